Source: an optimization exercise on an open RTL-to-GDS flow (aim: small area and a short achievable clock period). Production flows keep margins and buffers that such runs may drop. Where RTL was checked, it was by simulation tests only, not by an equivalence proof against the original. Runs are listed by start time; runs that overlapped did not see each other's results, and the first one shown may already differ from the original design. The series may have gaps, and a smaller design here may also do less where the tests do not look. For run 3, only the layout was checked, not whether the RTL still works.

[flow/design.v]
module mux2x1 (
    input [31:0]in1,
    input [31:0]in2,
    input select,
    output reg [31:0] out
);
always @(*) begin
    if (!select) begin
        out<=in1;
    end else begin
        out<=in2;
    end
end
endmodule
module mux4x1 (
    input [31:0]in1,
    input [31:0]in2,
    input [31:0]in3,
    input [31:0]in4,
    input [1:0]select,
    output reg [31:0] out
);
always @(*) begin
    case (select)
        2'b00:begin
            out<=in1;
        end
        2'b01:begin
            out<=in2;
        end
        2'b10:begin
            out<=in3;
        end
        2'b11:begin
            out<=in4;
        end
    endcase
end
endmodule
module mux5x1 (
    input [31:0]in1,
    input [31:0]in2,
    input [31:0]in3,
    input [31:0]in4,
    input [31:0]in5,
    input [2:0]select,
    output reg [31:0] out
);
always @(*) begin
    case (select)
        3'b000:begin
            out<=in1;
        end
        3'b001:begin
            out<=in2;
        end
        3'b010:begin
            out<=in3;
        end
        3'b011:begin
            out<=in4;
        end
        3'b100:begin
            out<=in5;
        end
        default:begin
            out<=in5;
        end
    endcase
end
endmodule
module complementer (
    input [31:0]in,
    output [31:0]out
);
wire [31:0]notout;
assign notout=in^32'b11111111111111111111111111111111;
assign out=notout+1;
endmodule
module alu(RESULT, DATA1, DATA2, SELECT, ROTATE,zero_signal,sign_bit_signal,sltu_bit_signal);		 
	input [31:0] DATA1,DATA2;
	output reg [31:0] RESULT;
	input [2:0] SELECT;
    input ROTATE;
    output zero_signal,sign_bit_signal,sltu_bit_signal;
	wire[31:0] ADD,AND,OR,XOR,SLL,SRL,SRA,SLT,SLTU;
	assign  ADD=DATA1 + DATA2;
	assign  AND=DATA1 & DATA2;
	assign  OR=DATA1 | DATA2;
	assign  XOR=DATA1 ^ DATA2;
	assign  SLL = DATA1 << DATA2; 
	assign  SRL = DATA1 >> DATA2;						  
    assign  SRA = DATA1 >>> DATA2;	
	assign  SLT = ($signed(DATA1) < $signed(DATA2)) ? 32'd1 : 32'd0; 
	assign  SLTU = ($unsigned(DATA1) < $unsigned(DATA2)) ? 32'd1 : 32'd0;
	always @ (*)
	begin
		case(SELECT)
			3'd0 : 
        	begin						
				RESULT <= ADD;
			end
			3'd1 : 
        	begin			
          		RESULT <= SLL;
        	end
			3'd2 : 
       		begin
				RESULT <= SLT;
			end
			3'd3 : 
        	begin
				RESULT <= SLTU;
			end
      		3'd4 : 
        	begin
				RESULT <= XOR;
			end
      		3'd5 : 
        	begin
				case(ROTATE)
            		1'b0:                       
              			RESULT <= SRL;
            		1'b1:                        
              			RESULT <= SRA;
				endcase
				end
			3'd6 :
        	begin
				RESULT <= OR;
			end
			3'd7 :
        	begin
				RESULT <= AND;
			end
		endcase
  end
  assign zero_signal= ~(|RESULT);                                       
  assign sign_bit_signal=RESULT[31];                                    
  assign sltu_bit_signal=SLTU[0];	
endmodule
module mul(RESULT, DATA1, DATA2, SELECT);
  input [31:0] DATA1, DATA2;
  input [2:0] SELECT;
  output reg [31:0] RESULT;
  wire [63:0] MUL,MULH,MULHU,MULHSU;
  wire [31:0] DIV,DIVU,REM,REMU;
	assign MUL = $signed(DATA1) * $signed(DATA2);                       
  assign MULHU = $unsigned(DATA1) * $unsigned(DATA2);     
  assign MULHSU = $signed(DATA1) * $unsigned(DATA2);      
  wire DIV_ZERO = (DATA2 == 32'd0);
  wire DIV_OVF = (DATA1 == 32'h80000000) && (DATA2 == 32'hffffffff);
  wire [31:0] DIV_S = $signed(DATA1) / $signed(DATA2);
  wire [31:0] REM_S = $signed(DATA1) % $signed(DATA2);
	assign DIV = DIV_ZERO ? 32'hffffffff : DIV_OVF ? 32'h80000000 : DIV_S;    
  assign DIVU = DIV_ZERO ? 32'hffffffff : $unsigned(DATA1) / $unsigned(DATA2);     
  assign REM = DIV_ZERO ? DATA1 : DIV_OVF ? 32'd0 : REM_S;    
  assign REMU = DIV_ZERO ? DATA1 : DATA1 % DATA2;                           
  always @(*) 
  begin
    case (SELECT)
      3'd0: RESULT <= MUL[31:0];  
      3'd1: RESULT <= MUL[63:32];   
      3'd2: RESULT <= MULHSU[63:32];   
      3'd3: RESULT <= MULHU[63:32];  
      3'd4: RESULT <= DIV;
      3'd5: RESULT <= DIVU;
      3'd6: RESULT <= REM;
      3'd7: RESULT <= REMU;
    endcase
  end
endmodule
module Branch_jump_controller (
    Branch_address,
    Alu_Jump_imm,
    func_3,
    branch_signal,
    jump_signal,
    zero_signal,
    sign_bit_signal,
    sltu_bit_signal,
    Branch_jump_PC_OUT,
    branch_jump_mux_signal
);
input [31:0] Branch_address,Alu_Jump_imm;
input [2:0] func_3;
input branch_signal,jump_signal,zero_signal,sign_bit_signal,sltu_bit_signal;
output reg branch_jump_mux_signal;
output reg [31:0] Branch_jump_PC_OUT;
wire beq,bge,bne,blt,bltu,bgeu;
assign  beq= (~func_3[2]) & (~func_3[1]) &  (~func_3[0]) & zero_signal;
assign  bne= (~func_3[2]) & (~func_3[1]) &  (func_3[0]) & (~zero_signal);
assign  bge= (func_3[2]) & (~func_3[1]) &  (func_3[0]) & (~sign_bit_signal);
assign  blt= (func_3[2]) & (~func_3[1]) &  (~func_3[0]) & (~zero_signal) & sign_bit_signal;
assign  bltu= (func_3[2]) & (func_3[1]) &  (~func_3[0]) & (~zero_signal) & sltu_bit_signal;
assign  bgeu= (func_3[2]) & (func_3[1]) &  (func_3[0]) & (~sltu_bit_signal);
always @(*)begin
    branch_jump_mux_signal<=(branch_signal &(beq|bge|bne|blt|bltu|bgeu)) | (jump_signal) | 1'b0;
end
always @(*) begin
    if (jump_signal==1'b1) begin
        Branch_jump_PC_OUT<=Alu_Jump_imm;
    end
    else begin
        Branch_jump_PC_OUT<=Branch_address;
    end
end
endmodule
module Wire_module (
    Instruction,
    B_imm,
    J_imm,
    S_imm,
    U_imm,
    I_imm
);
input  [31:0] Instruction;
output [31:0] B_imm,J_imm,S_imm,U_imm,I_imm;
assign B_imm={{20{Instruction[31]}},Instruction[7],Instruction[30:25],Instruction[11:8],1'b0};
assign J_imm={{12{Instruction[31]}},Instruction[19:12],Instruction[20],Instruction[30:21],1'b0};
assign S_imm={{21{Instruction[31]}},Instruction[30:25],Instruction[11:7]};
assign U_imm={Instruction[31:12],{12{1'b0}}};
assign I_imm={{21{Instruction[31]}},Instruction[30:20]};
endmodule
module control(
	d_mem_r, 
	d_mem_w,
	jump, 
	branch, 
	wrten_reg,
	mux_d_mem,
	mux_result,
	mux_inp_2,
	mux_complmnt, 
	mux_inp_1,
	mux_wire_module, 
	alu_op, 
	opcode, 
	fun_3, 
	fun_7
	);
	input [6:0] opcode;
	input [2:0] fun_3;
	input [6:0] fun_7;
	output reg [2:0] alu_op;
	output reg mux_complmnt, mux_inp_1, mux_inp_2, mux_d_mem, wrten_reg, branch, jump, d_mem_r, d_mem_w;
	output reg [2:0] mux_wire_module;
	output reg [1:0] mux_result;
	always @ (*)
	begin
		case(opcode)
			7'b0110111: begin
				d_mem_r <= 1'd0;
				d_mem_w <= 1'd0;
				jump <= 1'd0;
				branch <= 1'd0;
				wrten_reg <= 1'd1;
				mux_complmnt <= 1'd0;
				mux_d_mem <= 1'd1;
				mux_result <= 1'd1;
				mux_inp_2 <= 1'd0;
				mux_inp_1 <= 1'd0;
				mux_wire_module <= 3'd3;
				alu_op <= 3'd0;
			end
			7'b0010111: begin
				d_mem_r <= 1'd0;
				d_mem_w <= 1'd0;
				jump <= 1'd0;
				branch <= 1'd0;
				wrten_reg <= 1'd1;
				mux_complmnt <= 1'd0;
				mux_d_mem <= 1'd1;
				mux_result <= 2'd2;
				mux_inp_2 <= 1'd1;
				mux_inp_1 <= 1'd1;
				mux_wire_module <= 3'd3;
				alu_op <= 3'd0;
			end
			7'b1101111: begin
				d_mem_r <= 1'd0;
				d_mem_w <= 1'd0;
				jump <= 1'd1;
				branch <= 1'd0;
				wrten_reg <= 1'd1;
				mux_complmnt <= 1'd0;
				mux_d_mem <= 1'd1;
				mux_result <= 2'd3;
				mux_inp_2 <= 1'd1;
				mux_inp_1 <= 1'd1;
				mux_wire_module <= 3'd1;
				alu_op <= 3'd0;
			end
			7'b1100111: begin
				d_mem_r <= 1'd0;
				d_mem_w <= 1'd0;
				jump <= 1'd1;
				branch <= 1'd0;
				wrten_reg <= 1'd1;
				mux_complmnt <= 1'd0;
				mux_d_mem <= 1'd1;
				mux_result <= 2'd3;
				mux_inp_2 <= 1'd1;
				mux_inp_1 <= 1'd0;
				mux_wire_module <= 3'd4;
				alu_op <= 3'd0;
			end
			7'b1100011: begin
				d_mem_r <= 1'd0;
				d_mem_w <= 1'd0;
				jump <= 1'd0;
				branch <= 1'd1;
				wrten_reg <= 1'd0;
				mux_complmnt <= 1'd1;
				mux_d_mem <= 1'd0;
				mux_result <= 1'd0;
				mux_inp_2 <= 1'd0;
				mux_inp_1 <= 1'd0;
				mux_wire_module <= 3'd0;
				alu_op <= 3'd0;
			end
			7'b0000011: begin
				d_mem_r <= 1'd1;
				d_mem_w <= 1'd0;
				jump <= 1'd0;
				branch <= 1'd0;
				wrten_reg <= 1'd1;
				mux_complmnt <= 1'd0;
				mux_d_mem <= 1'd0;
				mux_result <= 2'd2;
				mux_inp_2 <= 1'd1;
				mux_inp_1 <= 1'd0;
				mux_wire_module <= 3'd4;
				alu_op <= 3'd0;
			end
			7'b0100011: begin
				d_mem_r <= 1'd0;
				d_mem_w <= 1'd1;
				jump <= 1'd0;
				branch <= 1'd0;
				wrten_reg <= 1'd0;
				mux_complmnt <= 1'd0;
				mux_d_mem <= 1'd0;
				mux_result <= 2'd2;
				mux_inp_2 <= 1'd1;
				mux_inp_1 <= 1'd0;
				mux_wire_module <= 3'd2;
				alu_op <= 3'd0;
			end
			7'b0010011: begin
				d_mem_r <= 1'd0;
				d_mem_w <= 1'd0;
				jump <= 1'd0;
				branch <= 1'd0;
				wrten_reg <= 1'd1;
				mux_complmnt <= 1'd0;
				mux_d_mem <= 1'd1;
				mux_result <= 2'd2;
				mux_inp_2 <= 1'd1;
				mux_inp_1 <= 1'd0;
				mux_wire_module <= 3'd4;
				alu_op <= fun_3;
			end
			7'b0110011: begin
				d_mem_r <= 1'd0;
				d_mem_w <= 1'd0;
				jump <= 1'd0;
				branch <= 1'd0;
				wrten_reg <= 1'd1;
				mux_complmnt <= fun_7[5] ? 1'd1 : 1'd0;
				mux_d_mem <= 1'd1;
				mux_result <= (fun_7 == 7'b0000001) ? 2'd0 : 2'd2;
				mux_inp_2 <= 1'd0;
				mux_inp_1 <= 1'd0;
				mux_wire_module <= 3'd0;
				alu_op <= fun_3;
			end
			default: begin
				d_mem_r <= 1'd0;
				d_mem_w <= 1'd0;
				jump <= 1'd0;
				branch <= 1'd0;
				wrten_reg <= 1'd0;
				mux_complmnt <= 1'd0;
				mux_d_mem <= 1'd0;
				mux_result <= 1'd0;
				mux_inp_2 <= 1'd0;
				mux_inp_1 <= 1'd0;
				mux_wire_module <= 3'd0;
				alu_op <= fun_3;
			end
		endcase
	end
endmodule
module reg_file (OUT1, OUT2, IN, INADDRESS, OUT1ADDRESS, OUT2ADDRESS, WRITE, CLK, RESET,reg0_output,reg1_output,reg2_output,reg3_output,reg4_output,reg5_output,reg6_output);
	input [31:0] IN;								 
	input [4:0] OUT1ADDRESS, OUT2ADDRESS;		 
	input [4:0] INADDRESS;						 
	input  WRITE, CLK, RESET;					 
	output reg [31:0] OUT1, OUT2;				 
	reg [31:0] Register [31:0];					 
	integer j;									 
	output [31:0] reg0_output,reg1_output,reg2_output,reg3_output,reg4_output,reg5_output,reg6_output;
	always @ (posedge CLK,posedge RESET)			
	begin
		if(RESET)
		begin
				for(j = 0; j <= 31; j = j +1 )
				begin
					Register[j] <= 32'b00000000000000000000000000000000;			 
				end
		end
		else if(WRITE)
		begin
			Register[INADDRESS] <= IN;		 
		end
	end
	always @ (*)
	begin
		OUT1 <= Register[OUT1ADDRESS];		 
		OUT2 <= Register[OUT2ADDRESS];		 
	end
	assign reg0_output=Register[0];
	assign reg1_output=Register[1];
	assign reg2_output=Register[2];
	assign reg3_output=Register[3];
	assign reg4_output=Register[4];
	assign reg5_output=Register[5];
	assign reg6_output=Register[6];
endmodule
module Data_load_controller (
    func3,
    data_mem_in,
    data_out
);
input [2:0] func3;
input [31:0] data_mem_in;
output reg [31:0] data_out;
wire [31:0] lb,lbu,lh,lhu;
assign lb ={{24{data_mem_in[7]}},data_mem_in[7:0]};
assign lbu ={{24{1'b0}},data_mem_in[7:0]};
assign lh ={{16{data_mem_in[15]}},data_mem_in[15:0]};
assign lhu ={{16{1'b0}},data_mem_in[15:0]};
always @(*) begin
    case(func3)
        3'b000:begin
            data_out<=lb;
        end
        3'b001:begin
            data_out<=lh;
        end
        3'b010:begin
            data_out<=data_mem_in;
        end
        3'b100:begin
            data_out<=lbu;
        end
        3'b101:begin
            data_out<=lhu;
        end
		  default: begin
				data_out <= 32'd0;
			end
    endcase
end
endmodule
module Data_store_controller (
    func3,
    to_data_memory,
    data2
);
input [2:0] func3;
input [31:0] data2;
output reg [31:0] to_data_memory;
wire [31:0] sh,sb;
assign sb ={{24{1'b0}},data2[7:0]};
assign sh ={{16{1'b0}},data2[15:0]};
always @(*)begin
    case(func3)
        3'b000: begin     
            to_data_memory <= sb;
        end
        3'b001: begin    
            to_data_memory <= sh;
        end
        3'b010:begin        
            to_data_memory <= data2;
        end
		  default: begin
				to_data_memory <= data2;
			end
    endcase
end
endmodule
module instruction_fetch_unit (
    input [31:0] branch_jump_addres,
    input branch_or_jump_signal,
    input data_memory_busywait,
    input reset,
    input clock,
    input instruction_mem_busywait,
    output reg [31:0] PC,INCREMENTED_PC_by_four,
    output busywait
);
wire [31:0]mux6out;
or(busywait,instruction_mem_busywait,data_memory_busywait);
mux2x1 mux6(INCREMENTED_PC_by_four,branch_jump_addres,branch_or_jump_signal,mux6out);
always @(*) begin
    INCREMENTED_PC_by_four <=PC+4;
end
always @(posedge clock,posedge reset) begin  
	 if(reset)begin
		PC <= -4;
	 end
    else if(busywait == 1'b0)begin  
        PC <= mux6out;
    end
end  
endmodule
module IF(pc_in, pc_4_in, instration_in, reset, clk,busywait,branch_jump_signal,pc_out, pc_4_out, instration_out);
  input [31:0] pc_in, pc_4_in, instration_in;
  output reg [31:0] pc_out, pc_4_out, instration_out;
  input busywait,branch_jump_signal;
  input  reset, clk;
  always @(posedge clk,posedge reset)
  begin
    if(reset)begin
      pc_out <=32'd0;
      pc_4_out <=32'd0;
      instration_out <=32'd0;
    end else if (branch_jump_signal)begin
      pc_out <=32'd0;
      pc_4_out <=32'd0;
      instration_out <=32'd0;
    end else if (!busywait) begin
      pc_out <=pc_in;
      pc_4_out <=pc_4_in;
      instration_out <=instration_in;
    end
  end
endmodule
module instruction_decode_unit (
  reg0_output,reg1_output,reg2_output,reg3_output,reg4_output,reg5_output,reg6_output,
  write_address_for_current_instruction,
  rotate_signal,
  d_mem_r, 
	d_mem_w,
  branch,
  jump,
  write_reg_en,
  mux_d_mem,
	mux_result,
	mux_inp_2, 
  mux_complmnt,
	mux_inp_1,
  alu_op,
  fun_3,
  data_1,
  data_2,
  mux_1_out,
  instration,
  data_in,
  write_reg_enable_signal_from_pre,
  write_address_from_pre,
  clk, 
  reset
  );
  output [4:0] write_address_for_current_instruction;
  output [31:0] data_1, data_2, mux_1_out;
  output mux_complmnt, mux_inp_2, mux_inp_1, mux_d_mem, write_reg_en,d_mem_r, d_mem_w, branch, jump,rotate_signal;
  output [2:0] alu_op, fun_3;
  output [1:0] mux_result;
  input [31:0] instration, data_in;
  input write_reg_enable_signal_from_pre, clk, reset;
  input [4:0] write_address_from_pre;
  wire [2:0] mux_wire_module;
  wire [31:0] B_imm, J_imm, S_imm, U_imm, I_imm;
  output [31:0] reg0_output,reg1_output,reg2_output,reg3_output,reg4_output,reg5_output,reg6_output;
  assign write_address_for_current_instruction=instration[11:7];
  assign fun_3=instration[14:12];
  assign rotate_signal=instration[30];
  control control_unit(d_mem_r, d_mem_w, jump, branch, write_reg_en, mux_d_mem, mux_result, mux_inp_2, mux_complmnt, mux_inp_1, mux_wire_module, alu_op, instration[6:0], instration[14:12], instration[31:25]); 
  reg_file register_file(data_1, data_2, data_in, write_address_from_pre, instration[19:15], instration[24:20], write_reg_enable_signal_from_pre, clk, reset,reg0_output,reg1_output,reg2_output,reg3_output,reg4_output,reg5_output,reg6_output);
  Wire_module wire_module(instration,B_imm, J_imm, S_imm, U_imm, I_imm);
  mux5x1 mux_1(B_imm, J_imm, S_imm, U_imm, I_imm, mux_wire_module, mux_1_out);
endmodule
module ID(
  rotate_signal_in,
  d_mem_r_in, 
	d_mem_w_in,
  branch_in,
  jump_in,
  write_reg_en_in,
  mux_d_mem_in,
	mux_result_in,
	mux_inp_2_in, 
  mux_complmnt_in,
	mux_inp_1_in,
  alu_op_in,
  fun_3_in,
  write_address_in,
  data_1_in,
  data_2_in,
  mux_1_out_in,
  pc_in,
  pc_4_in,
  reset,
  clk,
  busywait,
  branch_jump_signal,
  rotate_signal_out, mux_complmnt_out, mux_inp_2_out, mux_inp_1_out, mux_d_mem_out, write_reg_en_out,d_mem_r_out, d_mem_w_out, branch_out, jump_out,
  pc_4_out, pc_out, data_1_out, data_2_out, mux_1_out_out,mux_result_out,write_address_out,
  alu_op_out, fun_3_out
  );
  input [31:0] pc_4_in, pc_in, data_1_in, data_2_in, mux_1_out_in;
  output reg [31:0] pc_4_out, pc_out, data_1_out, data_2_out, mux_1_out_out;
  input rotate_signal_in, mux_complmnt_in, mux_inp_2_in, mux_inp_1_in, mux_d_mem_in, write_reg_en_in, reset, clk, d_mem_r_in, d_mem_w_in, branch_in, jump_in;
  output reg rotate_signal_out, mux_complmnt_out, mux_inp_2_out, mux_inp_1_out, mux_d_mem_out, write_reg_en_out,d_mem_r_out, d_mem_w_out, branch_out, jump_out;
  input [2:0] alu_op_in, fun_3_in;
  output reg [2:0] alu_op_out, fun_3_out;
  input busywait,branch_jump_signal;
  input [1:0] mux_result_in;
  output reg [1:0] mux_result_out;
  input [4:0] write_address_in;
  output reg [4:0] write_address_out;
  always @(posedge clk)
  begin
    if (!reset && !branch_jump_signal && !busywait)
      mux_result_out <= mux_result_in;
  end
  always @(posedge clk,posedge reset)
  begin
    if(reset)begin
      rotate_signal_out <=  1'b0;
      mux_complmnt_out <=  1'b0;
      mux_inp_2_out <= 1'b0;
      mux_inp_1_out <= 1'b0;
      mux_d_mem_out <=  1'b0;
      write_reg_en_out <= 1'b0;
      d_mem_r_out <= 1'b0;
      d_mem_w_out <=1'b0;
      branch_out <=1'b0;
      jump_out <=1'b0;
      alu_op_out <= 3'b000;
      fun_3_out <= 3'b000;
      pc_4_out <= 31'd0;
      pc_out <= 31'd0;
      data_1_out <= 31'd0;
      data_2_out <= 31'd0;
      mux_1_out_out <= 31'd0;
      write_address_out <= 5'd0;
    end else if(branch_jump_signal)begin
      rotate_signal_out <=  1'b0;
      mux_complmnt_out <=  1'b0;
      mux_inp_2_out <= 1'b0;
      mux_inp_1_out <= 1'b0;
      mux_d_mem_out <=  1'b0;
      write_reg_en_out <= 1'b0;
      d_mem_r_out <= 1'b0;
      d_mem_w_out <=1'b0;
      branch_out <=1'b0;
      jump_out <=1'b0;
      alu_op_out <= 3'b000;
      fun_3_out <= 3'b000;
      pc_4_out <= 31'd0;
      pc_out <= 31'd0;
      data_1_out <= 31'd0;
      data_2_out <= 31'd0;
      mux_1_out_out <= 31'd0;
      write_address_out <= 5'd0;
    end else if (!busywait) begin
      rotate_signal_out <=rotate_signal_in;
      mux_complmnt_out <=mux_complmnt_in;
      mux_inp_2_out <= mux_inp_2_in;
      mux_inp_1_out <=mux_inp_1_in;
      mux_d_mem_out <=  mux_d_mem_in;
      write_reg_en_out <= write_reg_en_in;
      d_mem_r_out <= d_mem_r_in;
      d_mem_w_out <=d_mem_w_in;
      branch_out <=branch_in;
      jump_out <=jump_in;
      pc_4_out <=pc_4_in;
      pc_out <= pc_in;
      data_1_out <=data_1_in;
      data_2_out <=data_2_in;
      mux_1_out_out <=mux_1_out_in;
      write_address_out <=write_address_in;
      alu_op_out <=alu_op_in;
      fun_3_out <=fun_3_in;
    end
  end
endmodule
module instruction_execute_unit (
    input [31:0] data1,data2,PC,INCREMENTED_PC_by_four,mux1out,
    input [1:0]mux4signal,
    input mux2signal,mux3signal,muxComplentsignal,rotate_signal,branch_signal,jump_signal,
    input [2:0]func3,aluop,
    output [31:0] branch_jump_addres,
    output [31:0] result,
    output branch_or_jump_signal
);
wire [31:0]input1,input2,alu_result,mul_div_result,input2Complement,complemtMuxOut;
wire zero_signal,sign_bit_signal,sltu_bit_signal;
reg [31:0] branch_adress;
mux2x1 mux2(data1,PC,mux2signal,input1);
mux2x1 mux3(data2,mux1out,mux3signal,input2);
complementer cmpl(input2,input2Complement);
mux2x1 muxComplent(input2,input2Complement,muxComplentsignal,complemtMuxOut);
mul mul_unit(mul_div_result,input1,input2,func3);
alu alu_unit(alu_result,input1,complemtMuxOut,aluop,rotate_signal,zero_signal,sign_bit_signal,sltu_bit_signal);
mux4x1 mux4(mul_div_result,mux1out,alu_result,INCREMENTED_PC_by_four,mux4signal,result);
Branch_jump_controller bjunit(branch_adress,alu_result,func3,branch_signal,jump_signal,zero_signal,sign_bit_signal,sltu_bit_signal,branch_jump_addres,branch_or_jump_signal);
always @(*) begin
    branch_adress<=PC+mux1out;
end
endmodule
module EX(
  d_mem_r_in, 
	d_mem_w_in,
  mux_d_mem_in,
  write_reg_en_in,
  write_address_in,
  fun_3_in,
  data_2_in,
  result_mux_4_in,
  reset,
  clk,
  busywait,
  data_2_out, 
  result_mux_4_out,
  mux_d_mem_out, 
  write_reg_en_out, 
  d_mem_r_out, 
  d_mem_w_out,
  fun_3_out,
  write_address_out
  );
  input [31:0] data_2_in, result_mux_4_in;
  output reg [31:0] data_2_out, result_mux_4_out;
  input mux_d_mem_in, write_reg_en_in, reset, clk, d_mem_r_in, d_mem_w_in,busywait;
  output reg mux_d_mem_out, write_reg_en_out, d_mem_r_out, d_mem_w_out;
  input [2:0] fun_3_in;
  output reg [2:0] fun_3_out;
  input [4:0] write_address_in;
  output reg [4:0] write_address_out;
  always @(posedge clk,posedge reset)
  begin
    if(reset)begin
      data_2_out <= 31'd0;
      result_mux_4_out <= 31'd0;
      mux_d_mem_out <= 1'b0;
      write_reg_en_out <= 1'b0;
      d_mem_r_out <= 1'b0;
      d_mem_w_out <= 1'b0;
      fun_3_out<= 3'b000;
      write_address_out <= 5'd0;
    end else if (!busywait) begin
      data_2_out <=data_2_in;
      result_mux_4_out <=result_mux_4_in;
      mux_d_mem_out <=mux_d_mem_in;
      write_reg_en_out <=write_reg_en_in;
      d_mem_r_out <= d_mem_r_in;
      d_mem_w_out <= d_mem_w_in;
      fun_3_out<=fun_3_in;
      write_address_out <=write_address_in;
    end
  end
endmodule
module memory_access_unit (
    input clock,reset,
    input mem_read_signal,mem_write_signal,mux5signal,
    input [31:0] mux4_out_result,data2,
    input [2:0] func3,
    input [31:0] data_from_dcache,
    input busywait_from_dcache,
    output data_memory_busywait,
    output [31:0] mux5_out_write_data,
    output dcache_read,dcache_write,
    output [31:0] dcache_address,dcache_writedata
);
    wire [31:0] load_data,store_data;
    wire [31:0] from_data_cache_out;
    assign from_data_cache_out = data_from_dcache;
    assign data_memory_busywait = busywait_from_dcache;
    assign dcache_read = mem_read_signal;
    assign dcache_write = mem_write_signal;
    assign dcache_address = mux4_out_result;
    assign dcache_writedata = store_data;
    Data_store_controller dsc(func3,store_data,data2);
    Data_load_controller dlc(func3,from_data_cache_out,load_data);
    mux2x1 mux5(load_data,mux4_out_result,mux5signal,mux5_out_write_data);
endmodule
module cpu(
    input clk,
    input reset,
    input [31:0] instruction_from_icache,
    input busywait_from_icache,
    input [31:0] data_from_dcache,
    input busywait_from_dcache,
    output [31:0] address_to_icache,
    output [31:0] reg0_output,reg1_output,reg2_output,reg3_output,reg4_output,reg5_output,reg6_output,
    output dcache_read,
    output dcache_write,
    output [31:0] dcache_address,
    output [31:0] dcache_writedata
  );
  wire d_mem_r_id_unit_out, d_mem_w_id_unit_out,branch_id_unit_out,jump_id_unit_out,write_reg_en_id_unit_out,mux_d_mem_id_unit_out,mux_inp_2_id_unit_out,mux_complmnt_id_unit_out,mux_inp_1_id_unit_out, rotate_signal_id_unit_out;
  wire branch_or_jump_signal,data_memory_busywait,busywait;
  wire [31:0] pc_instruction_fetch_unit_out,pc_4_instruction_fetch_unit_out,branch_jump_addres;
  wire [31:0]instruction_instruction_fetch_unit_out,pc_if_reg_out, pc_4_if_reg_out, instration_if_reg_out;
  wire [31:0] write_data,data_1_id_unit_out,data_2_id_unit_out,mux_1_out_id_unit_out;
  wire [4:0] write_address_for_current_instruction_id_unit_out;
  wire [1:0]mux_result_id_unit_out;
  wire [2:0] alu_op_id_unit_out,fun_3_id_unit_out,alu_op_id_reg_out,fun_3_id_reg_out,fun_3_ex_reg_out;
  wire rotate_signal_id_reg_out,mux_complmnt_id_reg_out,mux_inp_2_id_reg_out,mux_inp_1_id_reg_out,mux_d_mem_id_reg_out,write_reg_en_id_reg_out,d_mem_r_id_reg_out,d_mem_w_id_reg_out,branch_id_reg_out,jump_id_reg_out;
  wire [31:0] pc_4_id_reg_out,pc_id_reg_out,data_1_id_reg_out,data_2_id_reg_out,mux_1_out_id_reg_out;
  wire [1:0] mux_result_id_reg_out;
  wire [4:0] write_address_id_reg_out,write_address_ex_reg_out;
  wire [31:0]result_iex_unit_out,data_2_ex_reg_out,result_mux_4_ex_reg_out;
  wire mux_d_mem_ex_reg_out,write_reg_en_ex_reg_out,d_mem_r_ex_reg_out,d_mem_w_ex_reg_out;
  wire [31:0] Register_value_output_wires [31:0];
  assign address_to_icache = pc_instruction_fetch_unit_out;
  instruction_fetch_unit if_unit(
    branch_jump_addres, 
    branch_or_jump_signal, 
    data_memory_busywait, 
    reset, 
    clk, 
    busywait_from_icache,
    pc_instruction_fetch_unit_out, 
    pc_4_instruction_fetch_unit_out,
    busywait
    );
  IF if_reg(
    pc_instruction_fetch_unit_out, 
    pc_4_instruction_fetch_unit_out, 
    instruction_from_icache, 
    reset, 
    clk,
    busywait,
    branch_or_jump_signal,
    pc_if_reg_out, 
    pc_4_if_reg_out, 
    instration_if_reg_out
    );
  instruction_decode_unit id_unit(
    reg0_output,reg1_output,reg2_output,reg3_output,reg4_output,reg5_output,reg6_output,
    write_address_for_current_instruction_id_unit_out,
    rotate_signal_id_unit_out,
    d_mem_r_id_unit_out, 
    d_mem_w_id_unit_out,
    branch_id_unit_out,
    jump_id_unit_out,
    write_reg_en_id_unit_out,
    mux_d_mem_id_unit_out,
    mux_result_id_unit_out,
    mux_inp_2_id_unit_out, 
    mux_complmnt_id_unit_out,
    mux_inp_1_id_unit_out,
    alu_op_id_unit_out,
    fun_3_id_unit_out,
    data_1_id_unit_out,
    data_2_id_unit_out,
    mux_1_out_id_unit_out,
    instration_if_reg_out,
    write_data,
    write_reg_en_ex_reg_out,
    write_address_ex_reg_out,
    clk, 
    reset
    );
  ID id_reg(
  rotate_signal_id_unit_out,
  d_mem_r_id_unit_out, 
	d_mem_w_id_unit_out,
  branch_id_unit_out,
  jump_id_unit_out,
  write_reg_en_id_unit_out,
  mux_d_mem_id_unit_out,
	mux_result_id_unit_out,
	mux_inp_2_id_unit_out, 
  mux_complmnt_id_unit_out,
	mux_inp_1_id_unit_out,
  alu_op_id_unit_out,
  fun_3_id_unit_out,
  write_address_for_current_instruction_id_unit_out,
  data_1_id_unit_out,
  data_2_id_unit_out,
  mux_1_out_id_unit_out,
  pc_if_reg_out,
  pc_4_if_reg_out,
  reset,
  clk,
  busywait,
  branch_or_jump_signal,
  rotate_signal_id_reg_out, 
  mux_complmnt_id_reg_out, 
  mux_inp_2_id_reg_out, 
  mux_inp_1_id_reg_out, 
  mux_d_mem_id_reg_out, 
  write_reg_en_id_reg_out,
  d_mem_r_id_reg_out, 
  d_mem_w_id_reg_out, 
  branch_id_reg_out, 
  jump_id_reg_out,
  pc_4_id_reg_out, 
  pc_id_reg_out, 
  data_1_id_reg_out, 
  data_2_id_reg_out, 
  mux_1_out_id_reg_out,
  mux_result_id_reg_out,
  write_address_id_reg_out,
  alu_op_id_reg_out, 
  fun_3_id_reg_out
  );
  instruction_execute_unit iex_unit(
    data_1_id_reg_out,
    data_2_id_reg_out,
    pc_id_reg_out,
    pc_4_id_reg_out,
    mux_1_out_id_reg_out,
    mux_result_id_reg_out,
    mux_inp_1_id_reg_out,
    mux_inp_2_id_reg_out,
    mux_complmnt_id_reg_out,
    rotate_signal_id_reg_out,
    branch_id_reg_out,
    jump_id_reg_out,
    fun_3_id_reg_out,
    alu_op_id_reg_out,
    branch_jump_addres,
    result_iex_unit_out,
    branch_or_jump_signal
  );
  EX ex_reg(
    d_mem_r_id_reg_out, 
	  d_mem_w_id_reg_out,
    mux_d_mem_id_reg_out,
    write_reg_en_id_reg_out,
    write_address_id_reg_out,
    fun_3_id_reg_out,
    data_2_id_reg_out,
    result_iex_unit_out,
    reset,
    clk,
    busywait,
    data_2_ex_reg_out, 
    result_mux_4_ex_reg_out,
    mux_d_mem_ex_reg_out, 
    write_reg_en_ex_reg_out, 
    d_mem_r_ex_reg_out, 
    d_mem_w_ex_reg_out,
    fun_3_ex_reg_out,
    write_address_ex_reg_out
  );
  memory_access_unit mem_access_unit(
    clk,
    reset,
    d_mem_r_ex_reg_out,
    d_mem_w_ex_reg_out,
    mux_d_mem_ex_reg_out,
    result_mux_4_ex_reg_out,
    data_2_ex_reg_out,
    fun_3_ex_reg_out,
    data_from_dcache,
    busywait_from_dcache,
    data_memory_busywait,
    write_data,
    dcache_read,
    dcache_write,
    dcache_address,
    dcache_writedata
    );
endmodule
[flow/run.sh]
#!/bin/bash
# synth_recipe.tcl (not shown) runs the flow's synth.tcl, then flattens the netlist and writes it again
# the make line also repeats each setting of config.mk as NAME=value (left out here)
make -C /OpenROAD-flow-scripts/flow DESIGN_CONFIG=/design/flow/config.mk WORK_HOME=/design/flow/orfs CLKGATE_MAP_FILE= SYNTH_SCRIPT=/design/flow/synth_recipe.tcl finish
[flow/config.mk]
export PLATFORM = sky130hd
export DESIGN_NAME = cpu
export DESIGN_NICKNAME = cpu
export VERILOG_FILES = /design/flow/design.v
export SDC_FILE = /design/flow/constraint.sdc
export NUM_CORES = 8
export LEC_CHECK = 0
export CAP_MARGIN = 35
export CORE_MARGIN = 2
export CORE_UTILIZATION = 40
export SLEW_MARGIN = 35
[flow/constraint.sdc]
create_clock -name core_clock -period 120.0 [get_ports {clk}]
set_input_delay 24.0000 -clock core_clock [delete_from_list [all_inputs] [get_ports {clk}]]
set_output_delay 24.0000 -clock core_clock [all_outputs]
set_load 0.01 [all_outputs]
==> results of run 1 <==
sequential cells by signal, summed over array words and instances (netlist names), 2 cells and up:
register,cells
id_unit.register_file.Register,1024
ex_reg.data_2_out,32
ex_reg.result_mux_4_out,32
id_reg.data_1_out,32
id_reg.data_2_out,32
id_reg.mux_1_out_out,32
id_reg.pc_out,32
if_reg.instration_out,32
if_reg.pc_4_out,32
if_unit.PC,32
id_reg.pc_4_out,30
if_reg.pc_out,30
ex_reg.write_address_out,5
id_reg.write_address_out,5
ex_reg.fun_3_out,3
id_reg.alu_op_out,3
id_reg.fun_3_out,3
id_reg.mux_result_out,2
synthesized netlist by cell type, types with 41 or more instances:
| master | instances | area, sq um |
|---|---|---|
| nand4_1 | 291 | 1821 |
| inv_1 | 1856 | 6967 |
| o211ai_1 | 175 | 1314 |
| a31o_2 | 44 | 385.4 |
| mux2i_1 | 208 | 2082 |
| o31a_1 | 41 | 359.1 |
| nor3b_1 | 41 | 307.8 |
| mux2_2 | 149 | 1678 |
| o31ai_1 | 111 | 833.3 |
| xnor2_1 | 649 | 5684 |
| xor2_1 | 334 | 2925 |
| a31oi_1 | 232 | 1451 |
| o21ai_0 | 1342 | 6716 |
| nor2b_1 | 158 | 988.5 |
| a21oi_1 | 1905 | 9534 |
| nor2_1 | 2379 | 8930 |
| fa_1 | 1475 | 29530 |
| a211o_1 | 53 | 464.2 |
| and4_1 | 48 | 420.4 |
| buf_2 | 91 | 455.4 |
| or3_1 | 182 | 1139 |
| a21o_1 | 357 | 2680 |
| a221oi_1 | 565 | 4949 |
| a211oi_1 | 200 | 1501 |
| o21a_1 | 284 | 2132 |
| and2_1 | 108 | 675.7 |
| nand2b_1 | 166 | 1039 |
| or2_2 | 124 | 775.7 |
| o21bai_1 | 91 | 683.2 |
| o22ai_1 | 66 | 412.9 |
| a41oi_1 | 42 | 367.9 |
| buf_1 | 135 | 506.7 |
| clkbuf_1 | 1102 | 4136 |
| nor3_1 | 499 | 2497 |
| ha_1 | 1583 | 19810 |
| nor4_1 | 91 | 569.3 |
| nand3_1 | 379 | 1897 |
| dfrtp_1 | 1374 | 34380 |
| and3_1 | 135 | 844.6 |
| a22oi_1 | 64 | 480.5 |
| nand2_1 | 3115 | 11690 |
| o221ai_1 | 101 | 884.6 |
| a22o_1 | 470 | 4116 |
stage by stage:
stage	instances	util
detailed placement	29640	0.4325
finish	30010	0.4444
global placement	29610	0.4303
CTS	29910	0.4433
global route	29930	0.4440
floorplan	23670	-
worst max-delay path: cells and delay by family (launching register included):
family | cells | cell delay (ns)
adders and majority gates | 31 | 10.27
xor gates and xnor gates | 2 | 0.65
AOI/OAI and AO/OA | 174 | 52.96
and+or+nand+nor | 103 | 29.73
muxes | 6 | 2.80
buffers and inverters | 28 | 8.14
DFF | 1 | 0.68
path summary, 6_finish.rpt:
path                            slack, ns                                      to  depth (start not counted)                   startpoint
worst max-delay path                14.21             ex_reg.result_mux_4_out[23]                        344         id_reg.mux_inp_2_out
worst min-delay path                 0.47             ex_reg.write_address_out[3]                          2  id_reg.write_address_out[3]
max in group asynchronous           93.02                    id_reg.alu_op_out[0]                          6                        reset
worst max register to register      14.21             ex_reg.result_mux_4_out[23]                        344         id_reg.mux_inp_2_out
min in group asynchronous           24.19  id_unit.register_file.Register[28][14]                          2                        reset
worst min register to register       0.47             ex_reg.write_address_out[3]                          2  id_reg.write_address_out[3]
cell type report:
| class | count | area, sq um |
|---|---|---|
| Clock inverter | 45 | 619.3 |
| Inverter | 1886 | 7092 |
| Tap cell | 6223 | 7786 |
| Fill cell | 47290 | 262100 |
| Multi-Input combinational cell | 19010 | 144200 |
| Timing Repair Buffer | 1127 | 9894 |
| Clock buffer | 225 | 4508 |
| Sequential cell | 1406 | 35250 |
| Antenna cell | 88 | 220.2 |
cell usage in the layout (no fill, tap or decap), types with 486 or more instances in the layout:
| master | count |
|---|---|
| a221oi_1 | 564 |
| inv_1 | 1835 |
| nand2_1 | 3105 |
| dfrtp_1 | 1366 |
| a21oi_1 | 1873 |
| nor3_1 | 486 |
| ha_1 | 1582 |
| nor2_1 | 2283 |
| fa_1 | 1472 |
| xnor2_1 | 601 |
| o21ai_0 | 1322 |
| buf_4 | 669 |
per-layer routing:
metal | part of all wire | track usage
met2 | 0.40 | 0.6399
met4 | 0.098 | 0.3498
met1 | 0.37 | 0.5611
met5 | 0.00085 | 0.005001
met3 | 0.13 | 0.1601
kinds of logic after synthesis:
logic type | Yosys count | synth area share
AO/OA/AOI/OAI | 6689 | 0.2342
XOR/XNOR | 983 | 0.04540
adder cells (fa/ha/maj) | 3058 | 0.2602
buffers and inverters | 3253 | 0.06600
flip-flops | 1406 | 0.1858
multiplexers | 382 | 0.02265
AND/OR/NAND/NOR | 7894 | 0.1859
==> results.txt, run 1 <==
CP max FO 79; slew of the pin with the lowest slew margin 1.129 ns; CP max stage cell nor2_1; number of synthesized flops with an enable pin 2; Critical Path RT 120.67 ns; pin count of the biggest net entering global routing around 190; postcts setup bufs 0; ys async rst share 0.9986; number of synthesized register bits 1406; vias roughly 200k; Post-Syn Instances 23670; setup TNS 0 ns; initial antenna violation count 141; run status timing/DRC/antenna clean; Crit. End Element register; Layout Nets 26710; # DRC 0; Post-Syn Area per Cell 8.013 sq um; Main synth FF type dfrtp_1; die area 479600 sq um; mapped cell area 189600 sq um; vias in the first global route 189000; area of the core 471700 sq um; WS Path Type register to register; clock skew between 0.1 and 0.15 ns; share of cells above drive strength 1 0.07837; post_cts resized 0; fin area 209600 sq um; pre-CTS setup slack around 17 ns; htree depth 4; Max Cap Viol 0; final period utilization 0.8816; Starting DRT DRC Count roughly 29000; GRT Overall Usage 0.4531; RSZ-0062 raised after global routing no; die width 692.6 microns; CP Data Arrival Time around 110 ns; Clock Sinks 1406; Setup crit start kind register; CTS root buf clkbuf_16; Min Hold Slack between 0.4 and 0.5 ns; Post-DRT Antenna Nets 0; WL final 1121000 microns; YS warnings 16; grt total ovfl 0; Clk pin slew, worst setup/hold paths 0.08 ns; CP peak stage delay 0.81 ns; count of different cell masters after synthesis 137; IO buf count 389; first-pass GRT wire length 1535000 microns; Vias/cell 6.672; DR pass1 iterations 9; CTS tree done; worst rel slew slack 0.2379; Avg WL per Cell 37.35 microns; synthesis-to-finish area growth 10.53%; setup ws final 14.21 ns; Fin. Hold Viols 0; Initial Util 0.4020; clk buf depth 4; cts bufs inserted 156; row cnt 252; post-detail-place hpwl 848300 microns; maximum clock rate about 9.5 MHz; Routability Congestion around 1.1; Post-Place Cell Area 204000 sq um; Ports 390; Clock Latency Late Sink ~0.86 ns; Final Setup Violations 0; Most common cell on crit path ha_1; Slew Viols, Final 0; Hold Crit Class register to register; die height 692.6 microns; register area share after synthesis 0.1858; Min Clock Period, post-route around 110 ns; hold_buf cts 0; Post-Synthesis Net Count 26790
Power of run 1 is left out: the tool's default activity adds up to more than one toggle a clock period on the data nets, which glitch-free logic cannot reach.
==> run 2: too many edits to list; what changed since run 1 <==
flow/design.v: 974 -> 2579 lines; modules unchanged: 0
  srt_qsel: new, 1031 lines, not shown
  div_pre: new, 37 lines
  srt_step: new, 15 lines
  srt_iters: new, 28 lines
  div_post: new, 28 lines
  mul33: new, 1193 lines, shown in part
  reg_file: edited, 36 -> 23 lines
  cpu: edited, 182 -> 224 lines
  removed: mux2x1, mux4x1, mux5x1, complementer, alu, mul, Branch_jump_controller, Wire_module, control, Data_load_controller, Data_store_controller, instruction_fetch_unit, IF, instruction_decode_unit, ID, instruction_execute_unit, EX, memory_access_unit
==> module div_pre as of run 2 <==
module div_pre(
  input  [31:0] a, b,
  input         sgn,
  output [61:0] w,
  output [31:0] dp,
  output [4:0]  s,
  output        qneg, rneg, dz, one
);
  wire xs = sgn & a[31];
  wire ds = sgn & b[31];
  wire [31:0] xu = xs ? -a : a;
  wire [31:0] du = ds ? -b : b;
  wire le1 = ~|du[31:1];
  assign dz = le1 & ~du[0];
  assign one = le1 & du[0];
  assign qneg = xs ^ ds;
  assign rneg = xs;
  wire [31:0] d0 = du;
  wire s4 = ~|d0[31:16];
  wire [31:0] d1 = s4 ? {d0[15:0], 16'd0} : d0;
  wire s3 = ~|d1[31:24];
  wire [31:0] d2 = s3 ? {d1[23:0], 8'd0} : d1;
  wire s2 = ~|d2[31:28];
  wire [31:0] d3 = s2 ? {d2[27:0], 4'd0} : d2;
  wire s1 = ~|d3[31:30];
  wire [31:0] d4 = s1 ? {d3[29:0], 2'd0} : d3;
  wire s0 = ~d4[31];
  wire [31:0] d5 = s0 ? {d4[30:0], 1'd0} : d4;
  assign s = le1 ? 5'd0 : {s4, s3, s2, s1, s0};
  assign dp = le1 ? 32'd0 : d5;
  wire [61:0] x0 = {30'd0, xu};
  wire [61:0] x1 = (s4 & ~le1) ? {x0[45:0], 16'd0} : x0;
  wire [61:0] x2 = (s3 & ~le1) ? {x1[53:0], 8'd0} : x1;
  wire [61:0] x3 = (s2 & ~le1) ? {x2[57:0], 4'd0} : x2;
  wire [61:0] x4 = (s1 & ~le1) ? {x3[59:0], 2'd0} : x3;
  assign w = (s0 & ~le1) ? {x4[60:0], 1'd0} : x4;
endmodule
==> module srt_step as of run 2 <==
module srt_step(
  input  [34:0] si, ci,
  input  [31:0] dp,
  output [34:0] so, co,
  output [2:0]  q
);
  wire [6:0] y = si[34:28] + ci[34:28];
  srt_qsel sel(.idx(dp[30:28]), .y(y), .q(q));
  wire pos = ~q[2] & (q[1] | q[0]);
  wire [34:0] m = ({35{q[0]}} & {3'b000, dp}) | ({35{q[1]}} & {2'b00, dp, 1'b0});
  wire [34:0] x = m ^ {35{pos}};
  assign so = si ^ ci ^ x;
  wire [34:0] mj = (si & ci) | (si & x) | (ci & x);
  assign co = {mj[33:0], pos};
endmodule
==> module srt_iters as of run 2 <==
module srt_iters #(parameter J0 = 0, parameter J1 = 16) (
  input  [34:0] si, ci,
  input  [31:0] dp,
  input  [29:0] wl,
  output [34:0] so, co,
  output [3*(J1-J0)-1:0] qd
);
  wire [34:0] ss [J0:J1];
  wire [34:0] cc [J0:J1];
  assign ss[J0] = si;
  assign cc[J0] = ci;
  genvar j;
  generate
    for (j = J0; j < J1; j = j + 1) begin : it
      wire [34:0] sm, cy;
      srt_step st(.si(ss[j]), .ci(cc[j]), .dp(dp), .so(sm), .co(cy), .q(qd[3*(J1-1-j) +: 3]));
      if (j == 15) begin : last
        assign ss[j+1] = sm;
        assign cc[j+1] = cy;
      end else begin : mid
        assign ss[j+1] = {sm[32:0], wl[29-2*j -: 2]};
        assign cc[j+1] = {cy[32:0], 2'b00};
      end
    end
  endgenerate
  assign so = ss[J1];
  assign co = cc[J1];
endmodule
==> module div_post as of run 2 <==
module div_post(
  input  [34:0] rs, rc,
  input  [47:0] qd,
  input  [31:0] dp,
  input  [4:0]  s,
  input         qneg, rneg, dz, one, selr,
  output [31:0] res
);
  wire [34:0] r = rs + rc;
  wire [34:0] r2 = rs + rc + {3'b000, dp};
  wire neg = r[34];
  wire [31:0] rf = neg ? r2[31:0] : r[31:0];
  reg [31:0] p, n;
  integer k;
  always @(*) begin
    for (k = 0; k < 16; k = k + 1) begin
      p[2*k +: 2] = qd[3*k+2] ? 2'b00 : qd[3*k +: 2] & 2'b11;
      n[2*k +: 2] = qd[3*k+2] ? qd[3*k +: 2] : 2'b00;
    end
  end
  wire [31:0] qv = p + ~n + {31'd0, ~neg};
  wire [31:0] ru = rf >> s;
  wire [31:0] qu = one ? ru : qv;
  wire [31:0] rr = one ? 32'd0 : ru;
  wire [31:0] qs = qneg ? -qu : qu;
  wire [31:0] rsg = rneg ? -rr : rr;
  assign res = selr ? rsg : (dz ? 32'hffffffff : qs);
endmodule
==> module mul33 as of run 2, first 41 of 1193 lines <==
module mul33(input [32:0] a, input [32:0] b, output [63:0] p);
  wire [33:0] bx = {b[32], b};
  wire [34:0] ax = {{2{a[32]}}, a};
  wire neg0 = bx[1];
  wire one0 = bx[0] ^ 1'b0;
  wire two0 = (bx[1] & ~bx[0] & ~1'b0) | (~bx[1] & bx[0] & 1'b0);
  wire [34:0] pp0;
  assign pp0[0] = (one0 & ax[0]) ^ neg0;
  assign pp0[34:1] = (({34{one0}} & ax[34:1]) | ({34{two0}} & ax[33:0])) ^ {34{neg0}};
  wire neg1 = bx[3];
  wire one1 = bx[2] ^ bx[1];
  wire two1 = (bx[3] & ~bx[2] & ~bx[1]) | (~bx[3] & bx[2] & bx[1]);
  wire [34:0] pp1;
  assign pp1[0] = (one1 & ax[0]) ^ neg1;
  assign pp1[34:1] = (({34{one1}} & ax[34:1]) | ({34{two1}} & ax[33:0])) ^ {34{neg1}};
  wire neg2 = bx[5];
  wire one2 = bx[4] ^ bx[3];
  wire two2 = (bx[5] & ~bx[4] & ~bx[3]) | (~bx[5] & bx[4] & bx[3]);
  wire [34:0] pp2;
  assign pp2[0] = (one2 & ax[0]) ^ neg2;
  assign pp2[34:1] = (({34{one2}} & ax[34:1]) | ({34{two2}} & ax[33:0])) ^ {34{neg2}};
  wire neg3 = bx[7];
  wire one3 = bx[6] ^ bx[5];
  wire two3 = (bx[7] & ~bx[6] & ~bx[5]) | (~bx[7] & bx[6] & bx[5]);
  wire [34:0] pp3;
  assign pp3[0] = (one3 & ax[0]) ^ neg3;
  assign pp3[34:1] = (({34{one3}} & ax[34:1]) | ({34{two3}} & ax[33:0])) ^ {34{neg3}};
  wire neg4 = bx[9];
  wire one4 = bx[8] ^ bx[7];
  wire two4 = (bx[9] & ~bx[8] & ~bx[7]) | (~bx[9] & bx[8] & bx[7]);
  wire [34:0] pp4;
  assign pp4[0] = (one4 & ax[0]) ^ neg4;
  assign pp4[34:1] = (({34{one4}} & ax[34:1]) | ({34{two4}} & ax[33:0])) ^ {34{neg4}};
  wire neg5 = bx[11];
  wire one5 = bx[10] ^ bx[9];
  wire two5 = (bx[11] & ~bx[10] & ~bx[9]) | (~bx[11] & bx[10] & bx[9]);
  wire [34:0] pp5;
  assign pp5[0] = (one5 & ax[0]) ^ neg5;
  assign pp5[34:1] = (({34{one5}} & ax[34:1]) | ({34{two5}} & ax[33:0])) ^ {34{neg5}};
  wire neg6 = bx[13];
  wire one6 = bx[12] ^ bx[11];
==> module reg_file as of run 2 <==
module reg_file(
  input clk, input reset,
  input [4:0] ra1, ra2,
  output [31:0] rd1, rd2,
  input we, input [4:0] wa, input [31:0] wd,
  output [31:0] r0, r1, r2, r3, r4, r5, r6
);
  reg [31:0] r [0:31];
  integer i;
  always @(posedge clk or posedge reset)
    if (reset) begin
      for (i = 0; i < 32; i = i + 1) r[i] <= 32'd0;
    end else if (we) r[wa] <= wd;
  assign rd1 = r[ra1];
  assign rd2 = r[ra2];
  assign r0 = r[0];
  assign r1 = r[1];
  assign r2 = r[2];
  assign r3 = r[3];
  assign r4 = r[4];
  assign r5 = r[5];
  assign r6 = r[6];
endmodule
==> module cpu as of run 2 <==
module cpu(
    input clk,
    input reset,
    input [31:0] instruction_from_icache,
    input busywait_from_icache,
    input [31:0] data_from_dcache,
    input busywait_from_dcache,
    output [31:0] address_to_icache,
    output [31:0] reg0_output,reg1_output,reg2_output,reg3_output,reg4_output,reg5_output,reg6_output,
    output dcache_read,
    output dcache_write,
    output [31:0] dcache_address,
    output [31:0] dcache_writedata
  );
  localparam K1 = 5;
  localparam K2 = 7;
  wire stall = busywait_from_icache | busywait_from_dcache;
  wire bj;
  wire [31:0] bj_addr;
  reg [31:0] pc;
  always @(posedge clk or posedge reset)
    if (reset) pc <= 32'hFFFFFFFC;
    else if (!stall) pc <= bj ? bj_addr : pc + 32'd4;
  assign address_to_icache = pc;
  reg [31:0] ir;
  reg ir_v;
  always @(posedge clk or posedge reset)
    if (reset) ir_v <= 1'b0;
    else if (bj) ir_v <= 1'b0;
    else if (!stall) ir_v <= 1'b1;
  always @(posedge clk)
    if (!stall) ir <= instruction_from_icache;
  wire [6:0] opc = ir[6:0];
  wire [2:0] f3 = ir[14:12];
  wire [6:0] f7 = ir[31:25];
  wire is_lui   = opc == 7'b0110111;
  wire is_auipc = opc == 7'b0010111;
  wire is_jal   = opc == 7'b1101111;
  wire is_jalr  = opc == 7'b1100111;
  wire is_br    = opc == 7'b1100011;
  wire is_ld    = opc == 7'b0000011;
  wire is_st    = opc == 7'b0100011;
  wire is_opi   = opc == 7'b0010011;
  wire is_op    = opc == 7'b0110011;
  wire is_m     = is_op & (f7 == 7'b0000001);
  wire d_we = ir_v & (is_lui | is_auipc | is_jal | is_jalr | is_ld | is_opi | is_op);
  wire d_mr = ir_v & is_ld;
  wire d_mw = ir_v & is_st;
  wire d_br = ir_v & is_br;
  wire d_jp = ir_v & (is_jal | is_jalr);
  wire [1:0] d_rsel = is_lui ? 2'd1 : (is_jal | is_jalr) ? 2'd3 : (is_op & is_m) ? 2'd0 : 2'd2;
  wire d_in1 = is_auipc | is_jal;
  wire d_in2 = is_auipc | is_jal | is_jalr | is_ld | is_st | is_opi;
  wire d_cpl = is_br | (is_op & f7[5]);
  wire [2:0] d_aluop = (is_opi | is_op) ? f3 : 3'd0;
  wire [31:0] imm_i = {{21{ir[31]}}, ir[30:20]};
  wire [31:0] imm_s = {{21{ir[31]}}, ir[30:25], ir[11:7]};
  wire [31:0] imm_b = {{20{ir[31]}}, ir[7], ir[30:25], ir[11:8], 1'b0};
  wire [31:0] imm_u = {ir[31:12], 12'd0};
  wire [31:0] imm_j = {{12{ir[31]}}, ir[19:12], ir[20], ir[30:21], 1'b0};
  wire [31:0] d_imm = (is_lui | is_auipc) ? imm_u : is_jal ? imm_j : is_st ? imm_s : is_br ? imm_b : imm_i;
  wire [31:0] rs1v, rs2v, wdata;
  reg we_m;
  reg [4:0] rd_m;
  reg_file rf(
    .clk(clk), .reset(reset),
    .ra1(ir[19:15]), .ra2(ir[24:20]), .rd1(rs1v), .rd2(rs2v),
    .we(we_m), .wa(rd_m), .wd(wdata),
    .r0(reg0_output), .r1(reg1_output), .r2(reg2_output), .r3(reg3_output),
    .r4(reg4_output), .r5(reg5_output), .r6(reg6_output)
  );
  wire [61:0] dv_w;
  wire [31:0] dv_dp;
  wire [4:0]  dv_s;
  wire dv_qneg, dv_rneg, dv_dz, dv_one;
  div_pre dpre(.a(rs1v), .b(rs2v), .sgn(~f3[0]), .w(dv_w), .dp(dv_dp), .s(dv_s),
               .qneg(dv_qneg), .rneg(dv_rneg), .dz(dv_dz), .one(dv_one));
  wire [34:0] d_ds, d_dc;
  wire [3*K1-1:0] d_dq;
  srt_iters #(.J0(0), .J1(K1)) dit1(.si({3'b000, dv_w[61:30]}), .ci(35'd0), .dp(dv_dp),
               .wl(dv_w[29:0]), .so(d_ds), .co(d_dc), .qd(d_dq));
  reg we_x, mr_x, mw_x, br_x, jp_x;
  always @(posedge clk or posedge reset)
    if (reset) {we_x, mr_x, mw_x, br_x, jp_x} <= 5'd0;
    else if (bj) {we_x, mr_x, mw_x, br_x, jp_x} <= 5'd0;
    else if (!stall) {we_x, mr_x, mw_x, br_x, jp_x} <= {d_we, d_mr, d_mw, d_br, d_jp};
  reg [4:0] rd_x;
  reg [2:0] f3_x, aluop_x;
  reg [1:0] rsel_x;
  reg in1_x, in2_x, cpl_x, ld_x;
  reg [31:0] d1_x, d2_x, imm_x;
  reg [34:0] ds_x, dc_x;
  reg [3*K1-1:0] dq_x;
  reg [31:0] dp_x;
  reg [29:0] dw_x;
  reg [4:0] dvs_x;
  reg qneg_x, rneg_x, dz_x, one_x;
  always @(posedge clk)
    if (!stall) begin
      rd_x <= ir[11:7];
      f3_x <= f3;
      aluop_x <= d_aluop;
      rsel_x <= d_rsel;
      in1_x <= d_in1;
      in2_x <= d_in2;
      cpl_x <= d_cpl;
      ld_x <= is_ld;
      d1_x <= rs1v;
      d2_x <= rs2v;
      imm_x <= d_imm;
      ds_x <= d_ds;
      dc_x <= d_dc;
      dq_x <= d_dq;
      dp_x <= dv_dp;
      dw_x <= dv_w[29:0];
      dvs_x <= dv_s;
      {qneg_x, rneg_x, dz_x, one_x} <= {dv_qneg, dv_rneg, dv_dz, dv_one};
    end
  wire [31:0] pc_x = pc - 32'd8;       
  wire [31:0] op1 = in1_x ? pc_x : d1_x;
  wire [31:0] op2 = in2_x ? imm_x : d2_x;
  wire [31:0] op2c = cpl_x ? -op2 : op2;
  wire [31:0] sum = op1 + op2c;
  wire ltu = op1 < op2c;
  wire lts = (op1[31] ^ op2c[31]) ? op1[31] : ltu;
  wire big = |op2c[31:5];
  wire [31:0] sll = big ? 32'd0 : op1 << op2c[4:0];
  wire [31:0] srl = big ? 32'd0 : op1 >> op2c[4:0];
  reg [31:0] alu;
  always @(*)
    case (aluop_x)
      3'd0: alu = sum;
      3'd1: alu = sll;
      3'd2: alu = {31'd0, lts};
      3'd3: alu = {31'd0, ltu};
      3'd4: alu = op1 ^ op2c;
      3'd5: alu = srl;
      3'd6: alu = op1 | op2c;
      default: alu = op1 & op2c;
    endcase
  wire zero = ~|sum;
  wire sign = sum[31];
  reg cond;
  always @(*)
    case (f3_x)
      3'b000: cond = zero;
      3'b001: cond = ~zero;
      3'b100: cond = ~zero & sign;
      3'b101: cond = ~sign;
      3'b110: cond = ~zero & ltu;
      3'b111: cond = ~ltu;
      default: cond = 1'b0;
    endcase
  assign bj = (br_x & cond) | jp_x;
  assign bj_addr = jp_x ? sum : pc_x + imm_x;
  wire msg = f3_x[1:0] == 2'b01;
  wire [63:0] prod;
  mul33 mu(.a({msg & d1_x[31], d1_x}), .b({msg & d2_x[31], d2_x}), .p(prod));
  wire [31:0] mres = (f3_x[1:0] == 2'b00) ? prod[31:0] : prod[63:32];
  reg [31:0] res;
  always @(*)
    case (rsel_x)
      2'd0: res = mres;
      2'd1: res = imm_x;
      2'd2: res = alu;
      default: res = pc - 32'd4;
    endcase
  wire [34:0] x_ds, x_dc;
  wire [3*K2-1:0] x_dq;
  srt_iters #(.J0(K1), .J1(K1+K2)) dit2(.si(ds_x), .ci(dc_x), .dp(dp_x),
               .wl(dw_x), .so(x_ds), .co(x_dc), .qd(x_dq));
  reg mr_m, mw_m;
  always @(posedge clk or posedge reset)
    if (reset) {we_m, mr_m, mw_m} <= 3'd0;
    else if (!stall) {we_m, mr_m, mw_m} <= {we_x, mr_x, mw_x};
  reg [2:0] f3_m;
  reg ld_m, dv_m;
  reg [31:0] res_m, sd_m;
  reg [34:0] ds_m, dc_m;
  reg [3*(K1+K2)-1:0] dq_m;
  reg [31:0] dp_m;
  reg [29:0] dw_m;
  reg [4:0] dvs_m;
  reg qneg_m, rneg_m, dz_m, one_m;
  always @(posedge clk)
    if (!stall) begin
      rd_m <= rd_x;
      f3_m <= f3_x;
      ld_m <= ld_x;
      dv_m <= (rsel_x == 2'd0) & f3_x[2];
      res_m <= res;
      sd_m <= d2_x;
      ds_m <= x_ds;
      dc_m <= x_dc;
      dq_m <= {dq_x, x_dq};
      dp_m <= dp_x;
      dw_m <= dw_x;
      dvs_m <= dvs_x;
      {qneg_m, rneg_m, dz_m, one_m} <= {qneg_x, rneg_x, dz_x, one_x};
    end
  assign dcache_read = mr_m;
  assign dcache_write = mw_m;
  assign dcache_address = res_m;
  assign dcache_writedata = (f3_m == 3'b000) ? {24'd0, sd_m[7:0]} :
                            (f3_m == 3'b001) ? {16'd0, sd_m[15:0]} : sd_m;
  reg [31:0] ldv;
  always @(*)
    case (f3_m)
      3'b000: ldv = {{24{data_from_dcache[7]}}, data_from_dcache[7:0]};
      3'b001: ldv = {{16{data_from_dcache[15]}}, data_from_dcache[15:0]};
      3'b010: ldv = data_from_dcache;
      3'b100: ldv = {24'd0, data_from_dcache[7:0]};
      3'b101: ldv = {16'd0, data_from_dcache[15:0]};
      default: ldv = 32'd0;
    endcase
  wire [34:0] m_ds, m_dc;
  wire [3*(16-K1-K2)-1:0] m_dq;
  srt_iters #(.J0(K1+K2), .J1(16)) dit3(.si(ds_m), .ci(dc_m), .dp(dp_m),
               .wl(dw_m), .so(m_ds), .co(m_dc), .qd(m_dq));
  wire [31:0] dres;
  div_post dpost(.rs(m_ds), .rc(m_dc), .qd({dq_m, m_dq}), .dp(dp_m), .s(dvs_m),
                 .qneg(qneg_m), .rneg(rneg_m), .dz(dz_m), .one(one_m), .selr(f3_m[1]), .res(dres));
  assign wdata = ld_m ? ldv : dv_m ? dres : res_m;
endmodule
==> run 2 against run 1 <==
Compared with the run above: the layout now fails its checks (antenna rules); count of clock-buffer cells in the layout grew 13; critical path depth down 203; wire length is 17% lower; synthesized cell count down 4.4%; register-to-register slack better by 66 ns; final area shrank 9.5%; non-clock buffer count is 16 lower.
==> results.txt, run 2 <==
Min Clock Period, post-route 39.63 ns (-66.16 ns); area leader, netlist dfrtp_1; CTS root buf clkbuf_16; WL final 926000 microns (-17%); Clock Sinks 1577 (+12%); YS warnings 8 (-8); Critical Path RT 120.58 ns (-0.09 ns); CP Data Arrival Time 40.21 ns (-66.26 ns); Clk pin slew, worst setup/hold paths 0.06 ns (-0.02 ns); Crit. End Element register; Post-DRT Antenna Nets 1 (+1); Hold Crit Class register to register; pin count of the biggest net entering global routing 157 (-16%); CP max FO 61 (-23%); first-pass GRT wire length 1304000 microns (-15%); grt total ovfl 0 (unchanged); post_cts resized 0 (unchanged); Post-Place Cell Area 183000 sq um (-10%); number of synthesized register bits 1577 (+12%); Violated Checks antenna rules; htree depth 4 (unchanged); cts bufs inserted 182 (+17%); Post-Syn Area per Cell 7.668 sq um (-4.3%); clock skew 0.1440 ns (+0.03747 ns); Ports 390 (unchanged); worst rel slew slack 0.2521 (+0.01426); stages on the worst setup path 141 (-59%); Main synth FF type dfrtp_1; Layout Nets 23190 (-13%); setup TNS 0 ns (unchanged); IO buf count 389 (unchanged); Final Setup Violations 0 (unchanged); Top delay family on crit path compound AO/OA/AOI/OAI gates; reg2reg setup slack 80.37 ns (+66.16 ns); share of cells above drive strength 1 0.08356 (+0.005188); die width 662.5 microns (-4.3%); Starting DRT DRC Count 32960 (+14%); Synth Area in Simple Gates 0.1898 (+0.003933); ys async rst share 0.6753 (-0.3232); Post-synth top cells 2858 x nand2_1, 2107 x o21ai_0, 1938 x nor2_1, 1865 x clkbuf_1, 1536 x a21oi_1; FF-to-FF Start dc_x[28]; post-detail-place hpwl 650200 microns (-23%); adder-cell share of the synthesized area 0.1484 (-0.1117); Largest register FFs 1024 (unchanged); initial antenna violation count 86 (-39%); Buf+Inv Stages, Crit Path 22 (-21%); RSZ-0062 raised after global routing no; Avg WL per Cell 33.54 microns (-10%); fin area 189600 sq um (-9.5%); WHS Endpoint dq_m[21]; compound-cell area share of the yosys netlist 0.2756 (+0.04140); # DRC 0 (unchanged); number of synthesized flops with an enable pin 512 (+510); most common cell in the synthesized netlist nand2_1; DR pass1 iterations 10 (+1); vias in the first global route 171600 (-9.2%); postcts setup bufs 0 (unchanged); post-synthesis mux area share 0.03264 (+0.009988); Slew Viols, Final 0 (unchanged); Synth top area share 0.1493 (-0.03197); WS Path Type register to register; die area 438900 sq um (-8.5%); slew of the pin with the lowest slew margin 1.121 ns (-0.008272 ns); final period utilization 0.3303 (-0.5514); Clock Latency Late Sink 0.98 ns (+0.12 ns); Initial Util 0.4022 (about the same); die height 662.5 microns (-4.3%); count of different cell masters after synthesis 142 (+3.6%); register area share after synthesis 0.2425 (+0.05676); Vias/cell 6.836 (+2.5%); area of the core 431200 sq um (-8.6%); Post-Synth XOR/XNOR Area 0.02997 (-0.01543); mapped cell area 173400 sq um (-8.5%); maximum clock rate 25.23 MHz (+170%); top cells by area, synth dfrtp_1 15%, fa_1 11%, edfxtp_1 8.9%; hold_sp dq_x[0]; synthesis-to-finish area growth 9.347%; Top reg by flops rf.r; Setup crit start kind register; r2r endpoint ds_m[31]; run status complete, but fails checks; hold_buf cts 0 (unchanged); Post-Syn Instances 22620 (-4.4%); main combinational cell family by area after synthesis compound AO/OA/AOI/OAI gates; hold depth 0 (-2); row cnt 241 (-4.4%); commonest non-fill, non-tap cells in the layout 2819 x nand2_1, 2095 x o21ai_0, 1868 x nor2_1, 1514 x a21oi_1, 1373 x inv_1; clk buf depth 4 (unchanged); Post-Synthesis Net Count 24130 (-9.9%); leading cell type in the layout, fill and taps excluded nand2_1; CP max stage cell nor4_1; Fin. Hold Viols 0 (unchanged); Reg2Reg Depth 141 (-59%); Max Cap Viol 0 (unchanged); vias 188700 (-5.7%); CTS tree done; GRT Overall Usage 0.4040 (-0.04912); Most common cell on crit path a21oi_1; Routability Congestion 1.056 (-5.7%); CP peak stage delay 0.74 ns (-0.07 ns)
## run 2: cell count changes after synthesis, moves of 298 or more
cell	change
inv_1	-477
a22o_1	-393
o22ai_1	+512
ha_1	-1080
a21oi_1	-369
edfxtp_1	+510
o21ai_0	+765
nand3_1	+420
nor2_1	-441
dfrtp_1	-339
fa_1	-532
clkbuf_1	+763
a22oi_1	+686
and3_1	+298
## run 2: layout make-up
type                       instances  area, sq um
fill                           43560       241600
multi-input combinational      17370       118800
sequential                      1577        42060
timing repair buffer            1111         9915
tap                             5710         7144
inverter                        1433         5406
clock buffer                     238         5031
clock inverter                    96         1129
antenna                           70        175.2
## run 2: per-layer routing
metal | vias up | share of wire | global-route usage
met5 | - | 0.00084 | 0.01020
met4 | 40 | 0.081 | 0.2627
met3 | 3488 | 0.14 | 0.1449
met2 | 14880 | 0.40 | 0.5592
met1 | 91100 | 0.38 | 0.5270
li1 | 79230 | - | -
## run 2: how the worst max path moves through the flow
stage	start	end
finish	dc_x[28]	ds_m[31]
global route	dc_x[28]	ds_m[31]
CTS	dc_x[28]	ds_m[31]
detailed placement	dc_x[28]	ds_m[31]
global placement	dp_x[29]	ds_m[11]
floorplan	reset	br_x
## run 2: cells by family (layout without fill, tap and decap cells)
group                      count (synthesis)  in the layout
muxes                                    513            513
DFF                                     1577           1577
other                                      0             70
xor gates and xnor gates                 588            588
AOI/OAI and AO/OA                       7444           7444
adders and majority gates               1503           1503
and+or+nand+nor                         7326           7326
buffers and inverters                   3665           2878
## run 2: metrics by stage
step	util	worst slack, ns	cells	hold WS [ns]
finish	0.4398	80.37	27610	0.4103
floorplan	-	66.07	22620	0.4003
global placement	0.4229	80.04	27180	0.4002
global route	0.4394	77.74	27550	0.4103
CTS	0.4386	80.68	27530	0.4017
detailed placement	0.4243	80.84	27200	0.4045
## run 2: worst reg2reg max path, delay by kind of cell, from the launching register on
family,cells,cell delay [ns]
AOI/OAI and AO/OA,57,12.69
DFF,1,0.42
xor gates and xnor gates,8,3.86
adders and majority gates,20,7.79
and+or+nand+nor,31,7.99
buffers and inverters,22,5.39
muxes,3,1.20
Power of run 2 is left out for the same reason.
==> inputs of run 3 (changes only) <==
--- a/flow/design.v
+++ b/flow/design.v
@@ -1,1034 +1,3 @@
-module srt_qsel(input [2:0] idx, input [6:0] y, output reg [2:0] q);
-  always @(*) begin
-    case ({idx, y})
-      10'd64: q = 3'b110;
-      10'd65: q = 3'b110;
-      10'd66: q = 3'b110;
-      10'd67: q = 3'b110;
-      10'd68: q = 3'b110;
-      10'd69: q = 3'b110;
-      10'd70: q = 3'b110;
-      10'd71: q = 3'b110;
-      10'd72: q = 3'b110;
-      10'd73: q = 3'b110;
-      10'd74: q = 3'b110;
-      10'd75: q = 3'b110;
-      10'd76: q = 3'b110;
-      10'd77: q = 3'b110;
-      10'd78: q = 3'b110;
-      10'd79: q = 3'b110;
-      10'd80: q = 3'b110;
-      10'd81: q = 3'b110;
-      10'd82: q = 3'b110;
-      10'd83: q = 3'b110;
-      10'd84: q = 3'b110;
-      10'd85: q = 3'b110;
-      10'd86: q = 3'b110;
-      10'd87: q = 3'b110;
-      10'd88: q = 3'b110;
-      10'd89: q = 3'b110;
-      10'd90: q = 3'b110;
-      10'd91: q = 3'b110;
-      10'd92: q = 3'b110;
-      10'd93: q = 3'b110;
-      10'd94: q = 3'b110;
-      10'd95: q = 3'b110;
-      10'd96: q = 3'b110;
-      10'd97: q = 3'b110;
-      10'd98: q = 3'b110;
-      10'd99: q = 3'b110;
-      10'd100: q = 3'b110;
-      10'd101: q = 3'b110;
-      10'd102: q = 3'b110;
-      10'd103: q = 3'b110;
-      10'd104: q = 3'b110;
-      10'd105: q = 3'b110;
-      10'd106: q = 3'b110;
-      10'd107: q = 3'b110;
-      10'd108: q = 3'b110;
-      10'd109: q = 3'b110;
-      10'd110: q = 3'b110;
-      10'd111: q = 3'b110;
-      10'd112: q = 3'b110;
-      10'd113: q = 3'b110;
-      10'd114: q = 3'b110;
-      10'd115: q = 3'b101;
-      10'd116: q = 3'b101;
-      10'd117: q = 3'b101;
-      10'd118: q = 3'b101;
-      10'd119: q = 3'b101;
-      10'd120: q = 3'b101;
-      10'd121: q = 3'b101;
-      10'd122: q = 3'b101;
-      10'd123: q = 3'b000;
-      10'd124: q = 3'b000;
-      10'd125: q = 3'b000;
-      10'd126: q = 3'b000;
-      10'd127: q = 3'b000;
-      10'd0: q = 3'b000;
-      10'd1: q = 3'b000;
-      10'd2: q = 3'b000;
-      10'd3: q = 3'b000;
-      10'd4: q = 3'b001;
-      10'd5: q = 3'b001;
-      10'd6: q = 3'b001;
-      10'd7: q = 3'b001;
-      10'd8: q = 3'b001;
-      10'd9: q = 3'b001;
-      10'd10: q = 3'b001;
-      10'd11: q = 3'b001;
-      10'd12: q = 3'b010;
-      10'd13: q = 3'b010;
-      10'd14: q = 3'b010;
-      10'd15: q = 3'b010;
-      10'd16: q = 3'b010;
-      10'd17: q = 3'b010;
-      10'd18: q = 3'b010;
-      10'd19: q = 3'b010;
-      10'd20: q = 3'b010;
-      10'd21: q = 3'b010;
-      10'd22: q = 3'b010;
-      10'd23: q = 3'b010;
-      10'd24: q = 3'b010;
-      10'd25: q = 3'b010;
-      10'd26: q = 3'b010;
-      10'd27: q = 3'b010;
-      10'd28: q = 3'b010;
-      10'd29: q = 3'b010;
-      10'd30: q = 3'b010;
-      10'd31: q = 3'b010;
-      10'd32: q = 3'b010;
-      10'd33: q = 3'b010;
-      10'd34: q = 3'b010;
-      10'd35: q = 3'b010;
-      10'd36: q = 3'b010;
-      10'd37: q = 3'b010;
-      10'd38: q = 3'b010;
-      10'd39: q = 3'b010;
-      10'd40: q = 3'b010;
-      10'd41: q = 3'b010;
-      10'd42: q = 3'b010;
-      10'd43: q = 3'b010;
-      10'd44: q = 3'b010;
-      10'd45: q = 3'b010;
-      10'd46: q = 3'b010;
-      10'd47: q = 3'b010;
-      10'd48: q = 3'b010;
-      10'd49: q = 3'b010;
-      10'd50: q = 3'b010;
-      10'd51: q = 3'b010;
-      10'd52: q = 3'b010;
-      10'd53: q = 3'b010;
-      10'd54: q = 3'b010;
-      10'd55: q = 3'b010;
-      10'd56: q = 3'b010;
-      10'd57: q = 3'b010;
-      10'd58: q = 3'b010;
-      10'd59: q = 3'b010;
-      10'd60: q = 3'b010;
-      10'd61: q = 3'b010;
-      10'd62: q = 3'b010;
-      10'd63: q = 3'b010;
-      10'd192: q = 3'b110;
-      10'd193: q = 3'b110;
-      10'd194: q = 3'b110;
-      10'd195: q = 3'b110;
-      10'd196: q = 3'b110;
-      10'd197: q = 3'b110;
-      10'd198: q = 3'b110;
-      10'd199: q = 3'b110;
-      10'd200: q = 3'b110;
-      10'd201: q = 3'b110;
-      10'd202: q = 3'b110;
-      10'd203: q = 3'b110;
-      10'd204: q = 3'b110;
-      10'd205: q = 3'b110;
-      10'd206: q = 3'b110;
-      10'd207: q = 3'b110;
-      10'd208: q = 3'b110;
-      10'd209: q = 3'b110;
-      10'd210: q = 3'b110;
-      10'd211: q = 3'b110;
-      10'd212: q = 3'b110;
-      10'd213: q = 3'b110;
-      10'd214: q = 3'b110;
-      10'd215: q = 3'b110;
-      10'd216: q = 3'b110;
-      10'd217: q = 3'b110;
-      10'd218: q = 3'b110;
-      10'd219: q = 3'b110;
-      10'd220: q = 3'b110;
-      10'd221: q = 3'b110;
-      10'd222: q = 3'b110;
-      10'd223: q = 3'b110;
-      10'd224: q = 3'b110;
-      10'd225: q = 3'b110;
-      10'd226: q = 3'b110;
-      10'd227: q = 3'b110;
-      10'd228: q = 3'b110;
-      10'd229: q = 3'b110;
-      10'd230: q = 3'b110;
-      10'd231: q = 3'b110;
-      10'd232: q = 3'b110;
-      10'd233: q = 3'b110;
-      10'd234: q = 3'b110;
-      10'd235: q = 3'b110;
-      10'd236: q = 3'b110;
-      10'd237: q = 3'b110;
-      10'd238: q = 3'b110;
-      10'd239: q = 3'b110;
-      10'd240: q = 3'b110;
-      10'd241: q = 3'b101;
-      10'd242: q = 3'b101;
-      10'd243: q = 3'b101;
-      10'd244: q = 3'b101;
-      10'd245: q = 3'b101;
-      10'd246: q = 3'b101;
-      10'd247: q = 3'b101;
-      10'd248: q = 3'b101;
-      10'd249: q = 3'b101;
-      10'd250: q = 3'b000;
-      10'd251: q = 3'b000;
-      10'd252: q = 3'b000;
-      10'd253: q = 3'b000;
-      10'd254: q = 3'b000;
-      10'd255: q = 3'b000;
-      10'd128: q = 3'b000;
-      10'd129: q = 3'b000;
-      10'd130: q = 3'b000;
-      10'd131: q = 3'b000;
-      10'd132: q = 3'b000;
-      10'd133: q = 3'b001;
-      10'd134: q = 3'b001;
-      10'd135: q = 3'b001;
-      10'd136: q = 3'b001;
-      10'd137: q = 3'b001;
-      10'd138: q = 3'b001;
-      10'd139: q = 3'b001;
-      10'd140: q = 3'b001;
-      10'd141: q = 3'b001;
-      10'd142: q = 3'b010;
-      10'd143: q = 3'b010;
-      10'd144: q = 3'b010;
-      10'd145: q = 3'b010;
-      10'd146: q = 3'b010;
-      10'd147: q = 3'b010;
-      10'd148: q = 3'b010;
-      10'd149: q = 3'b010;
-      10'd150: q = 3'b010;
-      10'd151: q = 3'b010;
-      10'd152: q = 3'b010;
-      10'd153: q = 3'b010;
-      10'd154: q = 3'b010;
-      10'd155: q = 3'b010;
-      10'd156: q = 3'b010;
-      10'd157: q = 3'b010;
-      10'd158: q = 3'b010;
-      10'd159: q = 3'b010;
-      10'd160: q = 3'b010;
-      10'd161: q = 3'b010;
-      10'd162: q = 3'b010;
-      10'd163: q = 3'b010;
-      10'd164: q = 3'b010;
-      10'd165: q = 3'b010;
-      10'd166: q = 3'b010;
-      10'd167: q = 3'b010;
-      10'd168: q = 3'b010;
-      10'd169: q = 3'b010;
-      10'd170: q = 3'b010;
-      10'd171: q = 3'b010;
-      10'd172: q = 3'b010;
-      10'd173: q = 3'b010;
-      10'd174: q = 3'b010;
-      10'd175: q = 3'b010;
-      10'd176: q = 3'b010;
-      10'd177: q = 3'b010;
-      10'd178: q = 3'b010;
-      10'd179: q = 3'b010;
-      10'd180: q = 3'b010;
-      10'd181: q = 3'b010;
-      10'd182: q = 3'b010;
-      10'd183: q = 3'b010;
-      10'd184: q = 3'b010;
-      10'd185: q = 3'b010;
-      10'd186: q = 3'b010;
-      10'd187: q = 3'b010;
-      10'd188: q = 3'b010;
-      10'd189: q = 3'b010;
-      10'd190: q = 3'b010;
-      10'd191: q = 3'b010;
-      10'd320: q = 3'b110;
-      10'd321: q = 3'b110;
-      10'd322: q = 3'b110;
-      10'd323: q = 3'b110;
-      10'd324: q = 3'b110;
-      10'd325: q = 3'b110;
-      10'd326: q = 3'b110;
-      10'd327: q = 3'b110;
-      10'd328: q = 3'b110;
-      10'd329: q = 3'b110;
-      10'd330: q = 3'b110;
-      10'd331: q = 3'b110;
-      10'd332: q = 3'b110;
-      10'd333: q = 3'b110;
-      10'd334: q = 3'b110;
-      10'd335: q = 3'b110;
-      10'd336: q = 3'b110;
-      10'd337: q = 3'b110;
-      10'd338: q = 3'b110;
-      10'd339: q = 3'b110;
-      10'd340: q = 3'b110;
-      10'd341: q = 3'b110;
-      10'd342: q = 3'b110;
-      10'd343: q = 3'b110;
-      10'd344: q = 3'b110;
-      10'd345: q = 3'b110;
-      10'd346: q = 3'b110;
-      10'd347: q = 3'b110;
-      10'd348: q = 3'b110;
-      10'd349: q = 3'b110;
-      10'd350: q = 3'b110;
-      10'd351: q = 3'b110;
-      10'd352: q = 3'b110;
-      10'd353: q = 3'b110;
-      10'd354: q = 3'b110;
-      10'd355: q = 3'b110;
-      10'd356: q = 3'b110;
-      10'd357: q = 3'b110;
-      10'd358: q = 3'b110;
-      10'd359: q = 3'b110;
-      10'd360: q = 3'b110;
-      10'd361: q = 3'b110;
-      10'd362: q = 3'b110;
-      10'd363: q = 3'b110;
-      10'd364: q = 3'b110;
-      10'd365: q = 3'b110;
-      10'd366: q = 3'b110;
-      10'd367: q = 3'b110;
-      10'd368: q = 3'b101;
-      10'd369: q = 3'b101;
-      10'd370: q = 3'b101;
-      10'd371: q = 3'b101;
-      10'd372: q = 3'b101;
-      10'd373: q = 3'b101;
-      10'd374: q = 3'b101;
-      10'd375: q = 3'b101;
-      10'd376: q = 3'b101;
-      10'd377: q = 3'b101;
-      10'd378: q = 3'b000;
-      10'd379: q = 3'b000;
-      10'd380: q = 3'b000;
-      10'd381: q = 3'b000;
-      10'd382: q = 3'b000;
-      10'd383: q = 3'b000;
-      10'd256: q = 3'b000;
-      10'd257: q = 3'b000;
-      10'd258: q = 3'b000;
-      10'd259: q = 3'b000;
-      10'd260: q = 3'b000;
-      10'd261: q = 3'b001;
-      10'd262: q = 3'b001;
-      10'd263: q = 3'b001;
-      10'd264: q = 3'b001;
-      10'd265: q = 3'b001;
-      10'd266: q = 3'b001;
-      10'd267: q = 3'b001;
-      10'd268: q = 3'b001;
-      10'd269: q = 3'b001;
-      10'd270: q = 3'b001;
-      10'd271: q = 3'b010;
-      10'd272: q = 3'b010;
-      10'd273: q = 3'b010;
-      10'd274: q = 3'b010;
-      10'd275: q = 3'b010;
-      10'd276: q = 3'b010;
-      10'd277: q = 3'b010;
-      10'd278: q = 3'b010;
-      10'd279: q = 3'b010;
-      10'd280: q = 3'b010;
-      10'd281: q = 3'b010;
-      10'd282: q = 3'b010;
-      10'd283: q = 3'b010;
-      10'd284: q = 3'b010;
-      10'd285: q = 3'b010;
-      10'd286: q = 3'b010;
-      10'd287: q = 3'b010;
-      10'd288: q = 3'b010;
-      10'd289: q = 3'b010;
-      10'd290: q = 3'b010;
-      10'd291: q = 3'b010;
-      10'd292: q = 3'b010;
-      10'd293: q = 3'b010;
-      10'd294: q = 3'b010;
-      10'd295: q = 3'b010;
-      10'd296: q = 3'b010;
-      10'd297: q = 3'b010;
-      10'd298: q = 3'b010;
-      10'd299: q = 3'b010;
-      10'd300: q = 3'b010;
-      10'd301: q = 3'b010;
-      10'd302: q = 3'b010;
-      10'd303: q = 3'b010;
-      10'd304: q = 3'b010;
-      10'd305: q = 3'b010;
-      10'd306: q = 3'b010;
-      10'd307: q = 3'b010;
-      10'd308: q = 3'b010;
-      10'd309: q = 3'b010;
-      10'd310: q = 3'b010;
-      10'd311: q = 3'b010;
-      10'd312: q = 3'b010;
-      10'd313: q = 3'b010;
-      10'd314: q = 3'b010;
-      10'd315: q = 3'b010;
-      10'd316: q = 3'b010;
-      10'd317: q = 3'b010;
-      10'd318: q = 3'b010;
-      10'd319: q = 3'b010;
-      10'd448: q = 3'b110;
-      10'd449: q = 3'b110;
-      10'd450: q = 3'b110;
-      10'd451: q = 3'b110;
-      10'd452: q = 3'b110;
-      10'd453: q = 3'b110;
-      10'd454: q = 3'b110;
-      10'd455: q = 3'b110;
-      10'd456: q = 3'b110;
-      10'd457: q = 3'b110;
-      10'd458: q = 3'b110;
-      10'd459: q = 3'b110;
-      10'd460: q = 3'b110;
-      10'd461: q = 3'b110;
-      10'd462: q = 3'b110;
-      10'd463: q = 3'b110;
-      10'd464: q = 3'b110;
-      10'd465: q = 3'b110;
-      10'd466: q = 3'b110;
-      10'd467: q = 3'b110;
-      10'd468: q = 3'b110;
-      10'd469: q = 3'b110;
-      10'd470: q = 3'b110;
-      10'd471: q = 3'b110;
-      10'd472: q = 3'b110;
-      10'd473: q = 3'b110;
-      10'd474: q = 3'b110;
-      10'd475: q = 3'b110;
-      10'd476: q = 3'b110;
-      10'd477: q = 3'b110;
-      10'd478: q = 3'b110;
-      10'd479: q = 3'b110;
-      10'd480: q = 3'b110;
-      10'd481: q = 3'b110;
-      10'd482: q = 3'b110;
-      10'd483: q = 3'b110;
-      10'd484: q = 3'b110;
-      10'd485: q = 3'b110;
-      10'd486: q = 3'b110;
-      10'd487: q = 3'b110;
-      10'd488: q = 3'b110;
-      10'd489: q = 3'b110;
-      10'd490: q = 3'b110;
-      10'd491: q = 3'b110;
-      10'd492: q = 3'b110;
-      10'd493: q = 3'b110;
-      10'd494: q = 3'b101;
-      10'd495: q = 3'b101;
-      10'd496: q = 3'b101;
-      10'd497: q = 3'b101;
-      10'd498: q = 3'b101;
-      10'd499: q = 3'b101;
-      10'd500: q = 3'b101;
-      10'd501: q = 3'b101;
-      10'd502: q = 3'b101;
-      10'd503: q = 3'b101;
-      10'd504: q = 3'b101;
-      10'd505: q = 3'b000;
-      10'd506: q = 3'b000;
-      10'd507: q = 3'b000;
-      10'd508: q = 3'b000;
-      10'd509: q = 3'b000;
-      10'd510: q = 3'b000;
-      10'd511: q = 3'b000;
-      10'd384: q = 3'b000;
-      10'd385: q = 3'b000;
-      10'd386: q = 3'b000;
-      10'd387: q = 3'b000;
-      10'd388: q = 3'b000;
-      10'd389: q = 3'b000;
-      10'd390: q = 3'b001;
-      10'd391: q = 3'b001;
-      10'd392: q = 3'b001;
-      10'd393: q = 3'b001;
-      10'd394: q = 3'b001;
-      10'd395: q = 3'b001;
-      10'd396: q = 3'b001;
-      10'd397: q = 3'b001;
-      10'd398: q = 3'b001;
-      10'd399: q = 3'b001;
-      10'd400: q = 3'b001;
-      10'd401: q = 3'b010;
-      10'd402: q = 3'b010;
-      10'd403: q = 3'b010;
-      10'd404: q = 3'b010;
-      10'd405: q = 3'b010;
-      10'd406: q = 3'b010;
-      10'd407: q = 3'b010;
-      10'd408: q = 3'b010;
-      10'd409: q = 3'b010;
-      10'd410: q = 3'b010;
-      10'd411: q = 3'b010;
-      10'd412: q = 3'b010;
-      10'd413: q = 3'b010;
-      10'd414: q = 3'b010;
-      10'd415: q = 3'b010;
-      10'd416: q = 3'b010;
-      10'd417: q = 3'b010;
-      10'd418: q = 3'b010;
-      10'd419: q = 3'b010;
-      10'd420: q = 3'b010;
-      10'd421: q = 3'b010;
-      10'd422: q = 3'b010;
-      10'd423: q = 3'b010;
-      10'd424: q = 3'b010;
-      10'd425: q = 3'b010;
-      10'd426: q = 3'b010;
-      10'd427: q = 3'b010;
-      10'd428: q = 3'b010;
-      10'd429: q = 3'b010;
-      10'd430: q = 3'b010;
-      10'd431: q = 3'b010;
-      10'd432: q = 3'b010;
-      10'd433: q = 3'b010;
-      10'd434: q = 3'b010;
-      10'd435: q = 3'b010;
-      10'd436: q = 3'b010;
-      10'd437: q = 3'b010;
-      10'd438: q = 3'b010;
-      10'd439: q = 3'b010;
-      10'd440: q = 3'b010;
-      10'd441: q = 3'b010;
-      10'd442: q = 3'b010;
-      10'd443: q = 3'b010;
-      10'd444: q = 3'b010;
-      10'd445: q = 3'b010;
-      10'd446: q = 3'b010;
-      10'd447: q = 3'b010;
-      10'd576: q = 3'b110;
-      10'd577: q = 3'b110;
-      10'd578: q = 3'b110;
-      10'd579: q = 3'b110;
-      10'd580: q = 3'b110;
-      10'd581: q = 3'b110;
-      10'd582: q = 3'b110;
-      10'd583: q = 3'b110;
-      10'd584: q = 3'b110;
-      10'd585: q = 3'b110;
-      10'd586: q = 3'b110;
-      10'd587: q = 3'b110;
-      10'd588: q = 3'b110;
-      10'd589: q = 3'b110;
-      10'd590: q = 3'b110;
-      10'd591: q = 3'b110;
-      10'd592: q = 3'b110;
-      10'd593: q = 3'b110;
-      10'd594: q = 3'b110;
-      10'd595: q = 3'b110;
-      10'd596: q = 3'b110;
-      10'd597: q = 3'b110;
-      10'd598: q = 3'b110;
-      10'd599: q = 3'b110;
-      10'd600: q = 3'b110;
-      10'd601: q = 3'b110;
-      10'd602: q = 3'b110;
-      10'd603: q = 3'b110;
-      10'd604: q = 3'b110;
-      10'd605: q = 3'b110;
-      10'd606: q = 3'b110;
-      10'd607: q = 3'b110;
-      10'd608: q = 3'b110;
-      10'd609: q = 3'b110;
-      10'd610: q = 3'b110;
-      10'd611: q = 3'b110;
-      10'd612: q = 3'b110;
-      10'd613: q = 3'b110;
-      10'd614: q = 3'b110;
-      10'd615: q = 3'b110;
-      10'd616: q = 3'b110;
-      10'd617: q = 3'b110;
-      10'd618: q = 3'b110;
-      10'd619: q = 3'b110;
-      10'd620: q = 3'b101;
-      10'd621: q = 3'b101;
-      10'd622: q = 3'b101;
-      10'd623: q = 3'b101;
-      10'd624: q = 3'b101;
-      10'd625: q = 3'b101;
-      10'd626: q = 3'b101;
-      10'd627: q = 3'b101;
-      10'd628: q = 3'b101;
-      10'd629: q = 3'b101;
-      10'd630: q = 3'b101;
-      10'd631: q = 3'b101;
-      10'd632: q = 3'b000;
-      10'd633: q = 3'b000;
-      10'd634: q = 3'b000;
-      10'd635: q = 3'b000;
-      10'd636: q = 3'b000;
-      10'd637: q = 3'b000;
-      10'd638: q = 3'b000;
-      10'd639: q = 3'b000;
-      10'd512: q = 3'b000;
-      10'd513: q = 3'b000;
-      10'd514: q = 3'b000;
-      10'd515: q = 3'b000;
-      10'd516: q = 3'b000;
-      10'd517: q = 3'b000;
-      10'd518: q = 3'b000;
-      10'd519: q = 3'b001;
-      10'd520: q = 3'b001;
-      10'd521: q = 3'b001;
-      10'd522: q = 3'b001;
-      10'd523: q = 3'b001;
-      10'd524: q = 3'b001;
-      10'd525: q = 3'b001;
-      10'd526: q = 3'b001;
-      10'd527: q = 3'b001;
-      10'd528: q = 3'b001;
-      10'd529: q = 3'b001;
-      10'd530: q = 3'b001;
-      10'd531: q = 3'b010;
-      10'd532: q = 3'b010;
-      10'd533: q = 3'b010;
-      10'd534: q = 3'b010;
-      10'd535: q = 3'b010;
-      10'd536: q = 3'b010;
-      10'd537: q = 3'b010;
-      10'd538: q = 3'b010;
-      10'd539: q = 3'b010;
-      10'd540: q = 3'b010;
-      10'd541: q = 3'b010;
-      10'd542: q = 3'b010;
-      10'd543: q = 3'b010;
-      10'd544: q = 3'b010;
-      10'd545: q = 3'b010;
-      10'd546: q = 3'b010;
-      10'd547: q = 3'b010;
-      10'd548: q = 3'b010;
-      10'd549: q = 3'b010;
-      10'd550: q = 3'b010;
-      10'd551: q = 3'b010;
-      10'd552: q = 3'b010;
-      10'd553: q = 3'b010;
-      10'd554: q = 3'b010;
-      10'd555: q = 3'b010;
-      10'd556: q = 3'b010;
-      10'd557: q = 3'b010;
-      10'd558: q = 3'b010;
-      10'd559: q = 3'b010;
-      10'd560: q = 3'b010;
-      10'd561: q = 3'b010;
-      10'd562: q = 3'b010;
-      10'd563: q = 3'b010;
-      10'd564: q = 3'b010;
-      10'd565: q = 3'b010;
-      10'd566: q = 3'b010;
-      10'd567: q = 3'b010;
-      10'd568: q = 3'b010;
-      10'd569: q = 3'b010;
-      10'd570: q = 3'b010;
-      10'd571: q = 3'b010;
-      10'd572: q = 3'b010;
-      10'd573: q = 3'b010;
-      10'd574: q = 3'b010;
-      10'd575: q = 3'b010;
-      10'd704: q = 3'b110;
-      10'd705: q = 3'b110;
-      10'd706: q = 3'b110;
-      10'd707: q = 3'b110;
-      10'd708: q = 3'b110;
-      10'd709: q = 3'b110;
-      10'd710: q = 3'b110;
-      10'd711: q = 3'b110;
-      10'd712: q = 3'b110;
-      10'd713: q = 3'b110;
-      10'd714: q = 3'b110;
-      10'd715: q = 3'b110;
-      10'd716: q = 3'b110;
-      10'd717: q = 3'b110;
-      10'd718: q = 3'b110;
-      10'd719: q = 3'b110;
-      10'd720: q = 3'b110;
-      10'd721: q = 3'b110;
-      10'd722: q = 3'b110;
-      10'd723: q = 3'b110;
-      10'd724: q = 3'b110;
-      10'd725: q = 3'b110;
-      10'd726: q = 3'b110;
-      10'd727: q = 3'b110;
-      10'd728: q = 3'b110;
-      10'd729: q = 3'b110;
-      10'd730: q = 3'b110;
-      10'd731: q = 3'b110;
-      10'd732: q = 3'b110;
-      10'd733: q = 3'b110;
-      10'd734: q = 3'b110;
-      10'd735: q = 3'b110;
-      10'd736: q = 3'b110;
-      10'd737: q = 3'b110;
-      10'd738: q = 3'b110;
-      10'd739: q = 3'b110;
-      10'd740: q = 3'b110;
-      10'd741: q = 3'b110;
-      10'd742: q = 3'b110;
-      10'd743: q = 3'b110;
-      10'd744: q = 3'b110;
-      10'd745: q = 3'b110;
-      10'd746: q = 3'b110;
-      10'd747: q = 3'b101;
-      10'd748: q = 3'b101;
-      10'd749: q = 3'b101;
-      10'd750: q = 3'b101;
-      10'd751: q = 3'b101;
-      10'd752: q = 3'b101;
-      10'd753: q = 3'b101;
-      10'd754: q = 3'b101;
-      10'd755: q = 3'b101;
-      10'd756: q = 3'b101;
-      10'd757: q = 3'b101;
-      10'd758: q = 3'b101;
-      10'd759: q = 3'b101;
-      10'd760: q = 3'b000;
-      10'd761: q = 3'b000;
-      10'd762: q = 3'b000;
-      10'd763: q = 3'b000;
-      10'd764: q = 3'b000;
-      10'd765: q = 3'b000;
-      10'd766: q = 3'b000;
-      10'd767: q = 3'b000;
-      10'd640: q = 3'b000;
-      10'd641: q = 3'b000;
-      10'd642: q = 3'b000;
-      10'd643: q = 3'b000;
-      10'd644: q = 3'b000;
-      10'd645: q = 3'b000;
-      10'd646: q = 3'b000;
-      10'd647: q = 3'b001;
-      10'd648: q = 3'b001;
-      10'd649: q = 3'b001;
-      10'd650: q = 3'b001;
-      10'd651: q = 3'b001;
-      10'd652: q = 3'b001;
-      10'd653: q = 3'b001;
-      10'd654: q = 3'b001;
-      10'd655: q = 3'b001;
-      10'd656: q = 3'b001;
-      10'd657: q = 3'b001;
-      10'd658: q = 3'b001;
-      10'd659: q = 3'b001;
-      10'd660: q = 3'b010;
-      10'd661: q = 3'b010;
-      10'd662: q = 3'b010;
-      10'd663: q = 3'b010;
-      10'd664: q = 3'b010;
-      10'd665: q = 3'b010;
-      10'd666: q = 3'b010;
-      10'd667: q = 3'b010;
-      10'd668: q = 3'b010;
-      10'd669: q = 3'b010;
-      10'd670: q = 3'b010;
-      10'd671: q = 3'b010;
-      10'd672: q = 3'b010;
-      10'd673: q = 3'b010;
-      10'd674: q = 3'b010;
-      10'd675: q = 3'b010;
-      10'd676: q = 3'b010;
-      10'd677: q = 3'b010;
-      10'd678: q = 3'b010;
-      10'd679: q = 3'b010;
-      10'd680: q = 3'b010;
-      10'd681: q = 3'b010;
-      10'd682: q = 3'b010;
-      10'd683: q = 3'b010;
-      10'd684: q = 3'b010;
-      10'd685: q = 3'b010;
-      10'd686: q = 3'b010;
-      10'd687: q = 3'b010;
-      10'd688: q = 3'b010;
-      10'd689: q = 3'b010;
-      10'd690: q = 3'b010;
-      10'd691: q = 3'b010;
-      10'd692: q = 3'b010;
-      10'd693: q = 3'b010;
-      10'd694: q = 3'b010;
-      10'd695: q = 3'b010;
-      10'd696: q = 3'b010;
-      10'd697: q = 3'b010;
-      10'd698: q = 3'b010;
-      10'd699: q = 3'b010;
-      10'd700: q = 3'b010;
-      10'd701: q = 3'b010;
-      10'd702: q = 3'b010;
-      10'd703: q = 3'b010;
-      10'd832: q = 3'b110;
-      10'd833: q = 3'b110;
-      10'd834: q = 3'b110;
-      10'd835: q = 3'b110;
-      10'd836: q = 3'b110;
-      10'd837: q = 3'b110;
-      10'd838: q = 3'b110;
-      10'd839: q = 3'b110;
-      10'd840: q = 3'b110;
-      10'd841: q = 3'b110;
-      10'd842: q = 3'b110;
-      10'd843: q = 3'b110;
-      10'd844: q = 3'b110;
-      10'd845: q = 3'b110;
-      10'd846: q = 3'b110;
-      10'd847: q = 3'b110;
-      10'd848: q = 3'b110;
-      10'd849: q = 3'b110;
-      10'd850: q = 3'b110;
-      10'd851: q = 3'b110;
-      10'd852: q = 3'b110;
-      10'd853: q = 3'b110;
-      10'd854: q = 3'b110;
-      10'd855: q = 3'b110;
-      10'd856: q = 3'b110;
-      10'd857: q = 3'b110;
-      10'd858: q = 3'b110;
-      10'd859: q = 3'b110;
-      10'd860: q = 3'b110;
-      10'd861: q = 3'b110;
-      10'd862: q = 3'b110;
-      10'd863: q = 3'b110;
-      10'd864: q = 3'b110;
-      10'd865: q = 3'b110;
-      10'd866: q = 3'b110;
-      10'd867: q = 3'b110;
-      10'd868: q = 3'b110;
-      10'd869: q = 3'b110;
-      10'd870: q = 3'b110;
-      10'd871: q = 3'b110;
-      10'd872: q = 3'b110;
-      10'd873: q = 3'b101;
-      10'd874: q = 3'b101;
-      10'd875: q = 3'b101;
-      10'd876: q = 3'b101;
-      10'd877: q = 3'b101;
-      10'd878: q = 3'b101;
-      10'd879: q = 3'b101;
-      10'd880: q = 3'b101;
-      10'd881: q = 3'b101;
-      10'd882: q = 3'b101;
-      10'd883: q = 3'b101;
-      10'd884: q = 3'b101;
-      10'd885: q = 3'b101;
-      10'd886: q = 3'b101;
-      10'd887: q = 3'b000;
-      10'd888: q = 3'b000;
-      10'd889: q = 3'b000;
-      10'd890: q = 3'b000;
-      10'd891: q = 3'b000;
-      10'd892: q = 3'b000;
-      10'd893: q = 3'b000;
-      10'd894: q = 3'b000;
-      10'd895: q = 3'b000;
-      10'd768: q = 3'b000;
-      10'd769: q = 3'b000;
-      10'd770: q = 3'b000;
-      10'd771: q = 3'b000;
-      10'd772: q = 3'b000;
-      10'd773: q = 3'b000;
-      10'd774: q = 3'b000;
-      10'd775: q = 3'b000;
-      10'd776: q = 3'b001;
-      10'd777: q = 3'b001;
-      10'd778: q = 3'b001;
-      10'd779: q = 3'b001;
-      10'd780: q = 3'b001;
-      10'd781: q = 3'b001;
-      10'd782: q = 3'b001;
-      10'd783: q = 3'b001;
-      10'd784: q = 3'b001;
-      10'd785: q = 3'b001;
-      10'd786: q = 3'b001;
-      10'd787: q = 3'b001;
-      10'd788: q = 3'b001;
-      10'd789: q = 3'b001;
-      10'd790: q = 3'b010;
-      10'd791: q = 3'b010;
-      10'd792: q = 3'b010;
-      10'd793: q = 3'b010;
-      10'd794: q = 3'b010;
-      10'd795: q = 3'b010;
-      10'd796: q = 3'b010;
-      10'd797: q = 3'b010;
-      10'd798: q = 3'b010;
-      10'd799: q = 3'b010;
-      10'd800: q = 3'b010;
-      10'd801: q = 3'b010;
-      10'd802: q = 3'b010;
-      10'd803: q = 3'b010;
-      10'd804: q = 3'b010;
-      10'd805: q = 3'b010;
-      10'd806: q = 3'b010;
-      10'd807: q = 3'b010;
-      10'd808: q = 3'b010;
-      10'd809: q = 3'b010;
-      10'd810: q = 3'b010;
-      10'd811: q = 3'b010;
-      10'd812: q = 3'b010;
-      10'd813: q = 3'b010;
-      10'd814: q = 3'b010;
-      10'd815: q = 3'b010;
-      10'd816: q = 3'b010;
-      10'd817: q = 3'b010;
-      10'd818: q = 3'b010;
-      10'd819: q = 3'b010;
-      10'd820: q = 3'b010;
-      10'd821: q = 3'b010;
-      10'd822: q = 3'b010;
-      10'd823: q = 3'b010;
-      10'd824: q = 3'b010;
-      10'd825: q = 3'b010;
-      10'd826: q = 3'b010;
-      10'd827: q = 3'b010;
-      10'd828: q = 3'b010;
-      10'd829: q = 3'b010;
-      10'd830: q = 3'b010;
-      10'd831: q = 3'b010;
-      10'd960: q = 3'b110;
-      10'd961: q = 3'b110;
-      10'd962: q = 3'b110;
-      10'd963: q = 3'b110;
-      10'd964: q = 3'b110;
-      10'd965: q = 3'b110;
-      10'd966: q = 3'b110;
-      10'd967: q = 3'b110;
-      10'd968: q = 3'b110;
-      10'd969: q = 3'b110;
-      10'd970: q = 3'b110;
-      10'd971: q = 3'b110;
-      10'd972: q = 3'b110;
-      10'd973: q = 3'b110;
-      10'd974: q = 3'b110;
-      10'd975: q = 3'b110;
-      10'd976: q = 3'b110;
-      10'd977: q = 3'b110;
-      10'd978: q = 3'b110;
-      10'd979: q = 3'b110;
-      10'd980: q = 3'b110;
-      10'd981: q = 3'b110;
-      10'd982: q = 3'b110;
-      10'd983: q = 3'b110;
-      10'd984: q = 3'b110;
-      10'd985: q = 3'b110;
-      10'd986: q = 3'b110;
-      10'd987: q = 3'b110;
-      10'd988: q = 3'b110;
-      10'd989: q = 3'b110;
-      10'd990: q = 3'b110;
-      10'd991: q = 3'b110;
-      10'd992: q = 3'b110;
-      10'd993: q = 3'b110;
-      10'd994: q = 3'b110;
-      10'd995: q = 3'b110;
-      10'd996: q = 3'b110;
-      10'd997: q = 3'b110;
-      10'd998: q = 3'b110;
-      10'd999: q = 3'b101;
-      10'd1000: q = 3'b101;
-      10'd1001: q = 3'b101;
-      10'd1002: q = 3'b101;
-      10'd1003: q = 3'b101;
-      10'd1004: q = 3'b101;
-      10'd1005: q = 3'b101;
-      10'd1006: q = 3'b101;
-      10'd1007: q = 3'b101;
-      10'd1008: q = 3'b101;
-      10'd1009: q = 3'b101;
-      10'd1010: q = 3'b101;
-      10'd1011: q = 3'b101;
-      10'd1012: q = 3'b101;
-      10'd1013: q = 3'b101;
-      10'd1014: q = 3'b000;
-      10'd1015: q = 3'b000;
-      10'd1016: q = 3'b000;
-      10'd1017: q = 3'b000;
-      10'd1018: q = 3'b000;
-      10'd1019: q = 3'b000;
-      10'd1020: q = 3'b000;
-      10'd1021: q = 3'b000;
-      10'd1022: q = 3'b000;
-      10'd1023: q = 3'b000;
-      10'd896: q = 3'b000;
-      10'd897: q = 3'b000;
-      10'd898: q = 3'b000;
-      10'd899: q = 3'b000;
-      10'd900: q = 3'b000;
-      10'd901: q = 3'b000;
-      10'd902: q = 3'b000;
-      10'd903: q = 3'b000;
-      10'd904: q = 3'b000;
-      10'd905: q = 3'b001;
-      10'd906: q = 3'b001;
-      10'd907: q = 3'b001;
-      10'd908: q = 3'b001;
-      10'd909: q = 3'b001;
-      10'd910: q = 3'b001;
-      10'd911: q = 3'b001;
-      10'd912: q = 3'b001;
-      10'd913: q = 3'b001;
-      10'd914: q = 3'b001;
-      10'd915: q = 3'b001;
-      10'd916: q = 3'b001;
-      10'd917: q = 3'b001;
-      10'd918: q = 3'b001;
-      10'd919: q = 3'b001;
-      10'd920: q = 3'b010;
-      10'd921: q = 3'b010;
-      10'd922: q = 3'b010;
-      10'd923: q = 3'b010;
-      10'd924: q = 3'b010;
-      10'd925: q = 3'b010;
-      10'd926: q = 3'b010;
-      10'd927: q = 3'b010;
-      10'd928: q = 3'b010;
-      10'd929: q = 3'b010;
-      10'd930: q = 3'b010;
-      10'd931: q = 3'b010;
-      10'd932: q = 3'b010;
-      10'd933: q = 3'b010;
-      10'd934: q = 3'b010;
-      10'd935: q = 3'b010;
-      10'd936: q = 3'b010;
-      10'd937: q = 3'b010;
-      10'd938: q = 3'b010;
-      10'd939: q = 3'b010;
-      10'd940: q = 3'b010;
-      10'd941: q = 3'b010;
-      10'd942: q = 3'b010;
-      10'd943: q = 3'b010;
-      10'd944: q = 3'b010;
-      10'd945: q = 3'b010;
-      10'd946: q = 3'b010;
-      10'd947: q = 3'b010;
-      10'd948: q = 3'b010;
-      10'd949: q = 3'b010;
-      10'd950: q = 3'b010;
-      10'd951: q = 3'b010;
-      10'd952: q = 3'b010;
-      10'd953: q = 3'b010;
-      10'd954: q = 3'b010;
-      10'd955: q = 3'b010;
-      10'd956: q = 3'b010;
-      10'd957: q = 3'b010;
-      10'd958: q = 3'b010;
-      10'd959: q = 3'b010;
-      default: q = 3'b000;
-    endcase
-  end
-endmodule
 module div_pre(
   input  [31:0] a, b,
   input         sgn,
@@ -1073,9 +42,22 @@
   output [2:0]  q
 );
   wire [6:0] y = si[34:28] + ci[34:28];
-  srt_qsel sel(.idx(dp[30:28]), .y(y), .q(q));
-  wire pos = ~q[2] & (q[1] | q[0]);
-  wire [34:0] m = ({35{q[0]}} & {3'b000, dp}) | ({35{q[1]}} & {2'b00, dp, 1'b0});
+  wire hi = dp[30];
+  reg [6:0] m2;
+  always @(*)
+    case (dp[30:28])
+      3'd0: m2 = 7'd12; 3'd1: m2 = 7'd14; 3'd2: m2 = 7'd15; 3'd3: m2 = 7'd16;
+      3'd4: m2 = 7'd18; 3'd5: m2 = 7'd19; 3'd6: m2 = 7'd20; default: m2 = 7'd22;
+    endcase
+  wire ge2 = $signed(y) >= $signed(m2);
+  wire ge1 = $signed(y) >= $signed(hi ? 7'd6 : 7'd4);
+  wire ge0 = $signed(y) >= $signed(hi ? 7'h79 : 7'h7b);
+  wire gem1 = $signed(~y) <= $signed(m2);
+  wire pos = ge1;
+  wire two = ge2 | ~gem1;
+  wire one = (ge1 & ~ge2) | (gem1 & ~ge0);
+  assign q = {~ge0, two, one};
+  wire [34:0] m = ({35{one}} & {3'b000, dp}) | ({35{two}} & {2'b00, dp, 1'b0});
   wire [34:0] x = m ^ {35{pos}};
   assign so = si ^ ci ^ x;
   wire [34:0] mj = (si & ci) | (si & x) | (ci & x);
@@ -2337,21 +1319,37 @@
   input we, input [4:0] wa, input [31:0] wd,
   output [31:0] r0, r1, r2, r3, r4, r5, r6
 );
-  reg [31:0] r [0:31];
-  integer i;
+  wire [31:0] q [0:31];
+  reg [31:7] v;
+  genvar i;
+  generate
+    for (i = 0; i < 7; i = i + 1) begin : lo
+      reg [31:0] r;
+      always @(posedge clk or posedge reset)
+        if (reset) r <= 32'd0;
+        else if (we && wa == i) r <= wd;
+      assign q[i] = r;
+    end
+    for (i = 7; i < 32; i = i + 1) begin : hi
+      reg [31:0] r;
+      always @(posedge clk)
+        if (we && wa == i) r <= wd;
+      assign q[i] = r;
+    end
+  endgenerate
   always @(posedge clk or posedge reset)
-    if (reset) begin
-      for (i = 0; i < 32; i = i + 1) r[i] <= 32'd0;
-    end else if (we) r[wa] <= wd;
-  assign rd1 = r[ra1];
-  assign rd2 = r[ra2];
-  assign r0 = r[0];
-  assign r1 = r[1];
-  assign r2 = r[2];
-  assign r3 = r[3];
-  assign r4 = r[4];
-  assign r5 = r[5];
-  assign r6 = r[6];
+    if (reset) v <= 25'd0;
+    else if (we && wa >= 5'd7) v[wa] <= 1'b1;
+  wire [31:0] vall = {v, 7'b1111111};
+  assign rd1 = q[ra1] & {32{vall[ra1]}};
+  assign rd2 = q[ra2] & {32{vall[ra2]}};
+  assign r0 = q[0];
+  assign r1 = q[1];
+  assign r2 = q[2];
+  assign r3 = q[3];
+  assign r4 = q[4];
+  assign r5 = q[5];
+  assign r6 = q[6];
 endmodule
 module cpu(
     input clk,
@@ -2368,7 +1366,7 @@
     output [31:0] dcache_writedata
   );
   localparam K1 = 5;
-  localparam K2 = 7;
+  localparam K2 = 6;
   wire stall = busywait_from_icache | busywait_from_dcache;
   wire bj;
   wire [31:0] bj_addr;
@@ -2398,6 +1396,7 @@
   wire is_opi   = opc == 7'b0010011;
   wire is_op    = opc == 7'b0110011;
   wire is_m     = is_op & (f7 == 7'b0000001);
+  wire is_div   = is_m & f3[2];
   wire d_we = ir_v & (is_lui | is_auipc | is_jal | is_jalr | is_ld | is_opi | is_op);
   wire d_mr = ir_v & is_ld;
   wire d_mw = ir_v & is_st;
@@ -2444,9 +1443,8 @@
   reg [1:0] rsel_x;
   reg in1_x, in2_x, cpl_x, ld_x;
   reg [31:0] d1_x, d2_x, imm_x;
-  reg [34:0] ds_x, dc_x;
+  reg [2:0] dsh_x, dch_x;
   reg [3*K1-1:0] dq_x;
-  reg [31:0] dp_x;
   reg [29:0] dw_x;
   reg [4:0] dvs_x;
   reg qneg_x, rneg_x, dz_x, one_x;
@@ -2460,13 +1458,12 @@
       in2_x <= d_in2;
       cpl_x <= d_cpl;
       ld_x <= is_ld;
-      d1_x <= rs1v;
-      d2_x <= rs2v;
-      imm_x <= d_imm;
-      ds_x <= d_ds;
-      dc_x <= d_dc;
+      d1_x <= is_div ? d_ds[31:0] : rs1v;
+      d2_x <= is_div ? dv_dp : rs2v;
+      imm_x <= is_div ? d_dc[31:0] : d_imm;
+      dsh_x <= d_ds[34:32];
+      dch_x <= d_dc[34:32];
       dq_x <= d_dq;
-      dp_x <= dv_dp;
       dw_x <= dv_w[29:0];
       dvs_x <= dv_s;
       {qneg_x, rneg_x, dz_x, one_x} <= {dv_qneg, dv_rneg, dv_dz, dv_one};
@@ -2522,8 +1519,10 @@
     endcase
   wire [34:0] x_ds, x_dc;
   wire [3*K2-1:0] x_dq;
-  srt_iters #(.J0(K1), .J1(K1+K2)) dit2(.si(ds_x), .ci(dc_x), .dp(dp_x),
+  wire [31:0] dp_x = d2_x;
+  srt_iters #(.J0(K1), .J1(K1+K2)) dit2(.si({dsh_x, d1_x}), .ci({dch_x, imm_x}), .dp(dp_x),
                .wl(dw_x), .so(x_ds), .co(x_dc), .qd(x_dq));
+  wire div_x = (rsel_x == 2'd0) & f3_x[2];
   reg mr_m, mw_m;
   always @(posedge clk or posedge reset)
     if (reset) {we_m, mr_m, mw_m} <= 3'd0;
@@ -2531,9 +1530,9 @@
   reg [2:0] f3_m;
   reg ld_m, dv_m;
   reg [31:0] res_m, sd_m;
-  reg [34:0] ds_m, dc_m;
+  reg [2:0] dsh_m;
+  reg [34:0] dc_m;
   reg [3*(K1+K2)-1:0] dq_m;
-  reg [31:0] dp_m;
   reg [29:0] dw_m;
   reg [4:0] dvs_m;
   reg qneg_m, rneg_m, dz_m, one_m;
@@ -2542,13 +1541,12 @@
       rd_m <= rd_x;
       f3_m <= f3_x;
       ld_m <= ld_x;
-      dv_m <= (rsel_x == 2'd0) & f3_x[2];
-      res_m <= res;
+      dv_m <= div_x;
+      res_m <= div_x ? x_ds[31:0] : res;
       sd_m <= d2_x;
-      ds_m <= x_ds;
+      dsh_m <= x_ds[34:32];
       dc_m <= x_dc;
       dq_m <= {dq_x, x_dq};
-      dp_m <= dp_x;
       dw_m <= dw_x;
       dvs_m <= dvs_x;
       {qneg_m, rneg_m, dz_m, one_m} <= {qneg_x, rneg_x, dz_x, one_x};
@@ -2570,7 +1568,8 @@
     endcase
   wire [34:0] m_ds, m_dc;
   wire [3*(16-K1-K2)-1:0] m_dq;
-  srt_iters #(.J0(K1+K2), .J1(16)) dit3(.si(ds_m), .ci(dc_m), .dp(dp_m),
+  wire [31:0] dp_m = sd_m;
+  srt_iters #(.J0(K1+K2), .J1(16)) dit3(.si({dsh_m, res_m}), .ci(dc_m), .dp(dp_m),
                .wl(dw_m), .so(m_ds), .co(m_dc), .qd(m_dq));
   wire [31:0] dres;
   div_post dpost(.rs(m_ds), .rc(m_dc), .qd({dq_m, m_dq}), .dp(dp_m), .s(dvs_m),
--- a/flow/config.mk
+++ b/flow/config.mk
@@ -7,5 +7,5 @@
 export LEC_CHECK = 0
 export CAP_MARGIN = 35
 export CORE_MARGIN = 2
-export CORE_UTILIZATION = 40
+export CORE_UTILIZATION = 30
 export SLEW_MARGIN = 35
==> run 3 against run 2 <==
Compared with the run above: clock skew up 0.031 ns; highest routed layer unchanged; die area up 20%; the run now finishes clean; register-to-register slack better by 4.6 ns; global-route usage down 10 points; utilization decreased by 10 points; via count fell by 15%; flip-flop and latch count fell by 134; synthesized cell count fell by 19%.
==> results.txt, run 3 <==
stages on the worst setup path 125 (-11%); # DRC 0 (unchanged); clock skew 0.1746 ns (+0.03055 ns); Top delay family on crit path compound AO/OA/AOI/OAI gates; Most common cell on crit path xnor2_1; post-detail-place hpwl 584500 microns (-10%); DR pass1 iterations 13 (+3); register area share after synthesis 0.2686 (+0.02601); postcts setup bufs 0 (unchanged); CTS root buf clkbuf_16; Clk pin slew, worst setup/hold paths 0.06 ns (about the same); Slew Viols, Final 0 (unchanged); hold_sp dvs_x[1]; slew of the pin with the lowest slew margin 1.122 ns (+0.001255 ns); Fin. Hold Viols 0 (unchanged); commonest non-fill, non-tap cells in the layout 1570 x nand2_1, 1369 x nor2_1, 1327 x inv_1, 1278 x o21ai_0, 1153 x edfxtp_1; Clock Latency Late Sink 1.03 ns (+0.05 ns); pin count of the biggest net entering global routing 167 (+6.4%); CP Data Arrival Time 35.58 ns (-4.63 ns); Crit. End Element register; cts bufs inserted 168 (-7.7%); grt total ovfl 0 (unchanged); FF-to-FF Start res_m[29]; WS Path Type register to register; Critical Path RT 120.59 ns (about the same); die height 725.3 microns (+9.5%); Synth top area share 0.2218 (+0.07248); CP max stage cell or4_1; area of the core 517600 sq um (+20%); Layout Nets 19550 (-16%); Starting DRT DRC Count 27990 (-15%); reg2reg setup slack 85.01 ns (+4.64 ns); r2r endpoint rf.hi[23].r[21]; Vias/cell 6.387 (-6.6%); final period utilization 0.2916 (-0.03863); number of synthesized register bits 1443 (-8.5%); maximum clock rate 28.58 MHz (+13%); number of synthesized flops with an enable pin 1153 (+130%); Post-Syn Instances 18340 (-19%); ys async rst share 0.2010 (-0.4744); Final Setup Violations 0 (unchanged); initial antenna violation count 89 (+3.5%); largest registers rf.hi.r (800), rf.lo.r (224), dc_m (33); Buf+Inv Stages, Crit Path 16 (-27%); most common cell in the synthesized netlist nand2_1; GRT Overall Usage 0.3028 (-0.1012); Avg WL per Cell 33.51 microns (about the same); Post-Syn Area per Cell 8.510 sq um (+11%); hold_buf cts 0 (unchanged); YS warnings 7 (-1); post_cts resized 0 (unchanged); Reg2Reg Depth 125 (-11%); Top reg by flops rf.hi.r; leading cell type in the layout, fill and taps excluded nand2_1; htree depth 4 (unchanged); synthesis-to-finish area growth 12.14%; IO buf count 389 (unchanged); Post-DRT Antenna Nets 0 (-1); run status timing/DRC/antenna clean; mapped cell area 156100 sq um (-10%); vias in the first global route 146900 (-14%); Largest register FFs 800 (-22%); RSZ-0062 raised after global routing no; area leader, netlist edfxtp_1; hold depth 0 (unchanged); Post-Place Cell Area 168800 sq um (-7.7%); Initial Util 0.3016 (-0.1006); Clock Sinks 1443 (-8.5%); row cnt 264 (+9.5%); Min Clock Period, post-route 34.99 ns (-4.636 ns); CP max FO 36 (-41%); Post-Synthesis Net Count 20020 (-17%); clk buf depth 4 (unchanged); worst rel slew slack 0.2521 (about the same); CP peak stage delay 0.95 ns (+0.21 ns); Max Cap Viol 0 (unchanged); Ports 390 (unchanged); Post-synth top cells 1584 x nand2_1, 1420 x nor2_1, 1332 x inv_1, 1286 x clkbuf_1, 1283 x o21ai_0; vias 159700 (-15%); die width 725.3 microns (+9.5%); Hold Crit Class register to register; Routability Congestion 1.029 (-2.6%); post-layout util 0.3382 (-0.1016); top cells by area, synth edfxtp_1 22%, fa_1 12%, ha_1 5.3%; share of cells above drive strength 1 0.08262 (-0.0009378); setup TNS 0 ns (unchanged); count of different cell masters after synthesis 119 (-16%); die area 526100 sq um (+20%); Setup crit start kind register; fin area 175000 sq um (-7.7%); WL final 838000 microns (-9.5%); WHS Endpoint dvs_m[1]; CTS tree done; Main synth FF type edfxtp_1; first-pass GRT wire length 1154000 microns (-12%)
[run 3: worst max path at each step]
| stage | startpoint | end |
|---|---|---|
| global route | res_m[29] | rf.hi[12].r[21] |
| global placement | sd_m[29] | rf.hi[10].r[24] |
| CTS | res_m[29] | rf.hi[12].r[24] |
| detailed placement | res_m[29] | rf.hi[10].r[24] |
| finish | res_m[29] | rf.hi[23].r[21] |
| floorplan | busywait_from_dcache | aluop_x[0] |
[run 3: kinds of logic after synthesis]
| family | count (synthesis) | synth area share |
|---|---|---|
| compound gates | 5292 | 0.2210 |
| xor+xnor | 1029 | 0.05828 |
| fa+ha+maj | 1744 | 0.1831 |
| buf+inv | 3038 | 0.07521 |
| flops | 1443 | 0.2686 |
| mux | 482 | 0.03537 |
| simple gates | 5313 | 0.1585 |
[run 3: final cells by class]
| cell class | count | area, sq um |
|---|---|---|
| fill | 53490 | 342600 |
| tap | 6916 | 8653 |
| clock buffer | 224 | 4733 |
| inverter | 1352 | 5094 |
| sequential | 1443 | 41920 |
| antenna | 81 | 202.7 |
| timing repair buffer | 1045 | 9459 |
| clock inverter | 86 | 1060 |
| multi-input combinational | 13860 | 103900 |
[run 3: per-layer routing]
metal | wire length, microns | track usage
met1 | 301200 | 0.3706
met2 | 334900 | 0.4263
met3 | 128100 | 0.1292
met4 | 71910 | 0.2085
met5 | 1808 | 0.01261
[run 3: metrics by stage]
stage	setup WS (ns)	hold slack (ns)	instances
2_1_floorplan	84.88	0.4003	18340
3_3_place_gp	85.18	0.4031	24570
3_5_place_dp	85.70	0.4045	24610
4_1_cts	85.52	0.4133	24920
5_1_grt	82.92	0.4186	24940
6_report	85.01	0.4180	25010
Power of run 3 is left out for the same reason.
==> inputs of run 4 (changes only) <==
--- a/flow/design.v
+++ b/flow/design.v
@@ -1,20 +1,19 @@
 module div_pre(
   input  [31:0] a, b,
   input         sgn,
-  output [61:0] w,
+  output [62:0] w,
   output [31:0] dp,
   output [4:0]  s,
-  output        qneg, rneg, dz, one
+  output        xneg, ds, dz, one
 );
-  wire xs = sgn & a[31];
-  wire ds = sgn & b[31];
-  wire [31:0] xu = xs ? -a : a;
+  assign xneg = sgn & a[31];
+  assign ds = sgn & b[31];
   wire [31:0] du = ds ? -b : b;
   wire le1 = ~|du[31:1];
   assign dz = le1 & ~du[0];
   assign one = le1 & du[0];
-  assign qneg = xs ^ ds;
-  assign rneg = xs;
+  wire [32:0] xe = {xneg, a};
+  wire [32:0] xi = (one & ds) ? -xe : xe;
   wire [31:0] d0 = du;
   wire s4 = ~|d0[31:16];
   wire [31:0] d1 = s4 ? {d0[15:0], 16'd0} : d0;
@@ -28,17 +27,16 @@
   wire [31:0] d5 = s0 ? {d4[30:0], 1'd0} : d4;
   assign s = le1 ? 5'd0 : {s4, s3, s2, s1, s0};
   assign dp = le1 ? 32'd0 : d5;
-  wire [61:0] x0 = {30'd0, xu};
-  wire [61:0] x1 = (s4 & ~le1) ? {x0[45:0], 16'd0} : x0;
-  wire [61:0] x2 = (s3 & ~le1) ? {x1[53:0], 8'd0} : x1;
-  wire [61:0] x3 = (s2 & ~le1) ? {x2[57:0], 4'd0} : x2;
-  wire [61:0] x4 = (s1 & ~le1) ? {x3[59:0], 2'd0} : x3;
-  assign w = (s0 & ~le1) ? {x4[60:0], 1'd0} : x4;
+  wire [62:0] x0 = {{30{xi[32]}}, xi};
+  wire [62:0] x1 = (s4 & ~le1) ? {x0[46:0], 16'd0} : x0;
+  wire [62:0] x2 = (s3 & ~le1) ? {x1[54:0], 8'd0} : x1;
+  wire [62:0] x3 = (s2 & ~le1) ? {x2[58:0], 4'd0} : x2;
+  wire [62:0] x4 = (s1 & ~le1) ? {x3[60:0], 2'd0} : x3;
+  assign w = (s0 & ~le1) ? {x4[61:0], 1'd0} : x4;
 endmodule
-module srt_step(
+module srt_sel(
   input  [34:0] si, ci,
   input  [31:0] dp,
-  output [34:0] so, co,
   output [2:0]  q
 );
   wire [6:0] y = si[34:28] + ci[34:28];
@@ -53,22 +51,31 @@
   wire ge1 = $signed(y) >= $signed(hi ? 7'd6 : 7'd4);
   wire ge0 = $signed(y) >= $signed(hi ? 7'h79 : 7'h7b);
   wire gem1 = $signed(~y) <= $signed(m2);
-  wire pos = ge1;
   wire two = ge2 | ~gem1;
   wire one = (ge1 & ~ge2) | (gem1 & ~ge0);
   assign q = {~ge0, two, one};
-  wire [34:0] m = ({35{one}} & {3'b000, dp}) | ({35{two}} & {2'b00, dp, 1'b0});
+endmodule
+module srt_csa(
+  input  [34:0] si, ci,
+  input  [31:0] dp,
+  input  [2:0]  q,
+  output [34:0] so, co
+);
+  wire pos = ~q[2] & (q[1] | q[0]);
+  wire [34:0] m = ({35{q[0]}} & {3'b000, dp}) | ({35{q[1]}} & {2'b00, dp, 1'b0});
   wire [34:0] x = m ^ {35{pos}};
   assign so = si ^ ci ^ x;
   wire [34:0] mj = (si & ci) | (si & x) | (ci & x);
   assign co = {mj[33:0], pos};
 endmodule
-module srt_iters #(parameter J0 = 0, parameter J1 = 16) (
+module srt_iters #(parameter J0 = 0, parameter J1 = 16, parameter QI = 0, parameter QO = 0) (
   input  [34:0] si, ci,
   input  [31:0] dp,
   input  [29:0] wl,
+  input  [2:0]  qi,
   output [34:0] so, co,
-  output [3*(J1-J0)-1:0] qd
+  output [3*(J1-J0)-1:0] qd,
+  output [2:0]  qo
 );
   wire [34:0] ss [J0:J1];
   wire [34:0] cc [J0:J1];
@@ -78,7 +85,14 @@
   generate
     for (j = J0; j < J1; j = j + 1) begin : it
       wire [34:0] sm, cy;
-      srt_step st(.si(ss[j]), .ci(cc[j]), .dp(dp), .so(sm), .co(cy), .q(qd[3*(J1-1-j) +: 3]));
+      wire [2:0] q;
+      if (QI && j == J0) begin : qin
+        assign q = qi;
+      end else begin : qsel
+        srt_sel sl(.si(ss[j]), .ci(cc[j]), .dp(dp), .q(q));
+      end
+      srt_csa st(.si(ss[j]), .ci(cc[j]), .dp(dp), .q(q), .so(sm), .co(cy));
+      assign qd[3*(J1-1-j) +: 3] = q;
       if (j == 15) begin : last
         assign ss[j+1] = sm;
         assign cc[j+1] = cy;
@@ -87,6 +101,11 @@
         assign cc[j+1] = {cy[32:0], 2'b00};
       end
     end
+    if (QO) begin : qout
+      srt_sel sl(.si(ss[J1]), .ci(cc[J1]), .dp(dp), .q(qo));
+    end else begin : noqout
+      assign qo = 3'b000;
+    end
   endgenerate
   assign so = ss[J1];
   assign co = cc[J1];
@@ -96,28 +115,31 @@
   input  [47:0] qd,
   input  [31:0] dp,
   input  [4:0]  s,
-  input         qneg, rneg, dz, one, selr,
+  input         xneg, ds, dz, one, selr,
   output [31:0] res
 );
-  wire [34:0] r = rs + rc;
-  wire [34:0] r2 = rs + rc + {3'b000, dp};
-  wire neg = r[34];
-  wire [31:0] rf = neg ? r2[31:0] : r[31:0];
+  wire [34:0] r1 = rs + rc;
+  wire [34:0] r2 = rs + rc + (xneg ? ~{3'b000, dp} + 35'd1 : {3'b000, dp});
+  wire zero = ~|r1;
+  wire corr = xneg ? (~r1[34] & ~zero) : r1[34];
+  wire [34:0] rf = corr ? r2 : r1;
+  wire [34:0] rsh = $signed(rf) >>> s;
   reg [31:0] p, n;
   integer k;
   always @(*) begin
     for (k = 0; k < 16; k = k + 1) begin
-      p[2*k +: 2] = qd[3*k+2] ? 2'b00 : qd[3*k +: 2] & 2'b11;
+      p[2*k +: 2] = qd[3*k+2] ? 2'b00 : qd[3*k +: 2];
       n[2*k +: 2] = qd[3*k+2] ? qd[3*k +: 2] : 2'b00;
     end
   end
-  wire [31:0] qv = p + ~n + {31'd0, ~neg};
-  wire [31:0] ru = rf >> s;
-  wire [31:0] qu = one ? ru : qv;
-  wire [31:0] rr = one ? 32'd0 : ru;
-  wire [31:0] qs = qneg ? -qu : qu;
-  wire [31:0] rsg = rneg ? -rr : rr;
-  assign res = selr ? rsg : (dz ? 32'hffffffff : qs);
+  wire [31:0] qa = ds ? n : p;
+  wire [31:0] qb = ds ? p : n;
+  wire [31:0] q0 = qa - qb;
+  wire [31:0] qc = (xneg ^ ds) ? qa - qb + 32'd1 : qa - qb - 32'd1;
+  wire [31:0] qf = corr ? qc : q0;
+  wire [31:0] qv = dz ? 32'hffffffff : one ? rf[31:0] : qf;
+  wire [31:0] rv = one ? 32'd0 : rsh[31:0];
+  assign res = selr ? rv : qv;
 endmodule
 module mul33(input [32:0] a, input [32:0] b, output [63:0] p);
   wire [33:0] bx = {b[32], b};
@@ -1365,8 +1387,10 @@
     output [31:0] dcache_address,
     output [31:0] dcache_writedata
   );
-  localparam K1 = 5;
-  localparam K2 = 6;
+  localparam K1 = 4;
+  localparam K2 = 7;
+  localparam Q1 = 1;
+  localparam Q2 = 1;
   wire stall = busywait_from_icache | busywait_from_dcache;
   wire bj;
   wire [31:0] bj_addr;
@@ -1423,16 +1447,17 @@
     .r0(reg0_output), .r1(reg1_output), .r2(reg2_output), .r3(reg3_output),
     .r4(reg4_output), .r5(reg5_output), .r6(reg6_output)
   );
-  wire [61:0] dv_w;
+  wire [62:0] dv_w;
   wire [31:0] dv_dp;
   wire [4:0]  dv_s;
-  wire dv_qneg, dv_rneg, dv_dz, dv_one;
+  wire dv_xneg, dv_ds, dv_dz, dv_one;
   div_pre dpre(.a(rs1v), .b(rs2v), .sgn(~f3[0]), .w(dv_w), .dp(dv_dp), .s(dv_s),
-               .qneg(dv_qneg), .rneg(dv_rneg), .dz(dv_dz), .one(dv_one));
+               .xneg(dv_xneg), .ds(dv_ds), .dz(dv_dz), .one(dv_one));
   wire [34:0] d_ds, d_dc;
   wire [3*K1-1:0] d_dq;
-  srt_iters #(.J0(0), .J1(K1)) dit1(.si({3'b000, dv_w[61:30]}), .ci(35'd0), .dp(dv_dp),
-               .wl(dv_w[29:0]), .so(d_ds), .co(d_dc), .qd(d_dq));
+  wire [2:0] d_qo;
+  srt_iters #(.J0(0), .J1(K1), .QI(0), .QO(Q1)) dit1(.si({{2{dv_w[62]}}, dv_w[62:30]}), .ci(35'd0),
+               .dp(dv_dp), .wl(dv_w[29:0]), .qi(3'b000), .so(d_ds), .co(d_dc), .qd(d_dq), .qo(d_qo));
   reg we_x, mr_x, mw_x, br_x, jp_x;
   always @(posedge clk or posedge reset)
     if (reset) {we_x, mr_x, mw_x, br_x, jp_x} <= 5'd0;
@@ -1445,9 +1470,10 @@
   reg [31:0] d1_x, d2_x, imm_x;
   reg [2:0] dsh_x, dch_x;
   reg [3*K1-1:0] dq_x;
+  reg [2:0] qo_x;
   reg [29:0] dw_x;
   reg [4:0] dvs_x;
-  reg qneg_x, rneg_x, dz_x, one_x;
+  reg xneg_x, ds_x, dz_x, one_x;
   always @(posedge clk)
     if (!stall) begin
       rd_x <= ir[11:7];
@@ -1464,9 +1490,10 @@
       dsh_x <= d_ds[34:32];
       dch_x <= d_dc[34:32];
       dq_x <= d_dq;
+      qo_x <= d_qo;
       dw_x <= dv_w[29:0];
       dvs_x <= dv_s;
-      {qneg_x, rneg_x, dz_x, one_x} <= {dv_qneg, dv_rneg, dv_dz, dv_one};
+      {xneg_x, ds_x, dz_x, one_x} <= {dv_xneg, dv_ds, dv_dz, dv_one};
     end
   wire [31:0] pc_x = pc - 32'd8;       
   wire [31:0] op1 = in1_x ? pc_x : d1_x;
@@ -1520,8 +1547,9 @@
   wire [34:0] x_ds, x_dc;
   wire [3*K2-1:0] x_dq;
   wire [31:0] dp_x = d2_x;
-  srt_iters #(.J0(K1), .J1(K1+K2)) dit2(.si({dsh_x, d1_x}), .ci({dch_x, imm_x}), .dp(dp_x),
-               .wl(dw_x), .so(x_ds), .co(x_dc), .qd(x_dq));
+  wire [2:0] x_qo;
+  srt_iters #(.J0(K1), .J1(K1+K2), .QI(Q1), .QO(Q2)) dit2(.si({dsh_x, d1_x}), .ci({dch_x, imm_x}),
+               .dp(dp_x), .wl(dw_x), .qi(qo_x), .so(x_ds), .co(x_dc), .qd(x_dq), .qo(x_qo));
   wire div_x = (rsel_x == 2'd0) & f3_x[2];
   reg mr_m, mw_m;
   always @(posedge clk or posedge reset)
@@ -1533,9 +1561,10 @@
   reg [2:0] dsh_m;
   reg [34:0] dc_m;
   reg [3*(K1+K2)-1:0] dq_m;
+  reg [2:0] qo_m;
   reg [29:0] dw_m;
   reg [4:0] dvs_m;
-  reg qneg_m, rneg_m, dz_m, one_m;
+  reg xneg_m, ds_m, dz_m, one_m;
   always @(posedge clk)
     if (!stall) begin
       rd_m <= rd_x;
@@ -1547,9 +1576,10 @@
       dsh_m <= x_ds[34:32];
       dc_m <= x_dc;
       dq_m <= {dq_x, x_dq};
+      qo_m <= x_qo;
       dw_m <= dw_x;
       dvs_m <= dvs_x;
-      {qneg_m, rneg_m, dz_m, one_m} <= {qneg_x, rneg_x, dz_x, one_x};
+      {xneg_m, ds_m, dz_m, one_m} <= {xneg_x, ds_x, dz_x, one_x};
     end
   assign dcache_read = mr_m;
   assign dcache_write = mw_m;
@@ -1569,10 +1599,11 @@
   wire [34:0] m_ds, m_dc;
   wire [3*(16-K1-K2)-1:0] m_dq;
   wire [31:0] dp_m = sd_m;
-  srt_iters #(.J0(K1+K2), .J1(16)) dit3(.si({dsh_m, res_m}), .ci(dc_m), .dp(dp_m),
-               .wl(dw_m), .so(m_ds), .co(m_dc), .qd(m_dq));
+  wire [2:0] m_qo;
+  srt_iters #(.J0(K1+K2), .J1(16), .QI(Q2), .QO(0)) dit3(.si({dsh_m, res_m}), .ci(dc_m),
+               .dp(dp_m), .wl(dw_m), .qi(qo_m), .so(m_ds), .co(m_dc), .qd(m_dq), .qo(m_qo));
   wire [31:0] dres;
   div_post dpost(.rs(m_ds), .rc(m_dc), .qd({dq_m, m_dq}), .dp(dp_m), .s(dvs_m),
-                 .qneg(qneg_m), .rneg(rneg_m), .dz(dz_m), .one(one_m), .selr(f3_m[1]), .res(dres));
+                 .xneg(xneg_m), .ds(ds_m), .dz(dz_m), .one(one_m), .selr(f3_m[1]), .res(dres));
   assign wdata = ld_m ? ldv : dv_m ? dres : res_m;
 endmodule
--- a/flow/config.mk
+++ b/flow/config.mk
@@ -5,7 +5,9 @@
 export SDC_FILE = /design/flow/constraint.sdc
 export NUM_CORES = 8
 export LEC_CHECK = 0
+export ABC_AREA = 1
 export CAP_MARGIN = 35
 export CORE_MARGIN = 2
 export CORE_UTILIZATION = 30
+export PLACE_DENSITY = 0.5
 export SLEW_MARGIN = 35
==> run 4 against run 3 <==
Compared with the run above: still clean; first-iteration DRC count fell by 23%; global-route usage rose by 1.3 points; count of clock-buffer cells in the layout rose by 2; register-to-register slack improved by 6.7 ns; die area fell by 4.7%; synthesized area fell by 4.7%.
==> results.txt, run 4 <==
run status timing/DRC/antenna clean; count of different cell masters after synthesis 76 (-36%); Clk pin slew, worst setup/hold paths 0.07 ns (about the same); postcts setup bufs 0 (unchanged); Max Cap Viol 0 (unchanged); FF-to-FF Start d2_x[25]; Clock Sinks 1442 (-0.069%); YS warnings 7 (unchanged); Critical Path RT 120.63 ns (+0.04 ns); post-layout util 0.3392 (+0.001028); mapped cell area 148700 sq um (-4.7%); DR pass1 iterations 9 (-4); CP max stage cell inv_2; Largest register FFs 800 (unchanged); Most common cell on crit path inv_1; Vias/cell 5.749 (-10%); Layout Nets 21030 (+7.6%); clock skew 0.1869 ns (+0.01235 ns); share of cells above drive strength 1 0.06327 (-0.01936); Fin. Hold Viols 0 (unchanged); CP startpoint d2_x[25]; CP peak stage delay 0.65 ns (-0.30 ns); CP max FO 31 (-14%); fin area 167500 sq um (-4.3%); CTS root buf clkbuf_16; RSZ-0062 raised after global routing no; Slew Viols, Final 0 (unchanged); final period utilization 0.2362 (-0.05542); Setup crit start kind register; slew of the pin with the lowest slew margin 1.110 ns (-0.01206 ns); htree depth 4 (unchanged); cts bufs inserted 174 (+3.6%); grt total ovfl 0 (unchanged); register area share after synthesis 0.2816 (+0.01305); Crit. End Element register; Routability Congestion 1.029 (unchanged); area leader, netlist edfxtp_1; Post-synth top cells 4869 x nand2_1, 2203 x inv_1, 1267 x xor2_1, 1195 x nor2_1, 1152 x edfxtp_1; Post-Place Cell Area 161500 sq um (-4.3%); pin count of the biggest net entering global routing 156 (-6.6%); largest registers rf.hi.r (800), rf.lo.r (224), dq_m (33); WS Path Type register to register; vias in the first global route 141400 (-3.7%); vias 149300 (-6.5%); die height 708.1 microns (-2.4%); IO buf count 389 (unchanged); Starting DRT DRC Count 21680 (-23%); maximum clock rate 35.28 MHz (+23%); setup TNS 0 ns (unchanged); Post-Syn Instances 19270 (+5.1%); post-detail-place hpwl 596100 microns (+2.0%); Min Clock Period, post-route 28.34 ns (-6.650 ns); area of the core 493900 sq um (-4.6%); Ports 390 (unchanged); Top reg by flops rf.hi.r; GRT Overall Usage 0.3156 (+0.01276); most common cell in the synthesized netlist nand2_1; # DRC 0 (unchanged); Initial Util 0.3012 (-0.0003903); CP Data Arrival Time 28.97 ns (-6.61 ns); Post-DRT Antenna Nets 0 (unchanged); initial antenna violation count 83 (-6.7%); hold_buf cts 0 (unchanged); WL final 822300 microns (-1.9%); ys async rst share 0.2011 (about the same); Post-Syn Area per Cell 7.720 sq um (-9.3%); die area 501500 sq um (-4.7%); worst rel slew slack 0.2523 (about the same); synthesis-to-finish area growth 12.63%; Hold Crit Class register to register; post_cts resized 0 (unchanged); Final Setup Violations 0 (unchanged); clk buf depth 4 (unchanged); Post-Synthesis Net Count 21020 (+5.0%); CTS tree done; row cnt 258 (-2.3%); number of synthesized flops with an enable pin 1152 (-0.087%); Avg WL per Cell 31.66 microns (-5.5%); number of synthesized register bits 1442 (-0.069%); leading cell type in the layout, fill and taps excluded nand2_1; Main synth FF type edfxtp_1; commonest non-fill, non-tap cells in the layout 4857 x nand2_1, 2186 x inv_1, 1266 x xor2_1, 1152 x edfxtp_1, 1134 x nor2_1; top cells by area, synth edfxtp_1 23%, fa_1 13%, nand2_1 12%; Clock Latency Late Sink 1.01 ns (-0.02 ns); die width 708.1 microns (-2.4%); first-pass GRT wire length 1124000 microns (-2.6%); hold_sp xneg_x; Synth top area share 0.2326 (+0.01075)
==> run 4: cell families (layout without fill, tap and decap cells) <==
family / count (synthesis) / after routing / synth area share
other: 0 / 47 / 0
xor gates and xnor gates: 1425 / 1425 / 0.08391
DFF: 1442 / 1442 / 0.2816
and+or+nand+nor: 7840 / 7840 / 0.2190
muxes: 24 / 24 / 0.001615
AOI/OAI and AO/OA: 3454 / 3454 / 0.1372
buffers and inverters: 3403 / 3561 / 0.08761
adders and majority gates: 1680 / 1680 / 0.1891
==> run 4: worst paths after layout <==
kind | end | slack (ns) | cells past startpoint
max | qo_m[0] | 91.66 | 125
min | xneg_m | 0.41 | 0
max reg2reg | qo_m[0] | 91.66 | 125
min reg2reg | xneg_m | 0.41 | 0
max in group asynchronous | rf.lo[1].r[25] | 94.53 | 4
min in group asynchronous | rf.lo[4].r[4] | 23.56 | 2
==> run 4: area by class of cell <==
class                   count  area [sq um]
fillers                 52470        326400
multi-input cells       14420         94620
flip-flops and latches   1442         41890
inverters                2308          8691
repair buffers            935          8325
well taps                6500          8133
clock buffers             226          4870
clock inverters            92         887.1
diodes                     47         117.6
==> run 4: worst max-delay path: cells and delay by family, from the launching register on <==
kind                       cells  cell delay, ns
adders and majority gates     28           11.17
AOI/OAI and AO/OA             39            5.93
DFF                            1            0.32
xor gates and xnor gates      14            3.33
buffers and inverters         28            4.93
and+or+nand+nor               16            2.34
==> run 4: through the flow <==
stage	setup slack, ns	hold slack, ns	instances
2_1_floorplan	85.27	0.4003	19270
3_3_place_gp	91.55	0.4022	25590
3_5_place_dp	91.72	0.4057	25600
4_1_cts	91.69	0.4033	25920
5_1_grt	89.36	0.4219	25940
6_report	91.66	0.4113	25970
==> run 4: per-layer routing <==
layer	up-vias	share of wire	track usage
met5	-	0.00053	0
met4	64	0.084	0.2163
met3	2682	0.12	0.08999
met2	10050	0.43	0.4765
met1	72440	0.37	0.3890
li1	64090	-	-
Power of run 4 is left out for the same reason.
==> inputs of run 5 (changes only) <==
--- a/flow/design.v
+++ b/flow/design.v
@@ -1336,7 +1336,7 @@
 endmodule
 module reg_file(
   input clk, input reset,
-  input [4:0] ra1, ra2,
+  input [31:0] ra1, ra2,
   output [31:0] rd1, rd2,
   input we, input [4:0] wa, input [31:0] wd,
   output [31:0] r0, r1, r2, r3, r4, r5, r6
@@ -1363,8 +1363,20 @@
     if (reset) v <= 25'd0;
     else if (we && wa >= 5'd7) v[wa] <= 1'b1;
   wire [31:0] vall = {v, 7'b1111111};
-  assign rd1 = q[ra1] & {32{vall[ra1]}};
-  assign rd2 = q[ra2] & {32{vall[ra2]}};
+  wire [31:0] s1 = ra1 & vall;
+  wire [31:0] s2 = ra2 & vall;
+  reg [31:0] o1, o2;
+  integer k;
+  always @(*) begin
+    o1 = 32'd0;
+    o2 = 32'd0;
+    for (k = 0; k < 32; k = k + 1) begin
+      o1 = o1 | (q[k] & {32{s1[k]}});
+      o2 = o2 | (q[k] & {32{s2[k]}});
+    end
+  end
+  assign rd1 = o1;
+  assign rd2 = o2;
   assign r0 = q[0];
   assign r1 = q[1];
   assign r2 = q[2];
@@ -1405,8 +1417,13 @@
     if (reset) ir_v <= 1'b0;
     else if (bj) ir_v <= 1'b0;
     else if (!stall) ir_v <= 1'b1;
+  reg [31:0] ra1_oh, ra2_oh;
   always @(posedge clk)
-    if (!stall) ir <= instruction_from_icache;
+    if (!stall) begin
+      ir <= instruction_from_icache;
+      ra1_oh <= 32'd1 << instruction_from_icache[19:15];
+      ra2_oh <= 32'd1 << instruction_from_icache[24:20];
+    end
   wire [6:0] opc = ir[6:0];
   wire [2:0] f3 = ir[14:12];
   wire [6:0] f7 = ir[31:25];
@@ -1442,7 +1459,7 @@
   reg [4:0] rd_m;
   reg_file rf(
     .clk(clk), .reset(reset),
-    .ra1(ir[19:15]), .ra2(ir[24:20]), .rd1(rs1v), .rd2(rs2v),
+    .ra1(ra1_oh), .ra2(ra2_oh), .rd1(rs1v), .rd2(rs2v),
     .we(we_m), .wa(rd_m), .wd(wdata),
     .r0(reg0_output), .r1(reg1_output), .r2(reg2_output), .r3(reg3_output),
     .r4(reg4_output), .r5(reg5_output), .r6(reg6_output)
@@ -1503,17 +1520,24 @@
   wire ltu = op1 < op2c;
   wire lts = (op1[31] ^ op2c[31]) ? op1[31] : ltu;
   wire big = |op2c[31:5];
-  wire [31:0] sll = big ? 32'd0 : op1 << op2c[4:0];
-  wire [31:0] srl = big ? 32'd0 : op1 >> op2c[4:0];
+  wire shl = ~aluop_x[2];
+  reg [31:0] shin, shout, shres;
+  integer b;
+  always @(*) begin
+    for (b = 0; b < 32; b = b + 1) shin[b] = shl ? op1[31-b] : op1[b];
+    shout = shin >> op2c[4:0];
+    for (b = 0; b < 32; b = b + 1) shres[b] = shl ? shout[31-b] : shout[b];
+  end
+  wire [31:0] sh = big ? 32'd0 : shres;
   reg [31:0] alu;
   always @(*)
     case (aluop_x)
       3'd0: alu = sum;
-      3'd1: alu = sll;
+      3'd1: alu = sh;
       3'd2: alu = {31'd0, lts};
       3'd3: alu = {31'd0, ltu};
       3'd4: alu = op1 ^ op2c;
-      3'd5: alu = srl;
+      3'd5: alu = sh;
       3'd6: alu = op1 | op2c;
       default: alu = op1 & op2c;
     endcase
@@ -1572,7 +1596,8 @@
       ld_m <= ld_x;
       dv_m <= div_x;
       res_m <= div_x ? x_ds[31:0] : res;
-      sd_m <= d2_x;
+      sd_m <= (f3_x == 3'b000) ? {24'd0, d2_x[7:0]} :
+              (f3_x == 3'b001) ? {16'd0, d2_x[15:0]} : d2_x;
       dsh_m <= x_ds[34:32];
       dc_m <= x_dc;
       dq_m <= {dq_x, x_dq};
@@ -1584,8 +1609,7 @@
   assign dcache_read = mr_m;
   assign dcache_write = mw_m;
   assign dcache_address = res_m;
-  assign dcache_writedata = (f3_m == 3'b000) ? {24'd0, sd_m[7:0]} :
-                            (f3_m == 3'b001) ? {16'd0, sd_m[15:0]} : sd_m;
+  assign dcache_writedata = sd_m;
   reg [31:0] ldv;
   always @(*)
     case (f3_m)
==> run 5 against run 4 <==
Compared with the run above: die area is 0.65% higher; non-clock buffer count is 4 lower; setup slack worse by 2.2 ns; synthesized area is 0.66% higher; critical path depth is 2 lower; clock skew is 0.038 ns lower; cell count is 0.44% lower; final area is 0.65% higher; still clean; wire length is 1.1% higher.
==> results.txt, run 5 <==
GRT Overall Usage 0.3183 (+0.002670); htree depth 4 (unchanged); FF+latch area 43810 sq um (+4.6%); run status timing/DRC/antenna clean; cts bufs inserted 180 (+3.4%); Clk pin slew, worst setup/hold paths 0.08 ns (about the same); number of synthesized flops with an enable pin 1216 (+5.6%); first-pass GRT wire length 1131000 microns (+0.61%); mapped cell area 149700 sq um (+0.66%); postcts setup bufs 0 (unchanged); Post-DRT Antenna Nets 0 (unchanged); commonest non-fill, non-tap cells in the layout 4484 x nand2_1, 2206 x inv_1, 1283 x xor2_1, 1220 x nor2_1, 1216 x edfxtp_1; final period utilization 0.2549 (+0.01869); Synth top area share 0.2439 (+0.01132); top cells by area, synth edfxtp_1 24%, fa_1 13%, nand2_1 11%; register area share after synthesis 0.2926 (+0.01100); vias 147400 (-1.3%); vias in the first global route 138200 (-2.3%); initial antenna violation count 73 (-12%); Routability Congestion 1.073 (+4.2%); Ports 390 (unchanged); worst rel slew slack 0.2548 (+0.002447); IO buf count 389 (unchanged); maximum clock rate 32.69 MHz (-7.3%); ys async rst share 0.1926 (-0.008546); Post-synth top cells 4492 x nand2_1, 2231 x inv_1, 1286 x xor2_1, 1259 x nor2_1, 1216 x edfxtp_1; slew of the pin with the lowest slew margin 1.118 ns (+0.008058 ns); fin area 168600 sq um (+0.65%); area of the core 497400 sq um (+0.72%); Clock Sinks 1506 (+4.4%); CTS tree done; Avg WL per Cell 32.15 microns (+1.5%); Min Clock Period, post-route 30.59 ns (+2.243 ns); Crit. End Element register; largest registers rf.hi.r (800), rf.lo.r (224), dq_m (33); Starting DRT DRC Count 21160 (-2.4%); post-detail-place hpwl 606100 microns (+1.7%); YS warnings 7 (unchanged); CP max stage cell clkinv_1; CP peak stage delay 0.71 ns (+0.06 ns); Clock Latency Late Sink 1.00 ns (about the same); Max Cap Viol 0 (unchanged); DR pass1 iterations 9 (unchanged); grt total ovfl 0 (unchanged); Post-Place Cell Area 162300 sq um (+0.49%); CP max FO 32 (+3.2%); row cnt 259 (+0.39%); post_cts resized 0 (unchanged); Vias/cell 5.702 (-0.82%); Critical Path RT 120.66 ns (+0.03 ns); Post-Synthesis Net Count 20720 (-1.4%); Setup crit start kind register; Top reg by flops rf.hi.r; die width 710.5 microns (+0.33%); leading cell type in the layout, fill and taps excluded nand2_1; area of the multi-input gates 93330 sq um (-1.4%); Layout Nets 20770 (-1.3%); # DRC 0 (unchanged); WS Path Type register to register; Initial Util 0.3010 (about the same); CP Data Arrival Time 31.25 ns (+2.28 ns); die height 710.5 microns (+0.33%); count of different cell masters after synthesis 79 (+3.9%); die area 504700 sq um (+0.65%); setup TNS 0 ns (unchanged); Largest register FFs 800 (unchanged); Most common cell on crit path inv_1; synthesis-to-finish area growth 12.62% (about the same); number of synthesized register bits 1506 (+4.4%); clock skew 0.1489 ns (-0.03804 ns); share of cells above drive strength 1 0.06450 (+0.001234); Slew Viols, Final 0 (unchanged); RSZ-0062 raised after global routing no; Final Setup Violations 0 (unchanged); Hold Crit Class register to register; clk buf depth 4 (unchanged); pin count of the biggest net entering global routing 103 (-34%); Main synth FF type edfxtp_1; hold_buf cts 0 (unchanged); area leader, netlist edfxtp_1; Post-Syn Instances 18970 (-1.6%); Post-Syn Area per Cell 7.894 sq um (+2.3%); Fin. Hold Viols 0 (unchanged); CTS root buf clkbuf_16; WL final 831300 microns (+1.1%); Filler Cell Count 52710 (+0.45%); most common cell in the synthesized netlist nand2_1
==> run 5: worst max-delay path: cells and delay by family (launching register included) <==
kind	cells	cell delay, ns
flops	1	0.46
compound gates	34	6.83
buf+inv	30	5.42
simple gates	17	2.70
xor+xnor	14	3.93
fa+ha+maj	28	10.97
==> run 5: per-stage QoR <==
stage                     cells  hold WS, ns  setup WS [ns]  utilization
after floorplan           18970       0.4003          83.00            -
after global placement    25480       0.4024          89.35       0.3258
after detailed placement  25480       0.4062          89.53       0.3263
after CTS                 25820       0.3941          89.53       0.3386
after global routing      25820       0.4033          86.97       0.3388
final                     25860       0.3925          89.41       0.3390
==> run 5: area by class of cell <==
class / count / area share
Tap cell: 6655 / 0.04938
Antenna cell: 41 / 0.0006085
Clock inverter: 125 / 0.008467
Multi-Input combinational cell: 14050 / 0.5535
Timing Repair Buffer: 931 / 0.04809
Clock buffer: 206 / 0.02772
Sequential cell: 1506 / 0.2598
Inverter: 2348 / 0.05238
==> run 5: layer usage <==
| layer | up-vias | wire (microns) | global-route usage |
|---|---|---|---|
| met5 | - | 442 | 0.002570 |
| met2 | 9843 | 344500 | 0.4658 |
| li1 | 63150 | - | - |
| met3 | 2442 | 95140 | 0.08503 |
| met1 | 71980 | 317300 | 0.4047 |
| met4 | 34 | 73850 | 0.2273 |
==> run 5: final timing paths <==
kind,cells after the start,slack [ns],end,from
setup / recovery,123,89.41,qo_m[0],qo_x[0]
hold reg to reg,0,0.39,dw_m[5],dit2.wl[5]
min in group asynchronous,2,23.58,rf.lo[5].r[29],reset
setup reg to reg,123,89.41,qo_m[0],qo_x[0]
max in group asynchronous,4,94.16,jp_x,reset
hold / removal,0,0.39,dw_m[5],dit2.wl[5]
==> run 5: logic make-up (layout without fill, tap and decap cells) <==
group / Yosys count / after routing / share of synthesized area
other: 0 / 41 / 0
AND/OR/NAND/NOR: 7514 / 7514 / 0.2087
buffers and inverters: 3413 / 3610 / 0.08762
multiplexers: 42 / 42 / 0.002816
adder cells (fa/ha/maj): 1683 / 1683 / 0.1881
flip-flops: 1506 / 1506 / 0.2926
XOR/XNOR: 1445 / 1445 / 0.08453
AO/OA/AOI/OAI: 3363 / 3363 / 0.1356
Power of run 5 is left out for the same reason.
==> inputs of run 6 (changes only) <==
--- a/flow/design.v
+++ b/flow/design.v
@@ -1399,8 +1399,8 @@
     output [31:0] dcache_address,
     output [31:0] dcache_writedata
   );
-  localparam K1 = 4;
-  localparam K2 = 7;
+  localparam K1 = 5;
+  localparam K2 = 6;
   localparam Q1 = 1;
   localparam Q2 = 1;
   wire stall = busywait_from_icache | busywait_from_dcache;
==> run 6 against run 5 <==
Compared with the run above: final area rose by 0.62%; synthesized area is 0.72% higher; utilization barely moved; critical path depth grew 11; hold slack gained 0.025 ns; global-route usage increased by 0.80 points; synthesized cell count is 1.3% higher; wire length rose by 3.4%; die area is 0.72% higher; critical path type unchanged.
==> results.txt, run 6 <==
Synth top area share 0.2423 (-0.001555); Most common cell on crit path inv_1; CTS root buf clkbuf_16; # DRC 0 (unchanged); first-pass GRT wire length 1168000 microns (+3.3%); row cnt 260 (+0.39%); Hold Crit Class register to register; commonest non-fill, non-tap cells in the layout 4426 x nand2_1, 2298 x inv_1, 1331 x nand3_1, 1279 x xor2_1, 1243 x nor2_1; Post-DRT Antenna Nets 0 (unchanged); post-detail-place hpwl 659000 microns (+8.7%); GRT Overall Usage 0.3262 (+0.007951); Clk pin slew, worst setup/hold paths 0.06 ns (-0.02 ns); initial antenna violation count 61 (-16%); Clock Sinks 1507 (+0.066%); number of synthesized register bits 1507 (+0.066%); IO buf count 389 (unchanged); synthesis-to-finish area growth 12.50%; CTS tree done; Routability Congestion 1.040 (-3.0%); Fin. Hold Viols 0 (unchanged); area of the core 501000 sq um (+0.71%); Filler Cell Count 53290 (+1.1%); YS warnings 7 (unchanged); worst rel slew slack 0.2596 (+0.004885); Final Setup Violations 0 (unchanged); CP max stage cell edfxtp_1; Post-Syn Area per Cell 7.852 sq um (-0.53%); Avg WL per Cell 32.94 microns (+2.5%); CP Data Arrival Time 30.36 ns (-0.89 ns); share of cells above drive strength 1 0.06528 (+0.0007843); Min Clock Period, post-route 29.64 ns (-0.9462 ns); Setup crit start kind register; post_cts resized 0 (unchanged); Ports 390 (unchanged); grt total ovfl 0 (unchanged); maximum clock rate 33.74 MHz (+3.2%); WS Path Type register to register; CP max FO 35 (+9.4%); Min Hold Slack 0.4171 ns (+0.02464 ns); hold_buf cts 0 (unchanged); Critical Path RT 120.72 ns (+0.06 ns); setup TNS 0 ns (unchanged); Slew Viols, Final 0 (unchanged); number of synthesized flops with an enable pin 1217 (+0.082%); CP peak stage delay 0.71 ns (about the same); vias in the first global route 139900 (+1.2%); Initial Util 0.3010 (about the same); Clock Latency Late Sink 0.95 ns (-0.05 ns); top cells by area, synth edfxtp_1 24%, fa_1 13%, nand2_1 11%; Starting DRT DRC Count 20090 (-5.1%); Main synth FF type edfxtp_1; pin count of the biggest net entering global routing 130 (+26%); clk buf depth 4 (unchanged); RSZ-0062 raised after global routing no; die area 508400 sq um (+0.72%); Largest register FFs 800 (unchanged); register area share after synthesis 0.2907 (-0.001906); htree depth 4 (unchanged); Top reg by flops rf.hi.r; Top delay family on crit path adder cells; cts bufs inserted 185 (+2.8%); Vias/cell 5.674 (-0.48%); largest registers rf.hi.r (800), rf.lo.r (224), dq_m (33); ys async rst share 0.1924 (about the same); most common cell in the synthesized netlist nand2_1; DR pass1 iterations 7 (-2); WL final 859500 microns (+3.4%); slew of the pin with the lowest slew margin 1.111 ns (-0.007328 ns); count of different cell masters after synthesis 78 (-1.3%); Buf+Inv Stages, Crit Path 31 (+3.3%); vias 148000 (+0.41%); Max Cap Viol 0 (unchanged); final period utilization 0.2470 (-0.007885); Post-synth top cells 4441 x nand2_1, 2314 x inv_1, 1333 x nand3_1, 1287 x nor2_1, 1281 x xor2_1; Post-Synthesis Net Count 20960 (+1.2%); postcts setup bufs 0 (unchanged); run status timing/DRC/antenna clean; leading cell type in the layout, fill and taps excluded nand2_1; clock skew 0.1171 ns (-0.03181 ns); die width 713.0 microns (+0.36%); die height 713.0 microns (+0.36%); mapped cell area 150800 sq um (+0.72%); Layout Nets 20970 (+1.0%); Post-Syn Instances 19210 (+1.3%); Crit. End Element register; area leader, netlist edfxtp_1
-- run 6: cell count changes after synthesis, moves of 20 or more --
cell / delta
inv_1: +83
o21ai_0: +39
a31oi_1: -21
a21oi_1: +35
nand2_1: -51
nor2_1: +28
nand3_1: +159
o21bai_1: -23
clkbuf_1: -33
a22o_1: +20
buf_2: +36
-- run 6: cell type report --
class | count | area [sq um] | share of cell area
multi-input combinational | 14180 | 93960 | 0.5538
clock buffer | 225 | 4900 | 0.02888
antenna | 31 | 77.57 | 0.0004572
sequential | 1507 | 43840 | 0.2584
timing repair buffer | 920 | 8019 | 0.04726
clock inverter | 116 | 1358 | 0.008001
inverter | 2434 | 9150 | 0.05393
tap | 6681 | 8359 | 0.04927
-- run 6: layer usage --
layer | GRT usage | part of all wire | routed length (microns) | vias up
met4 | 0.1802 | 0.068 | 58760 | 34
met3 | 0.08802 | 0.11 | 91730 | 1943
met2 | 0.4989 | 0.43 | 370900 | 9051
met5 | 0 | 0.00029 | 247 | -
met1 | 0.4170 | 0.39 | 337800 | 73210
li1 | - | - | - | 63810
-- run 6: cells by family (layout without fill, tap and decap cells) --
group / after synthesis / count (layout) / synth area share
DFF: 1507 / 1507 / 0.2907
xor gates and xnor gates: 1435 / 1435 / 0.08339
adders and majority gates: 1683 / 1683 / 0.1868
buffers and inverters: 3523 / 3695 / 0.09053
and+or+nand+nor: 7664 / 7664 / 0.2126
other: 0 / 31 / 0
AOI/OAI and AO/OA: 3350 / 3350 / 0.1331
muxes: 43 / 43 / 0.002862
-- run 6: stage by stage --
stage	cells	setup slack, ns	instance area, sq um	util
2_1_floorplan	19210	83.12	150800	-
3_3_place_gp	25700	90.20	163000	0.3253
3_5_place_dp	25710	90.51	163300	0.3259
4_1_cts	26050	90.39	169500	0.3384
5_1_grt	26060	88.03	169600	0.3385
6_report	26090	90.36	169700	0.3387
-- run 6: path summary, 6_finish.rpt --
| kind | startpoint | to | slack [ns] | cells after the start |
|---|---|---|---|---|
| hold reg to reg | dz_x | dz_m | 0.42 | 0 |
| min in group asynchronous | reset | we_x | 23.58 | 2 |
| setup / recovery | ra2_oh[15] | qo_x[0] | 90.36 | 134 |
| max in group asynchronous | reset | rf.v[16] | 92.60 | 7 |
| hold / removal | dz_x | dz_m | 0.42 | 0 |
| setup reg to reg | ra2_oh[15] | qo_x[0] | 90.36 | 134 |
-- run 6: worst reg2reg max path, delay by kind of cell (launching register included) --
family / cells / cell delay [ns]
compound gates: 33 / 5.92
xor+xnor: 9 / 2.18
fa+ha+maj: 21 / 8.06
buf+inv: 31 / 6.00
flops: 1 / 0.71
simple gates: 40 / 6.64
Power of run 6 is left out for the same reason.
==> inputs of run 7 (changes only) <==
--- a/flow/design.v
+++ b/flow/design.v
@@ -1401,7 +1401,7 @@
   );
   localparam K1 = 5;
   localparam K2 = 6;
-  localparam Q1 = 1;
+  localparam Q1 = 0;
   localparam Q2 = 1;
   wire stall = busywait_from_icache | busywait_from_dcache;
   wire bj;
==> run 7 against run 6 <==
Compared with the run above: cell count is 0.35% lower; synthesized area about the same; count of clock-buffer cells in the layout down 5; flip-flop and latch count rose by 1; die area about the same; critical path depth fell by 7; register-to-register slack gained 1.6 ns; hold slack got worse by 0.047 ns; final area down 0.60%; synthesized cell count decreased by 0.49%; via count up 0.64%; clock skew rose by 0.0052 ns; largest cell class unchanged.
==> results.txt, run 7 <==
run status timing/DRC/antenna clean; Clock Latency Late Sink 0.92 ns (-0.03 ns); Post-synth top cells 4652 x nand2_1, 2230 x inv_1, 1292 x nand3_1, 1254 x xor2_1, 1218 x edfxtp_1; Post-Synth XOR/XNOR Area 0.08118 (-0.002211); Clock Sinks 1508 (+0.066%); row cnt 260 (unchanged); maximum clock rate 35.66 MHz (+5.7%); Crit. End Element register; postcts setup bufs 0 (unchanged); register area share after synthesis 0.2911 (+0.0004238); largest registers rf.hi.r (800), rf.lo.r (224), dq_m (33); post-layout util 0.3366 (-0.002018); leading cell type in the layout, fill and taps excluded nand2_1; area leader, netlist edfxtp_1; first-pass GRT wire length 1152000 microns (-1.4%); CP max FO 34 (-2.9%); number of synthesized register bits 1508 (+0.066%); most common cell in the synthesized netlist nand2_1; Slew Viols, Final 0 (unchanged); Layout Nets 20890 (-0.41%); area of the core 501000 sq um (unchanged); number of synthesized flops with an enable pin 1218 (+0.082%); final period utilization 0.2337 (-0.01329); hold_buf cts 0 (unchanged); die area 508000 sq um (about the same); Setup crit start kind register; Min Clock Period, post-route 28.05 ns (-1.595 ns); Clk pin slew, worst setup/hold paths 0.07 ns (about the same); slew of the pin with the lowest slew margin 1.101 ns (-0.009898 ns); Critical Path RT 120.56 ns (-0.16 ns); post-synthesis mux area share 0.001793 (-0.001069); count of different cell masters after synthesis 95 (+22%); synthesis-to-finish area growth 11.92%; YS warnings 7 (unchanged); Routability Congestion 1.014 (-2.5%); die width 712.7 microns (about the same); CP Data Arrival Time 28.60 ns (-1.76 ns); Avg WL per Cell 32.62 microns (-0.99%); GRT Overall Usage 0.3214 (-0.004815); CP peak stage delay 0.64 ns (-0.07 ns); post-detail-place hpwl 620000 microns (-5.9%); Final Setup Violations 0 (unchanged); CP max stage cell inv_2; die height 712.7 microns (about the same); htree depth 4 (unchanged); Initial Util 0.3008 (about the same); clock skew 0.1223 ns (+0.005209 ns); adder-cell share of the synthesized area 0.1867 (about the same); Fin. Hold Viols 0 (unchanged); worst rel slew slack 0.2613 (+0.001676); Main synth FF type edfxtp_1; share of cells above drive strength 1 0.06794 (+0.002660); commonest non-fill, non-tap cells in the layout 4642 x nand2_1, 2204 x inv_1, 1291 x nand3_1, 1251 x xor2_1, 1218 x edfxtp_1; DR pass1 iterations 7 (unchanged); Vias/cell 5.731 (+0.99%); Post-DRT Antenna Nets 0 (unchanged); cts bufs inserted 168 (-9.2%); # DRC 0 (unchanged); WL final 847900 microns (-1.3%); Top reg by flops rf.hi.r; Ports 390 (unchanged); Max Cap Viol 0 (unchanged); Post-Syn Area per Cell 7.885 sq um (+0.41%); ys async rst share 0.1923 (about the same); RSZ-0062 raised after global routing no; clk buf depth 4 (unchanged); initial antenna violation count 70 (+15%); top cells by area, synth edfxtp_1 24%, fa_1 13%, nand2_1 12%; Largest register FFs 800 (unchanged); WS Path Type register to register; pin count of the biggest net entering global routing 144 (+11%); CTS root buf clkbuf_16; grt total ovfl 0 (unchanged); Hold Crit Class register to register; post_cts resized 0 (unchanged); Synth top area share 0.2427 (+0.0003864); IO buf count 389 (unchanged); setup TNS 0 ns (unchanged); Most common cell on crit path inv_1; CTS tree done; vias in the first global route 140600 (+0.48%); main combinational cell family by area after synthesis simple AND/OR/NAND/NOR gates; mapped cell area 150700 sq um (about the same); Filler Cell Count 53430 (+0.27%); vias 149000 (+0.64%); Post-Syn Instances 19110 (-0.49%); compound-cell area share of the yosys netlist 0.1296 (-0.003526); Synth Area in Simple Gates 0.2191 (+0.006508); Starting DRT DRC Count 21570 (+7.4%); Post-Synthesis Net Count 20860 (-0.46%)
## run 7: changes by cell type in the layout (fill, tap and decap cells not counted), moves of 28 or more
cell / delta
a22o_1: -32
inv_1: -94
nor2_1: -146
a31oi_1: -35
xor2_1: -28
inv_2: +31
o21ai_0: -71
nand3_1: -40
nand2_1: +216
o21ai_2: -28
## run 7: worst max-delay path: cells and delay by family (launching register included)
kind	cells	cell delay, ns
adders and majority gates	25	9.04
buffers and inverters	31	6.06
AOI/OAI and AO/OA	28	4.78
and+or+nand+nor	31	4.31
xor gates and xnor gates	12	3.04
DFF	1	0.39
## run 7: metrics by stage
step / cell area [sq um] / hold slack [ns] / cells / setup WS, ns
floorplan: 150700 / 0.4003 / 19110 / 83.16
detailed placement: 163000 / 0.4054 / 25650 / 91.61
global route: 168600 / 0.4003 / 25960 / 89.58
finish: 168700 / 0.3705 / 26000 / 91.95
CTS: 168400 / 0.3791 / 25940 / 91.52
global placement: 162700 / 0.4002 / 25630 / 91.50
## run 7: cell type report
cell class,instances,area [sq um],share of cell area
antenna,51,127.6,0.0007567
clock inverter,75,698.2,0.004140
multi-input combinational,14150,93830,0.5563
sequential,1508,43870,0.2601
tap,6681,8359,0.04956
timing repair buffer,944,8257,0.04896
clock buffer,220,4614,0.02736
inverter,2366,8897,0.05275
## run 7: logic make-up (layout without fill, tap and decap cells)
group | count (synthesis) | in the layout
flops | 1508 | 1508
compound gates | 3250 | 3250
other cells | 0 | 51
mux | 27 | 27
simple gates | 7801 | 7801
xor+xnor | 1395 | 1395
buf+inv | 3450 | 3605
fa+ha+maj | 1680 | 1680
## run 7: per-layer routing
layer / GRT usage / part of all wire / up-vias
li1: - / - / 63510
met1: 0.4060 / 0.38 / 73020
met2: 0.4761 / 0.42 / 9895
met3: 0.09428 / 0.12 / 2529
met4: 0.2111 / 0.082 / 34
met5: 0.001225 / 0.00056 / -
## run 7: path summary, 6_finish.rpt
| check | end | cells after the start | from | slack, ns |
|---|---|---|---|---|
| min in group asynchronous | rf.lo[6].r[3] | 2 | reset | 23.74 |
| min reg2reg | dw_m[5] | 0 | dit2.wl[5] | 0.37 |
| max in group asynchronous | rf.v[14] | 4 | reset | 94.38 |
| min | dw_m[5] | 0 | dit2.wl[5] | 0.37 |
| max reg2reg | qo_m[0] | 127 | d2_x[30] | 91.95 |
| max | qo_m[0] | 127 | d2_x[30] | 91.95 |
Power of run 7 is left out for the same reason.
==> inputs of run 8 (changes only) <==
--- a/flow/config.mk
+++ b/flow/config.mk
@@ -9,5 +9,8 @@
 export CAP_MARGIN = 35
 export CORE_MARGIN = 2
 export CORE_UTILIZATION = 30
+export CTS_BUF_LIST = sky130_fd_sc_hd__clkbuf_8
+export CTS_CLUSTER_DIAMETER = 70
+export CTS_CLUSTER_SIZE = 14
 export PLACE_DENSITY = 0.5
 export SLEW_MARGIN = 35
==> run 8 against run 7 <==
Compared with the run above: still clean on timing, DRC and antenna; synthesized cell count is the same; register-to-register slack better by 0.03 ns; first-iteration DRC count shrank 0.72%; die area stayed put; via count about the same; utilization shrank 0.55 points; count of clock-buffer cells in the layout is 70 lower; critical path type unchanged; highest routed layer unchanged.
==> results.txt, run 8 <==
Post-Syn Instances 19110 (unchanged); reg2reg setup slack 91.98 ns (+0.03 ns); Ports 390 (unchanged); Reg2Reg Depth 127 (unchanged); Clock Latency Late Sink 1.06 ns (+0.14 ns); WHS Endpoint dq_m[24]; post_cts resized 0 (unchanged); maximum clock rate 35.69 MHz (+0.11%); count of different cell masters after synthesis 95 (unchanged); Vias/cell 5.748 (+0.30%); FF-to-FF Start d2_x[30]; Critical Path RT 120.66 ns (+0.10 ns); post-synthesis mux area share 0.001793 (unchanged); CP peak stage delay 0.64 ns (about the same); CP max stage cell inv_2; clk buf depth 4 (unchanged); postcts setup bufs 0 (unchanged); commonest non-fill, non-tap cells in the layout 4642 x nand2_1, 2245 x inv_1, 1291 x nand3_1, 1251 x xor2_1, 1218 x edfxtp_1; Post-Synthesis Net Count 20860 (unchanged); CP max FO 34 (unchanged); synthesis-to-finish area growth 10.10%; Filler Cell Count 53720 (+0.55%); Top reg by flops rf.hi.r; Post-Synth XOR/XNOR Area 0.08118 (unchanged); die area 508000 sq um (unchanged); clock skew 0.1700 ns (+0.04772 ns); number of synthesized register bits 1508 (unchanged); Most common cell on crit path inv_1; CP startpoint d2_x[30]; CTS tree done; Post-synth top cells 4652 x nand2_1, 2230 x inv_1, 1292 x nand3_1, 1254 x xor2_1, 1218 x edfxtp_1; YS warnings 7 (unchanged); Final Setup Violations 0 (unchanged); GRT Overall Usage 0.3213 (about the same); Largest register FFs 800 (unchanged); hold_buf cts 0 (unchanged); initial antenna violation count 69 (-1.4%); pin count of the biggest net entering global routing 144 (unchanged); Routability Congestion 1.014 (unchanged); Max Cap Viol 0 (unchanged); CP Data Arrival Time 28.68 ns (+0.08 ns); register area share after synthesis 0.2911 (unchanged); post-detail-place hpwl 620000 microns (unchanged); setup TNS 0 ns (unchanged); die width 712.7 microns (unchanged); main combinational cell family by area after synthesis simple AND/OR/NAND/NOR gates; post-layout util 0.3312 (-0.005485); die height 712.7 microns (unchanged); Post-Syn Area per Cell 7.885 sq um (unchanged); Main synth FF type edfxtp_1; htree depth 4 (unchanged); WS Path Type register to register; Min Clock Period, post-route 28.02 ns (-0.03050 ns); Crit. End Element register; Initial Util 0.3008 (unchanged); ys async rst share 0.1923 (unchanged); worst rel slew slack 0.2721 (+0.01075); compound-cell area share of the yosys netlist 0.1296 (unchanged); Synth Area in Simple Gates 0.2191 (unchanged); number of synthesized flops with an enable pin 1218 (unchanged); Layout Nets 20870 (-0.11%); WL final 848100 microns (about the same); Slew Viols, Final 0 (unchanged); Post-DRT Antenna Nets 0 (unchanged); vias in the first global route 140500 (-0.031%); leading cell type in the layout, fill and taps excluded nand2_1; hold_sp dq_x[6]; run status timing/DRC/antenna clean; final period utilization 0.2335 (-0.0002542); mapped cell area 150700 sq um (unchanged); r2r endpoint qo_m[0]; Setup crit start kind register; # DRC 0 (unchanged); adder-cell share of the synthesized area 0.1867 (unchanged); IO buf count 389 (unchanged); DR pass1 iterations 9 (+2); top cells by area, synth edfxtp_1 24%, fa_1 13%, nand2_1 12%; Fin. Hold Viols 0 (unchanged); Starting DRT DRC Count 21410 (-0.72%); Clock Sinks 1508 (unchanged); grt total ovfl 0 (unchanged); Avg WL per Cell 32.72 microns (+0.32%); largest registers rf.hi.r (800), rf.lo.r (224), dq_m (33); Min Hold Slack 0.4159 ns (+0.04540 ns); area leader, netlist edfxtp_1; Hold Crit Class register to register; vias 149000 (-0.0040%); Synth top area share 0.2427 (unchanged); first-pass GRT wire length 1152000 microns (about the same); cts bufs inserted 145 (-14%); CTS root buf clkbuf_8; RSZ-0062 raised after global routing no; hold depth 0 (unchanged); most common cell in the synthesized netlist nand2_1; area of the core 501000 sq um (unchanged); slew of the pin with the lowest slew margin 1.088 ns (-0.01215 ns); Clk pin slew, worst setup/hold paths 0.09 ns (+0.02 ns); row cnt 260 (unchanged); share of cells above drive strength 1 0.06503 (-0.002916)
run 8: cell counts after synthesis:
Identical to the previous run, type by type.
run 8: worst max-delay path, delay by kind of cell (launching register included):
kind	cells	cell delay [ns]
adders and majority gates	25	9.06
AOI/OAI and AO/OA	28	4.81
xor gates and xnor gates	12	3.03
and+or+nand+nor	31	4.24
buffers and inverters	31	6.06
DFF	1	0.40
run 8: worst max path at each step:
stage | end | slack, ns | cells after the start
after floorplan | we_m | 83.16 | 3
after global placement | qo_m[0] | 91.50 | 131
after detailed placement | qo_m[0] | 91.61 | 126
after CTS | qo_m[0] | 91.49 | 126
after global routing | qo_m[0] | 89.57 | 128
final | qo_m[0] | 91.98 | 127
run 8: metal layers:
layer | vias to the layer above | global-route usage | routed length [microns]
li1 | 63350 | - | -
met1 | 73170 | 0.4065 | 324300
met2 | 9949 | 0.4777 | 356100
met3 | 2480 | 0.09170 | 98630
met4 | 40 | 0.2086 | 68310
met5 | - | 0.006033 | 762
run 8: kinds of logic after synthesis:
family,after synthesis
AND/OR/NAND/NOR,7801
buffers and inverters,3450
AO/OA/AOI/OAI,3250
adder cells (fa/ha/maj),1680
flip-flops,1508
XOR/XNOR,1395
multiplexers,27
run 8: through the flow:
| stage | worst slack (ns) | area, sq um | std cells |
|---|---|---|---|
| floorplan | 83.16 | 150700 | 19110 |
| global placement | 91.50 | 162700 | 25630 |
| detailed placement | 91.61 | 163000 | 25650 |
| CTS | 91.49 | 165600 | 25870 |
| global route | 89.57 | 165800 | 25880 |
| finish | 91.98 | 165900 | 25920 |
run 8: layout make-up:
cell class,count,area (sq um),area share
clock inverter,71,508.0,0.003062
sequential,1508,43870,0.2644
antenna,45,112.6,0.0006787
inverter,2366,8897,0.05363
multi-input combinational,14150,93830,0.5656
timing repair buffer,944,8260,0.04979
clock buffer,150,2064,0.01244
tap,6681,8359,0.05039
Power of run 8 is left out for the same reason.
==> inputs of run 9 (changes only) <==
--- a/flow/config.mk
+++ b/flow/config.mk
@@ -13,4 +13,4 @@
 export CTS_CLUSTER_DIAMETER = 70
 export CTS_CLUSTER_SIZE = 14
 export PLACE_DENSITY = 0.5
-export SLEW_MARGIN = 35
+export SLEW_MARGIN = 60
==> run 9 against run 8 <==
Compared with the run above: wire length is 0.21% higher; register-to-register slack better by 0.18 ns; flip-flop and latch count stayed put; first-iteration DRC count hardly changed; utilization is 0.62 points higher; still clean; non-clock buffer count is 144 higher; final area is 1.9% higher; critical endpoint unchanged.
==> results.txt, run 9 <==
CP max stage cell edfxtp_1; grt met3 use 0.09005 (-0.001642); Main synth FF type edfxtp_1; GRT met1 Usage 0.4088 (+0.002323); initial antenna violation count 69 (unchanged); RSZ-0062 raised after global routing no; row cnt 260 (unchanged); clk buf depth 4 (unchanged); Min Clock Period, post-route 27.84 ns (-0.1760 ns); CTS root buf clkbuf_8; Filler Cell Count 53580 (-0.27%); count of different cell masters after synthesis 95 (unchanged); mapped cell area 150700 sq um (unchanged); slew of the pin with the lowest slew margin 0.7447 ns (-0.3438 ns); cts bufs inserted 146 (+0.69%); Synth Area in Simple Gates 0.2191 (unchanged); area leader, netlist edfxtp_1; Synth top area share 0.2427 (unchanged); Post-DRT Antenna Nets 0 (unchanged); r2r endpoint qo_m[0]; reg2reg setup slack 92.16 ns (+0.18 ns); Post-Synth XOR/XNOR Area 0.08118 (unchanged); Top reg by flops rf.hi.r; number of synthesized flops with an enable pin 1218 (unchanged); first-pass GRT wire length 1155000 microns (+0.29%); Layout Nets 21010 (+0.69%); worst rel slew slack 0.5036 (+0.2315); Top delay family on crit path adder cells; die area 508000 sq um (unchanged); Avg WL per Cell 32.60 microns (-0.36%); final period utilization 0.2320 (-0.001467); Clk pin slew, worst setup/hold paths 0.10 ns (about the same); Reg2Reg Depth 129 (+1.6%); main combinational cell family by area after synthesis simple AND/OR/NAND/NOR gates; grt total ovfl 0 (unchanged); grt peak-use layer met2; post-synthesis mux area share 0.001793 (unchanged); top cells by area, synth edfxtp_1 24%, fa_1 13%, nand2_1 12%; Post-Syn Area per Cell 7.885 sq um (unchanged); leading cell type in the layout, fill and taps excluded nand2_1; post_cts resized 0 (unchanged); FF-to-FF Start imm_x[28]; Setup crit start kind register; vias in the first global route 141700 (+0.84%); Critical Path RT 120.68 ns (+0.02 ns); clock skew 0.1873 ns (+0.01728 ns); Vias/cell 5.743 (about the same); Largest register FFs 800 (unchanged); pin count of the biggest net entering global routing 82 (-43%); Starting DRT DRC Count 21410 (-0.019%); hold_buf cts 0 (unchanged); Initial Util 0.3008 (unchanged); area of the core 501000 sq um (unchanged); Routability Congestion 1.014 (unchanged); WS Path Type register to register; register area share after synthesis 0.2911 (unchanged); postcts setup bufs 0 (unchanged); adder-cell share of the synthesized area 0.1867 (unchanged); synthesis-to-finish area growth 12.15%; Fin. Hold Viols 0 (unchanged); Clock Sinks 1508 (unchanged); die height 712.7 microns (unchanged); Max Cap Viol 0 (unchanged); met2 Use GR 0.4788 (+0.001034); CTS tree done; Ports 390 (unchanged); # DRC 0 (unchanged); Post-Synthesis Net Count 20860 (unchanged); CP peak stage delay 0.68 ns (+0.04 ns); vias 149700 (+0.48%); Buf+Inv Stages, Crit Path 30 (-3.2%); die width 712.7 microns (unchanged); crit path capture qo_m[0]; CP Data Arrival Time 28.52 ns (-0.16 ns); DR pass1 iterations 10 (+1); most common cell in the synthesized netlist nand2_1; Most common cell on crit path inv_1; setup TNS 0 ns (unchanged); Post-synth top cells 4652 x nand2_1, 2230 x inv_1, 1292 x nand3_1, 1254 x xor2_1, 1218 x edfxtp_1; YS warnings 7 (unchanged); post-detail-place hpwl 626900 microns (+1.1%); number of synthesized register bits 1508 (unchanged); Slew Viols, Final 0 (unchanged); ys async rst share 0.1923 (unchanged); maximum clock rate 35.92 MHz (+0.63%); compound-cell area share of the yosys netlist 0.1296 (unchanged); Post-Syn Instances 19110 (unchanged); run status timing/DRC/antenna clean; Crit. End Element register; GRT Overall Usage 0.3220 (+0.0007113); CP startpoint imm_x[28]; Final Setup Violations 0 (unchanged); CP max FO 32 (-5.9%); Clock Latency Late Sink 1.10 ns (+0.04 ns); Hold Crit Class register to register; commonest non-fill, non-tap cells in the layout 4618 x nand2_1, 2225 x inv_1, 1287 x nand3_1, 1237 x xor2_1, 1218 x edfxtp_1; WL final 849800 microns (+0.21%); IO buf count 389 (unchanged); share of cells above drive strength 1 0.08019 (+0.01516); htree depth 4 (unchanged); stages on the worst setup path 129 (+1.6%); largest registers rf.hi.r (800), rf.lo.r (224), dq_m (33)
[run 9: metrics by stage]
stage / setup WS (ns) / util / instance area [sq um] / instances / hold WS (ns)
after floorplan: 83.16 / - / 150700 / 19110 / 0.4003
after global placement: 91.50 / 0.3249 / 162700 / 25630 / 0.4002
after detailed placement: 92.63 / 0.3305 / 165600 / 25770 / 0.4045
after CTS: 92.47 / 0.3359 / 168300 / 26000 / 0.4069
after global routing: 89.77 / 0.3372 / 168900 / 26040 / 0.4196
final: 92.16 / 0.3373 / 169000 / 26070 / 0.4042
[run 9: worst min-delay path by stage]
stage               cells past startpoint  startpoint       end
floorplan                               0     dq_x[0]  dq_m[18]
global placement                        0     rd_x[3]   rd_m[3]
detailed placement                      0     dq_x[6]  dq_m[24]
CTS                                     0     dq_x[5]  dq_m[23]
global route                            0        dz_x      dz_m
finish                                  0     dq_x[5]  dq_m[23]
[run 9: cells by family (layout without fill, tap and decap cells)]
kind of cell,count (synthesis),count (layout)
compound gates,3250,3250
xor+xnor,1395,1395
fa+ha+maj,1680,1680
buf+inv,3450,3681
flops,1508,1508
mux,27,27
other cells,0,42
simple gates,7801,7801
[run 9: final cells by class]
class / count / area, sq um / share of cell area
multi-input cells: 14150 / 94630 / 0.5600
repair buffers: 1088 / 10380 / 0.06143
diodes: 42 / 105.1 / 0.0006219
clock buffers: 148 / 2037 / 0.01205
inverters: 2366 / 8960 / 0.05302
clock inverters: 79 / 649.4 / 0.003842
well taps: 6681 / 8359 / 0.04946
flip-flops and latches: 1508 / 43870 / 0.2596
[run 9: worst register-to-register path: cells and delay by family, from the launching register on]
family          cells  cell delay (ns)
buf+inv            30             4.76
xor+xnor           13             3.34
flops               1             0.68
fa+ha+maj          27             9.93
simple gates       31             3.88
compound gates     28             4.87
[run 9: per-layer routing]
metal	vias up	part of all wire
li1	63670	-
met1	73330	0.39
met2	10010	0.42
met3	2636	0.11
met4	60	0.081
met5	-	0.00049
Power of run 9 is left out for the same reason.
==> inputs of run 10 (changes only) <==
--- a/flow/design.v
+++ b/flow/design.v
@@ -2,48 +2,55 @@
   input  [31:0] a, b,
   input         sgn,
   output [62:0] w,
-  output [31:0] dp,
+  output [32:0] dp,
+  output [2:0]  idx,
   output [4:0]  s,
   output        xneg, ds, dz, one
 );
   assign xneg = sgn & a[31];
   assign ds = sgn & b[31];
-  wire [31:0] du = ds ? -b : b;
-  wire le1 = ~|du[31:1];
-  assign dz = le1 & ~du[0];
-  assign one = le1 & du[0];
-  wire [32:0] xe = {xneg, a};
-  wire [32:0] xi = (one & ds) ? -xe : xe;
-  wire [31:0] d0 = du;
-  wire s4 = ~|d0[31:16];
-  wire [31:0] d1 = s4 ? {d0[15:0], 16'd0} : d0;
-  wire s3 = ~|d1[31:24];
-  wire [31:0] d2 = s3 ? {d1[23:0], 8'd0} : d1;
-  wire s2 = ~|d2[31:28];
-  wire [31:0] d3 = s2 ? {d2[27:0], 4'd0} : d2;
-  wire s1 = ~|d3[31:30];
-  wire [31:0] d4 = s1 ? {d3[29:0], 2'd0} : d3;
-  wire s0 = ~d4[31];
-  wire [31:0] d5 = s0 ? {d4[30:0], 1'd0} : d4;
-  assign s = le1 ? 5'd0 : {s4, s3, s2, s1, s0};
-  assign dp = le1 ? 32'd0 : d5;
-  wire [62:0] x0 = {{30{xi[32]}}, xi};
-  wire [62:0] x1 = (s4 & ~le1) ? {x0[46:0], 16'd0} : x0;
-  wire [62:0] x2 = (s3 & ~le1) ? {x1[54:0], 8'd0} : x1;
-  wire [62:0] x3 = (s2 & ~le1) ? {x2[58:0], 4'd0} : x2;
-  wire [62:0] x4 = (s1 & ~le1) ? {x3[60:0], 2'd0} : x3;
-  assign w = (s0 & ~le1) ? {x4[61:0], 1'd0} : x4;
+  assign dz = b == 32'd0;
+  assign one = b == 32'd1;
+  wire le1 = dz | one;
+  wire m1 = sgn & (b == 32'hffffffff);
+  wire [31:0] t0 = ds ? ~b : b;
+  wire [32:0] b0 = {ds, b};
+  wire s4 = ~|t0[31:16];
+  wire [31:0] t1 = s4 ? {t0[15:0], 16'd0} : t0;
+  wire s3 = ~|t1[31:24];
+  wire [31:0] t2 = s3 ? {t1[23:0], 8'd0} : t1;
+  wire s2 = ~|t2[31:28];
+  wire [31:0] t3 = s2 ? {t2[27:0], 4'd0} : t2;
+  wire s1 = ~|t3[31:30];
+  wire [31:0] t4 = s1 ? {t3[29:0], 2'd0} : t3;
+  wire s0 = ~t4[31];
+  wire [4:0] sh = le1 ? 5'd0 : {s4, s3, s2, s1, s0};
+  assign s = sh;
+  wire [32:0] b1 = sh[4] ? {b0[16:0], 16'd0} : b0;
+  wire [32:0] b2 = sh[3] ? {b1[24:0], 8'd0} : b1;
+  wire [32:0] b3 = sh[2] ? {b2[28:0], 4'd0} : b2;
+  wire [32:0] b4 = sh[1] ? {b3[30:0], 2'd0} : b3;
+  wire [32:0] b5 = sh[0] ? {b4[31:0], 1'd0} : b4;
+  assign dp = le1 ? 33'd0 : b5;
+  assign idx = m1 ? 3'd0 : ds ? ~dp[30:28] : dp[30:28];
+  wire [62:0] x0 = {{30{xneg}}, xneg, a};
+  wire [62:0] x1 = sh[4] ? {x0[46:0], 16'd0} : x0;
+  wire [62:0] x2 = sh[3] ? {x1[54:0], 8'd0} : x1;
+  wire [62:0] x3 = sh[2] ? {x2[58:0], 4'd0} : x2;
+  wire [62:0] x4 = sh[1] ? {x3[60:0], 2'd0} : x3;
+  assign w = sh[0] ? {x4[61:0], 1'd0} : x4;
 endmodule
 module srt_sel(
   input  [34:0] si, ci,
-  input  [31:0] dp,
+  input  [2:0]  idx,
+  input         ds,
   output [2:0]  q
 );
   wire [6:0] y = si[34:28] + ci[34:28];
-  wire hi = dp[30];
+  wire hi = idx[2];
   reg [6:0] m2;
   always @(*)
-    case (dp[30:28])
+    case (idx)
       3'd0: m2 = 7'd12; 3'd1: m2 = 7'd14; 3'd2: m2 = 7'd15; 3'd3: m2 = 7'd16;
       3'd4: m2 = 7'd18; 3'd5: m2 = 7'd19; 3'd6: m2 = 7'd20; default: m2 = 7'd22;
     endcase
@@ -53,16 +60,16 @@
   wire gem1 = $signed(~y) <= $signed(m2);
   wire two = ge2 | ~gem1;
   wire one = (ge1 & ~ge2) | (gem1 & ~ge0);
-  assign q = {~ge0, two, one};
+  assign q = {(two | one) & (~ge0 ^ ds), two, one};
 endmodule
 module srt_csa(
   input  [34:0] si, ci,
-  input  [31:0] dp,
+  input  [32:0] dp,
   input  [2:0]  q,
   output [34:0] so, co
 );
   wire pos = ~q[2] & (q[1] | q[0]);
-  wire [34:0] m = ({35{q[0]}} & {3'b000, dp}) | ({35{q[1]}} & {2'b00, dp, 1'b0});
+  wire [34:0] m = ({35{q[0]}} & {{2{dp[32]}}, dp}) | ({35{q[1]}} & {dp[32], dp, 1'b0});
   wire [34:0] x = m ^ {35{pos}};
   assign so = si ^ ci ^ x;
   wire [34:0] mj = (si & ci) | (si & x) | (ci & x);
@@ -70,7 +77,9 @@
 endmodule
 module srt_iters #(parameter J0 = 0, parameter J1 = 16, parameter QI = 0, parameter QO = 0) (
   input  [34:0] si, ci,
-  input  [31:0] dp,
+  input  [32:0] dp,
+  input  [2:0]  idx,
+  input         ds,
   input  [29:0] wl,
   input  [2:0]  qi,
   output [34:0] so, co,
@@ -89,7 +98,7 @@
       if (QI && j == J0) begin : qin
         assign q = qi;
       end else begin : qsel
-        srt_sel sl(.si(ss[j]), .ci(cc[j]), .dp(dp), .q(q));
+        srt_sel sl(.si(ss[j]), .ci(cc[j]), .idx(idx), .ds(ds), .q(q));
       end
       srt_csa st(.si(ss[j]), .ci(cc[j]), .dp(dp), .q(q), .so(sm), .co(cy));
       assign qd[3*(J1-1-j) +: 3] = q;
@@ -102,7 +111,7 @@
       end
     end
     if (QO) begin : qout
-      srt_sel sl(.si(ss[J1]), .ci(cc[J1]), .dp(dp), .q(qo));
+      srt_sel sl(.si(ss[J1]), .ci(cc[J1]), .idx(idx), .ds(ds), .q(qo));
     end else begin : noqout
       assign qo = 3'b000;
     end
@@ -113,13 +122,15 @@
 module div_post(
   input  [34:0] rs, rc,
   input  [47:0] qd,
-  input  [31:0] dp,
+  input  [32:0] dp,
   input  [4:0]  s,
   input         xneg, ds, dz, one, selr,
   output [31:0] res
 );
+  wire sub = xneg ^ ds;
+  wire [34:0] dpe = {{2{dp[32]}}, dp};
   wire [34:0] r1 = rs + rc;
-  wire [34:0] r2 = rs + rc + (xneg ? ~{3'b000, dp} + 35'd1 : {3'b000, dp});
+  wire [34:0] r2 = rs + rc + (dpe ^ {35{sub}}) + {34'd0, sub};
   wire zero = ~|r1;
   wire corr = xneg ? (~r1[34] & ~zero) : r1[34];
   wire [34:0] rf = corr ? r2 : r1;
@@ -132,10 +143,8 @@
       n[2*k +: 2] = qd[3*k+2] ? qd[3*k +: 2] : 2'b00;
     end
   end
-  wire [31:0] qa = ds ? n : p;
-  wire [31:0] qb = ds ? p : n;
-  wire [31:0] q0 = qa - qb;
-  wire [31:0] qc = (xneg ^ ds) ? qa - qb + 32'd1 : qa - qb - 32'd1;
+  wire [31:0] q0 = p - n;
+  wire [31:0] qc = sub ? q0 + 32'd1 : q0 - 32'd1;
   wire [31:0] qf = corr ? qc : q0;
   wire [31:0] qv = dz ? 32'hffffffff : one ? rf[31:0] : qf;
   wire [31:0] rv = one ? 32'd0 : rsh[31:0];
@@ -1401,7 +1410,7 @@
   );
   localparam K1 = 5;
   localparam K2 = 6;
-  localparam Q1 = 0;
+  localparam Q1 = 1;
   localparam Q2 = 1;
   wire stall = busywait_from_icache | busywait_from_dcache;
   wire bj;
@@ -1465,16 +1474,17 @@
     .r4(reg4_output), .r5(reg5_output), .r6(reg6_output)
   );
   wire [62:0] dv_w;
-  wire [31:0] dv_dp;
+  wire [32:0] dv_dp;
+  wire [2:0]  dv_idx;
   wire [4:0]  dv_s;
   wire dv_xneg, dv_ds, dv_dz, dv_one;
-  div_pre dpre(.a(rs1v), .b(rs2v), .sgn(~f3[0]), .w(dv_w), .dp(dv_dp), .s(dv_s),
+  div_pre dpre(.a(rs1v), .b(rs2v), .sgn(~f3[0]), .w(dv_w), .dp(dv_dp), .idx(dv_idx), .s(dv_s),
                .xneg(dv_xneg), .ds(dv_ds), .dz(dv_dz), .one(dv_one));
   wire [34:0] d_ds, d_dc;
   wire [3*K1-1:0] d_dq;
   wire [2:0] d_qo;
   srt_iters #(.J0(0), .J1(K1), .QI(0), .QO(Q1)) dit1(.si({{2{dv_w[62]}}, dv_w[62:30]}), .ci(35'd0),
-               .dp(dv_dp), .wl(dv_w[29:0]), .qi(3'b000), .so(d_ds), .co(d_dc), .qd(d_dq), .qo(d_qo));
+               .dp(dv_dp), .idx(dv_idx), .ds(dv_ds), .wl(dv_w[29:0]), .qi(3'b000), .so(d_ds), .co(d_dc), .qd(d_dq), .qo(d_qo));
   reg we_x, mr_x, mw_x, br_x, jp_x;
   always @(posedge clk or posedge reset)
     if (reset) {we_x, mr_x, mw_x, br_x, jp_x} <= 5'd0;
@@ -1485,7 +1495,8 @@
   reg [1:0] rsel_x;
   reg in1_x, in2_x, cpl_x, ld_x;
   reg [31:0] d1_x, d2_x, imm_x;
-  reg [2:0] dsh_x, dch_x;
+  reg [2:0] dsh_x, dch_x, idx_x;
+  reg dps_x;
   reg [3*K1-1:0] dq_x;
   reg [2:0] qo_x;
   reg [29:0] dw_x;
@@ -1502,7 +1513,9 @@
       cpl_x <= d_cpl;
       ld_x <= is_ld;
       d1_x <= is_div ? d_ds[31:0] : rs1v;
-      d2_x <= is_div ? dv_dp : rs2v;
+      d2_x <= is_div ? dv_dp[31:0] : rs2v;
+      dps_x <= dv_dp[32];
+      idx_x <= dv_idx;
       imm_x <= is_div ? d_dc[31:0] : d_imm;
       dsh_x <= d_ds[34:32];
       dch_x <= d_dc[34:32];
@@ -1570,10 +1583,10 @@
     endcase
   wire [34:0] x_ds, x_dc;
   wire [3*K2-1:0] x_dq;
-  wire [31:0] dp_x = d2_x;
+  wire [32:0] dp_x = {dps_x, d2_x};
   wire [2:0] x_qo;
   srt_iters #(.J0(K1), .J1(K1+K2), .QI(Q1), .QO(Q2)) dit2(.si({dsh_x, d1_x}), .ci({dch_x, imm_x}),
-               .dp(dp_x), .wl(dw_x), .qi(qo_x), .so(x_ds), .co(x_dc), .qd(x_dq), .qo(x_qo));
+               .dp(dp_x), .idx(idx_x), .ds(ds_x), .wl(dw_x), .qi(qo_x), .so(x_ds), .co(x_dc), .qd(x_dq), .qo(x_qo));
   wire div_x = (rsel_x == 2'd0) & f3_x[2];
   reg mr_m, mw_m;
   always @(posedge clk or posedge reset)
@@ -1582,7 +1595,8 @@
   reg [2:0] f3_m;
   reg ld_m, dv_m;
   reg [31:0] res_m, sd_m;
-  reg [2:0] dsh_m;
+  reg [2:0] dsh_m, idx_m;
+  reg dps_m;
   reg [34:0] dc_m;
   reg [3*(K1+K2)-1:0] dq_m;
   reg [2:0] qo_m;
@@ -1599,6 +1613,8 @@
       sd_m <= (f3_x == 3'b000) ? {24'd0, d2_x[7:0]} :
               (f3_x == 3'b001) ? {16'd0, d2_x[15:0]} : d2_x;
       dsh_m <= x_ds[34:32];
+      dps_m <= dps_x;
+      idx_m <= idx_x;
       dc_m <= x_dc;
       dq_m <= {dq_x, x_dq};
       qo_m <= x_qo;
@@ -1622,10 +1638,10 @@
     endcase
   wire [34:0] m_ds, m_dc;
   wire [3*(16-K1-K2)-1:0] m_dq;
-  wire [31:0] dp_m = sd_m;
+  wire [32:0] dp_m = {dps_m, sd_m};
   wire [2:0] m_qo;
   srt_iters #(.J0(K1+K2), .J1(16), .QI(Q2), .QO(0)) dit3(.si({dsh_m, res_m}), .ci(dc_m),
-               .dp(dp_m), .wl(dw_m), .qi(qo_m), .so(m_ds), .co(m_dc), .qd(m_dq), .qo(m_qo));
+               .dp(dp_m), .idx(idx_m), .ds(ds_m), .wl(dw_m), .qi(qo_m), .so(m_ds), .co(m_dc), .qd(m_dq), .qo(m_qo));
   wire [31:0] dres;
   div_post dpost(.rs(m_ds), .rc(m_dc), .qd({dq_m, m_dq}), .dp(dp_m), .s(dvs_m),
                  .xneg(xneg_m), .ds(ds_m), .dz(dz_m), .one(one_m), .selr(f3_m[1]), .res(dres));
--- a/flow/config.mk
+++ b/flow/config.mk
@@ -13,4 +13,4 @@
 export CTS_CLUSTER_DIAMETER = 70
 export CTS_CLUSTER_SIZE = 14
 export PLACE_DENSITY = 0.5
-export SLEW_MARGIN = 60
+export SLEW_MARGIN = 35
==> run 10 against run 9 <==
Compared with the run above: still clean on timing, DRC and antenna; synthesized cell count decreased by 2.7%; register-to-register slack lost 2.1 ns; global-route usage is essentially flat; final area is 2.6% lower; flip-flop and latch count increased by 7; synthesized area fell by 1.4%; maximum frequency decreased by 7.0%; via count decreased by 2.5%; critical path depth grew 21; setup slack got worse by 2.1 ns; sequential share of layout area is 0.82 points higher.
==> results.txt, run 10 <==
CP peak stage delay 0.78 ns (+0.10 ns); post-detail-place hpwl 628800 microns (+0.29%); initial antenna violation count 83 (+20%); RSZ-0062 raised after global routing no; maximum clock rate 33.41 MHz (-7.0%); CTS tree done; Clock Latency Late Sink 1.20 ns (+0.10 ns); top layer reached by signal wires met5; length of routed met3 wiring 98980 microns (+3.0%); GRT Overall Usage 0.3221 (about the same); post-layout util 0.3337 (-0.003609); Max Cap Viol 0 (unchanged); Largest register FFs 800 (unchanged); Synth top area share 0.2477 (+0.004973); largest registers rf.hi.r (800), rf.lo.r (224), dq_m (33); Starting DRT DRC Count 21850 (+2.0%); Main synth FF type edfxtp_1; run status timing/DRC/antenna clean; Final Setup Violations 0 (unchanged); commonest non-fill, non-tap cells in the layout 4311 x nand2_1, 2321 x inv_1, 1258 x xor2_1, 1225 x edfxtp_1, 1029 x o21ai_0; Ports 390 (unchanged); Post-Syn Instances 18590 (-2.7%); Post-Synthesis Net Count 20300 (-2.7%); vias in the first global route 137500 (-3.0%); Initial Util 0.3011 (about the same); vias 146000 (-2.5%); slew of the pin with the lowest slew margin 1.144 ns (+0.3996 ns); ys async rst share 0.1914 (-0.0008886); count of different cell masters after synthesis 86 (-9.5%); postcts setup bufs 0 (unchanged); die width 707.6 microns (-0.72%); YS warnings 7 (unchanged); post_cts resized 0 (unchanged); WS Path Type register to register; die area 500700 sq um (-1.4%); area of the core 493300 sq um (-1.5%); Crit. End Element register; worst rel slew slack 0.2291 (-0.2744); M1 WL 324800 microns (-0.87%); Layout Nets 20390 (-3.0%); WL final 834100 microns (-1.8%); clock skew 0.1754 ns (-0.01186 ns); setup TNS 0 ns (unchanged); hold_buf cts 0 (unchanged); Clk pin slew, worst setup/hold paths 0.11 ns (about the same); share of cells above drive strength 1 0.06656 (-0.01363); CP Data Arrival Time 30.72 ns (+2.20 ns); synthesis-to-finish area growth 10.84%; grt total ovfl 0 (unchanged); most common cell in the synthesized netlist nand2_1; area leader, netlist edfxtp_1; CP max FO 67 (+110%); register area share after synthesis 0.2968 (+0.005683); DR pass1 iterations 9 (-1); met2 wire len 348100 microns (-2.4%); Most common cell on crit path nor2_1; Post-DRT Antenna Nets 0 (unchanged); Reg2Reg Depth 150 (+16%); clk buf depth 4 (unchanged); Top delay family on crit path simple AND/OR/NAND/NOR gates; Buf+Inv Stages, Crit Path 32 (+6.7%); mapped cell area 148500 sq um (-1.4%); row cnt 258 (-0.77%); Min Clock Period, post-route 29.93 ns (+2.088 ns); top cells by area, synth edfxtp_1 25%, fa_1 13%, nand2_1 11%; leading cell type in the layout, fill and taps excluded nand2_1; Post-synth top cells 4325 x nand2_1, 2289 x inv_1, 1261 x xor2_1, 1225 x edfxtp_1, 1069 x nor2_1; number of synthesized flops with an enable pin 1225 (+0.57%); Avg WL per Cell 32.91 microns (+0.93%); Top reg by flops rf.hi.r; stages on the worst setup path 150 (+16%); CTS root buf clkbuf_8; CP max stage cell edfxtp_1; Vias/cell 5.760 (+0.30%); number of synthesized register bits 1515 (+0.46%); die height 707.6 microns (-0.72%); Critical Path RT 120.79 ns (+0.11 ns); Hold Crit Class register to register; Fin. Hold Viols 0 (unchanged); final period utilization 0.2494 (+0.01740); htree depth 4 (unchanged); Post-Syn Area per Cell 7.990 sq um (+1.3%); Setup crit start kind register; pin count of the biggest net entering global routing 144 (+76%); IO buf count 389 (unchanged); Slew Viols, Final 0 (unchanged); hold depth 0 (unchanged); Routability Congestion 1.046 (+3.2%); cts bufs inserted 156 (+6.8%); # DRC 0 (unchanged); Clock Sinks 1515 (+0.46%); first-pass GRT wire length 1139000 microns (-1.4%)
run 10: changes by cell type after synthesis, sizes merged, moves of 24 or more:
| cell | previous run | this run |
|---|---|---|
| nor2 | 1165 | 1097 |
| xnor2 | 139 | 163 |
| clkbuf | 760 | 707 |
| nand2 | 4752 | 4412 |
| a221oi | 36 | 110 |
| o2111ai | 65 | 103 |
| ha | 733 | 701 |
| nand3 | 1314 | 1044 |
| o21ai | 1041 | 1130 |
| inv | 2323 | 2359 |
run 10: path summary, 6_finish.rpt:
check | startpoint | end | slack (ns)
max in group asynchronous | reset | rf.v[25] | 94.79
worst min-delay path | dvs_x[1] | dvs_m[1] | 0.42
worst max register to register | ra2_oh[21] | qo_x[2] | 90.07
worst max-delay path | ra2_oh[21] | qo_x[2] | 90.07
worst min register to register | dvs_x[1] | dvs_m[1] | 0.42
min in group asynchronous | reset | rf.lo[5].r[4] | 23.26
run 10: layout make-up:
type,count,area (sq um)
diodes,52,130.1
clock buffers,166,2285
clock inverters,112,815.8
fillers,52330,328600
inverters,2411,9074
multi-input cells,13640,91870
flip-flops and latches,1515,44080
well taps,6500,8133
repair buffers,951,8227
run 10: routing by layer:
layer	vias up	GRT usage
met5	-	0.00009613
met4	40	0.1920
met3	2258	0.09122
met2	10270	0.4760
met1	71350	0.4172
li1	62100	-
run 10: cell families (layout without fill, tap and decap cells):
| family | after synthesis | after routing | share of synthesized area |
|---|---|---|---|
| compound gates | 3438 | 3438 | 0.1394 |
| xor+xnor | 1424 | 1424 | 0.08398 |
| fa+ha+maj | 1647 | 1647 | 0.1866 |
| buf+inv | 3432 | 3640 | 0.09021 |
| flops | 1515 | 1515 | 0.2968 |
| mux | 39 | 39 | 0.002629 |
| other cells | 0 | 52 | 0 |
| simple gates | 7092 | 7092 | 0.2004 |
run 10: per-stage QoR:
stage	hold slack [ns]	setup slack, ns	cell area (sq um)	instances
3_5_place_dp	0.4045	90.28	161300	25010
5_1_grt	0.4303	87.90	164500	25310
3_3_place_gp	0.4021	89.86	161000	25000
4_1_cts	0.4230	90.15	164400	25290
2_1_floorplan	0.4003	83.08	148500	18590
6_report	0.4207	90.07	164600	25350
Power of run 10 is left out for the same reason.
==> inputs of run 11 (changes only) <==
--- a/flow/design.v
+++ b/flow/design.v
@@ -130,7 +130,8 @@
   wire sub = xneg ^ ds;
   wire [34:0] dpe = {{2{dp[32]}}, dp};
   wire [34:0] r1 = rs + rc;
-  wire [34:0] r2 = rs + rc + (dpe ^ {35{sub}}) + {34'd0, sub};
+  wire [34:0] dpa = sub ? -dpe : dpe;
+  wire [34:0] r2 = rs + rc + dpa;
   wire zero = ~|r1;
   wire corr = xneg ? (~r1[34] & ~zero) : r1[34];
   wire [34:0] rf = corr ? r2 : r1;
@@ -1410,7 +1411,7 @@
   );
   localparam K1 = 5;
   localparam K2 = 6;
-  localparam Q1 = 1;
+  localparam Q1 = 0;
   localparam Q2 = 1;
   wire stall = busywait_from_icache | busywait_from_dcache;
   wire bj;
==> run 11 against run 10 <==
Compared with the run above: final area rose by 1.1%; maximum frequency rose by 3.4%; synthesized area rose by 0.70%; count of clock-buffer cells in the layout fell by 4; register-to-register slack improved by 0.99 ns; wire length rose by 3.7%; utilization rose by 0.10 points; hold slack got worse by 0.020 ns; highest routed layer unchanged; synthesized cell count rose by 1.9%; critical path type unchanged; still clean on timing, DRC and antenna.
==> results.txt, run 11 <==
vias in the first global route 140800 (+2.4%); share of cells above drive strength 1 0.06583 (-0.0007282); Slew Viols, Final 0 (unchanged); first-pass GRT wire length 1169000 microns (+2.7%); commonest non-fill, non-tap cells in the layout 4515 x nand2_1, 2331 x inv_1, 1277 x xor2_1, 1226 x edfxtp_1, 1128 x nand3_1; Fin. Hold Viols 0 (unchanged); Routability Congestion 1.077 (+2.9%); run status timing/DRC/antenna clean; WL final 864900 microns (+3.7%); IO buf count 389 (unchanged); Starting DRT DRC Count 23010 (+5.3%); hold_buf cts 0 (unchanged); DR pass1 iterations 27 (+18); register area share after synthesis 0.2950 (-0.001848); worst rel slew slack 0.2473 (+0.01820); CTS tree done; synthesis-to-finish area growth 11.27%; row cnt 259 (+0.39%); CP max stage cell nand2_1; Setup crit start kind register; setup TNS 0 ns (unchanged); CP Data Arrival Time 29.77 ns (-0.95 ns); ys async rst share 0.1913 (about the same); Crit. End Element register; post-layout util 0.3347 (+0.001003); CP peak stage delay 0.68 ns (-0.10 ns); most common cell in the synthesized netlist nand2_1; Post-Syn Instances 18940 (+1.9%); vias 149200 (+2.2%); Most common cell on crit path nand2_1; CP max FO 90 (+34%); pin count of the biggest net entering global routing 142 (-1.4%); # DRC 0 (unchanged); htree depth 4 (unchanged); top cells by area, synth edfxtp_1 25%, fa_1 13%, nand2_1 11%; WS Path Type register to register; post-detail-place hpwl 634300 microns (+0.88%); maximum clock rate 34.56 MHz (+3.4%); die height 710.0 microns (+0.34%); Main synth FF type edfxtp_1; slew of the pin with the lowest slew margin 1.126 ns (-0.01794 ns); Post-synth top cells 4531 x nand2_1, 2310 x inv_1, 1281 x xor2_1, 1226 x edfxtp_1; Min Clock Period, post-route 28.94 ns (-0.9903 ns); Synth top area share 0.2462 (-0.001509); RSZ-0062 raised after global routing no; Avg WL per Cell 33.43 microns (+1.6%); CTS root buf clkbuf_8; GRT Overall Usage 0.3315 (+0.009386); post_cts resized 0 (unchanged); final period utilization 0.2411 (-0.008253); number of synthesized register bits 1516 (+0.066%); mapped cell area 149500 sq um (+0.70%); Clock Latency Late Sink 1.16 ns (-0.04 ns); area of the core 497100 sq um (+0.78%); leading cell type in the layout, fill and taps excluded nand2_1; Post-Synthesis Net Count 20660 (+1.8%); Initial Util 0.3008 (about the same); Critical Path RT 120.83 ns (+0.04 ns); Final Setup Violations 0 (unchanged); Largest register FFs 800 (unchanged); Clock Sinks 1516 (+0.066%); die width 710.0 microns (+0.34%); Max Cap Viol 0 (unchanged); count of different cell masters after synthesis 84 (-2.3%); Post-Syn Area per Cell 7.895 sq um (-1.2%); Post-DRT Antenna Nets 0 (unchanged); Hold Crit Class register to register; initial antenna violation count 92 (+11%); YS warnings 7 (unchanged); Vias/cell 5.766 (+0.10%); Top reg by flops rf.hi.r; number of synthesized flops with an enable pin 1226 (+0.082%); area leader, netlist edfxtp_1; die area 504100 sq um (+0.69%); postcts setup bufs 0 (unchanged); clk buf depth 4 (unchanged); largest registers rf.hi.r (800), rf.lo.r (224), dq_m (33); Ports 390 (unchanged); cts bufs inserted 157 (+0.64%); clock skew 0.1608 ns (-0.01463 ns); grt total ovfl 0 (unchanged); Layout Nets 20780 (+1.9%); Clk pin slew, worst setup/hold paths 0.10 ns (about the same)
-- run 11: cell types whose count changed after synthesis, sizes merged, moves of 26 or more --
cell,delta
xnor2,-26
a22oi,+31
nand3,+100
nand4,+80
clkbuf,+51
o21ai,-38
buf,-27
a21oi,+62
nand2,+168
o22ai,-47
nor2,+46
o2111ai,-37
-- run 11: area by class of cell --
type	count	area, sq um
flip-flops and latches	1516	44110
clock inverters	105	773.2
multi-input cells	13960	92910
clock buffers	162	2230
diodes	50	125.1
well taps	6655	8327
inverters	2421	9121
fillers	52980	330700
repair buffers	1007	8801
-- run 11: stage by stage --
step | instances | cell area, sq um | setup slack (ns) | hold slack (ns)
global route | 25830 | 166300 | 89.33 | 0.4261
detailed placement | 25550 | 163100 | 91.40 | 0.4066
global placement | 25530 | 162700 | 90.17 | 0.4013
finish | 25880 | 166400 | 91.06 | 0.4010
CTS | 25820 | 166100 | 91.39 | 0.4050
floorplan | 18940 | 149500 | 83.07 | 0.4003
-- run 11: path summary, 6_finish.rpt --
check	to	depth (start not counted)	slack, ns	start
setup / recovery	d1_x[31]	125	91.06	ra2_oh[19]
hold / removal	dz_m	0	0.40	dz_x
setup reg to reg	d1_x[31]	125	91.06	ra2_oh[19]
hold reg to reg	dz_m	0	0.40	dz_x
max in group asynchronous	rf.v[9]	5	94.77	reset
min in group asynchronous	rf.lo[5].r[13]	2	23.26	reset
-- run 11: cells by family (layout without fill, tap and decap cells) --
group / Yosys count / in the layout / synth area share
compound gates: 3402 / 3402 / 0.1370
other cells: 0 / 50 / 0
fa+ha+maj: 1649 / 1649 / 0.1855
simple gates: 7474 / 7474 / 0.2086
mux: 15 / 15 / 0.001004
xor+xnor: 1419 / 1419 / 0.08316
buf+inv: 3466 / 3695 / 0.08977
flops: 1516 / 1516 / 0.2950
-- run 11: metal layers --
| metal | wire length, microns | up-vias | GRT usage | part of all wire |
|---|---|---|---|---|
| met4 | 87620 | 62 | 0.2665 | 0.10 |
| met2 | 353100 | 10550 | 0.4798 | 0.41 |
| met5 | 589 | - | 0 | 0.00068 |
| met3 | 107600 | 2860 | 0.1048 | 0.12 |
| li1 | - | 63280 | - | - |
| met1 | 316000 | 72450 | 0.4045 | 0.37 |
-- run 11: worst max-delay path, delay by kind of cell (launching register included) --
| family | cells | cell delay [ns] |
|---|---|---|
| adder cells (fa/ha/maj) | 16 | 6.26 |
| AO/OA/AOI/OAI | 23 | 4.82 |
| AND/OR/NAND/NOR | 53 | 9.01 |
| flip-flops | 1 | 0.34 |
| buffers and inverters | 25 | 5.92 |
| XOR/XNOR | 8 | 2.04 |
Power of run 11 is left out for the same reason.
==> inputs of run 12 (changes only) <==
--- a/flow/design.v
+++ b/flow/design.v
@@ -1427,13 +1427,10 @@
     if (reset) ir_v <= 1'b0;
     else if (bj) ir_v <= 1'b0;
     else if (!stall) ir_v <= 1'b1;
-  reg [31:0] ra1_oh, ra2_oh;
   always @(posedge clk)
-    if (!stall) begin
-      ir <= instruction_from_icache;
-      ra1_oh <= 32'd1 << instruction_from_icache[19:15];
-      ra2_oh <= 32'd1 << instruction_from_icache[24:20];
-    end
+    if (!stall) ir <= instruction_from_icache;
+  wire [31:0] ra1_oh = 32'd1 << ir[19:15];
+  wire [31:0] ra2_oh = 32'd1 << ir[24:20];
   wire [6:0] opc = ir[6:0];
   wire [2:0] f3 = ir[14:12];
   wire [6:0] f7 = ir[31:25];
==> run 12 against run 11 <==
Compared with the run above: synthesized area shrank 2.2%; cell count decreased by 2.6%; global-route usage about the same; non-clock buffer count shrank 38; register-to-register slack worse by 1.8 ns; critical path type unchanged; final area down 2.1%; synthesized cell count down 2.4%; via count decreased by 1.4%; sequential share of layout area shrank 0.62 points.
==> results.txt, run 12 <==
run status timing/DRC/antenna clean; Post-synth top cells 4372 x nand2_1, 2319 x inv_1, 1203 x xor2_1, 1162 x edfxtp_1, 1084 x nor2_1; mapped cell area 146300 sq um (-2.2%); number of synthesized flops with an enable pin 1162 (-5.2%); die height 702.4 microns (-1.1%); cts bufs inserted 151 (-3.8%); adder-cell share of the synthesized area 0.1896 (+0.004101); CP peak stage delay 0.81 ns (+0.13 ns); commonest non-fill, non-tap cells in the layout 4354 x nand2_1, 2362 x inv_1, 1201 x xor2_1, 1162 x edfxtp_1, 1023 x nor2_1; CP max stage cell nor2_1; Clock Sinks 1452 (-4.2%); Synth top area share 0.2385 (-0.007691); area of the core 485900 sq um (-2.3%); synthesis-to-finish area growth 11.36% (about the same); Routability Congestion 1.007 (-6.5%); Clk pin slew, worst setup/hold paths 0.10 ns (about the same); Post-Syn Area per Cell 7.913 sq um (+0.22%); largest registers rf.hi.r (800), rf.lo.r (224), dq_m (33); YS warnings 7 (unchanged); final period utilization 0.2564 (+0.01521); pin count of the biggest net entering global routing 92 (-35%); FF-to-FF Start ir[23]; pre-CTS setup slack 90.02 ns (-1.378 ns); Starting DRT DRC Count 22030 (-4.2%); row cnt 256 (-1.2%); post-detail-place hpwl 620000 microns (-2.3%); grt total ovfl 0 (unchanged); WL final 848300 microns (-1.9%); vias in the first global route 138300 (-1.7%); Most common cell on crit path nand2_1; Setup crit start kind register; setup TNS 0 ns (unchanged); Filler Cell Count 51730 (-2.4%); Post-DRT Antenna Nets 0 (unchanged); post-layout util 0.3353 (+0.0005690); post_cts resized 0 (unchanged); Final Setup Violations 0 (unchanged); slew of the pin with the lowest slew margin 1.092 ns (-0.03389 ns); Crit. End Element register; WHS Endpoint dw_m[2]; hold_sp dit2.wl[2]; DR pass1 iterations 7 (-74%); first-pass GRT wire length 1147000 microns (-1.8%); Initial Util 0.3011 (about the same); Critical Path RT 120.65 ns (-0.18 ns); clk buf depth 4 (unchanged); worst rel slew slack 0.2717 (+0.02442); Hold Crit Class register to register; CTS root buf clkbuf_8; Top reg by flops rf.hi.r; hold depth 0 (unchanged); Ports 390 (unchanged); compound-cell area share of the yosys netlist 0.1455 (+0.008495); WS Path Type register to register; Synth Area in Simple Gates 0.1994 (-0.009240); share of cells above drive strength 1 0.06586 (about the same); clock skew 0.2281 ns (+0.06736 ns); Inst Count DP 24890 (-2.6%); Min Clock Period, post-route 30.76 ns (+1.825 ns); number of synthesized register bits 1452 (-4.2%); die area 493300 sq um (-2.2%); hold_buf cts 0 (unchanged); main combinational cell family by area after synthesis simple AND/OR/NAND/NOR gates; count of different cell masters after synthesis 81 (-3.6%); Main synth FF type edfxtp_1; GRT Overall Usage 0.3320 (+0.0004795); vias 147100 (-1.4%); leading cell type in the layout, fill and taps excluded nand2_1; most common cell in the synthesized netlist nand2_1; CP Data Arrival Time 31.42 ns (+1.65 ns); # DRC 0 (unchanged); area leader, netlist edfxtp_1; CTS tree done; post-route insts no fill 25200 (-2.6%); setup ws final 89.24 ns (-1.825 ns); die width 702.4 microns (-1.1%); Layout Nets 20320 (-2.2%); maximum clock rate 32.51 MHz (-5.9%); top cells by area, synth edfxtp_1 24%, fa_1 13%, nand2_1 11%; Reg2Reg Depth 131 (+4.8%); Largest register FFs 800 (unchanged); IO buf count 389 (unchanged); CP max FO 79 (-12%); initial antenna violation count 102 (+11%); Avg WL per Cell 33.66 microns (+0.72%); postcts setup bufs 0 (unchanged); reg2reg setup slack 89.24 ns (-1.83 ns); post-synthesis mux area share 0.003147 (+0.002143); Clock Latency Late Sink 1.10 ns (-0.06 ns); ys async rst share 0.1997 (+0.008432); Max Cap Viol 0 (unchanged); r2r endpoint d1_x[31]; Fin. Hold Viols 0 (unchanged); Vias/cell 5.837 (+1.2%); Post-Syn Instances 18490 (-2.4%); RSZ-0062 raised after global routing no; Slew Viols, Final 0 (unchanged); Post-Synthesis Net Count 20210 (-2.2%); register area share after synthesis 0.2883 (-0.006612); htree depth 4 (unchanged); Post-Synth XOR/XNOR Area 0.08386 (+0.0007016)
==> run 12: cell count changes after synthesis, sizes merged, moves of 27 or more <==
cell	delta
clkbuf	-27
a22oi	+36
o2111ai	+30
mux2i	+31
o22ai	+54
nand4	-41
xnor2	+59
nand3	-216
nand2	-176
edfxtp	-64
a31oi	-27
a221oi	+29
a21oi	-62
xor2	-78
==> run 12: logic make-up after synthesis <==
logic type      Yosys count
fa+ha+maj              1649
mux                      46
compound gates         3479
xor+xnor               1400
buf+inv                3447
simple gates           7017
flops                  1452
==> run 12: layout make-up <==
| class | count | area (sq um) | area share |
|---|---|---|---|
| clock inverter | 103 | 817.0 | 0.005015 |
| tap | 6450 | 8070 | 0.04953 |
| antenna | 43 | 107.6 | 0.0006604 |
| sequential | 1452 | 42190 | 0.2589 |
| inverter | 2437 | 9165 | 0.05625 |
| timing repair buffer | 969 | 8471 | 0.05199 |
| clock buffer | 154 | 2120 | 0.01301 |
| multi-input combinational | 13590 | 91990 | 0.5646 |
==> run 12: worst max-delay path, delay by kind of cell, from the launching register on <==
family / cells / cell delay (ns)
buffers and inverters: 30 / 8.85
adders and majority gates: 15 / 5.81
and+or+nand+nor: 55 / 9.64
xor gates and xnor gates: 5 / 1.10
DFF: 1 / 0.36
AOI/OAI and AO/OA: 26 / 4.36
==> run 12: routing by layer <==
metal | global-route usage | up-vias | part of all wire
li1 | - | 61860 | -
met1 | 0.4305 | 72120 | 0.39
met2 | 0.4821 | 10550 | 0.41
met3 | 0.1018 | 2494 | 0.12
met4 | 0.2013 | 54 | 0.074
met5 | 0.001078 | - | 0.00050
==> run 12: through the flow <==
stage	instance area (sq um)	hold slack, ns
after global placement	159400	0.4017
final	162900	0.4265
after detailed placement	159700	0.4056
after CTS	162700	0.4290
after floorplan	146300	0.4003
after global routing	162900	0.4393
==> run 12: worst max-delay path by stage <==
stage                                    start       end  slack [ns]  cells after the start
after floorplan           busywait_from_dcache      we_m       84.56                      4
after global placement                  ir[20]  d1_x[21]       89.28                    131
after detailed placement                ir[23]  d1_x[19]       90.02                    129
after CTS                               ir[23]  d1_x[19]       89.92                    129
after global routing                    ir[21]  d1_x[31]       87.47                    131
final                                   ir[23]  d1_x[31]       89.24                    131
Power of run 12 is left out for the same reason.
==> inputs of run 13 (changes only) <==
==> flow/design.v: back to that of run 7 <==
--- a/flow/config.mk
+++ b/flow/config.mk
@@ -8,9 +8,9 @@
 export ABC_AREA = 1
 export CAP_MARGIN = 35
 export CORE_MARGIN = 2
-export CORE_UTILIZATION = 30
+export CORE_UTILIZATION = 35
 export CTS_BUF_LIST = sky130_fd_sc_hd__clkbuf_8
 export CTS_CLUSTER_DIAMETER = 70
 export CTS_CLUSTER_SIZE = 14
-export PLACE_DENSITY = 0.5
+export PLACE_DENSITY = 0.6
 export SLEW_MARGIN = 35
==> run 13 against run 12 <==
Compared with the run above: sequential share of layout area is 0.72 points higher; setup slack better by 2.5 ns; synthesized area is 3.0% higher; largest cell class unchanged; die area is 12% lower; via count is 2.6% higher; wire length is 3.3% lower; count of clock-buffer cells in the layout is 6 higher; flip-flop and latch count is 56 higher; final area is 1.2% higher; clock skew is 0.0083 ns higher; hold slack worse by 0.020 ns; highest routed layer unchanged; critical path depth is 1 higher.
==> results.txt, run 13 <==
pin count of the biggest net entering global routing 79 (-14%); WS Path Type register to register; most common cell in the synthesized netlist nand2_1; die width 660.2 microns (-6.0%); vias in the first global route 140000 (+1.2%); Fin. Hold Viols 0 (unchanged); run status timing/DRC/antenna clean; htree depth 4 (unchanged); setup ws final 91.69 ns (+2.451 ns); post-detail-place hpwl 592100 microns (-4.5%); Top reg by flops rf.hi.r; vias 150900 (+2.6%); clk buf depth 4 (unchanged); hold depth 0 (unchanged); CP Data Arrival Time 29.00 ns (-2.42 ns); area leader, netlist edfxtp_1; Main synth FF type edfxtp_1; Clock Sinks 1508 (+3.9%); Critical Path RT 120.69 ns (+0.04 ns); CTS tree done; die area 435800 sq um (-12%); clock skew 0.2365 ns (+0.008333 ns); Reg2Reg Depth 132 (+0.76%); row cnt 240 (-6.3%); top cells by area, synth edfxtp_1 24%, fa_1 13%, nand2_1 12%; Post-Place Cell Area 161700 sq um (+1.2%); Hold Crit Class register to register; Final Setup Violations 0 (unchanged); die height 660.2 microns (-6.0%); maximum clock rate 35.32 MHz (+8.7%); commonest non-fill, non-tap cells in the layout 4645 x nand2_1, 2228 x inv_1, 1291 x nand3_1, 1249 x xor2_1, 1218 x edfxtp_1; share of cells above drive strength 1 0.06555 (-0.0003140); postcts setup bufs 0 (unchanged); number of synthesized register bits 1508 (+3.9%); Post-Syn Instances 19110 (+3.4%); ys async rst share 0.1923 (-0.007417); Crit. End Element register; Initial Util 0.3522 (+0.05105); cts bufs inserted 151 (unchanged); Largest register FFs 800 (unchanged); Clock Latency Late Sink 1.17 ns (+0.07 ns); CP max FO 35 (-56%); count of different cell masters after synthesis 95 (+17%); mapped cell area 150700 sq um (+3.0%); leading cell type in the layout, fill and taps excluded nand2_1; GRT Overall Usage 0.3635 (+0.03153); Setup crit start kind register; Min Clock Period, post-route 28.31 ns (-2.451 ns); Vias/cell 6.059 (+3.8%); CP max stage cell nand2_1; area of the core 427900 sq um (-12%); first-pass GRT wire length 1118000 microns (-2.6%); Post-synth top cells 4652 x nand2_1, 2230 x inv_1, 1292 x nand3_1, 1254 x xor2_1, 1218 x edfxtp_1; YS warnings 7 (unchanged); largest registers rf.hi.r (800), rf.lo.r (224), dq_m (33); Starting DRT DRC Count 23700 (+7.6%); post_cts resized 0 (unchanged); worst rel slew slack 0.2517 (-0.01999); grt total ovfl 0 (unchanged); DR pass1 iterations 10 (+3); Post-Synthesis Net Count 20860 (+3.2%); register area share after synthesis 0.2911 (+0.002777); IO buf count 389 (unchanged); Most common cell on crit path nand2_1; final period utilization 0.2359 (-0.02042); Post-DRT Antenna Nets 0 (unchanged); Slew Viols, Final 0 (unchanged); fin area 164800 sq um (+1.2%); Inst Count DP 24620 (-1.1%); Synth top area share 0.2427 (+0.004227); Avg WL per Cell 32.92 microns (-2.2%); RSZ-0062 raised after global routing no; Max Cap Viol 0 (unchanged); setup TNS 0 ns (unchanged); number of synthesized flops with an enable pin 1218 (+4.8%); Ports 390 (unchanged); pre-CTS setup slack 91.80 ns (+1.776 ns); Routability Congestion 1.066 (+5.9%); # DRC 0 (unchanged); hold_buf cts 0 (unchanged); Layout Nets 20840 (+2.6%); post-route insts no fill 24910 (-1.2%); Clk pin slew, worst setup/hold paths 0.11 ns (about the same); Post-Syn Area per Cell 7.885 sq um (-0.35%); initial antenna violation count 78 (-24%); synthesis-to-finish area growth 9.381%; WL final 820000 microns (-3.3%); slew of the pin with the lowest slew margin 1.122 ns (+0.02998 ns); CTS root buf clkbuf_8; CP peak stage delay 0.72 ns (-0.09 ns)
[run 13: changes by cell type after synthesis, sizes merged, moves of 56 or more]
| cell | change |
|---|---|
| nand3 | +386 |
| nand2 | +348 |
| a221oi | -92 |
| a22oi | -74 |
| o21ai | -74 |
| xnor2 | -57 |
| edfxtp | +56 |
[run 13: area by class of cell]
| class | count | area [sq um] |
|---|---|---|
| Fill cell | 44020 | 263100 |
| Clock inverter | 79 | 585.6 |
| Clock buffer | 160 | 2202 |
| Inverter | 2366 | 8904 |
| Sequential cell | 1508 | 43870 |
| Multi-Input combinational cell | 14150 | 93870 |
| Timing Repair Buffer | 911 | 8173 |
| Tap cell | 5687 | 7116 |
| Antenna cell | 41 | 102.6 |
[run 13: through the flow]
step,util,hold slack (ns)
after global placement,0.3765,0.4009
final,0.3852,0.4070
after CTS,0.3845,0.4225
after global routing,0.3850,0.4311
after floorplan,-,0.4003
after detailed placement,0.3780,0.4045
[run 13: final timing paths]
kind	from	endpoint	slack, ns
min reg2reg	dvs_x[1]	dvs_m[1]	0.41
max in group asynchronous	reset	rf.lo[6].r[5]	94.99
max	ra2_oh[21]	d1_x[31]	91.69
min in group asynchronous	reset	rf.v[22]	23.37
min	dvs_x[1]	dvs_m[1]	0.41
max reg2reg	ra2_oh[21]	d1_x[31]	91.69
[run 13: logic make-up after synthesis]
| logic type | after synthesis | synth area share |
|---|---|---|
| flip-flops | 1508 | 0.2911 |
| adder cells (fa/ha/maj) | 1680 | 0.1867 |
| AO/OA/AOI/OAI | 3250 | 0.1296 |
| multiplexers | 27 | 0.001793 |
| AND/OR/NAND/NOR | 7801 | 0.2191 |
| buffers and inverters | 3450 | 0.09051 |
| XOR/XNOR | 1395 | 0.08118 |
[run 13: per-layer routing]
layer | up-vias | track usage | routed length, microns
li1 | 63330 | - | -
met1 | 72390 | 0.4434 | 296000
met2 | 12020 | 0.5305 | 337000
met4 | 58 | 0.2546 | 73020
met3 | 3120 | 0.1328 | 113400
met5 | - | 0 | 506
[run 13: worst max-delay path, delay by kind of cell, from the launching register on]
kind | cells | cell delay [ns]
compound gates | 28 | 4.32
xor+xnor | 7 | 1.58
simple gates | 47 | 7.43
fa+ha+maj | 19 | 7.04
flops | 1 | 0.37
buf+inv | 31 | 6.80
Power of run 13 is left out for the same reason.
==> inputs of run 14 (changes only) <==
--- a/flow/config.mk
+++ b/flow/config.mk
@@ -8,9 +8,10 @@
 export ABC_AREA = 1
 export CAP_MARGIN = 35
 export CORE_MARGIN = 2
-export CORE_UTILIZATION = 35
+export CORE_UTILIZATION = 30
 export CTS_BUF_LIST = sky130_fd_sc_hd__clkbuf_8
 export CTS_CLUSTER_DIAMETER = 70
 export CTS_CLUSTER_SIZE = 14
-export PLACE_DENSITY = 0.6
+export GPL_TIMING_DRIVEN = 0
+export PLACE_DENSITY = 0.5
 export SLEW_MARGIN = 35
==> run 14 against run 13 <==
Compared with the run above: cell count up 7.8%; critical endpoint is now imm_x[22]; critical path type unchanged; non-clock buffer count grew 836; wire length rose by 29%; maximum frequency decreased by 12%; still clean on timing, DRC and antenna.
==> results.txt, run 14 <==
Filler Cell Count 53600 (+22%); Setup crit start kind register; Min Hold Slack 0.4203 ns (+0.01333 ns); postcts setup bufs 0 (unchanged); CTS tree done; vias 156700 (+3.9%); top cells by area, synth edfxtp_1 24%, fa_1 13%, nand2_1 12%; initial antenna violation count 133 (+71%); slew of the pin with the lowest slew margin 1.152 ns (+0.02913 ns); Routability Congestion 1.071 (+0.51%); vias in the first global route 147600 (+5.4%); # DRC 0 (unchanged); setup TNS 0 ns (unchanged); WL final 1055000 microns (+29%); hold_sp dq_x[2]; Layout Nets 21690 (+4.1%); commonest non-fill, non-tap cells in the layout 4625 x nand2_1, 2257 x inv_1, 1291 x nand3_1, 1243 x xor2_1, 1218 x edfxtp_1; Top delay family on crit path simple AND/OR/NAND/NOR gates; run status timing/DRC/antenna clean; Post-Syn Instances 19110 (unchanged); CP max stage cell nor2_2; GRT Overall Usage 0.4007 (+0.03723); RSZ-0062 raised after global routing no; reg2reg setup slack 87.83 ns (-3.86 ns); Buf+Inv Stages, Crit Path 27 (-13%); register area share after synthesis 0.2911 (unchanged); maximum clock rate 31.09 MHz (-12%); Vias/cell 5.839 (-3.6%); clock skew 0.2285 ns (-0.007946 ns); pin count of the biggest net entering global routing 78 (-1.3%); Most common cell on crit path nand2_1; die area 508000 sq um (+17%); Post-DRT Antenna Nets 0 (unchanged); mapped cell area 150700 sq um (unchanged); Post-Synthesis Net Count 20860 (unchanged); Post-Syn Area per Cell 7.885 sq um (unchanged); grt total ovfl 0 (unchanged); final period utilization 0.2681 (+0.03215); first-pass GRT wire length 1371000 microns (+23%); Crit. End Element register; synthesis-to-finish area growth 15.64%; Clk pin slew, worst setup/hold paths 0.12 ns (about the same); Slew Viols, Final 0 (unchanged); leading cell type in the layout, fill and taps excluded nand2_1; Min Clock Period, post-route 32.17 ns (+3.858 ns); number of synthesized register bits 1508 (unchanged); area leader, netlist edfxtp_1; number of synthesized flops with an enable pin 1218 (unchanged); FF-to-FF Start rf.v[14]; CTS root buf clkbuf_8; YS warnings 7 (unchanged); Max Cap Viol 0 (unchanged); Critical Path RT 120.83 ns (+0.14 ns); Hold Crit Class register to register; Ports 390 (unchanged); Avg WL per Cell 39.33 microns (+19%); die height 712.7 microns (+8.0%); die width 712.7 microns (+8.0%); Fin. Hold Viols 0 (unchanged); WHS Endpoint dq_m[20]; WS Path Type register to register; CP max FO 17 (-51%); post-detail-place hpwl 862500 microns (+46%); largest registers rf.hi.r (800), rf.lo.r (224), dq_m (33); CP Data Arrival Time 33.00 ns (+4.00 ns); ys async rst share 0.1923 (unchanged); post_cts resized 0 (unchanged); DR pass1 iterations 8 (-2); clk buf depth 4 (unchanged); Synth top area share 0.2427 (unchanged); Clock Latency Late Sink 1.24 ns (+0.07 ns); Top reg by flops rf.hi.r; Starting DRT DRC Count 21570 (-9.0%); Final Setup Violations 0 (unchanged); cts bufs inserted 170 (+13%); Post-synth top cells 4652 x nand2_1, 2230 x inv_1, 1292 x nand3_1, 1254 x xor2_1, 1218 x edfxtp_1; IO buf count 389 (unchanged); hold_buf cts 0 (unchanged); Clock Sinks 1508 (unchanged); r2r endpoint imm_x[22]; htree depth 4 (unchanged); Initial Util 0.3008 (-0.05136); CP peak stage delay 0.89 ns (+0.17 ns); Reg2Reg Depth 128 (-3.0%); area of the core 501000 sq um (+17%); worst rel slew slack 0.2242 (-0.02753); most common cell in the synthesized netlist nand2_1; count of different cell masters after synthesis 95 (unchanged); share of cells above drive strength 1 0.07697 (+0.01142); row cnt 260 (+8.3%); Largest register FFs 800 (unchanged); Main synth FF type edfxtp_1; hold depth 0 (unchanged)
run 14: changes by cell type in the layout (fill, tap and decap cells not counted), sizes merged:
cell,delta
clkbuf,+776
clkdlybuf4s50,-1
clkinv,+17
buf,+60
diode,+44
bufinv,+11
inv,+17
dlygate4sd1,+16
run 14: cells by family after synthesis:
kind of cell / Yosys count / synth area share
AOI/OAI and AO/OA: 3250 / 0.1296
xor gates and xnor gates: 1395 / 0.08118
adders and majority gates: 1680 / 0.1867
buffers and inverters: 3450 / 0.09051
DFF: 1508 / 0.2911
muxes: 27 / 0.001793
and+or+nand+nor: 7801 / 0.2191
run 14: final cells by class:
class | instances | area (sq um) | share of cell area
multi-input combinational | 14150 | 94140 | 0.5402
clock buffer | 175 | 2409 | 0.01382
timing repair buffer | 663 | 9996 | 0.05736
tap | 6681 | 8359 | 0.04797
clock inverter | 124 | 1280 | 0.007345
buffer | 1084 | 5094 | 0.02923
inverter | 2366 | 8900 | 0.05107
sequential | 1508 | 43870 | 0.2518
antenna | 85 | 212.7 | 0.001221
run 14: worst register-to-register path, delay by kind of cell (launching register included):
kind	cells	cell delay (ns)
buf+inv	27	7.27
simple gates	48	9.41
xor+xnor	7	1.86
flops	1	0.62
fa+ha+maj	18	7.29
compound gates	28	5.39
run 14: worst max path at each step:
stage / startpoint / end / slack, ns / cells past startpoint
detailed placement: d2_x[30] / qo_m[0] / 88.42 / 132
global placement: busywait_from_dcache / mr_m / 69.21 / 5
floorplan: busywait_from_dcache / we_m / 83.16 / 3
CTS: d2_x[30] / qo_m[0] / 88.30 / 132
global route: d2_x[30] / qo_m[1] / 86.12 / 129
finish: rf.v[14] / imm_x[22] / 87.83 / 128
run 14: through the flow:
stage | area, sq um | util | cells | setup slack, ns
after floorplan | 150700 | - | 19110 | 83.16
after global placement | 162900 | 0.3252 | 26180 | 69.21
after detailed placement | 170200 | 0.3398 | 26450 | 88.42
after CTS | 173900 | 0.3472 | 26750 | 88.30
after global routing | 174100 | 0.3475 | 26760 | 86.12
final | 174300 | 0.3478 | 26840 | 87.83
run 14: metal layers:
| metal | track usage | share of wire |
|---|---|---|
| met2 | 0.6164 | 0.43 |
| met1 | 0.4698 | 0.36 |
| met3 | 0.1034 | 0.098 |
| met4 | 0.3321 | 0.10 |
| met5 | 0.004242 | 0.00087 |
Power of run 14 is left out for the same reason.
==> inputs of run 15 (changes only) <==
--- a/flow/config.mk
+++ b/flow/config.mk
@@ -10,8 +10,7 @@
 export CORE_MARGIN = 2
 export CORE_UTILIZATION = 30
 export CTS_BUF_LIST = sky130_fd_sc_hd__clkbuf_8
-export CTS_CLUSTER_DIAMETER = 70
+export CTS_CLUSTER_DIAMETER = 60
 export CTS_CLUSTER_SIZE = 14
-export GPL_TIMING_DRIVEN = 0
-export PLACE_DENSITY = 0.5
+export PLACE_DENSITY = 0.55
 export SLEW_MARGIN = 35
==> run 15 against run 14 <==
Compared with the run above: still clean; cell count decreased by 3.4%; wire length decreased by 21%; synthesized area did not move; maximum frequency increased by 12%; largest cell class unchanged; highest routed layer unchanged.
==> results.txt, run 15 <==
hold depth 0 (unchanged); pin count of the biggest net entering global routing 153 (+96%); postcts setup bufs 0 (unchanged); number of synthesized register bits 1508 (unchanged); met2 Use GR 0.4665 (-0.1499); area of the core 501000 sq um (unchanged); CP max FO 34 (+17); synthesis-to-finish area growth 10.23%; GRT Overall Usage 0.3163 (-0.08439); run status timing/DRC/antenna clean; commonest non-fill, non-tap cells in the layout 4645 x nand2_1, 2246 x inv_1, 1290 x nand3_1, 1251 x xor2_1, 1218 x edfxtp_1; maximum clock rate 34.82 MHz (+12%); YS warnings 7 (unchanged); CTS root buf clkbuf_8; mapped cell area 150700 sq um (unchanged); grt total ovfl 0 (unchanged); Vias/cell 5.802 (-0.64%); Synth top area share 0.2427 (unchanged); grt met3 use 0.1107 (+0.007322); Crit. End Element register; Critical Path RT 120.69 ns (-0.14 ns); Reg2Reg Depth 125 (-2.3%); post-detail-place hpwl 609100 microns (-29%); Post-synth top cells 4652 x nand2_1, 2230 x inv_1, 1292 x nand3_1, 1254 x xor2_1, 1218 x edfxtp_1; Post-Syn Instances 19110 (unchanged); count of different cell masters after synthesis 95 (unchanged); Clock Sinks 1508 (unchanged); grt peak-use layer met2; final period utilization 0.2393 (-0.02878); leading cell type in the layout, fill and taps excluded nand2_1; slew of the pin with the lowest slew margin 1.104 ns (-0.04772 ns); Final Setup Violations 0 (unchanged); first-pass GRT wire length 1136000 microns (-17%); # DRC 0 (unchanged); FF-to-FF Start d2_x[29]; WS Path Type register to register; Layout Nets 20840 (-3.9%); vias in the first global route 140300 (-4.9%); CP peak stage delay 1.04 ns (+0.15 ns); Initial Util 0.3008 (unchanged); clock skew 0.1784 ns (-0.05011 ns); Starting DRT DRC Count 23270 (+7.9%); Largest register FFs 800 (unchanged); CP max stage cell edfxtp_1; die area 508000 sq um (unchanged); Ports 390 (unchanged); CTS tree done; r2r endpoint qo_m[0]; vias 150400 (-4.0%); initial antenna violation count 76 (-43%); setup TNS 0 ns (unchanged); Min Clock Period, post-route 28.72 ns (-3.454 ns); DR pass1 iterations 10 (+2); Post-Syn Area per Cell 7.885 sq um (unchanged); Hold Crit Class register to register; ys async rst share 0.1923 (unchanged); GRT met1 Usage 0.3912 (-0.07856); htree depth 4 (unchanged); Main synth FF type edfxtp_1; Fin. Hold Viols 0 (unchanged); worst rel slew slack 0.2641 (+0.03993); Routability Congestion 1.046 (-2.4%); Clk pin slew, worst setup/hold paths 0.10 ns (-0.02 ns); register area share after synthesis 0.2911 (unchanged); reg2reg setup slack 91.28 ns (+3.45 ns); Max Cap Viol 0 (unchanged); row cnt 260 (unchanged); Avg WL per Cell 32.26 microns (-18%); number of synthesized flops with an enable pin 1218 (unchanged); Post-Synthesis Net Count 20860 (unchanged); top cells by area, synth edfxtp_1 24%, fa_1 13%, nand2_1 12%; area leader, netlist edfxtp_1; post_cts resized 0 (unchanged); Setup crit start kind register; die height 712.7 microns (unchanged); hold_buf cts 0 (unchanged); clk buf depth 4 (unchanged); Post-DRT Antenna Nets 0 (unchanged); die width 712.7 microns (unchanged); WHS Endpoint dvs_m[1]; share of cells above drive strength 1 0.06414 (-0.01283); largest registers rf.hi.r (800), rf.lo.r (224), dq_m (33); Slew Viols, Final 0 (unchanged); cts bufs inserted 150 (-12%); CP Data Arrival Time 29.40 ns (-3.60 ns); Clock Latency Late Sink 1.08 ns (-0.16 ns); RSZ-0062 raised after global routing no; hold_sp dvs_x[1]; Most common cell on crit path inv_1; WL final 836400 microns (-21%); most common cell in the synthesized netlist nand2_1; IO buf count 389 (unchanged); Top reg by flops rf.hi.r
-- run 15: critical path: cells and delay by family, from the launching register on --
family | cells | cell delay, ns
adder cells (fa/ha/maj) | 25 | 9.25
buffers and inverters | 30 | 5.80
AO/OA/AOI/OAI | 29 | 5.05
AND/OR/NAND/NOR | 29 | 3.98
XOR/XNOR | 12 | 3.19
flip-flops | 1 | 1.04
-- run 15: metal layers --
layer	share of wire	routed length, microns	vias up
met5	0.0014	1147	-
met3	0.13	110100	2873
met2	0.42	347100	11170
met4	0.081	67670	76
met1	0.37	310300	72950
li1	-	-	63360
-- run 15: layout make-up --
cell class,count,area [sq um]
Antenna cell,68,170.2
Timing Repair Buffer,911,8228
Clock buffer,151,2078
Tap cell,6681,8359
Sequential cell,1508,43870
Inverter,2366,8899
Clock inverter,87,650.6
Multi-Input combinational cell,14150,93860
Fill cell,53480,334900
-- run 15: cell families (layout without fill, tap and decap cells) --
logic type	count (synthesis)	after routing	share of synthesized area
AO/OA/AOI/OAI	3250	3250	0.1296
XOR/XNOR	1395	1395	0.08118
adder cells (fa/ha/maj)	1680	1680	0.1867
buffers and inverters	3450	3515	0.09051
flip-flops	1508	1508	0.2911
multiplexers	27	27	0.001793
other	0	68	0
AND/OR/NAND/NOR	7801	7801	0.2191
-- run 15: how the worst max path moves through the flow --
stage	start	endpoint	slack, ns
global route	d2_x[29]	qo_m[0]	89.14
floorplan	busywait_from_dcache	we_m	83.16
global placement	d2_x[29]	qo_m[0]	90.54
CTS	d2_x[30]	qo_m[0]	91.09
finish	d2_x[29]	qo_m[0]	91.28
detailed placement	d2_x[30]	qo_m[0]	91.15
-- run 15: stage by stage --
step,instances,utilization,area (sq um),hold WS [ns],worst slack (ns)
floorplan,19110,-,150700,0.4003,83.16
global placement,25590,0.3243,162500,0.4017,90.54
detailed placement,25610,0.3252,162900,0.4045,91.15
CTS,25840,0.3306,165600,0.4117,91.09
global route,25860,0.3313,166000,0.4216,89.14
finish,25930,0.3316,166100,0.4140,91.28
Power of run 15 is left out for the same reason.
==> inputs of run 16 (changes only) <==
==> flow/design.v: back to that of run 11 <==
--- a/flow/config.mk
+++ b/flow/config.mk
@@ -8,9 +8,9 @@
 export ABC_AREA = 1
 export CAP_MARGIN = 35
 export CORE_MARGIN = 2
-export CORE_UTILIZATION = 30
+export CORE_UTILIZATION = 35
 export CTS_BUF_LIST = sky130_fd_sc_hd__clkbuf_8
-export CTS_CLUSTER_DIAMETER = 60
+export CTS_CLUSTER_DIAMETER = 70
 export CTS_CLUSTER_SIZE = 14
-export PLACE_DENSITY = 0.55
+export PLACE_DENSITY = 0.6
 export SLEW_MARGIN = 35
==> run 16 against run 15 <==
Compared with the run above: non-clock buffer count is 43 higher; via count is 0.85% higher; critical path depth is 1 lower; highest routed layer unchanged.
==> results.txt, run 16 <==
run status timing/DRC/antenna clean; area leader, netlist edfxtp_1; Main synth FF type edfxtp_1; grt total ovfl 0 (unchanged); vias in the first global route 141300 (+0.70%); post-detail-place hpwl 584700 microns (-4.0%); vias 151700 (+0.85%); slew of the pin with the lowest slew margin 1.110 ns (+0.006676 ns); cts bufs inserted 146 (-2.7%); Largest register FFs 800 (unchanged); area of the core 426400 sq um (-15%); GRT Overall Usage 0.3608 (+0.04452); clk buf depth 4 (unchanged); Clock Sinks 1516 (+0.53%); synthesis-to-finish area growth 10.04%; Post-synth top cells 4531 x nand2_1, 2310 x inv_1, 1281 x xor2_1, 1226 x edfxtp_1; largest registers rf.hi.r (800), rf.lo.r (224), dq_m (33); number of synthesized register bits 1516 (+0.53%); count of different cell masters after synthesis 84 (-12%); # DRC 0 (unchanged); clock skew 0.2126 ns (+0.03419 ns); worst rel slew slack 0.2586 (-0.005529); Clk pin slew, worst setup/hold paths 0.10 ns (about the same); Hold Crit Class register to register; IO buf count 389 (unchanged); htree depth 4 (unchanged); row cnt 240 (-7.7%); FF-to-FF Start rf.v[29]; Post-Syn Instances 18940 (-0.89%); mapped cell area 149500 sq um (-0.76%); register area share after synthesis 0.2950 (+0.003835); Clock Latency Late Sink 1.17 ns (+0.09 ns); Vias/cell 6.109 (+5.3%); maximum clock rate 33.11 MHz (-4.9%); Most common cell on crit path nand2_1; YS warnings 7 (unchanged); Layout Nets 20720 (-0.59%); Critical Path RT 120.77 ns (+0.08 ns); CP Data Arrival Time 30.97 ns (+1.57 ns); leading cell type in the layout, fill and taps excluded nand2_1; most common cell in the synthesized netlist nand2_1; pin count of the biggest net entering global routing 163 (+6.5%); CP max stage cell dfrtp_1; Initial Util 0.3507 (+0.04992); top cells by area, synth edfxtp_1 25%, fa_1 13%, nand2_1 11%; Synth top area share 0.2462 (+0.003465); CP max FO 53 (+56%); hold depth 0 (unchanged); die width 657.7 microns (-7.7%); die area 432500 sq um (-15%); Ports 390 (unchanged); WL final 808300 microns (-3.4%); Post-DRT Antenna Nets 0 (unchanged); RSZ-0062 raised after global routing no; CP peak stage delay 0.91 ns (-0.13 ns); share of cells above drive strength 1 0.06168 (-0.002465); post_cts resized 0 (unchanged); Fin. Hold Viols 0 (unchanged); Min Clock Period, post-route 30.20 ns (+1.486 ns); Top reg by flops rf.hi.r; setup TNS 0 ns (unchanged); Crit. End Element register; ys async rst share 0.1913 (-0.001015); area of the multi-input gates 92930 sq um (-0.99%); Filler Cell Count 44150 (-17%); Routability Congestion 1.089 (+4.1%); CTS root buf clkbuf_8; Setup crit start kind register; commonest non-fill, non-tap cells in the layout 4512 x nand2_1, 2332 x inv_1, 1277 x xor2_1, 1226 x edfxtp_1, 1128 x nand3_1; hold_buf cts 0 (unchanged); Max Cap Viol 0 (unchanged); die height 657.7 microns (-7.7%); Avg WL per Cell 32.55 microns (+0.89%); Final Setup Violations 0 (unchanged); first-pass GRT wire length 1109000 microns (-2.4%); Post-Syn Area per Cell 7.895 sq um (+0.13%); DR pass1 iterations 14 (+4); WS Path Type register to register; Starting DRT DRC Count 26170 (+12%); number of synthesized flops with an enable pin 1226 (+0.66%); hold_sp dq_x[6]; postcts setup bufs 0 (unchanged); FF+latch area 44110 sq um (+0.54%); CTS tree done; CP startpoint rf.v[29]; initial antenna violation count 91 (+20%); final period utilization 0.2517 (+0.01238); Slew Viols, Final 0 (unchanged); Reg2Reg Depth 124 (-0.80%); Post-Synthesis Net Count 20660 (-0.96%)
## run 16: cell count changes after synthesis, moves of 28 or more
cell	previous run	this run
nand3_1	1292	1129
nand2_1	4652	4531
o21ai_0	895	997
inv_1	2230	2310
nand4_1	219	292
o21ai_1	132	61
a221oi_1	36	99
a21oi_1	605	652
inv_2	91	51
a22oi_1	6	44
ha_1	733	703
buf_2	123	95
## run 16: path summary, 6_finish.rpt
check / end / slack [ns]
worst max-delay path: d1_x[29] / 89.80
worst max register to register: d1_x[29] / 89.80
worst min-delay path: dq_m[24] / 0.43
min in group asynchronous: rf.lo[4].r[5] / 23.39
max in group asynchronous: rf.lo[1].r[27] / 94.81
worst min register to register: dq_m[24] / 0.43
## run 16: metrics by stage
step             util  setup WS (ns)  hold WS, ns  std cells  instance area (sq um)
2_1_floorplan       -          83.07       0.4003      18940                 149500
3_3_place_gp   0.3773          91.30       0.4031      24500                 160900
3_5_place_dp   0.3784          91.28       0.4051      24520                 161400
4_1_cts        0.3846          91.11       0.4289      24750                 164000
5_1_grt        0.3856          88.61       0.4318      24780                 164400
6_report       0.3859          89.80       0.4280      24830                 164600
## run 16: per-layer routing
metal | track usage | share of wire | vias to the layer above
li1 | - | - | 63150
met3 | 0.1623 | 0.15 | 3618
met2 | 0.5056 | 0.40 | 12770
met1 | 0.4246 | 0.35 | 72100
met4 | 0.2857 | 0.10 | 68
met5 | 0.01596 | 0.0013 | -
## run 16: cell families (layout without fill, tap and decap cells)
family          Yosys count  after routing  share of synthesized area
compound gates         3402           3402                     0.1370
xor+xnor               1419           1419                    0.08316
fa+ha+maj              1649           1649                     0.1855
buf+inv                3466           3608                    0.08977
flops                  1516           1516                     0.2950
mux                      15             15                   0.001004
other cells               0             61                          0
simple gates           7474           7474                     0.2086
## run 16: area by class of cell
class | instances | share of cell area
diodes | 61 | 0.0009276
clock buffers | 151 | 0.01263
clock inverters | 82 | 0.003429
inverters | 2421 | 0.05537
multi-input cells | 13960 | 0.5647
flip-flops and latches | 1516 | 0.2681
well taps | 5687 | 0.04324
repair buffers | 954 | 0.05159
## run 16: critical path, delay by kind of cell, from the launching register on
kind	cells	cell delay (ns)
simple gates	53	8.97
fa+ha+maj	16	6.53
compound gates	23	5.23
xor+xnor	8	1.90
flops	1	0.91
buf+inv	24	6.02
Power of run 16 is left out for the same reason.
==> inputs of run 17 (changes only) <==
--- a/flow/design.v
+++ b/flow/design.v
@@ -2,55 +2,48 @@
   input  [31:0] a, b,
   input         sgn,
   output [62:0] w,
-  output [32:0] dp,
-  output [2:0]  idx,
+  output [31:0] dp,
   output [4:0]  s,
   output        xneg, ds, dz, one
 );
   assign xneg = sgn & a[31];
   assign ds = sgn & b[31];
-  assign dz = b == 32'd0;
-  assign one = b == 32'd1;
-  wire le1 = dz | one;
-  wire m1 = sgn & (b == 32'hffffffff);
-  wire [31:0] t0 = ds ? ~b : b;
-  wire [32:0] b0 = {ds, b};
-  wire s4 = ~|t0[31:16];
-  wire [31:0] t1 = s4 ? {t0[15:0], 16'd0} : t0;
-  wire s3 = ~|t1[31:24];
-  wire [31:0] t2 = s3 ? {t1[23:0], 8'd0} : t1;
-  wire s2 = ~|t2[31:28];
-  wire [31:0] t3 = s2 ? {t2[27:0], 4'd0} : t2;
-  wire s1 = ~|t3[31:30];
-  wire [31:0] t4 = s1 ? {t3[29:0], 2'd0} : t3;
-  wire s0 = ~t4[31];
-  wire [4:0] sh = le1 ? 5'd0 : {s4, s3, s2, s1, s0};
-  assign s = sh;
-  wire [32:0] b1 = sh[4] ? {b0[16:0], 16'd0} : b0;
-  wire [32:0] b2 = sh[3] ? {b1[24:0], 8'd0} : b1;
-  wire [32:0] b3 = sh[2] ? {b2[28:0], 4'd0} : b2;
-  wire [32:0] b4 = sh[1] ? {b3[30:0], 2'd0} : b3;
-  wire [32:0] b5 = sh[0] ? {b4[31:0], 1'd0} : b4;
-  assign dp = le1 ? 33'd0 : b5;
-  assign idx = m1 ? 3'd0 : ds ? ~dp[30:28] : dp[30:28];
-  wire [62:0] x0 = {{30{xneg}}, xneg, a};
-  wire [62:0] x1 = sh[4] ? {x0[46:0], 16'd0} : x0;
-  wire [62:0] x2 = sh[3] ? {x1[54:0], 8'd0} : x1;
-  wire [62:0] x3 = sh[2] ? {x2[58:0], 4'd0} : x2;
-  wire [62:0] x4 = sh[1] ? {x3[60:0], 2'd0} : x3;
-  assign w = sh[0] ? {x4[61:0], 1'd0} : x4;
+  wire [31:0] du = ds ? -b : b;
+  wire le1 = ~|du[31:1];
+  assign dz = le1 & ~du[0];
+  assign one = le1 & du[0];
+  wire [32:0] xe = {xneg, a};
+  wire [32:0] xi = (one & ds) ? -xe : xe;
+  wire [31:0] d0 = du;
+  wire s4 = ~|d0[31:16];
+  wire [31:0] d1 = s4 ? {d0[15:0], 16'd0} : d0;
+  wire s3 = ~|d1[31:24];
+  wire [31:0] d2 = s3 ? {d1[23:0], 8'd0} : d1;
+  wire s2 = ~|d2[31:28];
+  wire [31:0] d3 = s2 ? {d2[27:0], 4'd0} : d2;
+  wire s1 = ~|d3[31:30];
+  wire [31:0] d4 = s1 ? {d3[29:0], 2'd0} : d3;
+  wire s0 = ~d4[31];
+  wire [31:0] d5 = s0 ? {d4[30:0], 1'd0} : d4;
+  assign s = le1 ? 5'd0 : {s4, s3, s2, s1, s0};
+  assign dp = le1 ? 32'd0 : d5;
+  wire [62:0] x0 = {{30{xi[32]}}, xi};
+  wire [62:0] x1 = (s4 & ~le1) ? {x0[46:0], 16'd0} : x0;
+  wire [62:0] x2 = (s3 & ~le1) ? {x1[54:0], 8'd0} : x1;
+  wire [62:0] x3 = (s2 & ~le1) ? {x2[58:0], 4'd0} : x2;
+  wire [62:0] x4 = (s1 & ~le1) ? {x3[60:0], 2'd0} : x3;
+  assign w = (s0 & ~le1) ? {x4[61:0], 1'd0} : x4;
 endmodule
 module srt_sel(
   input  [34:0] si, ci,
-  input  [2:0]  idx,
-  input         ds,
+  input  [31:0] dp,
   output [2:0]  q
 );
   wire [6:0] y = si[34:28] + ci[34:28];
-  wire hi = idx[2];
+  wire hi = dp[30];
   reg [6:0] m2;
   always @(*)
-    case (idx)
+    case (dp[30:28])
       3'd0: m2 = 7'd12; 3'd1: m2 = 7'd14; 3'd2: m2 = 7'd15; 3'd3: m2 = 7'd16;
       3'd4: m2 = 7'd18; 3'd5: m2 = 7'd19; 3'd6: m2 = 7'd20; default: m2 = 7'd22;
     endcase
@@ -60,16 +53,16 @@
   wire gem1 = $signed(~y) <= $signed(m2);
   wire two = ge2 | ~gem1;
   wire one = (ge1 & ~ge2) | (gem1 & ~ge0);
-  assign q = {(two | one) & (~ge0 ^ ds), two, one};
+  assign q = {~ge0, two, one};
 endmodule
 module srt_csa(
   input  [34:0] si, ci,
-  input  [32:0] dp,
+  input  [31:0] dp,
   input  [2:0]  q,
   output [34:0] so, co
 );
   wire pos = ~q[2] & (q[1] | q[0]);
-  wire [34:0] m = ({35{q[0]}} & {{2{dp[32]}}, dp}) | ({35{q[1]}} & {dp[32], dp, 1'b0});
+  wire [34:0] m = ({35{q[0]}} & {3'b000, dp}) | ({35{q[1]}} & {2'b00, dp, 1'b0});
   wire [34:0] x = m ^ {35{pos}};
   assign so = si ^ ci ^ x;
   wire [34:0] mj = (si & ci) | (si & x) | (ci & x);
@@ -77,9 +70,7 @@
 endmodule
 module srt_iters #(parameter J0 = 0, parameter J1 = 16, parameter QI = 0, parameter QO = 0) (
   input  [34:0] si, ci,
-  input  [32:0] dp,
-  input  [2:0]  idx,
-  input         ds,
+  input  [31:0] dp,
   input  [29:0] wl,
   input  [2:0]  qi,
   output [34:0] so, co,
@@ -98,7 +89,7 @@
       if (QI && j == J0) begin : qin
         assign q = qi;
       end else begin : qsel
-        srt_sel sl(.si(ss[j]), .ci(cc[j]), .idx(idx), .ds(ds), .q(q));
+        srt_sel sl(.si(ss[j]), .ci(cc[j]), .dp(dp), .q(q));
       end
       srt_csa st(.si(ss[j]), .ci(cc[j]), .dp(dp), .q(q), .so(sm), .co(cy));
       assign qd[3*(J1-1-j) +: 3] = q;
@@ -111,7 +102,7 @@
       end
     end
     if (QO) begin : qout
-      srt_sel sl(.si(ss[J1]), .ci(cc[J1]), .idx(idx), .ds(ds), .q(qo));
+      srt_sel sl(.si(ss[J1]), .ci(cc[J1]), .dp(dp), .q(qo));
     end else begin : noqout
       assign qo = 3'b000;
     end
@@ -122,16 +113,13 @@
 module div_post(
   input  [34:0] rs, rc,
   input  [47:0] qd,
-  input  [32:0] dp,
+  input  [31:0] dp,
   input  [4:0]  s,
   input         xneg, ds, dz, one, selr,
   output [31:0] res
 );
-  wire sub = xneg ^ ds;
-  wire [34:0] dpe = {{2{dp[32]}}, dp};
   wire [34:0] r1 = rs + rc;
-  wire [34:0] dpa = sub ? -dpe : dpe;
-  wire [34:0] r2 = rs + rc + dpa;
+  wire [34:0] r2 = rs + rc + (xneg ? ~{3'b000, dp} + 35'd1 : {3'b000, dp});
   wire zero = ~|r1;
   wire corr = xneg ? (~r1[34] & ~zero) : r1[34];
   wire [34:0] rf = corr ? r2 : r1;
@@ -144,8 +132,10 @@
       n[2*k +: 2] = qd[3*k+2] ? qd[3*k +: 2] : 2'b00;
     end
   end
-  wire [31:0] q0 = p - n;
-  wire [31:0] qc = sub ? q0 + 32'd1 : q0 - 32'd1;
+  wire [31:0] qa = ds ? n : p;
+  wire [31:0] qb = ds ? p : n;
+  wire [31:0] q0 = qa - qb;
+  wire [31:0] qc = (xneg ^ ds) ? qa - qb + 32'd1 : qa - qb - 32'd1;
   wire [31:0] qf = corr ? qc : q0;
   wire [31:0] qv = dz ? 32'hffffffff : one ? rf[31:0] : qf;
   wire [31:0] rv = one ? 32'd0 : rsh[31:0];
@@ -1427,12 +1417,22 @@
     if (reset) ir_v <= 1'b0;
     else if (bj) ir_v <= 1'b0;
     else if (!stall) ir_v <= 1'b1;
-  reg [31:0] ra1_oh, ra2_oh;
+  reg [3:0] ra1_h, ra2_h;
+  reg [7:0] ra1_l, ra2_l;
   always @(posedge clk)
     if (!stall) begin
       ir <= instruction_from_icache;
-      ra1_oh <= 32'd1 << instruction_from_icache[19:15];
-      ra2_oh <= 32'd1 << instruction_from_icache[24:20];
+      ra1_h <= 4'd1 << instruction_from_icache[19:18];
+      ra1_l <= 8'd1 << instruction_from_icache[17:15];
+      ra2_h <= 4'd1 << instruction_from_icache[24:23];
+      ra2_l <= 8'd1 << instruction_from_icache[22:20];
+    end
+  reg [31:0] ra1_oh, ra2_oh;
+  integer r;
+  always @(*)
+    for (r = 0; r < 32; r = r + 1) begin
+      ra1_oh[r] = ra1_h[r >> 3] & ra1_l[r & 7];
+      ra2_oh[r] = ra2_h[r >> 3] & ra2_l[r & 7];
     end
   wire [6:0] opc = ir[6:0];
   wire [2:0] f3 = ir[14:12];
@@ -1475,17 +1475,16 @@
     .r4(reg4_output), .r5(reg5_output), .r6(reg6_output)
   );
   wire [62:0] dv_w;
-  wire [32:0] dv_dp;
-  wire [2:0]  dv_idx;
+  wire [31:0] dv_dp;
   wire [4:0]  dv_s;
   wire dv_xneg, dv_ds, dv_dz, dv_one;
-  div_pre dpre(.a(rs1v), .b(rs2v), .sgn(~f3[0]), .w(dv_w), .dp(dv_dp), .idx(dv_idx), .s(dv_s),
+  div_pre dpre(.a(rs1v), .b(rs2v), .sgn(~f3[0]), .w(dv_w), .dp(dv_dp), .s(dv_s),
                .xneg(dv_xneg), .ds(dv_ds), .dz(dv_dz), .one(dv_one));
   wire [34:0] d_ds, d_dc;
   wire [3*K1-1:0] d_dq;
   wire [2:0] d_qo;
   srt_iters #(.J0(0), .J1(K1), .QI(0), .QO(Q1)) dit1(.si({{2{dv_w[62]}}, dv_w[62:30]}), .ci(35'd0),
-               .dp(dv_dp), .idx(dv_idx), .ds(dv_ds), .wl(dv_w[29:0]), .qi(3'b000), .so(d_ds), .co(d_dc), .qd(d_dq), .qo(d_qo));
+               .dp(dv_dp), .wl(dv_w[29:0]), .qi(3'b000), .so(d_ds), .co(d_dc), .qd(d_dq), .qo(d_qo));
   reg we_x, mr_x, mw_x, br_x, jp_x;
   always @(posedge clk or posedge reset)
     if (reset) {we_x, mr_x, mw_x, br_x, jp_x} <= 5'd0;
@@ -1496,8 +1495,7 @@
   reg [1:0] rsel_x;
   reg in1_x, in2_x, cpl_x, ld_x;
   reg [31:0] d1_x, d2_x, imm_x;
-  reg [2:0] dsh_x, dch_x, idx_x;
-  reg dps_x;
+  reg [2:0] dsh_x, dch_x;
   reg [3*K1-1:0] dq_x;
   reg [2:0] qo_x;
   reg [29:0] dw_x;
@@ -1514,9 +1512,7 @@
       cpl_x <= d_cpl;
       ld_x <= is_ld;
       d1_x <= is_div ? d_ds[31:0] : rs1v;
-      d2_x <= is_div ? dv_dp[31:0] : rs2v;
-      dps_x <= dv_dp[32];
-      idx_x <= dv_idx;
+      d2_x <= is_div ? dv_dp : rs2v;
       imm_x <= is_div ? d_dc[31:0] : d_imm;
       dsh_x <= d_ds[34:32];
       dch_x <= d_dc[34:32];
@@ -1584,10 +1580,10 @@
     endcase
   wire [34:0] x_ds, x_dc;
   wire [3*K2-1:0] x_dq;
-  wire [32:0] dp_x = {dps_x, d2_x};
+  wire [31:0] dp_x = d2_x;
   wire [2:0] x_qo;
   srt_iters #(.J0(K1), .J1(K1+K2), .QI(Q1), .QO(Q2)) dit2(.si({dsh_x, d1_x}), .ci({dch_x, imm_x}),
-               .dp(dp_x), .idx(idx_x), .ds(ds_x), .wl(dw_x), .qi(qo_x), .so(x_ds), .co(x_dc), .qd(x_dq), .qo(x_qo));
+               .dp(dp_x), .wl(dw_x), .qi(qo_x), .so(x_ds), .co(x_dc), .qd(x_dq), .qo(x_qo));
   wire div_x = (rsel_x == 2'd0) & f3_x[2];
   reg mr_m, mw_m;
   always @(posedge clk or posedge reset)
@@ -1596,8 +1592,7 @@
   reg [2:0] f3_m;
   reg ld_m, dv_m;
   reg [31:0] res_m, sd_m;
-  reg [2:0] dsh_m, idx_m;
-  reg dps_m;
+  reg [2:0] dsh_m;
   reg [34:0] dc_m;
   reg [3*(K1+K2)-1:0] dq_m;
   reg [2:0] qo_m;
@@ -1614,8 +1609,6 @@
       sd_m <= (f3_x == 3'b000) ? {24'd0, d2_x[7:0]} :
               (f3_x == 3'b001) ? {16'd0, d2_x[15:0]} : d2_x;
       dsh_m <= x_ds[34:32];
-      dps_m <= dps_x;
-      idx_m <= idx_x;
       dc_m <= x_dc;
       dq_m <= {dq_x, x_dq};
       qo_m <= x_qo;
@@ -1639,10 +1632,10 @@
     endcase
   wire [34:0] m_ds, m_dc;
   wire [3*(16-K1-K2)-1:0] m_dq;
-  wire [32:0] dp_m = {dps_m, sd_m};
+  wire [31:0] dp_m = sd_m;
   wire [2:0] m_qo;
   srt_iters #(.J0(K1+K2), .J1(16), .QI(Q2), .QO(0)) dit3(.si({dsh_m, res_m}), .ci(dc_m),
-               .dp(dp_m), .idx(idx_m), .ds(ds_m), .wl(dw_m), .qi(qo_m), .so(m_ds), .co(m_dc), .qd(m_dq), .qo(m_qo));
+               .dp(dp_m), .wl(dw_m), .qi(qo_m), .so(m_ds), .co(m_dc), .qd(m_dq), .qo(m_qo));
   wire [31:0] dres;
   div_post dpost(.rs(m_ds), .rc(m_dc), .qd({dq_m, m_dq}), .dp(dp_m), .s(dvs_m),
                  .xneg(xneg_m), .ds(ds_m), .dz(dz_m), .one(one_m), .selr(f3_m[1]), .res(dres));
--- a/flow/config.mk
+++ b/flow/config.mk
@@ -8,9 +8,9 @@
 export ABC_AREA = 1
 export CAP_MARGIN = 35
 export CORE_MARGIN = 2
-export CORE_UTILIZATION = 35
+export CORE_UTILIZATION = 30
 export CTS_BUF_LIST = sky130_fd_sc_hd__clkbuf_8
 export CTS_CLUSTER_DIAMETER = 70
 export CTS_CLUSTER_SIZE = 14
-export PLACE_DENSITY = 0.6
+export PLACE_DENSITY = 0.5
 export SLEW_MARGIN = 35
==> run 17 against run 16 <==
Compared with the run above: still clean on timing, DRC and antenna; synthesized area increased by 0.37%; register-to-register slack improved by 1.5 ns; die area increased by 17%; critical path depth increased by 6; via count decreased by 0.50%; cell count increased by 4.5%; non-clock buffer count decreased by 5; clock skew decreased by 0.042 ns; utilization decreased by 5.3 points; critical path type unchanged; largest cell class unchanged.
==> results.txt, run 17 <==
Clock Sinks 1468 (-3.2%); Initial Util 0.3014 (-0.04936); grt peak-use layer met2; Vias/cell 5.815 (-4.8%); clock skew 0.1706 ns (-0.04203 ns); Post-Place Cell Area 162600 sq um (+0.79%); Top delay family on crit path buffers and inverters; Setup crit start kind register; YS warnings 7 (unchanged); leading cell type in the layout, fill and taps excluded nand2_1; CTS root buf clkbuf_8; Routability Congestion 1.055 (-3.1%); Post-synth top cells 4029 x nand2_1, 2552 x inv_1, 1429 x nor2_1, 1245 x xor2_1, 1178 x edfxtp_1; CTS tree done; Top reg by flops rf.hi.r; die width 711.3 microns (+8.2%); Critical Path RT 120.77 ns (about the same); register area share after synthesis 0.2843 (-0.01069); final period utilization 0.2390 (-0.01273); share of cells above drive strength 1 0.06168 (about the same); Buf+Inv Stages, Crit Path 32 (+33%); htree depth 4 (unchanged); grt total ovfl 0 (unchanged); die height 711.3 microns (+8.2%); largest registers rf.hi.r (800), rf.lo.r (224), dq_m (33); Post-DRT Antenna Nets 0 (unchanged); CP Data Arrival Time 29.45 ns (-1.52 ns); commonest non-fill, non-tap cells in the layout 4013 x nand2_1, 2572 x inv_1, 1386 x nor2_1, 1242 x xor2_1, 1178 x edfxtp_1; GRT met1 Usage 0.4150 (-0.009542); number of synthesized register bits 1468 (-3.2%); DR pass1 iterations 10 (-4); worst rel slew slack 0.2744 (+0.01580); Hold Crit Class register to register; top cells by area, synth edfxtp_1 24%, fa_1 13%, nand2_1 10%; Min Clock Period, post-route 28.67 ns (-1.527 ns); Slew Viols, Final 0 (unchanged); run status timing/DRC/antenna clean; CP max FO 38 (-28%); mapped cell area 150100 sq um (+0.37%); synthesis-to-finish area growth 10.51%; slew of the pin with the lowest slew margin 1.088 ns (-0.02208 ns); area of the core 498100 sq um (+17%); Largest register FFs 800 (unchanged); Crit. End Element register; Most common cell on crit path nand2_1; WS Path Type register to register; post-layout util 0.3330 (-0.05288); postcts setup bufs 0 (unchanged); GRT Overall Usage 0.3272 (-0.03366); Main synth FF type edfxtp_1; die area 506000 sq um (+17%); WL final 864000 microns (+6.9%); maximum clock rate 34.87 MHz (+5.3%); hold_buf cts 0 (unchanged); first-pass GRT wire length 1169000 microns (+5.4%); Post-Syn Instances 19160 (+1.1%); met2 Use GR 0.4811 (-0.02458); CP max stage cell nand3_2; post-detail-place hpwl 623900 microns (+6.7%); # DRC 0 (unchanged); Avg WL per Cell 33.29 microns (+2.3%); Max Cap Viol 0 (unchanged); vias 150900 (-0.50%); setup TNS 0 ns (unchanged); count of different cell masters after synthesis 82 (-2.4%); Ports 390 (unchanged); most common cell in the synthesized netlist nand2_1; vias in the first global route 141100 (-0.15%); cts bufs inserted 151 (+3.4%); pin count of the biggest net entering global routing 80 (-51%); grt met3 use 0.1025 (-0.05984); IO buf count 389 (unchanged); ys async rst share 0.1975 (+0.006255); number of synthesized flops with an enable pin 1178 (-3.9%); Filler Cell Count 53200 (+21%); CP peak stage delay 0.85 ns (-0.06 ns); clk buf depth 4 (unchanged); Clock Latency Late Sink 1.16 ns (about the same); fin area 165900 sq um (+0.80%); post_cts resized 0 (unchanged); Fin. Hold Viols 0 (unchanged); Clk pin slew, worst setup/hold paths 0.10 ns (about the same); Final Setup Violations 0 (unchanged); Post-Syn Area per Cell 7.835 sq um (-0.77%); RSZ-0062 raised after global routing no; Layout Nets 20890 (+0.86%); initial antenna violation count 89 (-2.2%); Post-Synthesis Net Count 20910 (+1.2%); Starting DRT DRC Count 23770 (-9.2%); Synth top area share 0.2357 (-0.01051); area leader, netlist edfxtp_1; row cnt 259 (+7.9%); Min Hold Slack 0.4268 ns (-0.001214 ns)
## run 17: cell count changes after synthesis, moves of 36 or more
cell      change
nor2_1      +300
nand2_1     -502
xor2_1       -36
o22ai_1      +97
o21ai_0      +61
o21ai_1      +46
inv_1       +242
edfxtp_1     -48
nand4_1     +269
nand3_1     -262
## run 17: worst register-to-register path, delay by kind of cell (launching register included)
| kind | cells | cell delay (ns) |
|---|---|---|
| and+or+nand+nor | 47 | 7.67 |
| adders and majority gates | 17 | 6.47 |
| AOI/OAI and AO/OA | 27 | 3.97 |
| buffers and inverters | 32 | 8.18 |
| DFF | 1 | 0.33 |
| xor gates and xnor gates | 7 | 1.80 |
## run 17: cell families (layout without fill, tap and decap cells)
kind of cell,after synthesis,in the layout,share of synthesized area
buf+inv,3775,3861,0.09861
mux,37,37,0.002476
simple gates,7271,7271,0.2055
xor+xnor,1373,1373,0.08012
fa+ha+maj,1683,1683,0.1877
flops,1468,1468,0.2843
compound gates,3551,3551,0.1413
other cells,0,57,0
## run 17: final timing paths
kind,start,end,slack [ns],cells after the start
min in group asynchronous,reset,rf.lo[0].r[28],23.31,2
hold reg to reg,rd_x[1],rd_m[1],0.43,0
setup reg to reg,ra2_l[3],imm_x[15],91.33,130
max in group asynchronous,reset,rf.v[7],94.08,5
setup / recovery,ra2_l[3],imm_x[15],91.33,130
hold / removal,rd_x[1],rd_m[1],0.43,0
## run 17: layout make-up
type | instances | area [sq um] | share of cell area
multi-input combinational | 13920 | 93380 | 0.5630
antenna | 57 | 142.6 | 0.0008599
tap | 6655 | 8327 | 0.05020
inverter | 2658 | 10000 | 0.06031
timing repair buffer | 949 | 8461 | 0.05101
clock buffer | 160 | 2202 | 0.01328
clock inverter | 94 | 681.9 | 0.004111
sequential | 1468 | 42670 | 0.2572
## run 17: per-layer routing
layer | vias up | part of all wire
met5 | - | 0.00059
met4 | 44 | 0.077
met3 | 2594 | 0.12
met2 | 10610 | 0.42
met1 | 73850 | 0.38
li1 | 63840 | -
## run 17: stage by stage
step | setup WS, ns | instances
floorplan | 84.10 | 19160
global placement | 91.92 | 25630
detailed placement | 92.15 | 25640
CTS | 92.05 | 25890
global route | 89.11 | 25910
finish | 91.33 | 25960
Power of run 17 is left out for the same reason.
==> inputs of run 18 (changes only) <==
--- a/flow/design.v
+++ b/flow/design.v
@@ -1417,22 +1417,12 @@
     if (reset) ir_v <= 1'b0;
     else if (bj) ir_v <= 1'b0;
     else if (!stall) ir_v <= 1'b1;
-  reg [3:0] ra1_h, ra2_h;
-  reg [7:0] ra1_l, ra2_l;
+  reg [31:0] ra1_oh, ra2_oh;
   always @(posedge clk)
     if (!stall) begin
       ir <= instruction_from_icache;
-      ra1_h <= 4'd1 << instruction_from_icache[19:18];
-      ra1_l <= 8'd1 << instruction_from_icache[17:15];
-      ra2_h <= 4'd1 << instruction_from_icache[24:23];
-      ra2_l <= 8'd1 << instruction_from_icache[22:20];
-    end
-  reg [31:0] ra1_oh, ra2_oh;
-  integer r;
-  always @(*)
-    for (r = 0; r < 32; r = r + 1) begin
-      ra1_oh[r] = ra1_h[r >> 3] & ra1_l[r & 7];
-      ra2_oh[r] = ra2_h[r >> 3] & ra2_l[r & 7];
+      ra1_oh <= 32'd1 << instruction_from_icache[19:15];
+      ra2_oh <= 32'd1 << instruction_from_icache[24:20];
     end
   wire [6:0] opc = ir[6:0];
   wire [2:0] f3 = ir[14:12];
--- a/flow/config.mk
+++ b/flow/config.mk
@@ -13,4 +13,4 @@
 export CTS_CLUSTER_DIAMETER = 70
 export CTS_CLUSTER_SIZE = 14
 export PLACE_DENSITY = 0.5
-export SLEW_MARGIN = 35
+export SLEW_MARGIN = 50
==> run 18 against run 17 <==
Compared with the run above: critical path depth did not move; count of clock-buffer cells in the layout fell by 7; cell count did not move; non-clock buffer count rose by 24; synthesized cell count fell by 0.25%; hold slack got worse by 0.011 ns; critical endpoint is now qo_m[0].
==> results.txt, run 18 <==
CP Data Arrival Time 28.66 ns (-0.79 ns); register area share after synthesis 0.2911 (+0.006855); row cnt 260 (+0.39%); Avg WL per Cell 32.68 microns (-1.8%); post-layout util 0.3324 (-0.0006640); DR pass1 iterations 8 (-2); cts bufs inserted 148 (-2.0%); vias 149100 (-1.2%); Final Setup Violations 0 (unchanged); Largest register FFs 800 (unchanged); Min Clock Period, post-route 27.98 ns (-0.6901 ns); clock skew 0.2019 ns (+0.03129 ns); share of cells above drive strength 1 0.06969 (+0.008008); CP peak stage delay 0.55 ns (-0.30 ns); largest registers rf.hi.r (800), rf.lo.r (224), dq_m (33); CP max stage cell fa_1; die width 712.7 microns (+0.20%); worst rel slew slack 0.3622 (+0.08777); vias in the first global route 140700 (-0.31%); Main synth FF type edfxtp_1; postcts setup bufs 0 (unchanged); # DRC 0 (unchanged); Synth top area share 0.2427 (+0.007045); Routability Congestion 1.014 (-3.9%); CP max FO 34 (-11%); count of different cell masters after synthesis 95 (+16%); mapped cell area 150700 sq um (+0.39%); Post-DRT Antenna Nets 0 (unchanged); final period utilization 0.2332 (-0.005751); ys async rst share 0.1923 (-0.005240); clk buf depth 4 (unchanged); top cells by area, synth edfxtp_1 24%, fa_1 13%, nand2_1 12%; hold_buf cts 0 (unchanged); area leader, netlist edfxtp_1; run status timing/DRC/antenna clean; Ports 390 (unchanged); htree depth 4 (unchanged); Vias/cell 5.745 (-1.2%); Setup crit start kind register; YS warnings 7 (unchanged); CTS root buf clkbuf_8; RSZ-0062 raised after global routing no; most common cell in the synthesized netlist nand2_1; Most common cell on crit path inv_1; CTS tree done; Clock Latency Late Sink 1.07 ns (-0.09 ns); Crit. End Element register; commonest non-fill, non-tap cells in the layout 4627 x nand2_1, 2233 x inv_1, 1291 x nand3_1, 1250 x xor2_1, 1218 x edfxtp_1; die area 508000 sq um (+0.39%); number of synthesized register bits 1508 (+2.7%); maximum clock rate 35.73 MHz (+2.5%); Critical Path RT 120.68 ns (-0.09 ns); leading cell type in the layout, fill and taps excluded nand2_1; Starting DRT DRC Count 21430 (-9.9%); setup ws final 92.02 ns (+0.6901 ns); slew of the pin with the lowest slew margin 0.9467 ns (-0.1417 ns); pin count of the biggest net entering global routing 82 (+2.5%); number of synthesized flops with an enable pin 1218 (+3.4%); IO buf count 389 (unchanged); Clk pin slew, worst setup/hold paths 0.09 ns (about the same); Max Cap Viol 0 (unchanged); die height 712.7 microns (+0.20%); initial antenna violation count 69 (-22%); Post-Syn Area per Cell 7.885 sq um (+0.64%); WS Path Type register to register; Slew Viols, Final 0 (unchanged); Top reg by flops rf.hi.r; first-pass GRT wire length 1152000 microns (-1.5%); Layout Nets 20900 (+0.019%); GRT Overall Usage 0.3215 (-0.005730); Initial Util 0.3008 (-0.0005625); setup TNS 0 ns (unchanged); Post-synth top cells 4652 x nand2_1, 2230 x inv_1, 1292 x nand3_1, 1254 x xor2_1, 1218 x edfxtp_1; grt total ovfl 0 (unchanged); post_cts resized 0 (unchanged); Hold Crit Class register to register; synthesis-to-finish area growth 10.50% (about the same); WL final 848100 microns (-1.8%); Fin. Hold Viols 0 (unchanged); Clock Sinks 1508 (+2.7%); area of the core 501000 sq um (+0.58%); pre-CTS setup slack 92.38 ns (+0.2309 ns); Post-Syn Instances 19110 (-0.25%); post-detail-place hpwl 621500 microns (-0.39%); Post-Synthesis Net Count 20860 (-0.24%)
==> run 18: cell count changes after synthesis, sizes merged, moves of 22 or more <==
cell	change
o21ai	-128
nor2	-282
a22oi	-62
clkbuf	-35
o211ai	-22
a221oi	-83
nand3	+422
nand2	+687
a22o	+51
o22ai	-65
nand4	-338
a21oi	-22
edfxtp	+40
inv	-282
==> run 18: kinds of logic (layout without fill, tap and decap cells) <==
| logic type | after synthesis | in the layout | share of synthesized area |
|---|---|---|---|
| muxes | 27 | 27 | 0.001793 |
| xor gates and xnor gates | 1395 | 1395 | 0.08118 |
| buffers and inverters | 3450 | 3567 | 0.09051 |
| AOI/OAI and AO/OA | 3250 | 3250 | 0.1296 |
| adders and majority gates | 1680 | 1680 | 0.1867 |
| and+or+nand+nor | 7801 | 7801 | 0.2191 |
| DFF | 1508 | 1508 | 0.2911 |
| other | 0 | 47 | 0 |
==> run 18: final timing paths <==
check	from	end	slack, ns	cells after the start
worst max register to register	d2_x[30]	qo_m[0]	92.02	130
worst min register to register	dq_x[5]	dq_m[23]	0.42	0
min in group asynchronous	reset	rf.lo[6].r[3]	23.55	2
worst min-delay path	dq_x[5]	dq_m[23]	0.42	0
max in group asynchronous	reset	we_m	94.72	4
worst max-delay path	d2_x[30]	qo_m[0]	92.02	130
==> run 18: worst max-delay path: cells and delay by family, from the launching register on <==
family | cells | cell delay, ns
fa+ha+maj | 25 | 9.22
buf+inv | 33 | 5.90
compound gates | 29 | 4.94
simple gates | 31 | 4.14
xor+xnor | 12 | 2.92
flops | 1 | 0.40
==> run 18: routing by layer <==
metal	vias up	global-route usage	part of all wire
met1	73190	0.4079	0.39
met3	2536	0.09108	0.11
met5	-	0	0.00058
met2	9912	0.4775	0.42
li1	63430	-	-
met4	54	0.2093	0.082
==> run 18: metrics by stage <==
step | instances | hold WS (ns) | cell area (sq um)
finish | 25960 | 0.4153 | 166500
floorplan | 19110 | 0.4003 | 150700
detailed placement | 25680 | 0.4056 | 163600
CTS | 25900 | 0.4143 | 166200
global placement | 25630 | 0.4002 | 162700
global route | 25920 | 0.4271 | 166400
==> run 18: layout make-up <==
class / count / area [sq um]
antenna: 47 / 117.6
clock buffer: 153 / 2106
clock inverter: 75 / 484.2
fill: 53700 / 334500
inverter: 2366 / 8925
multi-input combinational: 14150 / 94050
sequential: 1508 / 43870
tap: 6681 / 8359
timing repair buffer: 973 / 8594
Power of run 18 is left out for the same reason.

-- port drivers added, routing unchanged --
The flow's constraints put no driver on any port. The routed layouts listed below were extracted and timed again, unchanged, in two steps.
Step 1, drivers: a clkbuf_16 drives clk and a buf_2 each remaining input, both assumed.
Step 2, shift: input delay + t, output delay - t, t = (earliest + latest rising clock arrival at the registers) / 2. This alone moves slack from input paths to output paths.
Three values: no drivers, after step 1, after step 2; two values: the first two.
| run | shift t [ns] | slack for setup (ns) | worst register clock-pin slew, ns |
|---|---|---|---|
| run 1 | 0.921 | 14.207 / 14.207 / 14.207 | 0.08 / 0.08 |
| run 2 | 1.034 | 80.369 / 80.370 / 80.370 | 0.08 / 0.08 |
| run 3 | 1.048 | 85.006 / 85.006 / 85.006 | 0.08 / 0.08 |
| run 4 | 1.024 | 91.656 / 91.656 / 91.656 | 0.07 / 0.07 |
| run 5 | 1.012 | 89.413 / 89.413 / 89.413 | 0.10 / 0.10 |
| run 6 | 1.014 | 90.359 / 90.359 / 90.359 | 0.08 / 0.08 |
| run 7 | 0.994 | 91.954 / 91.954 / 91.954 | 0.08 / 0.08 |
| run 8 | 1.109 | 91.985 / 91.985 / 91.985 | 0.12 / 0.12 |
| run 9 | 1.131 | 92.161 / 92.161 / 92.161 | 0.12 / 0.12 |
| run 10 | 1.228 | 90.073 / 90.073 / 90.073 | 0.11 / 0.11 |
| run 11 | 1.203 | 91.063 / 91.063 / 91.063 | 0.12 / 0.12 |
| run 12 | 1.113 | 89.238 / 89.238 / 89.238 | 0.12 / 0.12 |
| run 13 | 1.160 | 91.688 / 91.688 / 91.688 | 0.12 / 0.12 |
| run 14 | 1.238 | 87.831 / 87.831 / 87.831 | 0.12 / 0.12 |
| run 15 | 1.127 | 91.285 / 91.285 / 91.285 | 0.12 / 0.12 |
| run 16 | 1.171 | 89.799 / 89.799 / 89.799 | 0.11 / 0.11 |
| run 17 | 1.199 | 91.326 / 91.326 / 91.326 | 0.12 / 0.12 |
| run 18 | 1.097 | 92.016 / 92.016 / 92.016 | 0.12 / 0.12 |
